This design comes from an exercise in tuning for small area and a short achievable clock period on the open sky130 flow, not from production work.
RTL that was checked went through simulation tests only; none was proved equivalent to the original.
Order is by start time. A run may have started before the one above it ended, and the first run may already hold edits.
Some runs may be left out. An edit can pass the tests and still lose a function that they never use.
For runs 3 to 6, only the layout was checked, not whether the RTL still works.

==> flow/design.v <==
module hog_fetch #(
    parameter   PIX_W   = 8,
    parameter   CELL_S  = 10,  
    parameter  PIX_N   = CELL_S * CELL_S - 4,  
    parameter  IN_W    = PIX_W * PIX_N,
    parameter  OUT_W   = PIX_W * 4  
) (
    input                       clk,
    input                       rst,
    input                       ready,
    output                      request,
    input   [IN_W - 1   : 0]    i_data,
    output                      i_valid,
    output  [OUT_W - 1  : 0]    o_data  
);
    reg [5 : 0] cnt;  
    reg [IN_W - 1 : 0] i_data_r;
    wire [PIX_W - 1 : 0] top;
    wire [PIX_W - 1 : 0] bot;
    wire [PIX_W - 1 : 0] left;
    wire [PIX_W - 1 : 0] right;
    localparam bias_top = 64;
    localparam bias_bot = 88 - 56;
    localparam bias_left = 72;
    localparam bias_right = 79;
    assign top = (cnt == 0) ? i_data[64 * 8 +: 8] :
        (cnt < PIX_W) ? i_data_r[(cnt + bias_top) * PIX_W +: PIX_W] : i_data_r[(cnt - PIX_W) * PIX_W +: PIX_W];
    assign bot = (cnt == 0) ? i_data[8 * 8 +: 8] :
        (cnt >= PIX_W * (PIX_W - 1)) ? i_data_r[(cnt + bias_bot) * PIX_W +: PIX_W] : i_data_r[(cnt + PIX_W) * PIX_W +: PIX_W];
    assign left = (cnt == 0) ? i_data[72 * 8 +: 8] :
       (cnt % 8 == 0) ? i_data_r[(cnt / 8 + bias_left) * PIX_W +: PIX_W] : i_data_r[(cnt - 1) * PIX_W +: PIX_W];
    assign right = (cnt == 0) ? i_data[1 * 8 +: 8] :
       ((cnt + 1) % 8 == 0) ? i_data_r[((cnt + 1) / 8 + bias_right) * PIX_W +: PIX_W] : i_data_r[(cnt + 1) * PIX_W +: PIX_W];
    assign o_data = {top, bot, left, right};
    assign request = (cnt == 0); 
    always @(posedge clk) begin
        if(~rst)
            cnt <= 0;
        else if(request && ready)
            cnt <= cnt + 1'b1;
        else if(cnt != 0)
            cnt <= cnt + 1'b1;
    end
    always @(posedge clk) begin
        if(request && ready)
            i_data_r <= i_data;
    end
    assign i_valid = (cnt != 0) ? 1 :
        (request && ready) ? 1 : 0;
endmodule
module sum_sq_diff # (
    parameter PIX_W = 8
)(  
    input                                   clk, 
    input               [PIX_W - 1  : 0]    top, 
    input               [PIX_W - 1  : 0]    bot,  
    input               [PIX_W - 1  : 0]    left,  
    input               [PIX_W - 1  : 0]    right,
    output reg signed   [PIX_W      : 0]    ver_diff,  
    output reg signed   [PIX_W      : 0]    hor_diff,  
    output              [2 * PIX_W  : 0]    result
);
    reg [2 * PIX_W : 0]        ver_sq;  
    reg [2 * PIX_W : 0]        hor_sq;  
    reg [2 * PIX_W : 0] sum;  
    always @(posedge clk) begin
        ver_diff <= bot - top;
        hor_diff <= right - left;
        ver_sq <= ver_diff * ver_diff;
        hor_sq <= hor_diff * hor_diff;
        sum <= ver_sq + hor_sq;
    end
    assign result = sum;
endmodule
module sqrt #(
    parameter           IN_W    = 18,
    parameter           OUT_F   = 4,
    parameter integer  OUT_I   = (IN_W + 2 - 1) / 2,  
    parameter          OUT_W   = OUT_I + OUT_F
) (
    input                       clk,
    input  [IN_W - 1    : 0]    in,
    output [OUT_W - 1   : 0]    out
);
    localparam IN_ALI_W = 2 * OUT_W;
    wire [IN_ALI_W - 1 : 0] in_ali;  
    assign in_ali = in << (IN_ALI_W - OUT_I * 2);
    wire [IN_ALI_W - 1 : 0] d_o [0 : OUT_W - 1];
    wire [OUT_W - 1 : 0] q_o [0 : OUT_W - 1];
    genvar i;
    generate
        sqrt_pe #(
            .Q_W     (OUT_W),
            .LOOP    (1)
        ) u_sqrt_pe_0 (
            .clk     (clk),
            .d_i     (in_ali),
            .q_i     ({OUT_W{1'b0}}),
            .d_o     (d_o[0]),
            .q_o     (q_o[0])
        );
        for(i = 2 ; i <= OUT_W; i = i + 1) begin : SQRT_PE_GEN
            if(2 * i < OUT_W + 2) begin
                sqrt_pe #(
                    .Q_W     (OUT_W),
                    .LOOP    (i)
                ) u_sqrt_pe (
                    .clk     (clk),
                    .d_i     (d_o[i - 2]),
                    .q_i     (q_o[i - 2]),
                    .d_o     (d_o[i - 1]),
                    .q_o     (q_o[i - 1])
                );
            end else begin
                sqrt_pe2 #(
                    .Q_W     (OUT_W),
                    .LOOP    (i)
                ) u_sqrt_pe2 (
                    .clk     (clk),
                    .d_i     (d_o[i - 2]),
                    .q_i     (q_o[i - 2]),
                    .d_o     (d_o[i - 1]),
                    .q_o     (q_o[i - 1])
                );
            end
        end
    endgenerate
    assign out = q_o[OUT_W - 1];
endmodule
module sqrt_pe2 #(
    parameter Q_W   = 12,  
    parameter LOOP  = 1,  
    parameter D_W  = 2 * Q_W  
) (
    input                       clk,
    input       [D_W - 1 :  0]  d_i,  
    input       [Q_W - 1 :  0]  q_i,  
    output reg  [D_W - 1 :  0]  d_o,  
    output reg  [Q_W - 1 :  0]  q_o  
);
    localparam CUT = D_W - LOOP * 2;
    wire signed [LOOP * 2 - 1 : 0] ac_d;  
    wire signed [Q_W + 1 : 0] ac_dr;  
    wire sign;
    wire signed [LOOP * 2 : 0] ac_r;  
    assign sign = ac_r[LOOP * 2];
    assign ac_dr = {q_i, 2'b01};
    assign ac_d = d_i[D_W - 1 : CUT];
    assign ac_r = ac_d - ac_dr;
    generate
        if(CUT > 0) begin
            always @(posedge clk) begin
                if (sign) begin
                    d_o <= d_i;
                    q_o <= q_i << 1;
                end else begin
                    d_o <= {ac_r, d_i[CUT - 1 : 0]};
                    q_o <= {q_i, 1'b1};
                end
            end
        end else begin
            always @(posedge clk) begin
                if (sign) begin
                    d_o <= d_i;
                    q_o <= q_i << 1;
                end else begin
                    d_o <= ac_r;
                    q_o <= {q_i, 1'b1};
                end
            end
        end
    endgenerate
endmodule
module sqrt_pe #(
    parameter Q_W   = 12,  
    parameter LOOP  = 1,  
    parameter D_W  = 2 * Q_W  
) (
    input                       clk,
    input       [D_W - 1 :  0]  d_i,  
    input       [Q_W - 1 :  0]  q_i,  
    output reg  [D_W - 1 :  0]  d_o,  
    output reg  [Q_W - 1 :  0]  q_o  
);
    localparam CUT = D_W - LOOP * 2;
    wire [LOOP * 2 - 1 : 0] ac_d;  
    wire signed [Q_W + 1 : 0] ac_dr;  
    wire sign;
    wire signed [Q_W + 2 : 0] ac_r;  
    assign ac_dr = {q_i, 2'b01};
    assign ac_d = d_i[D_W - 1 : CUT];
    assign ac_r = ac_d - ac_dr;
    assign sign = ac_r[Q_W + 2];
    generate
        if(CUT > 0) begin
            always @(posedge clk) begin
                if (sign) begin
                    d_o <= d_i;
                    q_o <= q_i << 1;
                end else begin
                    d_o <= {ac_r, d_i[CUT - 1 : 0]};
                    q_o <= {q_i, 1'b1};
                end
            end
        end else begin
            always @(posedge clk) begin
                if (sign) begin
                    d_o <= d_i;
                    q_o <= q_i << 1;
                end else begin
                    d_o <= ac_r;
                    q_o <= {q_i, 1'b1};
                end
            end
        end
    endgenerate
endmodule
module div #(
    parameter   A_W     = 9,
    parameter   B_W     = 9,
    parameter   O_I_W   = 4,  
    parameter   O_F_W   = 16,  
    parameter  O_W     = O_I_W + O_F_W  
) (
    input clk,
    input signed    [A_W - 1 : 0] a,
    input signed    [B_W - 1 : 0] b,
    output          [O_W - 1 : 0] o
);
    reg [O_W - 1 : 0] o_r;
    wire signed [A_W + O_F_W - 1 : 0] a_w;
    reg signed [A_W + O_F_W - 1 : 0] temp;
    assign a_w = a << O_F_W;
    reg [O_W - 1 : 0] temp2;
    localparam signed [19:0] tan80 = 20'h5ABD9;
    localparam signed [19:0] tan100 = 20'hA5426;
    always @(posedge clk) begin
        if(b == 0 && a[A_W - 1] == 0)
            temp <= {1'b0, {(O_W - 1){1'b1}}};
        else if (b == 0 && a[A_W - 1] == 1)
            temp <= {1'b1, {(O_W - 2){1'b0}}, 1'b1};
        else 
            temp <= a_w / b;
        temp2 <= (temp > tan80) ? tan80 :
            (temp < tan100) ? tan100 : temp;
        o_r <= temp2;
    end
    assign o = o_r;
endmodule
module mag_cal #(
    parameter   PIX_W = 8,  
    parameter   MAG_F = 4, 
    parameter   TAN_I = 4,  
    parameter   TAN_F = 16,  
    parameter  MAG_I = PIX_W + 1,  
    parameter  MAG_W = MAG_I + MAG_F,
    parameter  TAN_W = TAN_I + TAN_F
) (
    input                           clk,
    input                           rst,
    input                           i_valid,
    input   [PIX_W * 4 - 1  : 0]    pixel,
    output  [MAG_W - 1      : 0]    magnitude,
    output  [TAN_W - 1      : 0]    tan,
    output                          o_valid
);
    wire signed [PIX_W - 1 : 0] top;
    wire signed [PIX_W - 1 : 0] bot;
    wire signed [PIX_W - 1 : 0] left;
    wire signed [PIX_W - 1 : 0] right;
    wire [PIX_W : 0] ver_diff;
    wire [PIX_W : 0] hor_diff;
    wire [2 * PIX_W : 0] result;
    assign {top, bot, left, right} = pixel;
    sum_sq_diff #(
        .PIX_W       (PIX_W)
    ) u_sum_sq_diff (
        .clk         (clk),
        .top         (top),
        .bot         (bot),
        .left        (left),
        .right       (right),
        .ver_diff    (ver_diff),
        .hor_diff    (hor_diff),
        .result      (result)
    );
    localparam pi_cycles = 16;  
    localparam pi_remain = pi_cycles - 4;
    wire [TAN_W - 1 : 0] tan_w;
    reg [TAN_W - 1 : 0] tan_r [0 : pi_remain - 1];
    reg valid_r [0 : pi_cycles - 1];
    sqrt #(
        .IN_W     (2 * PIX_W + 1),
        .OUT_F    (MAG_F)
    ) u_sqrt (
        .clk      (clk),
        .in       (result),
        .out      (magnitude)
    );
    div #(
        .A_W      (PIX_W + 1),
        .B_W      (PIX_W + 1),
        .O_I_W    (TAN_I),
        .O_F_W    (TAN_F)
    ) u_div (
        .clk      (clk),
        .a        (ver_diff),
        .b        (hor_diff),
        .o        (tan_w)
    );
    genvar i;
    generate
        always @(posedge clk) begin
            tan_r[0] <= tan_w;
        end
        for(i = 1; i <= pi_remain - 1; i = i + 1) begin : TAN_ASSIGN
            always @(posedge clk) begin
                tan_r[i] <= tan_r[i - 1];
            end
        end
    endgenerate
    generate
        always @(posedge clk) begin
            if(!rst)  valid_r[0] <= 0;
            else valid_r[0] <= i_valid;
        end
        for(i = 1; i <= pi_cycles - 1; i = i + 1) begin : VALID_GEN
            always @(posedge clk) begin
                if(!rst)  valid_r[i] <= 0;
                else valid_r[i] <= valid_r[i - 1];
            end
        end
    endgenerate
    assign o_valid = valid_r[pi_cycles - 1];
    assign tan = tan_r[pi_remain - 1];
endmodule
module bin_ctr #(
    parameter  TAN_W   = 20,
    parameter  CODE_W  = 4,
    parameter  CNT_W   = 6,
    parameter  MAX_CNT = 64
)(
    input                               clk,
    input                               rst,
    input                               i_valid,
    input signed    [TAN_W - 1  : 0]    tan,
    output          [CODE_W - 1 : 0]    code,
    output reg      [CNT_W - 1  : 0]    cnt,
    output reg                          o_valid
);
    localparam signed [19:0] tan0 = 20'h0;
    localparam signed [19:0] tan20 = 20'h5D2D;
    localparam signed [19:0] tan40 = 20'hD6CF;
    localparam signed [19:0] tan60 = 20'h1BB68;
    localparam signed [19:0] tan80 = 20'h5ABD9;
    localparam signed [19:0] tan100 = 20'hA5427;
    localparam signed [19:0] tan120 = 20'hE4498;
    localparam signed [19:0] tan140 = 20'hF2931;
    localparam signed [19:0] tan160 = 20'hFA2D3;
    always @(posedge clk) begin
        if(!rst) begin
            cnt <= 0;
            o_valid <= 0;
        end else if(i_valid) begin
            cnt <= cnt + 1;
            if(cnt == MAX_CNT - 1)
                o_valid <= 1;
            else
                o_valid <= 0;
        end else
            o_valid <= 0;
    end
    assign code = (tan0 <= tan  && tan < tan20) ? 0 :
        (tan20 <= tan && tan < tan40) ? 1 :
        (tan40 <= tan && tan < tan60) ? 2 :
        (tan60 <= tan && tan < tan80) ? 3 :
        (tan80 <= tan || tan < tan100) ? 4 :
        (tan100 <= tan && tan < tan120) ? 5 :
        (tan120 <= tan && tan < tan140) ? 6 :
        (tan140 <= tan && tan < tan160) ? 7 : 8;
endmodule
module bin_cal #(
    parameter   TAN_W   = 12,
    parameter   MAG_I   = 9,
    parameter   MAG_F   = 4,
    parameter   BIN_I   = 16,  
    parameter  BIN_F   = MAG_F,  
    parameter  BIN_W   = BIN_I + BIN_F,  
    parameter  MAG_W   = MAG_I + MAG_F
) (
    input                           clk,
    input                           rst,
    input                           i_valid,
    input   [MAG_W - 1      : 0]    magnitude,
    input   [TAN_W - 1      : 0]    tan,
    output                          o_valid,
    output  [BIN_W * 9 - 1  : 0]    bin
);
    localparam  CODE_W  = 4;
    reg [BIN_W - 1 : 0] bin_r [0 : 8];  
    wire [CODE_W - 1 : 0] code;
    wire [5 : 0] cnt;
    bin_ctr u_bin_ctr (
        .clk        (clk),
        .rst        (rst),
        .i_valid    (i_valid),
        .tan        (tan),
        .code       (code),
        .cnt        (cnt),
        .o_valid    (o_valid)
    );
    integer i;
    always @(posedge clk) begin
        if(i_valid) begin
            if(!cnt) begin
                for(i = 0; i < 9; i = i + 1)
                    bin_r[i] <= 0;
                bin_r[code] <= magnitude;
            end else begin
                bin_r[code] <= bin_r[code] + magnitude;
            end       
        end
    end
    assign bin = {
        bin_r[8],
        bin_r[7],
        bin_r[6],
        bin_r[5],
        bin_r[4],
        bin_r[3],
        bin_r[2],
        bin_r[1],
        bin_r[0]
    };
endmodule
module dp_ram #(
  parameter   DATA_W  = 180,
  parameter   ADDR_W  = 6,
  parameter   MEM_S   = 2 ** ADDR_W
) (
  input                         clk,
  input                         write_en,
  input       [ADDR_W - 1 : 0]  addr_a,
  input       [ADDR_W - 1 : 0]  addr_b,
  input       [DATA_W - 1 : 0]  i_data,
  output reg  [DATA_W - 1 : 0]  o_data
);
  reg [DATA_W - 1 : 0] ram [MEM_S - 1 : 0];
  always @(posedge clk) begin 
    if (write_en)   
      ram[addr_a] <= i_data;
  end
  always @(posedge clk) begin 
    o_data <= ram[addr_b];
  end
endmodule
module div2 #(
    parameter   A_W     = 9,
    parameter   B_W     = 9,
    parameter   O_I_W   = 4,  
    parameter   O_F_W   = 8,  
    parameter  O_W     = O_I_W + O_F_W  
) (
    input                       clk,
    input   [A_W - 1    : 0]    a,
    input   [B_W - 1    : 0]    b,
    output  [O_W - 1    : 0]    o
);
    reg [O_W - 1 : 0] o_r;
    reg  [A_W + O_F_W - 1 : 0] a_w;
    always @(posedge clk) begin
        a_w <= a << O_F_W;
        o_r <= a_w / b;
    end
    assign o = o_r;
endmodule
module normalize #(
    parameter BIN_I     = 16,  
    parameter BIN_F     = 4,  
    parameter FEA_I     = 4,  
    parameter FEA_F     = 8,  
    parameter BIN_W    = BIN_I + BIN_F,  
    parameter FEA_W    = FEA_I + FEA_F  
) (
    input                           clk,
    input                           rst,
    input   [9 * BIN_W - 1  : 0]    bin,
    input                           i_valid,
    output  [FEA_W - 1      : 0]    fea,
    output                          o_valid
);
    localparam SUM_W = BIN_W + 2;
    localparam ADDR_W = 6;
    localparam MAX_ADDR = 42;
    localparam CELL_NUM = 1200;
    localparam CNT_W = 11;  
    localparam QUO_I = 0;
    localparam QUO_F = FEA_F * 2;
    localparam QUO_W = QUO_I + QUO_F;
    localparam LINE = 40;
    localparam epsilon = 12'h1;
    reg [CNT_W - 1 : 0] cnt;
    reg o_valid_r;
    always @(posedge clk) begin
        if(!rst)
            cnt <= 0;
        else if(i_valid) begin
            if(cnt == CELL_NUM)
                cnt <= 0;
            else
                cnt <= cnt + 1;
        end else if(cnt == CELL_NUM && o_valid_r && ~o_valid) begin
                cnt <= 0;
        end
    end
    wire [ADDR_W - 1 : 0] addr_a;
    assign addr_a = cnt % MAX_ADDR;
    reg [6 : 0] cnt_after_valid;
    reg [ADDR_W - 1 : 0] addr_b;
    wire [9 * BIN_W - 1 : 0] o_data;
    always @(posedge clk) begin
        if(!rst)
            cnt_after_valid <= 0;
        else if(i_valid)
            cnt_after_valid <= 1;
        else
            cnt_after_valid <= cnt_after_valid + 1;
    end
    localparam div_with_fea_a = 8;
    localparam div_with_fea_b = div_with_fea_a + 9;
    localparam div_with_fea_c = div_with_fea_b + 9;
    localparam div_with_fea_d = div_with_fea_c + 9;
    always @(*) begin
        if(cnt_after_valid == 1 || (div_with_fea_a <= cnt_after_valid && cnt_after_valid < div_with_fea_b)) begin
            addr_b = addr_a;
        end else if(cnt_after_valid == 2 || (div_with_fea_b <= cnt_after_valid && cnt_after_valid < div_with_fea_c)) begin
            if(addr_a == MAX_ADDR - 1)
                addr_b = 0;
            else
                addr_b = addr_a + 1;
        end else if(cnt_after_valid == 3 || (div_with_fea_c <= cnt_after_valid && cnt_after_valid < div_with_fea_d)) begin
            if (addr_a == 0)
                addr_b = MAX_ADDR - 2;
            else if (addr_a == 1)
                addr_b = MAX_ADDR - 1;
            else
                addr_b = addr_a - 2;
        end else if(cnt_after_valid == 4 || div_with_fea_d <= cnt_after_valid) begin
            if (addr_a == 0)
                addr_b = MAX_ADDR - 1;
            else
                addr_b = addr_a - 1;
        end else
            addr_b = 1;
    end
    wire accumulate;
    assign accumulate = (2 < cnt_after_valid && cnt_after_valid < 6);
    wire save;
    assign save = cnt_after_valid >= 6;
    dp_ram #(
        .DATA_W      (9 * BIN_W),
        .ADDR_W      (ADDR_W),
        .MEM_S       (MAX_ADDR)
    ) u_dp_ram (
        .clk         (clk),
        .write_en    (i_valid),
        .addr_a      (addr_a),
        .addr_b      (addr_b),
        .i_data      (bin),
        .o_data      (o_data)
    );
    wire [SUM_W - 1 : 0] b_sum;
    reg [SUM_W - 1 : 0] sum;
    assign b_sum = bin_sum(o_data);
    always @(posedge clk) begin
        if(save)
            sum <= sum;
        else if(accumulate)
            sum <= sum + b_sum;
        else
            sum <= b_sum + epsilon;
    end
    wire [BIN_W - 1 : 0] dividend;
    assign dividend = (!(cnt_after_valid % 9)) ? o_data[0 +: 20] :
        (cnt_after_valid % 9 == 1) ? o_data[20 +: 20] :
        (cnt_after_valid % 9 == 2) ? o_data[40 +: 20] :
        (cnt_after_valid % 9 == 3) ? o_data[60 +: 20] :
        (cnt_after_valid % 9 == 4) ? o_data[80 +: 20] :
        (cnt_after_valid % 9 == 5) ? o_data[100 +: 20] :
        (cnt_after_valid % 9 == 6) ? o_data[120 +: 20] :
        (cnt_after_valid % 9 == 7) ? o_data[140 +: 20] : o_data[160 +: 20];
    wire [QUO_W - 1 : 0] quotient; 
    div2 #(
        .A_W      (BIN_W),
        .B_W      (SUM_W),
        .O_I_W    (QUO_I),
        .O_F_W    (QUO_F)
    ) u_div2 (
        .clk      (clk),
        .a        (dividend),
        .b        (sum),
        .o        (quotient)
    );
    wire [QUO_W / 2 - 1 : 0] sqrt_q;
    sqrt #(
        .IN_W     (QUO_W),
        .OUT_F    (0)
    ) u_sqrt (
        .clk      (clk),
        .in       (quotient),
        .out      (sqrt_q)
    );
    assign fea = {4'b0, sqrt_q};
    localparam s_valid_time = div_with_fea_a + FEA_F + 3;
    localparam e_valid_time = s_valid_time + 36;
    assign o_valid = (cnt >= MAX_ADDR && s_valid_time <= cnt_after_valid && cnt_after_valid < e_valid_time && cnt % LINE != 1);
    always @(posedge clk) begin
        o_valid_r <= o_valid;
    end
    function [21 : 0] bin_sum(input [179 : 0] bin);
        begin
            bin_sum = bin[0 +: 20] 
                + bin[20 +: 20]
                + bin[40 +: 20]
                + bin[60 +: 20]
                + bin[80 +: 20]
                + bin[100 +: 20]
                + bin[120 +: 20]
                + bin[140 +: 20]
                + bin[160 +: 20];
        end
    endfunction
endmodule
module hog #(
    parameter   PIX_W   = 8,  
    parameter   MAG_F   = 4, 
    parameter   TAN_I   = 4,  
    parameter   TAN_F   = 16,  
    parameter   BIN_I   = 16,  
    parameter   FEA_I   = 4,  
    parameter   FEA_F   = 8,  
    parameter  FEA_W   = FEA_I + FEA_F,
    parameter  IN_W    = PIX_W * 4
) (
    input                       clk,
    input                       rst,
    input                       i_valid,
    input   [IN_W - 1   : 0]    i_data,
    output  [FEA_W - 1  : 0]    fea,
    output                      o_valid
);
    localparam TAN_W = TAN_I + TAN_F;
    localparam MAG_I = PIX_W + 1;
    localparam BIN_F = MAG_F;
    localparam MAG_W = MAG_I + MAG_F;
    localparam BIN_W = BIN_I + BIN_F;
    wire [MAG_W - 1 : 0] magnitude;
    wire [TAN_W - 1 : 0] tan;
    wire [BIN_W * 9 - 1 : 0] bin;
    wire mag_cal_valid;
    wire bin_cal_valid;
    mag_cal #(
        .PIX_W        (PIX_W),
        .MAG_F        (MAG_F),
        .TAN_I        (TAN_I),
        .TAN_F        (TAN_F)
    ) u_mag_cal (
        .clk          (clk),
        .rst          (rst),
        .i_valid      (i_valid),
        .pixel        (i_data),
        .magnitude    (magnitude),
        .tan          (tan),
        .o_valid      (mag_cal_valid)
    );
    bin_cal #(
        .TAN_W        (TAN_W),
        .MAG_I        (MAG_I),
        .MAG_F        (MAG_F),
        .BIN_I        (BIN_I)
    ) u_bin_cal (
        .clk          (clk),
        .rst          (rst),
        .i_valid      (mag_cal_valid),
        .magnitude    (magnitude),
        .tan          (tan),
        .o_valid      (bin_cal_valid),
        .bin          (bin)
    );
    normalize #(
        .BIN_I      (BIN_I),
        .BIN_F      (BIN_F),
        .FEA_I      (FEA_I),
        .FEA_F      (FEA_F)
    ) u_normalize (
        .clk        (clk),
        .rst        (rst),
        .bin        (bin),
        .i_valid    (bin_cal_valid),
        .fea        (fea),
        .o_valid    (o_valid)
    );
endmodule
module hog_top (
    input               clk,
    input               rst,
    input               ready,
    output              request,
    input   [767 : 0]   i_data_fetch,
    output  [19 : 0]    fea,
    output              o_valid
);
    wire            i_valid_hog;
    wire [31 : 0]   i_data_hog;
    hog_fetch #(
        .PIX_W      (8),
        .CELL_S     (10)
    ) u_hog_fetch (
        .clk        (clk),
        .rst        (rst),
        .ready      (ready),
        .request    (request),
        .i_data     (i_data_fetch),
        .i_valid    (i_valid_hog),
        .o_data     (i_data_hog)
    );
    hog #(
        .PIX_W      (8),
        .MAG_F      (4),
        .TAN_I      (4),
        .TAN_F      (16),
        .BIN_I      (16),
        .FEA_I      (4),
        .FEA_F      (16)
    ) u_hog (
        .clk        (clk),
        .rst        (rst),
        .i_valid    (i_valid_hog),
        .i_data     (i_data_hog),
        .fea        (fea),
        .o_valid    (o_valid)
    );
endmodule
==> flow/run.sh <==
#!/bin/bash
# synth_recipe.tcl (not shown) runs the flow's synth.tcl, then flattens the netlist and writes it again
# the make line also repeats each setting of config.mk as NAME=value (left out here)
make -C /OpenROAD-flow-scripts/flow DESIGN_CONFIG=/design/flow/config.mk WORK_HOME=/design/flow/orfs CLKGATE_MAP_FILE= SYNTH_SCRIPT=/design/flow/synth_recipe.tcl finish
==> flow/config.mk <==
export PLATFORM = sky130hd
export DESIGN_NAME = hog_top
export DESIGN_NICKNAME = hog_top
export VERILOG_FILES = /design/flow/design.v
export SDC_FILE = /design/flow/constraint.sdc
export NUM_CORES = 4
export LEC_CHECK = 0
export CAP_MARGIN = 20
export CORE_MARGIN = 2
export CORE_UTILIZATION = 35
export PLACE_DENSITY = 0.5
export SLEW_MARGIN = 20
export SYNTH_MEMORY_MAX_BITS = 65536
==> flow/constraint.sdc <==
create_clock -name core_clock -period 220.0 [get_ports {clk}]
set_input_delay 44.0000 -clock core_clock [delete_from_list [all_inputs] [get_ports {clk}]]
set_output_delay 44.0000 -clock core_clock [all_outputs]
set_load 0.01 [all_outputs]
==> summary.txt, run 1 <==
- Outcome: timing/DRC/antenna clean
- Crit path launch: u_hog.u_normalize.sum[21]
- Setup tns final: 0 ns
- Cell Count, Final, Fillers Out: 56,200
- Tot GR Track Use: 0.237
- Die width: approximately 1.2 mm
- Unrepaired setup endpoints after global routing: no
- Crit path capture type: register
- Seq/Total Area, Yosys: 0.593
- H-tree depth: 7
- CP max FO: a little under 60
- Critical path data arrival time: 204.66 ns
- Worst R2R Path Depth: 951
- Skew final: 0.169 ns
- Rows: approximately 430
- CTS sink count: between 10,000 and 15,000
- Drt wl/cell: 30.6 um
- Count of cell types in the netlist: 167
- First-pass GRT wire length: between 2000 and 2500 mm
- DRT Pass-1 Iters: 6
- Clock Latency Late Sink: 1.31 ns
- Core Area: roughly 1.4 mm2
- Hold Path Depth: 0
- Layout cell share with drive strength beyond 1: 0.174
- Placer Congestion: between 0.9 and 1
- CP bufs+invs: 47
- Syn_area_per_cell: 14.0 um2
- Flop-to-flop setup slack: 16.43 ns
- Die Span Y: 1.19 mm
- Most frequent cells in the layout: 8,590 x edfxtp_1, 3,487 x nand2_1, 2,574 x mux4_2, 1,764 x a21oi_1, 1,701 x nor2_1
- Required time of the critical path: 221.09 ns
- Tmin final: 203.57 ns
- DR vias: about 320k
- Fmax: just under 5 MHz
- Reg-to-Reg End: u_hog.u_normalize.u_div2.o_r[0]
- Hpwl dp: 1120 mm
- Multi-input combinational cell area: 0.190 mm2
- CTS tree: done
- DRT iter0 DRCs: around 34,000
- Register bit total from synthesis: 10,200
- DRT Wirelength: roughly 1700 mm
- Delay-heaviest family, CP: compound AO/OA/AOI/OAI gates
- Cell count after synthesis: 34,800
- DR DRC count: 0
- Antenna-violating nets left: 0
- Layout area overhead: 15.2%
- Vias in the first global route: 319,000
- Crit path depth: roughly 870
- Crit path capture: u_hog.u_normalize.u_div2.o_r[0]
- Max Cap Violations: 0
- Yosys warns: 42
- Initial core utilization: 0.351
- Worst slew pin tran: between 1 and 1.5 ns
- Top cells by area, synth: edfxtp_1 53%, mux4_2 12%, dfxtp_1 6.5%
- I/O Pins: 793
- Final Cycle Share: 0.925
- R2R Path Start: u_hog.u_normalize.sum[21]
- Via-per-instance ratio: roughly 5.7
- Crit Path Category: reg -> reg
- Largest area contributor in the netlist: edfxtp_1
- Placed cells: 54,000
- Post-synth ARST share: 0
- Crit start category: register
- Slowest stage cell, crit path: or4_1
- Initial antenna violation count: 219
- I/O Buffers: 788
- Worst-path clk slew: 0.06 ns
- Cell mode on critical path: o21a_1
- Hold WC Path Type: reg -> reg
- Final-layout fill cell count: 128,000
- CTS Buf Count: 1,205
- Main flop type after synthesis: edfxtp_1
- CTS Hold Bufs: 0
- Nets: 39,300
- Most common cell after layout, fill and taps aside: edfxtp_1
- Top-area cell type share of the netlist area: 0.528
- Cell area after synthesis: ~0.49 mm2
- Slew headroom: 0.189
- Max-slew violations: 0
- Max stage delay on crit path: 0.70 ns
- Die area: between 1 and 1.5 mm2
- GRT Residual Overflow: 0
- Number of synthesized flops with an enable pin: 8,590
- Final setup fails: 0
- CTS Buffer Depth: 6
- Final Hold Fails: 0
- Root Buffer: clkbuf_16
- Total area of sequential cells: 0.290 mm2
- Largest net degree at the start of global routing: between 150 and 200
per-stage QoR:
| step | hold slack [ns] | setup slack, ns | utilization | cell area [um2] |
|---|---|---|---|---|
| after floorplan | 0.310 | 24.27 | - | 489000 |
| after global placement | 0.310 | 12.90 | 0.378 | 525000 |
| after detailed placement | 0.312 | 12.88 | 0.378 | 525000 |
| after CTS | 0.238 | 11.47 | 0.404 | 562000 |
| after global routing | 0.249 | 0.00203 | 0.405 | 563000 |
| final | 0.269 | 16.43 | 0.405 | 563000 |
routing by layer:
metal  part of all wire  track usage
met4              0.047        0.100
met2               0.48        0.398
met5            0.00052            0
met1               0.40        0.305
met3              0.069       0.0379
logic make-up (layout without fill, tap and decap cells):
| group | count (synthesis) | after routing | synth area share |
|---|---|---|---|
| AO/OA/AOI/OAI | 6444 | 6444 | 0.0873 |
| XOR/XNOR | 1459 | 1459 | 0.0264 |
| adder cells (fa/ha/maj) | 1880 | 1880 | 0.0522 |
| buffers and inverters | 2602 | 5228 | 0.0221 |
| flip-flops | 10200 | 10200 | 0.593 |
| multiplexers | 3183 | 3183 | 0.132 |
| other | 2 | 321 | 0.0000154 |
| AND/OR/NAND/NOR | 9025 | 9026 | 0.0866 |
Yosys cell counts (140+ instances only):
library cell  number
nor2b_1          234
and3_1           282
fa_1             261
nor4_1           141
a21o_1           960
a31oi_1          316
o21a_1           496
and2_1           248
edfxtp_1        8590
mux2i_1          260
buf_1            416
dfxtp_1         1583
o21ai_0          967
nand4_1          215
or3_1            167
a211oi_1         203
nand2_1         3503
mux2_2           312
a311oi_1         233
o21bai_1         140
nor2_1          1751
inv_1            921
o31ai_1          244
a21oi_1         1780
ha_1            1614
clkbuf_1        1047
nand2b_1         291
xor2_1           447
nor3_1           552
or2_2            143
mux4_2          2574
nand3_1         1081
xnor2_1         1004
timing repair:
action	CTS	global route
hold endpoints to repair	0	0
buffers inserted	0	5
gates resized for setup	0	24
setup endpoints to repair	0	2
state kept, by name, summed over array words and instances (netlist names), 99 cells and up:
name and cells:
u_hog_fetch.i_data_r 768, u_hog.u_bin_cal.bin_r 240, u_hog.u_mag_cal.tan_r 240, u_hog.u_normalize.u_sqrt.SQRT_PE_GEN.genblk1.u_sqrt_pe.d_o 224
u_hog.u_normalize.u_dp_ram.o_data 180, u_hog.u_normalize.u_dp_ram.ram 7560, u_hog.u_mag_cal.u_sqrt.SQRT_PE_GEN.genblk1.u_sqrt_pe2.d_o 99, u_hog.u_normalize.u_sqrt.SQRT_PE_GEN.genblk1.u_sqrt_pe2.d_o 224
u_hog.u_normalize.u_sqrt.SQRT_PE_GEN.genblk1.u_sqrt_pe2.q_o 100, u_hog.u_mag_cal.u_sqrt.SQRT_PE_GEN.genblk1.u_sqrt_pe.d_o 108
layout make-up:
cell class	instances	share of cell area
well taps	18500	0.0411
clock inverters	481	0.00728
flip-flops and latches	10200	0.515
clock buffers	1575	0.0582
diodes	162	0.000720
inverters	948	0.00640
repair buffers	2224	0.0348
multi-input cells	22200	0.337
Power of run 1 is not shown: the default activity estimate is doubtful for this run.
==> inputs of run 2 (changes only) <==
==> flow/design.v (replaced) <==
module hog_top (
    input               clk,
    input               rst,
    input               ready,
    output              request,
    input   [767 : 0]   i_data_fetch,
    output  [19 : 0]    fea,
    output              o_valid
);
    reg  [5:0] fcnt;
    reg        req;
    wire       accept = req & ready;
    assign request = req;
    always @(posedge clk) begin
        if (!rst) begin
            fcnt <= 6'd0;
            req <= 1'b1;
        end else if (accept || !req) begin
            fcnt <= fcnt + 6'd1;
            req <= (fcnt == 6'd63);
        end
    end
    reg [7:0] ch [0:79];
    always @(posedge clk) begin
        ch[0] <= req ? i_data_fetch[512 +: 8] : ch[1];
        ch[1] <= req ? i_data_fetch[520 +: 8] : ch[2];
        ch[2] <= req ? i_data_fetch[528 +: 8] : ch[3];
        ch[3] <= req ? i_data_fetch[536 +: 8] : ch[4];
        ch[4] <= req ? i_data_fetch[544 +: 8] : ch[5];
        ch[5] <= req ? i_data_fetch[552 +: 8] : ch[6];
        ch[6] <= req ? i_data_fetch[560 +: 8] : ch[7];
        ch[7] <= req ? i_data_fetch[568 +: 8] : ch[8];
        ch[8] <= req ? i_data_fetch[0 +: 8] : ch[9];
        ch[9] <= req ? i_data_fetch[8 +: 8] : ch[10];
        ch[10] <= req ? i_data_fetch[16 +: 8] : ch[11];
        ch[11] <= req ? i_data_fetch[24 +: 8] : ch[12];
        ch[12] <= req ? i_data_fetch[32 +: 8] : ch[13];
        ch[13] <= req ? i_data_fetch[40 +: 8] : ch[14];
        ch[14] <= req ? i_data_fetch[48 +: 8] : ch[15];
        ch[15] <= req ? i_data_fetch[56 +: 8] : ch[16];
        ch[16] <= req ? i_data_fetch[64 +: 8] : ch[17];
        ch[17] <= req ? i_data_fetch[72 +: 8] : ch[18];
        ch[18] <= req ? i_data_fetch[80 +: 8] : ch[19];
        ch[19] <= req ? i_data_fetch[88 +: 8] : ch[20];
        ch[20] <= req ? i_data_fetch[96 +: 8] : ch[21];
        ch[21] <= req ? i_data_fetch[104 +: 8] : ch[22];
        ch[22] <= req ? i_data_fetch[112 +: 8] : ch[23];
        ch[23] <= req ? i_data_fetch[120 +: 8] : ch[24];
        ch[24] <= req ? i_data_fetch[128 +: 8] : ch[25];
        ch[25] <= req ? i_data_fetch[136 +: 8] : ch[26];
        ch[26] <= req ? i_data_fetch[144 +: 8] : ch[27];
        ch[27] <= req ? i_data_fetch[152 +: 8] : ch[28];
        ch[28] <= req ? i_data_fetch[160 +: 8] : ch[29];
        ch[29] <= req ? i_data_fetch[168 +: 8] : ch[30];
        ch[30] <= req ? i_data_fetch[176 +: 8] : ch[31];
        ch[31] <= req ? i_data_fetch[184 +: 8] : ch[32];
        ch[32] <= req ? i_data_fetch[192 +: 8] : ch[33];
        ch[33] <= req ? i_data_fetch[200 +: 8] : ch[34];
        ch[34] <= req ? i_data_fetch[208 +: 8] : ch[35];
        ch[35] <= req ? i_data_fetch[216 +: 8] : ch[36];
        ch[36] <= req ? i_data_fetch[224 +: 8] : ch[37];
        ch[37] <= req ? i_data_fetch[232 +: 8] : ch[38];
        ch[38] <= req ? i_data_fetch[240 +: 8] : ch[39];
        ch[39] <= req ? i_data_fetch[248 +: 8] : ch[40];
        ch[40] <= req ? i_data_fetch[256 +: 8] : ch[41];
        ch[41] <= req ? i_data_fetch[264 +: 8] : ch[42];
        ch[42] <= req ? i_data_fetch[272 +: 8] : ch[43];
        ch[43] <= req ? i_data_fetch[280 +: 8] : ch[44];
        ch[44] <= req ? i_data_fetch[288 +: 8] : ch[45];
        ch[45] <= req ? i_data_fetch[296 +: 8] : ch[46];
        ch[46] <= req ? i_data_fetch[304 +: 8] : ch[47];
        ch[47] <= req ? i_data_fetch[312 +: 8] : ch[48];
        ch[48] <= req ? i_data_fetch[320 +: 8] : ch[49];
        ch[49] <= req ? i_data_fetch[328 +: 8] : ch[50];
        ch[50] <= req ? i_data_fetch[336 +: 8] : ch[51];
        ch[51] <= req ? i_data_fetch[344 +: 8] : ch[52];
        ch[52] <= req ? i_data_fetch[352 +: 8] : ch[53];
        ch[53] <= req ? i_data_fetch[360 +: 8] : ch[54];
        ch[54] <= req ? i_data_fetch[368 +: 8] : ch[55];
        ch[55] <= req ? i_data_fetch[376 +: 8] : ch[56];
        ch[56] <= req ? i_data_fetch[384 +: 8] : ch[57];
        ch[57] <= req ? i_data_fetch[392 +: 8] : ch[58];
        ch[58] <= req ? i_data_fetch[400 +: 8] : ch[59];
        ch[59] <= req ? i_data_fetch[408 +: 8] : ch[60];
        ch[60] <= req ? i_data_fetch[416 +: 8] : ch[61];
        ch[61] <= req ? i_data_fetch[424 +: 8] : ch[62];
        ch[62] <= req ? i_data_fetch[432 +: 8] : ch[63];
        ch[63] <= req ? i_data_fetch[440 +: 8] : ch[64];
        ch[64] <= req ? i_data_fetch[448 +: 8] : ch[65];
        ch[65] <= req ? i_data_fetch[456 +: 8] : ch[66];
        ch[66] <= req ? i_data_fetch[464 +: 8] : ch[67];
        ch[67] <= req ? i_data_fetch[472 +: 8] : ch[68];
        ch[68] <= req ? i_data_fetch[480 +: 8] : ch[69];
        ch[69] <= req ? i_data_fetch[488 +: 8] : ch[70];
        ch[70] <= req ? i_data_fetch[496 +: 8] : ch[71];
        ch[71] <= req ? i_data_fetch[504 +: 8] : ch[72];
        ch[72] <= req ? i_data_fetch[704 +: 8] : ch[73];
        ch[73] <= req ? i_data_fetch[712 +: 8] : ch[74];
        ch[74] <= req ? i_data_fetch[720 +: 8] : ch[75];
        ch[75] <= req ? i_data_fetch[728 +: 8] : ch[76];
        ch[76] <= req ? i_data_fetch[736 +: 8] : ch[77];
        ch[77] <= req ? i_data_fetch[744 +: 8] : ch[78];
        ch[78] <= req ? i_data_fetch[752 +: 8] : ch[79];
        ch[79] <= i_data_fetch[760 +: 8];
    end
    reg [63:0] lcol, rcol;
    always @(posedge clk) begin
        if (req) begin
            lcol <= i_data_fetch[72*8 +: 64];
            rcol <= i_data_fetch[80*8 +: 64];
        end
    end
    reg lastpend;
    always @(posedge clk) lastpend <= rst & (fcnt == 6'd63);
    wire [5:0] pix = fcnt - 6'd1;
    wire       pv  = (fcnt != 6'd0) | lastpend;
    wire [7:0] lsel = lcol[pix[5:3]*8 +: 8];
    wire [7:0] rsel = rcol[pix[5:3]*8 +: 8];
    wire [7:0] p_top = ch[0];
    wire [7:0] p_bot = ch[16];
    wire [7:0] p_left  = (pix[2:0] == 3'd0) ? lsel : ch[7];
    wire [7:0] p_right = (pix[2:0] == 3'd7) ? rsel : ch[9];
    wire [8:0] dy = {1'b0, p_bot} - {1'b0, p_top};
    wire [8:0] dx = {1'b0, p_right} - {1'b0, p_left};
    wire [7:0] ay = dy[8] ? (~dy[7:0] + 8'd1) : dy[7:0];
    wire [7:0] ax = dx[8] ? (~dx[7:0] + 8'd1) : dx[7:0];
    wire       neg = (dy != 9'd0) & (dy[8] ^ dx[8]);
    reg  [7:0] s1_a, s1_b;
    reg        s1_neg;
    always @(posedge clk) begin
        s1_a <= ay;
        s1_b <= ax;
        s1_neg <= neg;
    end
    wire c1 = ({s1_a, 11'd0} >= 20'd745   * s1_b);
    wire c2 = ({s1_a, 12'd0} >= 20'd3437  * s1_b);
    wire c3 = ({s1_a, 13'd0} >= 22'd14189 * s1_b);
    wire c4 = ({s1_a,  6'd0} >= 17'd363   * s1_b);
    reg [3:0] code_w;
    always @(*) begin
        if (c4)              code_w = 4'd4;
        else if (!s1_neg) begin
            if (c3)          code_w = 4'd3;
            else if (c2)     code_w = 4'd2;
            else if (c1)     code_w = 4'd1;
            else             code_w = 4'd0;
        end else begin
            if (c3)          code_w = 4'd5;
            else if (c2)     code_w = 4'd6;
            else if (c1)     code_w = 4'd7;
            else             code_w = 4'd8;
        end
    end
    wire [16:0] sq = s1_a * s1_a + s1_b * s1_b;
    reg  [16:0] s2_x;
    reg  [3:0]  s2_code;
    always @(posedge clk) begin
        s2_x <= sq;
        s2_code <= code_w;
    end
    function [13+2:0] mrow;  
        input [14:0] rem;    
        input [12:0] root;   
        input [1:0]  two;
        reg   [16:0] r2, tr, df;
        begin
            r2 = {rem, two};
            tr = {2'b0, root, 2'b01};
            df = r2 - tr;
            if (r2 >= tr) mrow = {df[14:0], 1'b1};
            else          mrow = {r2[14:0], 1'b0};
        end
    endfunction
    wire [25:0] mN = {1'b0, s2_x, 8'b0};
    wire [14:0] mrem [0:13];
    wire [12:0] mroot [0:13];
    assign mrem[0] = 15'd0;
    assign mroot[0] = 13'd0;
    genvar gi;
    generate
        for (gi = 1; gi <= 7; gi = gi + 1) begin : MR1
            wire [15:0] o = mrow(mrem[gi-1], mroot[gi-1], mN[25-2*(gi-1) -: 2]);
            assign mrem[gi] = o[15:1];
            assign mroot[gi] = {mroot[gi-1][11:0], o[0]};
        end
    endgenerate
    reg [14:0] s3_rem;
    reg [6:0]  s3_root;
    reg [11:0] s3_low;   
    reg [3:0]  s3_code;
    always @(posedge clk) begin
        s3_rem <= mrem[7];
        s3_root <= mroot[7][6:0];
        s3_low <= mN[11:0];
        s3_code <= s2_code;
    end
    wire [14:0] mrem2 [7:13];
    wire [12:0] mroot2 [7:13];
    assign mrem2[7] = s3_rem;
    assign mroot2[7] = {6'd0, s3_root};
    generate
        for (gi = 8; gi <= 13; gi = gi + 1) begin : MR2
            wire [15:0] o = mrow(mrem2[gi-1], mroot2[gi-1], s3_low[11-2*(gi-8) -: 2]);
            assign mrem2[gi] = o[15:1];
            assign mroot2[gi] = {mroot2[gi-1][11:0], o[0]};
        end
    endgenerate
    reg [12:0] s4_mag;
    reg [3:0]  s4_code;
    always @(posedge clk) begin
        s4_mag <= mroot2[13];
        s4_code <= s3_code;
    end
    reg [9:1] pvv;
    always @(posedge clk) begin
        if (!rst) pvv <= 9'd0;
        else pvv <= {pvv[8:1], pv};
    end
    reg [12:0] s5_mag; reg [3:0] s5_code;
    always @(posedge clk) begin s5_mag <= s4_mag; s5_code <= s4_code; end
    reg [12:0] s6_mag; reg [3:0] s6_code;
    always @(posedge clk) begin s6_mag <= s5_mag; s6_code <= s5_code; end
    reg [12:0] s7_mag; reg [3:0] s7_code;
    always @(posedge clk) begin s7_mag <= s6_mag; s7_code <= s6_code; end
    reg [12:0] s8_mag; reg [3:0] s8_code;
    always @(posedge clk) begin s8_mag <= s7_mag; s8_code <= s7_code; end
    reg [12:0] s9_mag; reg [3:0] s9_code;
    always @(posedge clk) begin s9_mag <= s8_mag; s9_code <= s8_code; end
    wire [12:0] a_mag = s9_mag;
    wire [3:0]  a_code = s9_code;
    wire        a_v = pvv[9];
    reg [5:0]  acnt;
    reg        xflag;
    reg [18:0] acc [0:8];
    wire       afirst = (acnt == 6'd0);
    wire [18:0] acc_sel = afirst ? 19'd0 : acc[a_code];
    wire [18:0] acc_sum = acc_sel + {6'd0, a_mag};
    always @(posedge clk) begin
        if (!rst) begin
            acnt <= 6'd0;
            xflag <= 1'b0;
        end else begin
            if (a_v) acnt <= acnt + 6'd1;
            xflag <= a_v & (acnt == 6'd63);
        end
    end
    integer ii;
    always @(posedge clk) begin
        if (a_v) begin
            for (ii = 0; ii < 9; ii = ii + 1)
                if (a_code == ii)
                    acc[ii] <= acc_sum;
                else if (afirst)
                    acc[ii] <= 19'd0;
        end
    end
    reg [170:0] st [0:41];
    always @(posedge clk) begin
        if (xflag) begin
            st[0] <= {acc[8], acc[7], acc[6], acc[5], acc[4], acc[3], acc[2], acc[1], acc[0]};
            for (ii = 1; ii < 42; ii = ii + 1)
                st[ii] <= st[ii-1];
        end
    end
    reg [5:0] wp;
    always @(posedge clk) begin
        if (!rst) wp <= 6'd0;
        else wp <= {wp[4:0], xflag};
    end
    wire wflag = wp[5];
    reg [10:0] ncnt;
    reg [6:0]  tcnt;
    reg [5:0]  m40;       
    reg        ge42;      
    reg        ov, ovr;
    reg [10:0] ncnt_n;
    reg [5:0]  m40_n;
    reg        ge42_n;
    wire [6:0] tcnt_nr = wflag ? 7'd1 : tcnt + 7'd1;
    wire       frame_end = (ncnt == 11'd1200);
    always @(*) begin
        ncnt_n = ncnt;
        m40_n = m40;
        ge42_n = ge42;
        if (wflag) begin
            if (frame_end) begin
                ncnt_n = 11'd0; m40_n = 6'd0; ge42_n = 1'b0;
            end else begin
                ncnt_n = ncnt + 11'd1;
                m40_n = (m40 == 6'd39) ? 6'd0 : m40 + 6'd1;
                ge42_n = ge42 | (ncnt == 11'd41);
            end
        end else if (frame_end && ovr && !ov) begin
            ncnt_n = 11'd0; m40_n = 6'd0; ge42_n = 1'b0;
        end
    end
    wire ov_n = ge42_n && (tcnt_nr >= 7'd27) && (tcnt_nr < 7'd63) && (m40_n != 6'd1);
    always @(posedge clk) begin
        ncnt <= rst ? ncnt_n : 11'd0;
        m40 <= rst ? m40_n : 6'd0;
        ge42 <= rst & ge42_n;
        tcnt <= rst ? tcnt_nr : 7'd0;
        ov <= rst & ov_n;
        ovr <= ov;
    end
    assign o_valid = ov;
    localparam integer LL = 6;
    reg [3:0] rbin;      
    reg [2:0] rgrp;      
    reg       ract;
    reg       fresh;
    wire [6:0] rofs = tcnt_nr - (7'd9 - LL);
    always @(posedge clk) begin
        ract <= (rofs < 7'd54);
        rgrp <= rofs / 9;
        rbin <= rofs % 9;
        if (!rst) fresh <= 1'b0;
        else if (wflag) fresh <= 1'b1;
        else if (tcnt == 7'd127) fresh <= 1'b0;
    end
    reg [170:0] rcell;
    always @(*) begin
        case (rgrp)
            3'd0: rcell = st[40];
            3'd1: rcell = st[0];
            3'd2: rcell = st[41];
            3'd3: rcell = st[40];
            3'd4: rcell = st[1];
            default: rcell = st[0];
        endcase
    end
    wire [18:0] rdat = rcell[rbin*19 +: 19];
    reg [20:0] dsum;
    reg [19:0] psum;
    always @(posedge clk) begin
        if (ract && fresh && rgrp == 3'd0 && rbin == 4'd0)
            dsum <= {1'b0, psum} + {2'b0, rdat} + 21'd1;
        else if (ract && fresh && rgrp <= 3'd1)
            dsum <= dsum + {2'b0, rdat};
        if (ract && fresh && rgrp == 3'd3 && rbin == 4'd0)
            psum <= {1'b0, rdat};
        else if (ract && fresh && (rgrp == 3'd3 || rgrp == 3'd5))
            psum <= psum + {1'b0, rdat};
    end
    function [21:0] drow;    
        input [20:0] r;
        input [20:0] d;
        reg   [22:0] df;
        begin
            df = {1'b0, r, 1'b0} - {2'b0, d};
            if (!df[22]) drow = {df[20:0], 1'b1};
            else         drow = {r[19:0], 1'b0, 1'b0};
        end
    endfunction
    function [18:0] srow;    
        input [17:0] rem;
        input [15:0] root;
        input [1:0]  two;
        reg   [19:0] r2, tr, df;
        begin
            r2 = {rem, two};
            tr = {2'b0, root, 2'b01};
            df = r2 - tr;
            if (r2 >= tr) srow = {df[17:0], 1'b1};
            else          srow = {r2[17:0], 1'b0};
        end
    endfunction
    wire [20:0] dv_r0 = {2'b0, rdat};
    wire [21:0] dr1 = drow(dv_r0, dsum);
    wire [21:0] dr2 = drow(dr1[21:1], dsum);
    wire [18:0] sr1 = srow(18'd0, 16'd0, {dr1[0], dr2[0]});
    wire [15:0] sr1_rt = {15'd0, sr1[0]};
    wire [21:0] dr3 = drow(dr2[21:1], dsum);
    wire [21:0] dr4 = drow(dr3[21:1], dsum);
    wire [18:0] sr2 = srow(sr1[18:1], sr1_rt, {dr3[0], dr4[0]});
    wire [15:0] sr2_rt = {sr1_rt[14:0], sr2[0]};
    wire [21:0] dr5 = drow(dr4[21:1], dsum);
    reg [20:0] p0_r; reg [17:0] p0_srem; reg [15:0] p0_root;
    reg [0:0] p0_q;
    always @(posedge clk) begin
        p0_r <= dr5[21:1]; p0_srem <= sr2[18:1]; p0_root <= sr2_rt;
        p0_q <= {dr5[0]};
    end
    wire [21:0] dr6 = drow(p0_r, dsum);
    wire [18:0] sr3 = srow(p0_srem, p0_root, {p0_q[0], dr6[0]});
    wire [15:0] sr3_rt = {p0_root[14:0], sr3[0]};
    wire [21:0] dr7 = drow(dr6[21:1], dsum);
    wire [21:0] dr8 = drow(dr7[21:1], dsum);
    wire [18:0] sr4 = srow(sr3[18:1], sr3_rt, {dr7[0], dr8[0]});
    wire [15:0] sr4_rt = {sr3_rt[14:0], sr4[0]};
    wire [21:0] dr9 = drow(dr8[21:1], dsum);
    wire [21:0] dr10 = drow(dr9[21:1], dsum);
    wire [18:0] sr5 = srow(sr4[18:1], sr4_rt, {dr9[0], dr10[0]});
    wire [15:0] sr5_rt = {sr4_rt[14:0], sr5[0]};
    reg [20:0] p1_r; reg [17:0] p1_srem; reg [15:0] p1_root;
    always @(posedge clk) begin
        p1_r <= dr10[21:1]; p1_srem <= sr5[18:1]; p1_root <= sr5_rt;
    end
    wire [21:0] dr11 = drow(p1_r, dsum);
    wire [21:0] dr12 = drow(dr11[21:1], dsum);
    wire [18:0] sr6 = srow(p1_srem, p1_root, {dr11[0], dr12[0]});
    wire [15:0] sr6_rt = {p1_root[14:0], sr6[0]};
    wire [21:0] dr13 = drow(dr12[21:1], dsum);
    wire [21:0] dr14 = drow(dr13[21:1], dsum);
    wire [18:0] sr7 = srow(sr6[18:1], sr6_rt, {dr13[0], dr14[0]});
    wire [15:0] sr7_rt = {sr6_rt[14:0], sr7[0]};
    wire [21:0] dr15 = drow(dr14[21:1], dsum);
    reg [20:0] p2_r; reg [17:0] p2_srem; reg [15:0] p2_root;
    reg [0:0] p2_q;
    always @(posedge clk) begin
        p2_r <= dr15[21:1]; p2_srem <= sr7[18:1]; p2_root <= sr7_rt;
        p2_q <= {dr15[0]};
    end
    wire [21:0] dr16 = drow(p2_r, dsum);
    wire [18:0] sr8 = srow(p2_srem, p2_root, {p2_q[0], dr16[0]});
    wire [15:0] sr8_rt = {p2_root[14:0], sr8[0]};
    wire [21:0] dr17 = drow(dr16[21:1], dsum);
    wire [21:0] dr18 = drow(dr17[21:1], dsum);
    wire [18:0] sr9 = srow(sr8[18:1], sr8_rt, {dr17[0], dr18[0]});
    wire [15:0] sr9_rt = {sr8_rt[14:0], sr9[0]};
    wire [21:0] dr19 = drow(dr18[21:1], dsum);
    wire [21:0] dr20 = drow(dr19[21:1], dsum);
    wire [18:0] sr10 = srow(sr9[18:1], sr9_rt, {dr19[0], dr20[0]});
    wire [15:0] sr10_rt = {sr9_rt[14:0], sr10[0]};
    reg [20:0] p3_r; reg [17:0] p3_srem; reg [15:0] p3_root;
    always @(posedge clk) begin
        p3_r <= dr20[21:1]; p3_srem <= sr10[18:1]; p3_root <= sr10_rt;
    end
    wire [21:0] dr21 = drow(p3_r, dsum);
    wire [21:0] dr22 = drow(dr21[21:1], dsum);
    wire [18:0] sr11 = srow(p3_srem, p3_root, {dr21[0], dr22[0]});
    wire [15:0] sr11_rt = {p3_root[14:0], sr11[0]};
    wire [21:0] dr23 = drow(dr22[21:1], dsum);
    wire [21:0] dr24 = drow(dr23[21:1], dsum);
    wire [18:0] sr12 = srow(sr11[18:1], sr11_rt, {dr23[0], dr24[0]});
    wire [15:0] sr12_rt = {sr11_rt[14:0], sr12[0]};
    wire [21:0] dr25 = drow(dr24[21:1], dsum);
    wire [21:0] dr26 = drow(dr25[21:1], dsum);
    wire [18:0] sr13 = srow(sr12[18:1], sr12_rt, {dr25[0], dr26[0]});
    wire [15:0] sr13_rt = {sr12_rt[14:0], sr13[0]};
    reg [20:0] p4_r; reg [17:0] p4_srem; reg [15:0] p4_root;
    always @(posedge clk) begin
        p4_r <= dr26[21:1]; p4_srem <= sr13[18:1]; p4_root <= sr13_rt;
    end
    wire [21:0] dr27 = drow(p4_r, dsum);
    wire [21:0] dr28 = drow(dr27[21:1], dsum);
    wire [18:0] sr14 = srow(p4_srem, p4_root, {dr27[0], dr28[0]});
    wire [15:0] sr14_rt = {p4_root[14:0], sr14[0]};
    wire [21:0] dr29 = drow(dr28[21:1], dsum);
    wire [21:0] dr30 = drow(dr29[21:1], dsum);
    wire [18:0] sr15 = srow(sr14[18:1], sr14_rt, {dr29[0], dr30[0]});
    wire [15:0] sr15_rt = {sr14_rt[14:0], sr15[0]};
    wire [21:0] dr31 = drow(dr30[21:1], dsum);
    wire [21:0] dr32 = drow(dr31[21:1], dsum);
    wire [18:0] sr16 = srow(sr15[18:1], sr15_rt, {dr31[0], dr32[0]});
    wire [15:0] sr16_rt = {sr15_rt[14:0], sr16[0]};
    reg [15:0] fea_r;
    always @(posedge clk) fea_r <= sr16_rt;
    assign fea = {4'b0, fea_r};
endmodule
==> summary.txt, run 2 <==
- Crit Path Category: reg -> out
- Setup tns final: 0 ns (unchanged)
- Initial antenna violation count: 128 (-42%)
- Resized Gates After CTS: 0 (unchanged)
- Die Span Y: 976 um (-18%)
- Slowest stage cell, crit path: clkdlybuf4s50_1
- Layout area overhead: 16.1%
- Synth top cells by count: 7,521 x edfxtp_1, 1,184 x ha_1, 1,120 x dfxtp_1
- Antenna-violating nets left: 0 (unchanged)
- Required time of the critical path: 176.00 ns (-45.09 ns)
- DRT iter0 DRCs: 14,500 (-58%)
- CTS Hold Bufs: 0 (unchanged)
- Top reg by flops: st
- Number of synthesized flops with an enable pin: 7,521 (-12%)
- Rows: 356 (-18%)
- Fmax: 21.6 MHz (+340%)
- Post CTS Setup Buffer Count: 0 (unchanged)
- CTS sink count: 8,641 (-15%)
- Most frequent cells in the layout: 7,521 x edfxtp_1, 1,184 x ha_1, 1,112 x dfxtp_1, 1,049 x nor2_1, 998 x mux2_2
- CP max FO: 26 (-56%)
- CP bufs+invs: 1 (-98%)
- Worst slew pin tran: 1.25 ns (+0.0326 ns)
- Critical path data arrival time: 2.29 ns (-202.37 ns)
- Largest net degree at the start of global routing: 200 (+31%)
- Final-layout fill cell count: 84,600 (-34%)
- First-pass GRT wire length: 1050 mm (-56%)
- I/O Buffers: 788 (unchanged)
- Final Util: 0.408 (+0.00331)
- CTS Buffer Depth: 5 (-1)
- Tot GR Track Use: 0.144 (-0.0932)
- Register bit total from synthesis: 8,641 (-15%)
- Max-slew violations: 0 (unchanged)
- GRT Residual Overflow: 0 (unchanged)
- H-tree depth: 6 (-1)
- Worst-path clk slew: 0.07 ns (about the same)
- Top cells by area, synth: edfxtp_1 68%, dfxtp_1 6.8%, ha_1 4.5%
- Most common cell after layout, fill and taps aside: edfxtp_1
- Main flop type after synthesis: edfxtp_1
- Largest area contributor in the netlist: edfxtp_1
- Seq/Total Area, Yosys: 0.751 (+0.158)
- Core Area: 0.940 mm2 (-32%)
- Syn_area_per_cell: 16.6 um2 (+18%)
- Nets: 23,600 (-40%)
- CP cell instances: clkdlybuf4s50_1
- Final Cycle Share: 0.210 (-0.715)
- Drt wl/cell: 20.4 um (-33%)
- Final setup fails: 0 (unchanged)
- Count leader, synth: edfxtp_1
- Count of cell types in the netlist: 112 (-33%)
- Placer Congestion: 0.835 (-9.4%)
- Top Registers: st (7182), ch (640), acc (171)
- Initial core utilization: 0.351 (+0.000383)
- Hold WC Path Type: reg -> reg
- Crit start category: register
- Top-area cell type share of the netlist area: 0.683 (+0.155)
- Hold Path Depth: 0 (unchanged)
- Die width: 976 um (-18%)
- Crit path capture type: output port
- Cell count after synthesis: 19,900 (-43%)
- Vias in the first global route: 165,000 (-48%)
- Crit path depth: 1 (-99.9%)
- Skew final: 0.128 ns (-0.0413 ns)
- Hpwl dp: 474 mm (-58%)
- Max Cap Violations: 0 (unchanged)
- Slew headroom: 0.162 (-0.0273)
- DR DRC count: 0 (unchanged)
- Post-synth ARST share: 0 (unchanged)
- Root Buffer: clkbuf_16
- Yosys warns: 4 (-90%)
- DR vias: 168,000 (-48%)
- CTS Buf Count: 886 (-26%)
- I/O Pins: 793 (unchanged)
- Number of flip-flops in the largest register: 7,182 (-5.0%)
- Layout cell share with drive strength beyond 1: 0.129 (-0.0455)
- Outcome: timing/DRC/antenna clean
- Max stage delay on crit path: 0.63 ns (-0.07 ns)
- Delay-heaviest family, CP: buffers and inverters
- DRT Wirelength: 710 mm (-59%)
- Final Hold Fails: 0 (unchanged)
- Via-per-instance ratio: 4.83 (-16%)
- Tmin final: 46.29 ns (-157.28 ns)
- Worst R2R Path Depth: 95 (-90%)
- Cell area after synthesis: 0.331 mm2 (-32%)
- CTS tree: done
- Die area: 0.952 mm2 (-32%)
- Flop-to-flop setup slack: 195.15 ns (+178.72 ns)
- Unrepaired setup endpoints after global routing: no
- DRT Pass-1 Iters: 6 (unchanged)
- Clock Latency Late Sink: 1.13 ns (-0.18 ns)
[run 2: cell count changes in the layout (fill, tap and decap cells not counted), moves of 847 or more]
cell      previous run  this run
buf_4             1359       267
edfxtp_1          8590      7521
nand2_1           3487       826
mux4_2            2574        78
a21oi_1           1764       917
nand3_1           1077       220
[run 2: cell families (layout without fill, tap and decap cells)]
family	after synthesis	in the layout	synth area share
xor gates and xnor gates	819	819	0.0217
buffers and inverters	1199	3471	0.0138
muxes	1181	1181	0.0426
adders and majority gates	1357	1357	0.0553
other	2	51	0.0000227
DFF	8641	8641	0.751
and+or+nand+nor	3342	3342	0.0484
AOI/OAI and AO/OA	3390	3390	0.0670
[run 2: path summary, 6_finish.rpt]
check / start / to
setup / recovery: req / request
hold / removal: s2_x[3] / s3_low[11]
setup reg to reg: dsum[2] / p4_srem[13]
hold reg to reg: s2_x[3] / s3_low[11]
[run 2: per-stage QoR]
step	cells	setup WS, ns	hold WS, ns	instance area, um2
finish	34800	173.71	0.243	384000
global route	34700	173.55	0.245	384000
CTS	34700	173.57	0.231	383000
detailed placement	33100	174.03	0.312	355000
global placement	33100	174.03	0.311	355000
floorplan	19900	52.58	0.310	331000
[run 2: per-layer routing]
metal	wire [um]	GRT usage
met5	535	0
met4	22100	0.0452
met3	38900	0.0289
met2	310000	0.218
met1	338000	0.209
[run 2: layout make-up]
type | count | area, um2 | area share
Tap cell | 12500 | 15700 | 0.0409
Sequential cell | 8641 | 248000 | 0.647
Clock inverter | 497 | 4400 | 0.0115
Clock buffer | 1119 | 23700 | 0.0618
Multi-Input combinational cell | 10100 | 78000 | 0.203
Inverter | 765 | 2870 | 0.00749
Timing Repair Buffer | 1090 | 10500 | 0.0275
Antenna cell | 45 | 113 | 0.000294
[run 2: worst register-to-register path, delay by kind of cell (launching register included)]
family,cells,cell delay (ns)
multiplexers,1,0.43
AND/OR/NAND/NOR,20,3.68
flip-flops,1,0.42
buffers and inverters,16,5.06
adder cells (fa/ha/maj),7,2.16
AO/OA/AOI/OAI,51,13.01
Power of run 2 is not shown: default switching activity piles up to over one toggle a cycle in this logic, so the estimate is an artifact.
==> inputs of run 3 (changes only) <==
==> flow/design.v (replaced) <==
module magcode (
    input             clk,
    input      [7:0]  p_top,
    input      [7:0]  p_bot,
    input      [7:0]  p_left,
    input      [7:0]  p_right,
    output reg [12:0] mag,
    output reg [3:0]  code
);
    wire [8:0] dy = {1'b0, p_bot} - {1'b0, p_top};
    wire [8:0] dx = {1'b0, p_right} - {1'b0, p_left};
    wire [7:0] ay = dy[8] ? (~dy[7:0] + 8'd1) : dy[7:0];
    wire [7:0] ax = dx[8] ? (~dx[7:0] + 8'd1) : dx[7:0];
    wire       neg = (dy != 9'd0) & (dy[8] ^ dx[8]);
    reg  [7:0] s1_a, s1_b;
    reg        s1_neg;
    always @(posedge clk) begin
        s1_a <= ay;
        s1_b <= ax;
        s1_neg <= neg;
    end
    wire signed [23:0] e1 = $signed({1'b0, s1_a, 11'd0})
        - $signed({1'b0, s1_b})
        - $signed({1'b0, s1_b, 3'd0})
        + $signed({1'b0, s1_b, 5'd0})
        + $signed({1'b0, s1_b, 8'd0})
        - $signed({1'b0, s1_b, 10'd0});
    wire c1 = ~e1[23];
    wire signed [23:0] e2 = $signed({1'b0, s1_a, 12'd0})
        - $signed({1'b0, s1_b})
        + $signed({1'b0, s1_b, 2'd0})
        + $signed({1'b0, s1_b, 4'd0})
        + $signed({1'b0, s1_b, 7'd0})
        + $signed({1'b0, s1_b, 9'd0})
        - $signed({1'b0, s1_b, 12'd0});
    wire c2 = ~e2[23];
    wire signed [23:0] e3 = $signed({1'b0, s1_a, 13'd0})
        - $signed({1'b0, s1_b})
        + $signed({1'b0, s1_b, 2'd0})
        + $signed({1'b0, s1_b, 4'd0})
        + $signed({1'b0, s1_b, 7'd0})
        + $signed({1'b0, s1_b, 11'd0})
        - $signed({1'b0, s1_b, 14'd0});
    wire c3 = ~e3[23];
    wire signed [23:0] e4 = $signed({1'b0, s1_a, 6'd0})
        + $signed({1'b0, s1_b})
        + $signed({1'b0, s1_b, 2'd0})
        + $signed({1'b0, s1_b, 4'd0})
        + $signed({1'b0, s1_b, 7'd0})
        - $signed({1'b0, s1_b, 9'd0});
    wire c4 = ~e4[23];
    reg [3:0] code_w;
    always @(*) begin
        if (c4)              code_w = 4'd4;
        else if (!s1_neg) begin
            if (c3)          code_w = 4'd3;
            else if (c2)     code_w = 4'd2;
            else if (c1)     code_w = 4'd1;
            else             code_w = 4'd0;
        end else begin
            if (c3)          code_w = 4'd5;
            else if (c2)     code_w = 4'd6;
            else if (c1)     code_w = 4'd7;
            else             code_w = 4'd8;
        end
    end
    wire [16:0] sq = s1_a * s1_a + s1_b * s1_b;
    reg  [16:0] s2_x;
    reg  [3:0]  s2_code;
    always @(posedge clk) begin
        s2_x <= sq;
        s2_code <= code_w;
    end
    function [13+2:0] mrow;  
        input [14:0] rem;    
        input [12:0] root;   
        input [1:0]  two;
        reg   [16:0] r2, tr, df;
        reg          bw;
        integer k;
        begin
            r2 = {rem, two};
            tr = {2'b0, root, 2'b01};
            bw = 1'b0;
            for (k = 0; k < 17; k = k + 1) begin
                df[k] = r2[k] ^ tr[k] ^ bw;
                bw = (~r2[k] & tr[k]) | (~(r2[k] ^ tr[k]) & bw);
            end
            if (!bw) mrow = {df[14:0], 1'b1};
            else     mrow = {r2[14:0], 1'b0};
        end
    endfunction
    wire [25:0] mN = {1'b0, s2_x, 8'b0};
    wire [14:0] mrem [0:13];
    wire [12:0] mroot [0:13];
    assign mrem[0] = 15'd0;
    assign mroot[0] = 13'd0;
    genvar gi;
    generate
        for (gi = 1; gi <= 7; gi = gi + 1) begin : MR1
            wire [15:0] o = mrow(mrem[gi-1], mroot[gi-1], mN[25-2*(gi-1) -: 2]);
            assign mrem[gi] = o[15:1];
            assign mroot[gi] = {mroot[gi-1][11:0], o[0]};
        end
    endgenerate
    reg [14:0] s3_rem;
    reg [6:0]  s3_root;
    reg [11:0] s3_low;   
    reg [3:0]  s3_code;
    always @(posedge clk) begin
        s3_rem <= mrem[7];
        s3_root <= mroot[7][6:0];
        s3_low <= mN[11:0];
        s3_code <= s2_code;
    end
    wire [14:0] mrem2 [7:13];
    wire [12:0] mroot2 [7:13];
    assign mrem2[7] = s3_rem;
    assign mroot2[7] = {6'd0, s3_root};
    generate
        for (gi = 8; gi <= 13; gi = gi + 1) begin : MR2
            wire [15:0] o = mrow(mrem2[gi-1], mroot2[gi-1], s3_low[11-2*(gi-8) -: 2]);
            assign mrem2[gi] = o[15:1];
            assign mroot2[gi] = {mroot2[gi-1][11:0], o[0]};
        end
    endgenerate
    always @(posedge clk) begin
        mag <= mroot2[13];
        code <= s3_code;
    end
endmodule
module divsqrt (
    input             clk,
    input      [18:0] rdat,
    input      [20:0] dsum,
    output reg [15:0] fea
);
    function [21:0] drow;    
        input [20:0] r;
        input [20:0] d;
        reg   [21:0] a, b, df;
        reg          bw;
        integer k;
        begin
            a = {r, 1'b0};
            b = {1'b0, d};
            bw = 1'b0;
            for (k = 0; k < 22; k = k + 1) begin
                df[k] = a[k] ^ b[k] ^ bw;
                bw = (~a[k] & b[k]) | (~(a[k] ^ b[k]) & bw);
            end
            if (!bw) drow = {df[20:0], 1'b1};
            else     drow = {a[20:0], 1'b0};
        end
    endfunction
    function [18:0] srow;    
        input [17:0] rem;
        input [15:0] root;
        input [1:0]  two;
        reg   [19:0] r2, tr, df;
        reg          bw;
        integer k;
        begin
            r2 = {rem, two};
            tr = {2'b0, root, 2'b01};
            bw = 1'b0;
            for (k = 0; k < 20; k = k + 1) begin
                df[k] = r2[k] ^ tr[k] ^ bw;
                bw = (~r2[k] & tr[k]) | (~(r2[k] ^ tr[k]) & bw);
            end
            if (!bw) srow = {df[17:0], 1'b1};
            else     srow = {r2[17:0], 1'b0};
        end
    endfunction
    wire [20:0] dv_r0 = {2'b0, rdat};
    wire [21:0] dr1 = drow(dv_r0, dsum);
    wire [21:0] dr2 = drow(dr1[21:1], dsum);
    wire [21:0] dr3 = drow(dr2[21:1], dsum);
    wire [21:0] dr4 = drow(dr3[21:1], dsum);
    reg [20:0] p0_r;
    reg [3:0] p0_q;
    always @(posedge clk) begin
        p0_r <= dr4[21:1];
        p0_q <= {dr1[0], dr2[0], dr3[0], dr4[0]};
    end
    wire [18:0] sr1 = srow(18'd0, 16'd0, {p0_q[3], p0_q[2]});
    wire [1:0] sr1_rem = sr1[2:1];
    wire [0:0] sr1_rt = sr1[0];
    wire [18:0] sr2 = srow(sr1_rem, sr1_rt, {p0_q[1], p0_q[0]});
    wire [2:0] sr2_rem = sr2[3:1];
    wire [1:0] sr2_rt = {sr1_rt, sr2[0]};
    wire [21:0] dr5 = drow(p0_r, dsum);
    wire [21:0] dr6 = drow(dr5[21:1], dsum);
    wire [21:0] dr7 = drow(dr6[21:1], dsum);
    wire [21:0] dr8 = drow(dr7[21:1], dsum);
    reg [20:0] p1_r;
    reg [2:0] p1_srem;
    reg [1:0] p1_root;
    reg [3:0] p1_q;
    always @(posedge clk) begin
        p1_r <= dr8[21:1];
        p1_srem <= sr2_rem;
        p1_root <= sr2_rt;
        p1_q <= {dr5[0], dr6[0], dr7[0], dr8[0]};
    end
    wire [18:0] sr3 = srow(p1_srem, p1_root, {p1_q[3], p1_q[2]});
    wire [3:0] sr3_rem = sr3[4:1];
    wire [2:0] sr3_rt = {p1_root, sr3[0]};
    wire [18:0] sr4 = srow(sr3_rem, sr3_rt, {p1_q[1], p1_q[0]});
    wire [4:0] sr4_rem = sr4[5:1];
    wire [3:0] sr4_rt = {sr3_rt, sr4[0]};
    wire [21:0] dr9 = drow(p1_r, dsum);
    wire [21:0] dr10 = drow(dr9[21:1], dsum);
    wire [21:0] dr11 = drow(dr10[21:1], dsum);
    wire [21:0] dr12 = drow(dr11[21:1], dsum);
    reg [20:0] p2_r;
    reg [4:0] p2_srem;
    reg [3:0] p2_root;
    reg [3:0] p2_q;
    always @(posedge clk) begin
        p2_r <= dr12[21:1];
        p2_srem <= sr4_rem;
        p2_root <= sr4_rt;
        p2_q <= {dr9[0], dr10[0], dr11[0], dr12[0]};
    end
    wire [18:0] sr5 = srow(p2_srem, p2_root, {p2_q[3], p2_q[2]});
    wire [5:0] sr5_rem = sr5[6:1];
    wire [4:0] sr5_rt = {p2_root, sr5[0]};
    wire [18:0] sr6 = srow(sr5_rem, sr5_rt, {p2_q[1], p2_q[0]});
    wire [6:0] sr6_rem = sr6[7:1];
    wire [5:0] sr6_rt = {sr5_rt, sr6[0]};
    wire [21:0] dr13 = drow(p2_r, dsum);
    wire [21:0] dr14 = drow(dr13[21:1], dsum);
    wire [21:0] dr15 = drow(dr14[21:1], dsum);
    wire [21:0] dr16 = drow(dr15[21:1], dsum);
    reg [20:0] p3_r;
    reg [6:0] p3_srem;
    reg [5:0] p3_root;
    reg [3:0] p3_q;
    always @(posedge clk) begin
        p3_r <= dr16[21:1];
        p3_srem <= sr6_rem;
        p3_root <= sr6_rt;
        p3_q <= {dr13[0], dr14[0], dr15[0], dr16[0]};
    end
    wire [18:0] sr7 = srow(p3_srem, p3_root, {p3_q[3], p3_q[2]});
    wire [7:0] sr7_rem = sr7[8:1];
    wire [6:0] sr7_rt = {p3_root, sr7[0]};
    wire [18:0] sr8 = srow(sr7_rem, sr7_rt, {p3_q[1], p3_q[0]});
    wire [8:0] sr8_rem = sr8[9:1];
    wire [7:0] sr8_rt = {sr7_rt, sr8[0]};
    wire [21:0] dr17 = drow(p3_r, dsum);
    wire [21:0] dr18 = drow(dr17[21:1], dsum);
    wire [21:0] dr19 = drow(dr18[21:1], dsum);
    wire [21:0] dr20 = drow(dr19[21:1], dsum);
    reg [20:0] p4_r;
    reg [8:0] p4_srem;
    reg [7:0] p4_root;
    reg [3:0] p4_q;
    always @(posedge clk) begin
        p4_r <= dr20[21:1];
        p4_srem <= sr8_rem;
        p4_root <= sr8_rt;
        p4_q <= {dr17[0], dr18[0], dr19[0], dr20[0]};
    end
    wire [18:0] sr9 = srow(p4_srem, p4_root, {p4_q[3], p4_q[2]});
    wire [9:0] sr9_rem = sr9[10:1];
    wire [8:0] sr9_rt = {p4_root, sr9[0]};
    wire [18:0] sr10 = srow(sr9_rem, sr9_rt, {p4_q[1], p4_q[0]});
    wire [10:0] sr10_rem = sr10[11:1];
    wire [9:0] sr10_rt = {sr9_rt, sr10[0]};
    wire [21:0] dr21 = drow(p4_r, dsum);
    wire [21:0] dr22 = drow(dr21[21:1], dsum);
    wire [21:0] dr23 = drow(dr22[21:1], dsum);
    wire [21:0] dr24 = drow(dr23[21:1], dsum);
    reg [20:0] p5_r;
    reg [10:0] p5_srem;
    reg [9:0] p5_root;
    reg [3:0] p5_q;
    always @(posedge clk) begin
        p5_r <= dr24[21:1];
        p5_srem <= sr10_rem;
        p5_root <= sr10_rt;
        p5_q <= {dr21[0], dr22[0], dr23[0], dr24[0]};
    end
    wire [18:0] sr11 = srow(p5_srem, p5_root, {p5_q[3], p5_q[2]});
    wire [11:0] sr11_rem = sr11[12:1];
    wire [10:0] sr11_rt = {p5_root, sr11[0]};
    wire [18:0] sr12 = srow(sr11_rem, sr11_rt, {p5_q[1], p5_q[0]});
    wire [12:0] sr12_rem = sr12[13:1];
    wire [11:0] sr12_rt = {sr11_rt, sr12[0]};
    wire [21:0] dr25 = drow(p5_r, dsum);
    wire [21:0] dr26 = drow(dr25[21:1], dsum);
    wire [21:0] dr27 = drow(dr26[21:1], dsum);
    wire [21:0] dr28 = drow(dr27[21:1], dsum);
    reg [20:0] p6_r;
    reg [12:0] p6_srem;
    reg [11:0] p6_root;
    reg [3:0] p6_q;
    always @(posedge clk) begin
        p6_r <= dr28[21:1];
        p6_srem <= sr12_rem;
        p6_root <= sr12_rt;
        p6_q <= {dr25[0], dr26[0], dr27[0], dr28[0]};
    end
    wire [18:0] sr13 = srow(p6_srem, p6_root, {p6_q[3], p6_q[2]});
    wire [13:0] sr13_rem = sr13[14:1];
    wire [12:0] sr13_rt = {p6_root, sr13[0]};
    wire [18:0] sr14 = srow(sr13_rem, sr13_rt, {p6_q[1], p6_q[0]});
    wire [14:0] sr14_rem = sr14[15:1];
    wire [13:0] sr14_rt = {sr13_rt, sr14[0]};
    wire [21:0] dr29 = drow(p6_r, dsum);
    wire [21:0] dr30 = drow(dr29[21:1], dsum);
    wire [21:0] dr31 = drow(dr30[21:1], dsum);
    wire [21:0] dr32 = drow(dr31[21:1], dsum);
    reg [14:0] p7_srem;
    reg [13:0] p7_root;
    reg [3:0] p7_q;
    always @(posedge clk) begin
        p7_srem <= sr14_rem;
        p7_root <= sr14_rt;
        p7_q <= {dr29[0], dr30[0], dr31[0], dr32[0]};
    end
    wire [18:0] sr15 = srow(p7_srem, p7_root, {p7_q[3], p7_q[2]});
    wire [15:0] sr15_rem = sr15[16:1];
    wire [14:0] sr15_rt = {p7_root, sr15[0]};
    wire [18:0] sr16 = srow(sr15_rem, sr15_rt, {p7_q[1], p7_q[0]});
    wire [16:0] sr16_rem = sr16[17:1];
    wire [15:0] sr16_rt = {sr15_rt, sr16[0]};
    always @(posedge clk) fea <= sr16_rt;
endmodule
module hog_top (
    input               clk,
    input               rst,
    input               ready,
    output              request,
    input   [767 : 0]   i_data_fetch,
    output  [19 : 0]    fea,
    output              o_valid
);
    reg  [5:0] fcnt;
    reg        req;
    wire       accept = req & ready;
    assign request = req;
    always @(posedge clk) begin
        if (!rst) begin
            fcnt <= 6'd0;
            req <= 1'b1;
        end else if (accept || !req) begin
            fcnt <= fcnt + 6'd1;
            req <= (fcnt == 6'd63);
        end
    end
    reg [7:0] ch [0:79];
    always @(posedge clk) begin
        ch[0] <= req ? i_data_fetch[512 +: 8] : ch[1];
        ch[1] <= req ? i_data_fetch[520 +: 8] : ch[2];
        ch[2] <= req ? i_data_fetch[528 +: 8] : ch[3];
        ch[3] <= req ? i_data_fetch[536 +: 8] : ch[4];
        ch[4] <= req ? i_data_fetch[544 +: 8] : ch[5];
        ch[5] <= req ? i_data_fetch[552 +: 8] : ch[6];
        ch[6] <= req ? i_data_fetch[560 +: 8] : ch[7];
        ch[7] <= req ? i_data_fetch[568 +: 8] : ch[8];
        ch[8] <= req ? i_data_fetch[0 +: 8] : ch[9];
        ch[9] <= req ? i_data_fetch[8 +: 8] : ch[10];
        ch[10] <= req ? i_data_fetch[16 +: 8] : ch[11];
        ch[11] <= req ? i_data_fetch[24 +: 8] : ch[12];
        ch[12] <= req ? i_data_fetch[32 +: 8] : ch[13];
        ch[13] <= req ? i_data_fetch[40 +: 8] : ch[14];
        ch[14] <= req ? i_data_fetch[48 +: 8] : ch[15];
        ch[15] <= req ? i_data_fetch[56 +: 8] : ch[16];
        ch[16] <= req ? i_data_fetch[64 +: 8] : ch[17];
        ch[17] <= req ? i_data_fetch[72 +: 8] : ch[18];
        ch[18] <= req ? i_data_fetch[80 +: 8] : ch[19];
        ch[19] <= req ? i_data_fetch[88 +: 8] : ch[20];
        ch[20] <= req ? i_data_fetch[96 +: 8] : ch[21];
        ch[21] <= req ? i_data_fetch[104 +: 8] : ch[22];
        ch[22] <= req ? i_data_fetch[112 +: 8] : ch[23];
        ch[23] <= req ? i_data_fetch[120 +: 8] : ch[24];
        ch[24] <= req ? i_data_fetch[128 +: 8] : ch[25];
        ch[25] <= req ? i_data_fetch[136 +: 8] : ch[26];
        ch[26] <= req ? i_data_fetch[144 +: 8] : ch[27];
        ch[27] <= req ? i_data_fetch[152 +: 8] : ch[28];
        ch[28] <= req ? i_data_fetch[160 +: 8] : ch[29];
        ch[29] <= req ? i_data_fetch[168 +: 8] : ch[30];
        ch[30] <= req ? i_data_fetch[176 +: 8] : ch[31];
        ch[31] <= req ? i_data_fetch[184 +: 8] : ch[32];
        ch[32] <= req ? i_data_fetch[192 +: 8] : ch[33];
        ch[33] <= req ? i_data_fetch[200 +: 8] : ch[34];
        ch[34] <= req ? i_data_fetch[208 +: 8] : ch[35];
        ch[35] <= req ? i_data_fetch[216 +: 8] : ch[36];
        ch[36] <= req ? i_data_fetch[224 +: 8] : ch[37];
        ch[37] <= req ? i_data_fetch[232 +: 8] : ch[38];
        ch[38] <= req ? i_data_fetch[240 +: 8] : ch[39];
        ch[39] <= req ? i_data_fetch[248 +: 8] : ch[40];
        ch[40] <= req ? i_data_fetch[256 +: 8] : ch[41];
        ch[41] <= req ? i_data_fetch[264 +: 8] : ch[42];
        ch[42] <= req ? i_data_fetch[272 +: 8] : ch[43];
        ch[43] <= req ? i_data_fetch[280 +: 8] : ch[44];
        ch[44] <= req ? i_data_fetch[288 +: 8] : ch[45];
        ch[45] <= req ? i_data_fetch[296 +: 8] : ch[46];
        ch[46] <= req ? i_data_fetch[304 +: 8] : ch[47];
        ch[47] <= req ? i_data_fetch[312 +: 8] : ch[48];
        ch[48] <= req ? i_data_fetch[320 +: 8] : ch[49];
        ch[49] <= req ? i_data_fetch[328 +: 8] : ch[50];
        ch[50] <= req ? i_data_fetch[336 +: 8] : ch[51];
        ch[51] <= req ? i_data_fetch[344 +: 8] : ch[52];
        ch[52] <= req ? i_data_fetch[352 +: 8] : ch[53];
        ch[53] <= req ? i_data_fetch[360 +: 8] : ch[54];
        ch[54] <= req ? i_data_fetch[368 +: 8] : ch[55];
        ch[55] <= req ? i_data_fetch[376 +: 8] : ch[56];
        ch[56] <= req ? i_data_fetch[384 +: 8] : ch[57];
        ch[57] <= req ? i_data_fetch[392 +: 8] : ch[58];
        ch[58] <= req ? i_data_fetch[400 +: 8] : ch[59];
        ch[59] <= req ? i_data_fetch[408 +: 8] : ch[60];
        ch[60] <= req ? i_data_fetch[416 +: 8] : ch[61];
        ch[61] <= req ? i_data_fetch[424 +: 8] : ch[62];
        ch[62] <= req ? i_data_fetch[432 +: 8] : ch[63];
        ch[63] <= req ? i_data_fetch[440 +: 8] : ch[64];
        ch[64] <= req ? i_data_fetch[448 +: 8] : ch[65];
        ch[65] <= req ? i_data_fetch[456 +: 8] : ch[66];
        ch[66] <= req ? i_data_fetch[464 +: 8] : ch[67];
        ch[67] <= req ? i_data_fetch[472 +: 8] : ch[68];
        ch[68] <= req ? i_data_fetch[480 +: 8] : ch[69];
        ch[69] <= req ? i_data_fetch[488 +: 8] : ch[70];
        ch[70] <= req ? i_data_fetch[496 +: 8] : ch[71];
        ch[71] <= req ? i_data_fetch[504 +: 8] : ch[72];
        ch[72] <= req ? i_data_fetch[704 +: 8] : ch[73];
        ch[73] <= req ? i_data_fetch[712 +: 8] : ch[74];
        ch[74] <= req ? i_data_fetch[720 +: 8] : ch[75];
        ch[75] <= req ? i_data_fetch[728 +: 8] : ch[76];
        ch[76] <= req ? i_data_fetch[736 +: 8] : ch[77];
        ch[77] <= req ? i_data_fetch[744 +: 8] : ch[78];
        ch[78] <= req ? i_data_fetch[752 +: 8] : ch[79];
        ch[79] <= i_data_fetch[760 +: 8];
    end
    reg [63:0] lcol, rcol;
    always @(posedge clk) begin
        if (req) begin
            lcol <= i_data_fetch[72*8 +: 64];
            rcol <= i_data_fetch[80*8 +: 64];
        end
    end
    reg lastpend;
    always @(posedge clk) lastpend <= rst & (fcnt == 6'd63);
    wire [5:0] pix = fcnt - 6'd1;
    wire       pv  = (fcnt != 6'd0) | lastpend;
    wire [7:0] lsel = lcol[pix[5:3]*8 +: 8];
    wire [7:0] rsel = rcol[pix[5:3]*8 +: 8];
    wire [7:0] p_top = ch[0];
    wire [7:0] p_bot = ch[16];
    wire [7:0] p_left  = (pix[2:0] == 3'd0) ? lsel : ch[7];
    wire [7:0] p_right = (pix[2:0] == 3'd7) ? rsel : ch[9];
    wire [12:0] s4_mag;
    wire [3:0]  s4_code;
    magcode u_magcode (.clk(clk), .p_top(p_top), .p_bot(p_bot), .p_left(p_left),
        .p_right(p_right), .mag(s4_mag), .code(s4_code));
    reg [6:1] pvv;
    always @(posedge clk) begin
        if (!rst) pvv <= 6'd0;
        else pvv <= {pvv[5:1], pv};
    end
    reg [12:0] s5_mag; reg [3:0] s5_code;
    always @(posedge clk) begin s5_mag <= s4_mag; s5_code <= s4_code; end
    reg [12:0] s6_mag; reg [3:0] s6_code;
    always @(posedge clk) begin s6_mag <= s5_mag; s6_code <= s5_code; end
    wire [12:0] a_mag = s6_mag;
    wire [3:0]  a_code = s6_code;
    wire        a_v = pvv[6];
    reg [5:0]  acnt;
    reg        xflag;
    reg [18:0] acc [0:8];
    wire       afirst = (acnt == 6'd0);
    wire [18:0] acc_sel = afirst ? 19'd0 : acc[a_code];
    wire [18:0] acc_sum = acc_sel + {6'd0, a_mag};
    always @(posedge clk) begin
        if (!rst) begin
            acnt <= 6'd0;
            xflag <= 1'b0;
        end else begin
            if (a_v) acnt <= acnt + 6'd1;
            xflag <= a_v & (acnt == 6'd63);
        end
    end
    integer ii;
    always @(posedge clk) begin
        if (a_v) begin
            for (ii = 0; ii < 9; ii = ii + 1)
                if (a_code == ii)
                    acc[ii] <= acc_sum;
                else if (afirst)
                    acc[ii] <= 19'd0;
        end
    end
    reg [170:0] st [0:41];
    always @(posedge clk) begin
        if (xflag) begin
            st[0] <= {acc[8], acc[7], acc[6], acc[5], acc[4], acc[3], acc[2], acc[1], acc[0]};
            for (ii = 1; ii < 42; ii = ii + 1)
                st[ii] <= st[ii-1];
        end
    end
    reg [8:0] wp;
    always @(posedge clk) begin
        if (!rst) wp <= 9'd0;
        else wp <= {wp[7:0], xflag};
    end
    wire wflag = wp[8];
    reg [10:0] ncnt;
    reg [6:0]  tcnt;
    reg [5:0]  m40;       
    reg        ge42;      
    reg        ov, ovr;
    reg [10:0] ncnt_n;
    reg [5:0]  m40_n;
    reg        ge42_n;
    wire [6:0] tcnt_nr = wflag ? 7'd1 : tcnt + 7'd1;
    wire       frame_end = (ncnt == 11'd1200);
    always @(*) begin
        ncnt_n = ncnt;
        m40_n = m40;
        ge42_n = ge42;
        if (wflag) begin
            if (frame_end) begin
                ncnt_n = 11'd0; m40_n = 6'd0; ge42_n = 1'b0;
            end else begin
                ncnt_n = ncnt + 11'd1;
                m40_n = (m40 == 6'd39) ? 6'd0 : m40 + 6'd1;
                ge42_n = ge42 | (ncnt == 11'd41);
            end
        end else if (frame_end && ovr && !ov) begin
            ncnt_n = 11'd0; m40_n = 6'd0; ge42_n = 1'b0;
        end
    end
    wire ov_n = ge42_n && (tcnt_nr >= 7'd27) && (tcnt_nr < 7'd63) && (m40_n != 6'd1);
    always @(posedge clk) begin
        ncnt <= rst ? ncnt_n : 11'd0;
        m40 <= rst ? m40_n : 6'd0;
        ge42 <= rst & ge42_n;
        tcnt <= rst ? tcnt_nr : 7'd0;
        ov <= rst & ov_n;
        ovr <= ov;
    end
    assign o_valid = ov;
    localparam integer LL = 9;
    reg [3:0] rbin;      
    reg [2:0] rgrp;      
    reg       ract;      
    reg [4:0] scnt;      
    reg       fresh;
    wire [4:0] scnt_n = xflag ? 5'd1 : (scnt != 5'd0 && scnt != 5'd18) ? scnt + 5'd1 : 5'd0;
    wire [6:0] rofs = tcnt_nr - (7'd27 - LL);
    always @(posedge clk) begin
        scnt <= rst ? scnt_n : 5'd0;
        if (scnt_n != 5'd0) begin
            ract <= 1'b0;
            rgrp <= (scnt_n <= 5'd9) ? 3'd0 : 3'd1;
            rbin <= (scnt_n <= 5'd9) ? scnt_n - 5'd1 : scnt_n - 5'd10;
        end else begin
            ract <= (rofs < 7'd36);
            rgrp <= 3'd2 + rofs / 9;
            rbin <= rofs % 9;
        end
        if (!rst) fresh <= 1'b0;
        else if (wflag) fresh <= 1'b1;
        else if (tcnt == 7'd127) fresh <= 1'b0;
    end
    reg [170:0] rcell;
    always @(*) begin
        case (rgrp)
            3'd0: rcell = st[40];
            3'd1: rcell = st[0];
            3'd2: rcell = st[41];
            3'd3: rcell = st[40];
            3'd4: rcell = st[1];
            default: rcell = st[0];
        endcase
    end
    wire [18:0] rdat = rcell[rbin*19 +: 19];
    reg [20:0] sacc, dsum;
    reg [19:0] psum;
    always @(posedge clk) begin
        if (scnt == 5'd1)
            sacc <= {1'b0, psum} + {2'b0, rdat} + 21'd1;
        else if (scnt != 5'd0)
            sacc <= sacc + {2'b0, rdat};
        if (fresh && tcnt == 7'd26 - LL)
            dsum <= sacc;
        if (ract && fresh && rgrp == 3'd3 && rbin == 4'd0)
            psum <= {1'b0, rdat};
        else if (ract && fresh && (rgrp == 3'd3 || rgrp == 3'd5))
            psum <= psum + {1'b0, rdat};
    end
    wire [15:0] fea_r;
    divsqrt u_divsqrt (.clk(clk), .rdat(rdat), .dsum(dsum), .fea(fea_r));
    assign fea = {4'b0, fea_r};
endmodule
--- a/flow/config.mk
+++ b/flow/config.mk
@@ -8,6 +8,6 @@
 export CAP_MARGIN = 20
 export CORE_MARGIN = 2
-export CORE_UTILIZATION = 35
-export PLACE_DENSITY = 0.5
+export CORE_UTILIZATION = 55
+export PLACE_DENSITY = 0.65
 export SLEW_MARGIN = 20
 export SYNTH_MEMORY_MAX_BITS = 65536
==> summary.txt, run 3 <==
- CTS Buffer Depth: 4 (-1)
- Top reg by flops: st
- Final setup fails: 0 (unchanged)
- Setup tns final: 0 ns (unchanged)
- Tot GR Track Use: 0.196 (+0.0517)
- Top cells by area, synth: edfxtp_1 73%, dfxtp_1 7.4%, fa_1 5.8%
- Crit path capture type: output port
- Max Cap Violations: 0 (unchanged)
- Unrepaired setup endpoints after global routing: no
- Synth top cells by count: 7,542 x edfxtp_1, 1,143 x dfxtp_1, 1,025 x mux2_2
- Final-layout fill cell count: 38,100 (-55%)
- Number of flip-flops in the largest register: 7,182 (unchanged)
- H-tree depth: 6 (unchanged)
- Yosys warns: 6 (+2)
- Resized Gates After CTS: 0 (unchanged)
- Die Span Y: 755 um (-23%)
- CTS Buf Count: 807 (-8.9%)
- Multi-input combinational cell area: 0.0574 mm2 (-26%)
- CP max FO: 53 (+100%)
- Initial antenna violation count: 96 (-25%)
- Vias in the first global route: 131,000 (-20%)
- Crit Path Category: reg -> out
- Cell count after synthesis: 15,200 (-24%)
- WL met2: 245 mm (-21%)
- Largest net degree at the start of global routing: 219 (+9.5%)
- Placer Congestion: 0.903 (+8.1%)
- DR DRC count: 0 (unchanged)
- Layout area overhead: 14.5%
- Nets: 18,800 (-20%)
- CP bufs+invs: 1 (unchanged)
- Skew final: 0.0716 ns (-0.0559 ns)
- Cell area after synthesis: 0.310 mm2 (-6.2%)
- Hold WC Path Type: reg -> reg
- Antenna-violating nets left: 0 (unchanged)
- Highest Signal Layer: met5
- DRT iter0 DRCs: 12,700 (-13%)
- DRT Pass-1 Iters: 8 (+2)
- CTS tree: done
- Crit start category: register
- Most common cell after layout, fill and taps aside: edfxtp_1
- Outcome: timing/DRC/antenna clean
- Post CTS Setup Buffer Count: 0 (unchanged)
- Max stage delay on crit path: 0.82 ns (+0.19 ns)
- Via-per-instance ratio: 5.36 (+11%)
- GRT Residual Overflow: 0 (unchanged)
- Final Cycle Share: 0.212 (+0.00114)
- First-pass GRT wire length: 835 mm (-20%)
- Post-synth ARST share: 0 (unchanged)
- Delay-heaviest family, CP: flip-flops
- Required time of the critical path: 176.00 ns (about the same)
- Hpwl dp: 364 mm (-23%)
- Count of cell types in the netlist: 105 (-6.3%)
- Root Buffer: clkbuf_16
- Register bit total from synthesis: 8,685 (+0.51%)
- Clock Latency Late Sink: 1.11 ns (-0.02 ns)
- Most frequent cells in the layout: 7,542 x edfxtp_1, 1,136 x dfxtp_1, 1,025 x mux2_2, 900 x fa_1, 814 x clkbuf_16
- Initial core utilization: 0.552 (+0.201)
- Total area of sequential cells: 0.249 mm2 (+0.44%)
- Top Registers: st (7182), ch (640), acc (171)
- Largest area contributor in the netlist: edfxtp_1
- Tmin final: 46.55 ns (+0.251 ns)
- DRT Wirelength: 566 mm (-20%)
- Worst slew pin tran: 1.22 ns (-0.0285 ns)
- Main flop type after synthesis: edfxtp_1
- Critical path data arrival time: 2.55 ns (+0.26 ns)
- Drt wl/cell: 22.7 um (+11%)
- Metal-1 WL: 261 mm (-23%)
- Fmax: 21.5 MHz (-0.54%)
- DR vias: 133,000 (-21%)
- Number of synthesized flops with an enable pin: 7,542 (+0.28%)
- Syn_area_per_cell: 20.4 um2 (+23%)
- Worst-path clk slew: 0.06 ns (about the same)
- CP cell instances: clkdlybuf4s50_1
- Top-area cell type share of the netlist area: 0.731 (+0.0474)
- Die area: 0.569 mm2 (-40%)
- Die width: 755 um (-23%)
- CTS Hold Bufs: 0 (unchanged)
- Rows: 275 (-23%)
- Final Hold Fails: 0 (unchanged)
- Layout cell share with drive strength beyond 1: 0.154 (+0.0253)
- CTS sink count: 8,685 (+0.51%)
- Count leader, synth: edfxtp_1
- Met3 wire length: 37.0 mm (-4.9%)
- I/O Pins: 793 (unchanged)
- Seq/Total Area, Yosys: 0.805 (+0.0534)
- Slowest stage cell, crit path: dfxtp_4
- I/O Buffers: 788 (unchanged)
- Slew headroom: 0.185 (+0.0225)
- Max-slew violations: 0 (unchanged)
- Core Area: 0.561 mm2 (-40%)
[run 3: cell types whose count changed after synthesis, moves of 354 or more]
cell | previous run | this run
fa_1 | 173 | 900
ha_1 | 1184 | 458
o21ai_0 | 745 | 238
a21oi_1 | 919 | 331
nor2_1 | 1051 | 411
xnor2_1 | 502 | 148
[run 3: path summary, 6_finish.rpt]
check	from	cells after the start	slack, ns	to
hold / removal	u_magcode.code[2]	0	0.31	s5_code[2]
hold reg to reg	u_magcode.code[2]	0	0.31	s5_code[2]
setup / recovery	req	1	173.45	request
setup reg to reg	rgrp[0]	101	182.08	u_divsqrt.p0_r[15]
[run 3: metal layers]
metal,up-vias,GRT usage
li1,60800,-
met1,67700,0.301
met2,3824,0.283
met3,1028,0.0370
met4,18,0.0721
met5,-,0
[run 3: metrics by stage]
stage	cells	util	hold slack (ns)	worst slack [ns]	area, um2
6_report	24900	0.632	0.310	173.45	355000
3_3_place_gp	23400	0.585	0.311	173.99	328000
4_1_cts	24900	0.632	0.316	173.31	355000
3_5_place_dp	23400	0.585	0.312	173.99	328000
5_1_grt	24900	0.632	0.316	173.30	355000
2_1_floorplan	15200	-	0.310	53.63	310000
[run 3: logic make-up after synthesis]
family | synth area share
fa+ha+maj | 0.0766
flops | 0.805
buf+inv | 0.0113
compound gates | 0.0267
mux | 0.0554
other cells | 0.0000242
xor+xnor | 0.00587
simple gates | 0.0194
[run 3: area by class of cell]
type / count / share of cell area
well taps: 7479 / 0.0264
diodes: 23 / 0.000162
clock buffers: 987 / 0.0598
repair buffers: 1069 / 0.0288
multi-input cells: 5616 / 0.162
clock inverters: 508 / 0.0151
inverters: 527 / 0.00557
flip-flops and latches: 8685 / 0.703
Power of run 3 is not shown: the default activity estimate is doubtful for this run.
==> inputs of run 4 (changes only) <==
--- a/flow/config.mk
+++ b/flow/config.mk
@@ -9,4 +9,6 @@
 export CORE_MARGIN = 2
 export CORE_UTILIZATION = 55
+export CTS_BUF_LIST = sky130_fd_sc_hd__clkbuf_8
+export CTS_CLUSTER_SIZE = 25
 export PLACE_DENSITY = 0.65
 export SLEW_MARGIN = 20
==> summary.txt, run 4 <==
- Yosys warns: 6 (unchanged)
- Slowest stage cell, crit path: dfxtp_4
- Initial core utilization: 0.552 (unchanged)
- Required time of the critical path: 176.00 ns (about the same)
- Rows: 275 (unchanged)
- Max stage delay on crit path: 0.81 ns (about the same)
- Root Buffer: clkbuf_8
- Crit Path Category: reg -> out
- R2R Path Start: rgrp[0]
- GRT Residual Overflow: 0 (unchanged)
- Number of flip-flops in the largest register: 7,182 (unchanged)
- DRT Wirelength: 571 mm (+0.86%)
- Crit path capture type: output port
- Delay-heaviest family, CP: flip-flops
- Final-layout fill cell count: 38,500 (+1.1%)
- Layout cell share with drive strength beyond 1: 0.174 (+0.0202)
- Critical path data arrival time: 2.75 ns (+0.20 ns)
- CTS sink count: 8,685 (unchanged)
- Post-synth ARST share: 0 (unchanged)
- Final Hold Fails: 0 (unchanged)
- Max Cap Violations: 0 (unchanged)
- CP max FO: 53 (unchanged)
- Cell area after synthesis: 0.310 mm2 (unchanged)
- Hold WC Path Type: reg -> reg
- Post CTS Setup Buffer Count: 0 (unchanged)
- Via-per-instance ratio: 5.30 (-1.1%)
- H-tree depth: 7 (+1)
- Nets: 19,400 (+3.1%)
- Most frequent cells in the layout: 7,542 x edfxtp_1, 1,467 x clkbuf_8, 1,136 x dfxtp_1, 1,025 x mux2_2, 902 x inv_1
- Cell Count, Final, Fillers Out: 25,800 (+3.4%)
- Antenna-violating nets left: 0 (unchanged)
- Hold Path Depth: 0 (unchanged)
- CTS Buffer Depth: 5 (+1)
- Clock Latency Late Sink: 1.38 ns (+0.27 ns)
- Worst-path clk slew: 0.06 ns (about the same)
- Hpwl dp: 364 mm (unchanged)
- Resized Gates After CTS: 0 (unchanged)
- Drt wl/cell: 22.2 um (-2.5%)
- Worst slew pin tran: 1.25 ns (+0.0341 ns)
- DR DRC count: 0 (unchanged)
- Layout area overhead: 13.9%
- Flop-to-flop setup slack: 182.02 ns (-0.06 ns)
- Final setup fails: 0 (unchanged)
- Worst R2R Path Depth: 101 (unchanged)
- Most common cell after layout, fill and taps aside: edfxtp_1
- CP bufs+invs: 1 (unchanged)
- Register bit total from synthesis: 8,685 (unchanged)
- Slew headroom: 0.158 (-0.0267)
- Crit start category: register
- DRT Pass-1 Iters: 7 (-1)
- Hold path start: s5_mag[8]
- Busiest grt layer: met1
- Syn_area_per_cell: 20.4 um2 (unchanged)
- Seq/Total Area, Yosys: 0.805 (unchanged)
- Tot GR Track Use: 0.200 (+0.00440)
- Top Registers: st (7182), ch (640), acc (171)
- CTS tree: done
- Largest area contributor in the netlist: edfxtp_1
- I/O Buffers: 788 (unchanged)
- Unrepaired setup endpoints after global routing: no
- Met1 usage: 0.300 (-0.000914)
- M3 GR Usage: 0.0474 (+0.0104)
- Count of cell types in the netlist: 105 (unchanged)
- DR vias: 136,000 (+2.3%)
- Top reg by flops: st
- Fmax: 21.4 MHz (-0.44%)
- Die width: 755 um (unchanged)
- Final WS setup: 173.25 ns (-0.206 ns)
- Top-area cell type share of the netlist area: 0.731 (unchanged)
- CTS Buf Count: 1,390 (+72%)
- Crit path depth: 1 (unchanged)
- Placed cells: 23,400 (unchanged)
- Setup tns final: 0 ns (unchanged)
- Die Span Y: 755 um (unchanged)
- CP cell instances: clkdlybuf4s50_1
- Reg-to-Reg End: u_divsqrt.p0_r[1]
- Vias in the first global route: 136,000 (+3.4%)
- Count leader, synth: edfxtp_1
- Die area: 0.569 mm2 (unchanged)
- CTS Hold Bufs: 0 (unchanged)
- Worst hold endpoint: s6_mag[8]
- GR Util met2: 0.283 (about the same)
- Place WS: 173.99 ns (unchanged)
- Top cells by area, synth: edfxtp_1 73%, dfxtp_1 7.4%, fa_1 5.8%
- Synth top cells by count: 7,542 x edfxtp_1, 1,143 x dfxtp_1, 1,025 x mux2_2
- First-pass GRT wire length: 843 mm (+1.0%)
- Max-slew violations: 0 (unchanged)
- DRT iter0 DRCs: 12,600 (-0.66%)
- Placer Congestion: 0.903 (unchanged)
- Tmin final: 46.75 ns (+0.206 ns)
- Cell count after synthesis: 15,200 (unchanged)
- Final Cycle Share: 0.213 (+0.000936)
- Initial antenna violation count: 108 (+13%)
- Largest net degree at the start of global routing: 219 (unchanged)
- I/O Pins: 793 (unchanged)
- Outcome: timing/DRC/antenna clean
- Skew final: 0.130 ns (+0.0589 ns)
- Main flop type after synthesis: edfxtp_1
- Number of synthesized flops with an enable pin: 7,542 (unchanged)
- Core Area: 0.561 mm2 (unchanged)
-- run 4: cell counts after synthesis --
Identical to the previous run, type by type.
-- run 4: metrics by stage --
stage	instance area (um2)	hold WS, ns	utilization
after floorplan	310000	0.310	-
after global placement	328000	0.311	0.585
after detailed placement	328000	0.312	0.585
after CTS	353000	0.320	0.629
after global routing	353000	0.310	0.629
final	353000	0.305	0.629
-- run 4: cells by family after synthesis --
family / after synthesis / share of synthesized area
AO/OA/AOI/OAI: 1225 / 0.0267
XOR/XNOR: 207 / 0.00587
adder cells (fa/ha/maj): 1358 / 0.0766
buffers and inverters: 907 / 0.0113
flip-flops: 8685 / 0.805
multiplexers: 1485 / 0.0554
other: 2 / 0.0000242
AND/OR/NAND/NOR: 1333 / 0.0194
-- run 4: worst max path at each step --
stage / start / end / slack, ns
floorplan: xflag / st[0][0] / 53.63
finish: req / request / 173.25
global placement: rst / ov / 173.99
global route: req / request / 173.03
CTS: req / request / 173.02
detailed placement: rst / ov / 173.99
-- run 4: layout make-up --
type	instances	area (um2)	area share
tap	7479	9360	0.0265
clock inverter	880	4400	0.0125
antenna	31	77.6	0.000220
sequential	8685	249000	0.707
timing repair buffer	1067	10200	0.0288
multi-input combinational	5616	57400	0.163
inverter	527	1980	0.00561
clock buffer	1467	20200	0.0572
-- run 4: metal layers --
| metal | vias to the layer above | part of all wire |
|---|---|---|
| li1 | 62100 | - |
| met1 | 68700 | 0.46 |
| met2 | 4422 | 0.43 |
| met3 | 1271 | 0.068 |
| met4 | 12 | 0.040 |
| met5 | - | 0.00013 |
Power of run 4 is not shown: the default activity estimate is doubtful for this run.
==> inputs of run 5 (changes only) <==
--- a/flow/design.v
+++ b/flow/design.v
@@ -104,21 +104,22 @@
         end
     endgenerate
-    reg [14:0] s3_rem;
+    reg [7:0]  s3_rem;    
     reg [6:0]  s3_root;
-    reg [11:0] s3_low;   
+    reg [3:0]  s3_low;   
     reg [3:0]  s3_code;
     always @(posedge clk) begin
-        s3_rem <= mrem[7];
+        s3_rem <= mrem[7][7:0];
         s3_root <= mroot[7][6:0];
-        s3_low <= mN[11:0];
+        s3_low <= mN[11:8];
         s3_code <= s2_code;
     end
     wire [14:0] mrem2 [7:13];
     wire [12:0] mroot2 [7:13];
-    assign mrem2[7] = s3_rem;
+    assign mrem2[7] = {7'd0, s3_rem};
+    wire [11:0] mlow = {s3_low, 8'd0};
     assign mroot2[7] = {6'd0, s3_root};
     generate
         for (gi = 8; gi <= 13; gi = gi + 1) begin : MR2
-            wire [15:0] o = mrow(mrem2[gi-1], mroot2[gi-1], s3_low[11-2*(gi-8) -: 2]);
+            wire [15:0] o = mrow(mrem2[gi-1], mroot2[gi-1], mlow[11-2*(gi-8) -: 2]);
             assign mrem2[gi] = o[15:1];
             assign mroot2[gi] = {mroot2[gi-1][11:0], o[0]};
@@ -341,13 +342,16 @@
     reg  [5:0] fcnt;
     reg        req;
+    reg        req_o;    
     wire       accept = req & ready;
-    assign request = req;
+    assign request = req_o;
     always @(posedge clk) begin
         if (!rst) begin
             fcnt <= 6'd0;
             req <= 1'b1;
+            req_o <= 1'b1;
         end else if (accept || !req) begin
             fcnt <= fcnt + 6'd1;
             req <= (fcnt == 6'd63);
+            req_o <= ((fcnt + 6'd1) == 6'd0);
         end
     end
@@ -512,4 +516,5 @@
     reg        ge42;      
     reg        ov, ovr;
+    reg        ov_o;     
     reg [10:0] ncnt_n;
     reg [5:0]  m40_n;
@@ -533,4 +538,6 @@
         end
     end
+    wire [6:0] tw = tcnt_nr - 7'd27;
+    wire ov_n2 = ge42_n && (tw < 7'd36) && (m40_n != 6'd1);
     wire ov_n = ge42_n && (tcnt_nr >= 7'd27) && (tcnt_nr < 7'd63) && (m40_n != 6'd1);
     always @(posedge clk) begin
@@ -540,7 +547,8 @@
         tcnt <= rst ? tcnt_nr : 7'd0;
         ov <= rst & ov_n;
+        ov_o <= rst & ov_n2;
         ovr <= ov;
     end
-    assign o_valid = ov;
+    assign o_valid = ov_o;
     localparam integer LL = 9;
     reg [3:0] rbin;      
--- a/flow/config.mk
+++ b/flow/config.mk
@@ -9,6 +9,7 @@
 export CORE_MARGIN = 2
 export CORE_UTILIZATION = 55
-export CTS_BUF_LIST = sky130_fd_sc_hd__clkbuf_8
-export CTS_CLUSTER_SIZE = 25
+export CTS_BUF_LIST = sky130_fd_sc_hd__clkbuf_16
+export CTS_CLUSTER_DIAMETER = 50
+export CTS_CLUSTER_SIZE = 30
 export PLACE_DENSITY = 0.65
 export SLEW_MARGIN = 20
==> summary.txt, run 5 <==
- Outcome: timing/DRC/antenna clean
- Syn_area_per_cell: 20.3 um2 (-0.47%)
- Max-slew violations: 0 (unchanged)
- Core Area: 0.561 mm2 (unchanged)
- Yosys warns: 6 (unchanged)
- CTS Buf Count: 615 (-56%)
- Slowest stage cell, crit path: clkdlybuf4s50_1
- Mux cell area share after synthesis: 0.0551 (-0.000336)
- Hold WC Path Type: reg -> reg
- Final setup fails: 0 (unchanged)
- Worst hold endpoint: s5_mag[9]
- Post-Synth Adder-Cell Area: 0.0760 (-0.000602)
- CTS Hold Bufs: 0 (unchanged)
- Final Cycle Share: 0.209 (-0.00363)
- Largest area contributor in the netlist: edfxtp_1
- Largest net degree at the start of global routing: 209 (-4.6%)
- Post CTS Setup Buffer Count: 0 (unchanged)
- Most common cell after layout, fill and taps aside: edfxtp_1
- Root Buffer: clkbuf_16
- Worst R2R Path Depth: 102 (+0.99%)
- Hold path start: u_magcode.mag[9]
- Synth top cells by count: 7,542 x edfxtp_1, 1,140 x dfxtp_1, 1,038 x mux2_2
- CP bufs+invs: 1 (unchanged)
- Number of synthesized flops with an enable pin: 7,542 (unchanged)
- Final WS setup: 174.05 ns (+0.798 ns)
- Required time of the critical path: 176.00 ns (about the same)
- First-pass GRT wire length: 827 mm (-2.0%)
- Flop-to-flop setup slack: 183.15 ns (+1.13 ns)
- Slew headroom: 0.122 (-0.0354)
- Hold Path Depth: 0 (unchanged)
- Hpwl dp: 367 mm (+0.95%)
- Post-synth ARST share: 0 (unchanged)
- Worst slew pin tran: 1.31 ns (+0.0533 ns)
- Rows: 275 (unchanged)
- Cell area after synthesis: 0.310 mm2 (about the same)
- Initial core utilization: 0.552 (about the same)
- Main flop type after synthesis: edfxtp_1
- Crit start category: register
- Unrepaired setup endpoints after global routing: no
- Critical path data arrival time: 1.95 ns (-0.80 ns)
- Hold slack final: 0.320 ns (+0.0152 ns)
- Clock Latency Late Sink: 1.11 ns (-0.27 ns)
- Synth Area in Compound Gates: 0.0271 (+0.000331)
- Die Span Y: 755 um (about the same)
- CTS Buffer Depth: 4 (-1)
- Tmin final: 45.95 ns (-0.798 ns)
- Count leader, synth: edfxtp_1
- I/O Pins: 793 (unchanged)
- DR DRC count: 0 (unchanged)
- Top-area cell type share of the netlist area: 0.731 (about the same)
- Placer Congestion: 0.894 (-1.0%)
- Simple-Gate Fraction of Synth Area: 0.0206 (+0.00117)
- CTS tree: done
- Final Hold Fails: 0 (unchanged)
- R2R Path Start: rgrp[2]
- Antenna-violating nets left: 0 (unchanged)
- CP cell instances: clkdlybuf4s50_1
- DRT Wirelength: 562 mm (-1.5%)
- Max stage delay on crit path: 0.56 ns (-0.25 ns)
- Layout area overhead: 13.2%
- Cell count after synthesis: 15,300 (+0.49%)
- I/O Buffers: 788 (unchanged)
- Final-layout fill cell count: 38,600 (+0.052%)
- DR vias: 133,000 (-2.6%)
- Resized Gates After CTS: 0 (unchanged)
- Max Cap Violations: 0 (unchanged)
- Die area: 0.570 mm2 (about the same)
- CP max FO: 2 (-96%)
- Vias in the first global route: 130,000 (-4.7%)
- Fmax: 21.8 MHz (+1.7%)
- Worst-path clk slew: 0.07 ns (about the same)
- Most frequent cells in the layout: 7,542 x edfxtp_1, 1,132 x dfxtp_1, 1,038 x mux2_2, 901 x fa_1, 788 x clkdlybuf4s50_1
- Top cells by area, synth: edfxtp_1 73%, dfxtp_1 7.4%, fa_1 5.8%
- Initial antenna violation count: 97 (-10%)
- Largest family of logic cells by synthesized area: adder cells
- Layout cell share with drive strength beyond 1: 0.154 (-0.0205)
- Nets: 18,700 (-3.8%)
- Tot GR Track Use: 0.194 (-0.00629)
- Delay-heaviest family, CP: buffers and inverters
- CTS sink count: 8,682 (-0.035%)
- Count of cell types in the netlist: 111 (+5.7%)
- DRT Pass-1 Iters: 9 (+2)
- Setup tns final: 0 ns (unchanged)
- Die width: 755 um (about the same)
- Place WS: 173.54 ns (-0.446 ns)
- DRT iter0 DRCs: 13,200 (+4.5%)
- Synth Area in XOR/XNOR: 0.00581 (-0.0000655)
- Via-per-instance ratio: 5.40 (+1.9%)
- GRT Residual Overflow: 0 (unchanged)
- Top Registers: st (7182), ch (640), acc (171)
- Drt wl/cell: 22.8 um (+3.0%)
- Skew final: 0.0794 ns (-0.0511 ns)
- Seq/Total Area, Yosys: 0.804 (about the same)
- Top reg by flops: st
- Register bit total from synthesis: 8,682 (-0.035%)
- Crit Path Category: reg -> out
- Crit path capture type: output port
- H-tree depth: 6 (-1)
- Number of flip-flops in the largest register: 7,182 (unchanged)
- Reg-to-Reg End: u_divsqrt.p0_r[1]
run 5: kinds of logic (layout without fill, tap and decap cells):
| logic type | count (synthesis) | in the layout |
|---|---|---|
| AO/OA/AOI/OAI | 1244 | 1244 |
| AND/OR/NAND/NOR | 1411 | 1411 |
| multiplexers | 1487 | 1487 |
| flip-flops | 8682 | 8682 |
| XOR/XNOR | 204 | 204 |
| other | 1 | 36 |
| adder cells (fa/ha/maj) | 1343 | 1343 |
| buffers and inverters | 904 | 2733 |
run 5: metal layers:
metal  up-vias  global-route usage  share of wire
met4        31              0.0699          0.038
met1     67700               0.300           0.47
met5         -                   0        0.00088
li1      60600                   -              -
met2      3614               0.278           0.43
met3       988              0.0357          0.064
run 5: per-stage QoR:
stage	utilization	area, um2	instances
2_1_floorplan	-	310000	15300
3_3_place_gp	0.585	328000	23400
4_1_cts	0.625	351000	24600
6_report	0.625	351000	24600
5_1_grt	0.625	351000	24600
3_5_place_dp	0.585	328000	23400
run 5: worst max path at each step:
stage	end	cells after the start	from
final	request	1	req_o
after global routing	o_valid	1	ov_o
after CTS	o_valid	1	ov_o
after detailed placement	ov	6	rst
after global placement	ov	6	rst
after floorplan	st[0][0]	0	xflag
run 5: final cells by class:
cell class,instances,area [um2],share of cell area
inverters,510,1910,0.00546
repair buffers,1069,10300,0.0293
flip-flops and latches,8682,249000,0.710
multi-input cells,5693,57500,0.164
clock inverters,531,6900,0.0197
diodes,32,80.1,0.000228
clock buffers,623,15600,0.0444
well taps,7479,9360,0.0267
Power of run 5 is not shown: the default activity estimate is doubtful for this run.
==> inputs of run 6 (changes only) <==
--- a/flow/config.mk
+++ b/flow/config.mk
@@ -10,6 +10,6 @@
 export CORE_UTILIZATION = 55
 export CTS_BUF_LIST = sky130_fd_sc_hd__clkbuf_16
-export CTS_CLUSTER_DIAMETER = 50
-export CTS_CLUSTER_SIZE = 30
+export CTS_CLUSTER_DIAMETER = 80
+export CTS_CLUSTER_SIZE = 24
 export PLACE_DENSITY = 0.65
 export SLEW_MARGIN = 20
==> summary.txt, run 6 <==
- Outcome: timing/DRC/antenna clean
- Via-per-instance ratio: 5.44 (+0.80%)
- I/O Pins: 793 (unchanged)
- H-tree depth: 5 (-1)
- Final Hold Fails: 0 (unchanged)
- Largest area contributor in the netlist: edfxtp_1
- Delay-heaviest family, CP: buffers and inverters
- Required time of the critical path: 176.00 ns (about the same)
- Hold path start: u_magcode.code[0]
- Tmin final: 45.98 ns (+0.0230 ns)
- Drt wl/cell: 23.1 um (+1.3%)
- Yosys warns: 6 (unchanged)
- Placer Congestion: 0.894 (unchanged)
- I/O Buffers: 788 (unchanged)
- Clock Latency Late Sink: 1.06 ns (-0.05 ns)
- Register bit total from synthesis: 8,682 (unchanged)
- Slew headroom: 0.122 (-0.000742)
- CP max FO: 1 (-1)
- DRT Wirelength: 557 mm (-0.80%)
- CTS Buffer Depth: 4 (unchanged)
- Setup tns final: 0 ns (unchanged)
- Cell count after synthesis: 15,300 (unchanged)
- Syn_area_per_cell: 20.3 um2 (unchanged)
- Placed cells: 23,400 (unchanged)
- Die Span Y: 755 um (unchanged)
- Core Area: 0.561 mm2 (unchanged)
- Count leader, synth: edfxtp_1
- Resized Gates After CTS: 0 (unchanged)
- CTS Buf Count: 432 (-30%)
- Critical path data arrival time: 1.98 ns (+0.03 ns)
- Vias in the first global route: 127,000 (-1.9%)
- Count of cell types in the netlist: 111 (unchanged)
- Max-slew violations: 0 (unchanged)
- Crit start category: register
- Nets: 18,500 (-0.97%)
- Cell Count, Final, Fillers Out: 24,100 (-2.1%)
- CTS tree: done
- Largest net degree at the start of global routing: 209 (unchanged)
- CTS sink count: 8,682 (unchanged)
- Rows: 275 (unchanged)
- Fmax: 21.7 MHz (about the same)
- Flop-to-flop setup slack: 183.08 ns (-0.07 ns)
- Number of synthesized flops with an enable pin: 7,542 (unchanged)
- Final Util: 0.608 (-0.0172)
- GRT Residual Overflow: 0 (unchanged)
- Worst slew pin tran: 1.31 ns (+0.00111 ns)
- Max Cap Violations: 0 (unchanged)
- DR vias: 131,000 (-1.3%)
- Slowest stage cell, crit path: clkdlybuf4s50_1
- Initial core utilization: 0.552 (unchanged)
- Crit Path Category: reg -> out
- Worst R2R Path Depth: 102 (unchanged)
- DRT Pass-1 Iters: 6 (-3)
- Final Cycle Share: 0.209 (about the same)
- Top cells by area, synth: edfxtp_1 73%, dfxtp_1 7.4%, fa_1 5.8%
- Number of flip-flops in the largest register: 7,182 (unchanged)
- Initial antenna violation count: 87 (-10%)
- CP bufs+invs: 1 (unchanged)
- Post-synth ARST share: 0 (unchanged)
- Max stage delay on crit path: 0.57 ns (about the same)
- R2R Path Start: rgrp[2]
- CTS Hold Bufs: 0 (unchanged)
- Worst hold endpoint: s5_code[0]
- DRT iter0 DRCs: 13,100 (-0.36%)
- Reg-to-Reg End: u_divsqrt.p0_r[1]
- Post CTS Setup Buffer Count: 0 (unchanged)
- Most common cell after layout, fill and taps aside: edfxtp_1
- CP cell instances: clkdlybuf4s50_1
- Most frequent cells in the layout: 7,542 x edfxtp_1, 1,132 x dfxtp_1, 1,038 x mux2_2, 901 x fa_1, 788 x clkdlybuf4s50_1
- Hold Path Depth: 0 (unchanged)
- Die area: 0.570 mm2 (unchanged)
- Top reg by flops: st
- Layout area overhead: 10.1%
- First-pass GRT wire length: 818 mm (-1.1%)
- Place WS: 173.54 ns (unchanged)
- Hpwl dp: 367 mm (unchanged)
- Main flop type after synthesis: edfxtp_1
- Final WS setup: 174.02 ns (-0.0230 ns)
- Worst-path clk slew: 0.09 ns (+0.02 ns)
- Die width: 755 um (unchanged)
- Root Buffer: clkbuf_16
- Tot GR Track Use: 0.192 (-0.00194)
- Final-layout fill cell count: 39,500 (+2.5%)
- Seq/Total Area, Yosys: 0.804 (unchanged)
- DR DRC count: 0 (unchanged)
- Top-area cell type share of the netlist area: 0.731 (unchanged)
- Skew final: 0.0770 ns (-0.00237 ns)
- Crit path capture type: output port
- Unrepaired setup endpoints after global routing: no
- Final setup fails: 0 (unchanged)
- Top Registers: st (7182), ch (640), acc (171)
- Hold WC Path Type: reg -> reg
- Cell area after synthesis: 0.310 mm2 (unchanged)
- Layout cell share with drive strength beyond 1: 0.123 (-0.0304)
- Antenna-violating nets left: 0 (unchanged)
- Synth top cells by count: 7,542 x edfxtp_1, 1,140 x dfxtp_1, 1,038 x mux2_2
[run 6: cell count changes in the layout (fill, tap and decap cells not counted), moves of 3 or more]
cell	change
bufinv_16	-24
clkbuf_16	-187
clkinv_1	-17
clkinv_16	-3
clkinv_2	-21
clkinv_4	-27
clkinv_8	-71
clkinvlp_4	-28
inv_1	+83
inv_12	-42
inv_16	-21
inv_6	-81
inv_8	-82
[run 6: logic make-up (layout without fill, tap and decap cells)]
kind of cell / count (synthesis) / count (layout) / share of synthesized area
adder cells (fa/ha/maj): 1343 / 1343 / 0.0760
AND/OR/NAND/NOR: 1411 / 1411 / 0.0206
flip-flops: 8682 / 8682 / 0.804
multiplexers: 1487 / 1487 / 0.0551
buffers and inverters: 904 / 2215 / 0.0112
AO/OA/AOI/OAI: 1244 / 1244 / 0.0271
other: 1 / 37 / 0.0000121
XOR/XNOR: 204 / 204 / 0.00581
[run 6: cell type report]
| class | count | area, um2 | area share |
|---|---|---|---|
| clock buffers | 436 | 10900 | 0.0320 |
| diodes | 33 | 82.6 | 0.000242 |
| repair buffers | 1070 | 10300 | 0.0302 |
| multi-input cells | 5693 | 57500 | 0.168 |
| flip-flops and latches | 8682 | 249000 | 0.731 |
| inverters | 510 | 1910 | 0.00561 |
| clock inverters | 199 | 1920 | 0.00562 |
| well taps | 7479 | 9360 | 0.0274 |
[run 6: worst max path at each step]
stage	start	end	slack, ns	cells past startpoint
after floorplan	xflag	st[0][0]	53.63	0
after global placement	rst	ov	173.59	6
after detailed placement	rst	ov	173.54	6
after CTS	ov_o	o_valid	173.86	1
after global routing	ov_o	o_valid	173.90	1
final	ov_o	o_valid	174.02	1
[run 6: metal layers]
metal,track usage,part of all wire,vias to the layer above,routed length [um]
met2,0.277,0.43,3372,241000
li1,-,-,59700,-
met3,0.0315,0.060,876,33200
met1,0.300,0.47,67200,262000
met4,0.0665,0.038,28,21200
met5,0,0.00028,-,156
[run 6: stage by stage]
step	instance area (um2)	hold slack, ns
finish	341000	0.309
global route	341000	0.312
CTS	341000	0.320
detailed placement	328000	0.312
global placement	328000	0.311
floorplan	310000	0.310
Power of run 6 is not shown: the default activity estimate is doubtful for this run.
==> inputs of run 7 (changes only) <==
--- a/flow/design.v
+++ b/flow/design.v
@@ -20,33 +20,33 @@
         s1_neg <= neg;
     end
-    wire signed [23:0] e1 = $signed({1'b0, s1_a, 11'd0})
-        - $signed({1'b0, s1_b})
-        - $signed({1'b0, s1_b, 3'd0})
-        + $signed({1'b0, s1_b, 5'd0})
-        + $signed({1'b0, s1_b, 8'd0})
-        - $signed({1'b0, s1_b, 10'd0});
+    wire signed [23:0] e1 = ({1'b0, s1_a, 11'd0})
+        - ({1'b0, s1_b})
+        - ({1'b0, s1_b, 3'd0})
+        + ({1'b0, s1_b, 5'd0})
+        + ({1'b0, s1_b, 8'd0})
+        - ({1'b0, s1_b, 10'd0});
     wire c1 = ~e1[23];
-    wire signed [23:0] e2 = $signed({1'b0, s1_a, 12'd0})
-        - $signed({1'b0, s1_b})
-        + $signed({1'b0, s1_b, 2'd0})
-        + $signed({1'b0, s1_b, 4'd0})
-        + $signed({1'b0, s1_b, 7'd0})
-        + $signed({1'b0, s1_b, 9'd0})
-        - $signed({1'b0, s1_b, 12'd0});
+    wire signed [23:0] e2 = ({1'b0, s1_a, 12'd0})
+        - ({1'b0, s1_b})
+        + ({1'b0, s1_b, 2'd0})
+        + ({1'b0, s1_b, 4'd0})
+        + ({1'b0, s1_b, 7'd0})
+        + ({1'b0, s1_b, 9'd0})
+        - ({1'b0, s1_b, 12'd0});
     wire c2 = ~e2[23];
-    wire signed [23:0] e3 = $signed({1'b0, s1_a, 13'd0})
-        - $signed({1'b0, s1_b})
-        + $signed({1'b0, s1_b, 2'd0})
-        + $signed({1'b0, s1_b, 4'd0})
-        + $signed({1'b0, s1_b, 7'd0})
-        + $signed({1'b0, s1_b, 11'd0})
-        - $signed({1'b0, s1_b, 14'd0});
+    wire signed [23:0] e3 = ({1'b0, s1_a, 13'd0})
+        - ({1'b0, s1_b})
+        + ({1'b0, s1_b, 2'd0})
+        + ({1'b0, s1_b, 4'd0})
+        + ({1'b0, s1_b, 7'd0})
+        + ({1'b0, s1_b, 11'd0})
+        - ({1'b0, s1_b, 14'd0});
     wire c3 = ~e3[23];
-    wire signed [23:0] e4 = $signed({1'b0, s1_a, 6'd0})
-        + $signed({1'b0, s1_b})
-        + $signed({1'b0, s1_b, 2'd0})
-        + $signed({1'b0, s1_b, 4'd0})
-        + $signed({1'b0, s1_b, 7'd0})
-        - $signed({1'b0, s1_b, 9'd0});
+    wire signed [23:0] e4 = ({1'b0, s1_a, 6'd0})
+        + ({1'b0, s1_b})
+        + ({1'b0, s1_b, 2'd0})
+        + ({1'b0, s1_b, 4'd0})
+        + ({1'b0, s1_b, 7'd0})
+        - ({1'b0, s1_b, 9'd0});
     wire c4 = ~e4[23];
     reg [3:0] code_w;
==> summary.txt, run 7 <==
- Post-Synth Adder-Cell Area: 0.0760 (unchanged)
- DR DRC count: 0 (unchanged)
- Outcome: timing/DRC/antenna clean
- Main flop type after synthesis: edfxtp_1
- Slowest stage cell, crit path: clkdlybuf4s50_1
- Hold path start: u_magcode.code[0]
- Post CTS Setup Buffer Count: 0 (unchanged)
- Tot GR Track Use: 0.192 (unchanged)
- Top-area cell type share of the netlist area: 0.731 (unchanged)
- Root Buffer: clkbuf_16
- Syn_area_per_cell: 20.3 um2 (unchanged)
- CTS Buf Count: 432 (unchanged)
- Final Hold Fails: 0 (unchanged)
- R2R Path Start: rgrp[2]
- Placer Congestion: 0.894 (unchanged)
- Top reg by flops: st
- Synth Area in XOR/XNOR: 0.00581 (unchanged)
- Setup tns final: 0 ns (unchanged)
- H-tree depth: 5 (unchanged)
- Number of flip-flops in the largest register: 7,182 (unchanged)
- Crit path launch: ov_o
- Via-per-instance ratio: 5.44 (unchanged)
- Critical path data arrival time: 1.98 ns (about the same)
- Hpwl dp: 367 mm (unchanged)
- CTS sink count: 8,682 (unchanged)
- Largest area contributor in the netlist: edfxtp_1
- Crit path capture type: output port
- Layout area overhead: 10.1% (unchanged)
- CTS Hold Bufs: 0 (unchanged)
- Crit Path Category: reg -> out
- I/O Pins: 793 (unchanged)
- Worst-path clk slew: 0.09 ns (about the same)
- Synth Area in Compound Gates: 0.0271 (unchanged)
- Placed cells: 23,400 (unchanged)
- DRT iter0 DRCs: 13,100 (unchanged)
- Most common cell after layout, fill and taps aside: edfxtp_1
- Vias in the first global route: 127,000 (unchanged)
- Initial core utilization: 0.552 (unchanged)
- Resized Gates After CTS: 0 (unchanged)
- Crit start category: register
- I/O Buffers: 788 (unchanged)
- Cell count after synthesis: 15,300 (unchanged)
- Seq/Total Area, Yosys: 0.804 (unchanged)
- Post-synth ARST share: 0 (unchanged)
- Max Cap Violations: 0 (unchanged)
- Count of cell types in the netlist: 111 (unchanged)
- Top Registers: st (7182), ch (640), acc (171)
- Rows: 275 (unchanged)
- Largest net degree at the start of global routing: 209 (unchanged)
- Max stage delay on crit path: 0.57 ns (about the same)
- Yosys warns: 6 (unchanged)
- Fin area: 0.341 mm2 (unchanged)
- Worst slew pin tran: 1.31 ns (unchanged)
- Cell area after synthesis: 0.310 mm2 (unchanged)
- Final Cycle Share: 0.209 (unchanged)
- Initial antenna violation count: 87 (unchanged)
- Required time of the critical path: 176.00 ns (about the same)
- Mux cell area share after synthesis: 0.0551 (unchanged)
- Slew headroom: 0.122 (unchanged)
- Tmin final: 45.98 ns (unchanged)
- Die width: 755 um (unchanged)
- CP max FO: 1 (unchanged)
- DRT Wirelength: 557 mm (unchanged)
- Cell Count, Final, Fillers Out: 24,100 (unchanged)
- Final-layout fill cell count: 39,500 (unchanged)
- Hold WC Path Type: reg -> reg
- CP bufs+invs: 1 (unchanged)
- Fmax: 21.7 MHz (unchanged)
- Max-slew violations: 0 (unchanged)
- CTS tree: done
- Nets: 18,500 (unchanged)
- Delay-heaviest family, CP: buffers and inverters
- Largest family of logic cells by synthesized area: adder cells
- DR vias: 131,000 (unchanged)
- Most frequent cells in the layout: 7,542 x edfxtp_1, 1,132 x dfxtp_1, 1,038 x mux2_2, 901 x fa_1, 788 x clkdlybuf4s50_1
- Unrepaired setup endpoints after global routing: no
- Final setup fails: 0 (unchanged)
- Count leader, synth: edfxtp_1
- Clock Latency Late Sink: 1.06 ns (about the same)
- CP cell instances: clkdlybuf4s50_1
- Layout cell share with drive strength beyond 1: 0.123 (unchanged)
- First-pass GRT wire length: 818 mm (unchanged)
- Die area: 0.570 mm2 (unchanged)
- Instance area at placement: 0.328 mm2 (unchanged)
- Number of synthesized flops with an enable pin: 7,542 (unchanged)
- DRT Pass-1 Iters: 6 (unchanged)
- Die Span Y: 755 um (unchanged)
- Register bit total from synthesis: 8,682 (unchanged)
- Synth top cells by count: 7,542 x edfxtp_1, 1,140 x dfxtp_1, 1,038 x mux2_2
- GRT Residual Overflow: 0 (unchanged)
- Core Area: 0.561 mm2 (unchanged)
- Antenna-violating nets left: 0 (unchanged)
- Top cells by area, synth: edfxtp_1 73%, dfxtp_1 7.4%, fa_1 5.8%
- Skew final: 0.0770 ns (unchanged)
- Simple-Gate Fraction of Synth Area: 0.0206 (unchanged)
- CTS Buffer Depth: 4 (unchanged)
- Drt wl/cell: 23.1 um (unchanged)
-- run 7: cell counts in the layout (fill, tap and decap cells not counted) --
Identical to the previous run, type by type.
-- run 7: per-layer routing --
| layer | global-route usage | vias up | wire [um] |
|---|---|---|---|
| met1 | 0.300 | 67200 | 262000 |
| li1 | - | 59700 | - |
| met3 | 0.0315 | 876 | 33200 |
| met5 | 0 | - | 156 |
| met4 | 0.0665 | 28 | 21200 |
| met2 | 0.277 | 3372 | 241000 |
-- run 7: kinds of logic after synthesis --
kind of cell	Yosys count
AO/OA/AOI/OAI	1244
XOR/XNOR	204
adder cells (fa/ha/maj)	1343
buffers and inverters	904
flip-flops	8682
multiplexers	1487
other	1
AND/OR/NAND/NOR	1411
-- run 7: final timing paths --
kind / end / cells past startpoint / slack, ns
max: o_valid / 1 / 174.02
min: s5_code[0] / 0 / 0.31
max reg2reg: u_divsqrt.p0_r[1] / 102 / 183.08
min reg2reg: s5_code[0] / 0 / 0.31
-- run 7: area by class of cell --
type | count | area, um2 | area share
clock buffers | 436 | 10900 | 0.0320
diodes | 33 | 82.6 | 0.000242
well taps | 7479 | 9360 | 0.0274
flip-flops and latches | 8682 | 249000 | 0.731
multi-input cells | 5693 | 57500 | 0.168
repair buffers | 1070 | 10300 | 0.0302
clock inverters | 199 | 1920 | 0.00562
inverters | 510 | 1910 | 0.00561
-- run 7: metrics by stage --
step	utilization	worst slack, ns	hold slack (ns)
after floorplan	-	53.63	0.310
after global placement	0.585	173.59	0.311
after detailed placement	0.585	173.54	0.312
after CTS	0.608	173.86	0.320
after global routing	0.608	173.90	0.312
final	0.608	174.02	0.309
Power of run 7 is not shown: the default activity estimate is doubtful for this run.
==> inputs of run 8 (changes only) <==
==> flow/flow/run.sh (new file) <==
#!/bin/bash
# The standard layout (standard.sh: standard synthesis, floorplan,
# placement, CTS, routing), with one change: the buffers that the flow puts
# on every input and output port are sky130_fd_sc_hd__buf_2 cells instead of
# the default choice.  make's output goes to standard.log; each ORFS step
# keeps its own log under orfs/logs.
export BUFFER_PORTS_ARGS="-buffer_cell sky130_fd_sc_hd__buf_2"
bash standard.sh > standard.log 2>&1
==> flow/standard.sh (new file) <==
#!/bin/bash
# synth_recipe.tcl (not shown) runs the flow's synth.tcl, then flattens the netlist and writes it again
# the make line also repeats each setting of config.mk as NAME=value (left out here)
make -C /OpenROAD-flow-scripts/flow DESIGN_CONFIG=/design/flow/config.mk WORK_HOME=/design/flow/orfs CLKGATE_MAP_FILE= SYNTH_SCRIPT=/design/flow/synth_recipe.tcl "${@:-finish}"
removed: flow/run.sh
==> summary.txt, run 8 <==
- CTS sink count: 8,682 (unchanged)
- Die width: 755 um (unchanged)
- Worst slew pin tran: 1.19 ns (-0.117 ns)
- Die Span Y: 755 um (unchanged)
- Final Hold Fails: 0 (unchanged)
- Worst-path clk slew: 0.09 ns (about the same)
- Final Cycle Share: 0.207 (-0.00176)
- Max-slew violations: 0 (unchanged)
- Count leader, synth: edfxtp_1
- CP cell instances: buf_2
- Cell area after synthesis: 0.310 mm2 (unchanged)
- Final WS setup: 174.41 ns (+0.387 ns)
- CP bufs+invs: 1 (unchanged)
- Top reg by flops: st
- Most common cell after layout, fill and taps aside: edfxtp_1
- CTS Buf Count: 433 (+0.23%)
- CP max FO: 1 (unchanged)
- Root Buffer: clkbuf_16
- Nets: 18,500 (unchanged)
- Place WS: 174.54 ns (+0.996 ns)
- Vias in the first global route: 128,000 (+0.51%)
- Critical path data arrival time: 1.59 ns (-0.39 ns)
- Unrepaired setup endpoints after global routing: no
- Setup tns final: 0 ns (unchanged)
- Fmax: 21.9 MHz (+0.85%)
- Synth top cells by count: 7,542 x edfxtp_1, 1,140 x dfxtp_1, 1,038 x mux2_2
- Clock Latency Late Sink: 1.09 ns (+0.03 ns)
- Post CTS Setup Buffer Count: 0 (unchanged)
- Initial core utilization: 0.552 (unchanged)
- Layout area overhead: 8.94%
- Tmin final: 45.59 ns (-0.387 ns)
- I/O Buffers: 788 (unchanged)
- WL met2: 239 mm (-0.72%)
- Core Area: 0.561 mm2 (unchanged)
- Yosys warns: 6 (unchanged)
- Register bit total from synthesis: 8,682 (unchanged)
- H-tree depth: 5 (unchanged)
- Most frequent cells in the layout: 7,542 x edfxtp_1, 1,132 x dfxtp_1, 1,038 x mux2_2, 901 x fa_1, 788 x buf_2
- Delay-heaviest family, CP: flip-flops
- Max stage delay on crit path: 0.40 ns (-0.17 ns)
- Count of cell types in the netlist: 111 (unchanged)
- Initial antenna violation count: 182 (+110%)
- Syn_area_per_cell: 20.3 um2 (unchanged)
- Seq/Total Area, Yosys: 0.804 (unchanged)
- Final setup fails: 0 (unchanged)
- Hold WC Path Type: reg -> reg
- Die area: 0.570 mm2 (unchanged)
- Metal-1 WL: 259 mm (-1.3%)
- Crit start category: register
- DR vias: 131,000 (-0.075%)
- Top Registers: st (7182), ch (640), acc (171)
- GRT Residual Overflow: 0 (unchanged)
- CTS Buffer Depth: 4 (unchanged)
- CTS Hold Bufs: 0 (unchanged)
- Max Cap Violations: 0 (unchanged)
- Layout cell share with drive strength beyond 1: 0.171 (+0.0476)
- CTS tree: done
- Post-synth ARST share: 0 (unchanged)
- First-pass GRT wire length: 814 mm (-0.44%)
- Main flop type after synthesis: edfxtp_1
- Slowest stage cell, crit path: dfxtp_1
- Top-area cell type share of the netlist area: 0.731 (unchanged)
- Tot GR Track Use: 0.191 (-0.000906)
- Required time of the critical path: 176.00 ns (about the same)
- Placer Congestion: 0.893 (-0.12%)
- Hpwl dp: 366 mm (-0.34%)
- Number of synthesized flops with an enable pin: 7,542 (unchanged)
- Skew final: 0.113 ns (+0.0362 ns)
- DR DRC count: 0 (unchanged)
- Drt wl/cell: 22.9 um (-0.90%)
- I/O Pins: 793 (unchanged)
- Highest Signal Layer: met5
- Slew headroom: 0.206 (+0.0840)
- DRT Wirelength: 553 mm (-0.72%)
- DRT iter0 DRCs: 12,900 (-1.8%)
- Crit Path Category: reg -> out
- Cell count after synthesis: 15,300 (unchanged)
- Met3 wire length: 33.7 mm (+1.4%)
- Rows: 275 (unchanged)
- Top cells by area, synth: edfxtp_1 73%, dfxtp_1 7.4%, fa_1 5.8%
- Largest area contributor in the netlist: edfxtp_1
- Largest net degree at the start of global routing: 222 (+6.2%)
- Antenna-violating nets left: 0 (unchanged)
- Via-per-instance ratio: 5.43 (-0.25%)
- Number of flip-flops in the largest register: 7,182 (unchanged)
- DRT Pass-1 Iters: 8 (+2)
- Resized Gates After CTS: 0 (unchanged)
- Crit path capture type: output port
- Outcome: timing/DRC/antenna clean
-- run 8: cell count changes in the layout (fill, tap and decap cells not counted), moves of 4 or more --
cell and change:
inv_6 -10, clkinv_1 +4, clkdlybuf4s50_1 -788, buf_4 -5
buf_2 +788, inv_1 +21, diode_2 +16, inv_8 +4
-- run 8: worst reg2reg max path, delay by kind of cell, from the launching register on --
kind	cells	cell delay, ns
muxes	2	0.65
DFF	1	0.34
buffers and inverters	10	2.98
AOI/OAI and AO/OA	6	1.59
adders and majority gates	78	30.24
and+or+nand+nor	7	1.31
-- run 8: cell type report --
type / instances / area (um2)
sequential: 8682 / 249000
fill: 40000 / 224000
multi-input combinational: 5693 / 57500
clock buffer: 434 / 10900
tap: 7479 / 9360
timing repair buffer: 1069 / 6420
clock inverter: 229 / 2180
inverter: 510 / 1910
antenna: 49 / 123
-- run 8: path summary, 6_finish.rpt --
check | to | start | cells past startpoint | slack [ns]
setup / recovery | o_valid | ov_o | 1 | 174.41
hold / removal | s6_mag[0] | s5_mag[0] | 0 | 0.28
setup reg to reg | u_divsqrt.p0_r[20] | rgrp[1] | 103 | 182.77
hold reg to reg | s6_mag[0] | s5_mag[0] | 0 | 0.28
-- run 8: logic make-up (layout without fill, tap and decap cells) --
| family | after synthesis | count (layout) | share of synthesized area |
|---|---|---|---|
| multiplexers | 1487 | 1487 | 0.0551 |
| other | 1 | 53 | 0.0000121 |
| XOR/XNOR | 204 | 204 | 0.00581 |
| AND/OR/NAND/NOR | 1411 | 1411 | 0.0206 |
| buffers and inverters | 904 | 2242 | 0.0112 |
| adder cells (fa/ha/maj) | 1343 | 1343 | 0.0760 |
| flip-flops | 8682 | 8682 | 0.804 |
| AO/OA/AOI/OAI | 1244 | 1244 | 0.0271 |
-- run 8: per-stage QoR --
stage | instance area, um2 | utilization | hold WS, ns | cells
3_5_place_dp | 324000 | 0.578 | 0.312 | 23400
2_1_floorplan | 310000 | - | 0.310 | 15300
4_1_cts | 337000 | 0.601 | 0.283 | 24100
5_1_grt | 338000 | 0.602 | 0.288 | 24100
6_report | 338000 | 0.602 | 0.281 | 24100
3_3_place_gp | 324000 | 0.578 | 0.311 | 23400
-- run 8: layer usage --
layer / up-vias / GRT usage
li1: 59800 / -
met1: 66700 / 0.296
met2: 3452 / 0.277
met3: 1002 / 0.0348
met4: 90 / 0.0643
met5: - / 0
Power of run 8 is not shown: the default activity estimate is doubtful for this run.
==> inputs of run 9 (changes only) <==
==> flow/flow/run.sh (replaced) <==
#!/bin/bash
# The standard layout (standard.sh: standard synthesis, floorplan,
# placement, CTS, routing), with two changes: the buffers that the flow puts
# on every input and output port are sky130_fd_sc_hd__buf_2 cells, and CTS
# inserts no dummy loads.  make's output goes to standard.log; each ORFS step
# keeps its own log under orfs/logs.
export BUFFER_PORTS_ARGS="-buffer_cell sky130_fd_sc_hd__buf_2"
export CTS_ARGS="-sink_clustering_enable -repair_clock_nets -sink_clustering_size 28 -sink_clustering_max_diameter 90 -buf_list sky130_fd_sc_hd__clkbuf_16 -dont_use_dummy_load"
bash standard.sh > standard.log 2>&1
--- a/flow/config.mk
+++ b/flow/config.mk
@@ -10,6 +10,6 @@
 export CORE_UTILIZATION = 55
 export CTS_BUF_LIST = sky130_fd_sc_hd__clkbuf_16
-export CTS_CLUSTER_DIAMETER = 80
-export CTS_CLUSTER_SIZE = 24
+export CTS_CLUSTER_DIAMETER = 90
+export CTS_CLUSTER_SIZE = 28
 export PLACE_DENSITY = 0.65
 export SLEW_MARGIN = 20
==> summary.txt, run 9 <==
- Syn_area_per_cell: 20.3 um2 (unchanged)
- Cell Count, Final, Fillers Out: 23,800 (-1.3%)
- Mux cell area share after synthesis: 0.0551 (unchanged)
- Max Cap Violations: 0 (unchanged)
- Antenna-violating nets left: 0 (unchanged)
- Worst slew pin tran: 1.16 ns (-0.0308 ns)
- Root Buffer: clkbuf_16
- Layout cell share with drive strength beyond 1: 0.163 (-0.00740)
- Final Cycle Share: 0.207 (-0.000241)
- Delay-heaviest family, CP: flip-flops
- Synth top cells by count: 7,542 x edfxtp_1, 1,140 x dfxtp_1, 1,038 x mux2_2
- I/O Buffers: 788 (unchanged)
- WL met2: 238 mm (-0.37%)
- Setup tns final: 0 ns (unchanged)
- Slew headroom: 0.222 (+0.0159)
- Final WS setup: 174.46 ns (+0.0530 ns)
- Synth Area in Compound Gates: 0.0271 (unchanged)
- Max-slew violations: 0 (unchanged)
- First-pass GRT wire length: 808 mm (-0.79%)
- Via-per-instance ratio: 5.46 (+0.59%)
- CP cell instances: buf_2
- Outcome: timing/DRC/antenna clean
- Crit Path Category: reg -> out
- Main flop type after synthesis: edfxtp_1
- Crit start category: register
- Worst-path clk slew: 0.10 ns (about the same)
- Post CTS Setup Buffer Count: 0 (unchanged)
- Top-area cell type share of the netlist area: 0.731 (unchanged)
- CTS Buf Count: 363 (-16%)
- Final setup fails: 0 (unchanged)
- Largest area contributor in the netlist: edfxtp_1
- DRT Wirelength: 551 mm (-0.46%)
- DR vias: 130,000 (-0.68%)
- DR DRC count: 0 (unchanged)
- Synth Area in XOR/XNOR: 0.00581 (unchanged)
- Largest family of logic cells by synthesized area: adder cells
- Simple-Gate Fraction of Synth Area: 0.0206 (unchanged)
- H-tree depth: 5 (unchanged)
- Top reg by flops: st
- DRT iter0 DRCs: 13,100 (+1.4%)
- Post-Synth Adder-Cell Area: 0.0760 (unchanged)
- Unrepaired setup endpoints after global routing: no
- Placer Congestion: 0.893 (unchanged)
- CP max FO: 1 (unchanged)
- Slowest stage cell, crit path: dfxtp_1
- Skew final: 0.105 ns (-0.00822 ns)
- Die width: 755 um (unchanged)
- Hpwl dp: 366 mm (unchanged)
- Hold WC Path Type: reg -> reg
- Most frequent cells in the layout: 7,542 x edfxtp_1, 1,132 x dfxtp_1, 1,038 x mux2_2, 901 x fa_1, 788 x buf_2
- Number of synthesized flops with an enable pin: 7,542 (unchanged)
- Fmax: 22.0 MHz (+0.12%)
- Layout area overhead: 7.66%
- Number of flip-flops in the largest register: 7,182 (unchanged)
- Post-synth ARST share: 0 (unchanged)
- CTS tree: done
- Register bit total from synthesis: 8,682 (unchanged)
- Top Registers: st (7182), ch (640), acc (171)
- CTS Hold Bufs: 0 (unchanged)
- Placed cells: 23,400 (unchanged)
- Metal-1 WL: 258 mm (-0.25%)
- Max stage delay on crit path: 0.40 ns (about the same)
- Die Span Y: 755 um (unchanged)
- Yosys warns: 6 (unchanged)
- DRT Pass-1 Iters: 9 (+1)
- Count leader, synth: edfxtp_1
- Place WS: 174.54 ns (unchanged)
- Core Area: 0.561 mm2 (unchanged)
- Nets: 18,400 (-0.38%)
- Count of cell types in the netlist: 111 (unchanged)
- Die area: 0.570 mm2 (unchanged)
- CP bufs+invs: 1 (unchanged)
- Crit path capture type: output port
- Drt wl/cell: 23.1 um (+0.81%)
- GRT Residual Overflow: 0 (unchanged)
- Final Hold Fails: 0 (unchanged)
- I/O Pins: 793 (unchanged)
- Largest net degree at the start of global routing: 222 (unchanged)
- Initial antenna violation count: 181 (-0.55%)
- Tot GR Track Use: 0.190 (-0.00127)
- Highest Signal Layer: met5
- Resized Gates After CTS: 0 (unchanged)
- Cell count after synthesis: 15,300 (unchanged)
- Seq/Total Area, Yosys: 0.804 (unchanged)
- Final Util: 0.595 (-0.00708)
- Vias in the first global route: 126,000 (-1.2%)
- Initial core utilization: 0.552 (unchanged)
- Critical path data arrival time: 1.54 ns (-0.05 ns)
- Rows: 275 (unchanged)
- Met3 wire length: 32.3 mm (-4.0%)
- Required time of the critical path: 176.00 ns (about the same)
- CTS Buffer Depth: 4 (unchanged)
- CTS sink count: 8,682 (unchanged)
- Top cells by area, synth: edfxtp_1 73%, dfxtp_1 7.4%, fa_1 5.8%
- Clock Latency Late Sink: 1.02 ns (-0.07 ns)
- Cell area after synthesis: 0.310 mm2 (unchanged)
- Tmin final: 45.54 ns (-0.0530 ns)
- Most common cell after layout, fill and taps aside: edfxtp_1
[run 9: cell counts after synthesis]
Identical to the previous run, type by type.
[run 9: metal layers]
metal  GRT usage  vias up
met4      0.0649       88
li1            -    59400
met3      0.0308      972
met2       0.276     3340
met5           0        -
met1       0.295    66400
[run 9: per-stage QoR]
| step | hold WS [ns] | cell area (um2) |
|---|---|---|
| global placement | 0.311 | 324000 |
| global route | 0.320 | 334000 |
| CTS | 0.294 | 333000 |
| floorplan | 0.310 | 310000 |
| finish | 0.307 | 334000 |
| detailed placement | 0.312 | 324000 |
[run 9: final cells by class]
type / count / area (um2)
clock buffer: 363 / 9080
inverter: 510 / 1910
timing repair buffer: 1069 / 6420
fill: 40300 / 227000
tap: 7479 / 9360
antenna: 45 / 113
multi-input combinational: 5693 / 57500
sequential: 8682 / 249000
[run 9: final timing paths]
check / to / slack [ns] / cells past startpoint / startpoint
worst max-delay path: o_valid / 174.46 / 1 / ov_o
worst min-delay path: u_magcode.s3_low[3] / 0.31 / 0 / u_magcode.s2_x[3]
worst max register to register: u_divsqrt.p0_r[11] / 182.79 / 103 / rgrp[1]
worst min register to register: u_magcode.s3_low[3] / 0.31 / 0 / u_magcode.s2_x[3]
[run 9: cells by family (layout without fill, tap and decap cells)]
family          after synthesis  in the layout
simple gates               1411           1411
flops                      8682           8682
buf+inv                     904           1942
xor+xnor                    204            204
compound gates             1244           1244
mux                        1487           1487
other cells                   1             49
fa+ha+maj                  1343           1343
Power of run 9 is not shown: the default activity estimate is doubtful for this run.

-- what the ideal ports hide --
How much do the figures lean on ideal ports? The routed layouts below were timed once more, with nothing changed but the port constraints. Step 1 assumes that a clkbuf_16 drives the clock port and a buf_2 every other input. Step 2 moves the port delays by t, midway between the first and last clock arrival at a register: inputs arrive t later, outputs are due t later. That takes back most of the time a late clock gives input paths. Three values: ideal ports, drivers, drivers and shift; two values: the first two.
run | shift t [ns] | slack for setup (ns) | worst setup path at the end | clock arrival spread, ns
run 1 | 1.434 | 16.427 / 16.427 / 16.427 | register to register | 0.220 / 0.219
run 2 | 1.206 | 173.705 / 173.554 / 174.112 | input to register | 0.148 / 0.148
run 3 | 1.220 | 173.454 / 173.307 / 174.064 | input to register | 0.087 / 0.087
run 4 | 1.435 | 173.248 / 173.110 / 174.057 | input to register | 0.175 / 0.175
run 5 | 1.214 | 174.046 / 173.901 / 173.583 | input to register | 0.086 / 0.085
run 6 | 1.169 | 174.023 / 173.877 / 173.627 | input to register | 0.109 / 0.109
run 7 | 1.169 | 174.023 / 173.877 / 173.627 | input to register | 0.109 / 0.109
run 8 | 1.179 | 174.410 / 174.265 / 174.583 | input to register | 0.118 / 0.118
run 9 | 1.119 | 174.463 / 174.316 / 174.590 | input to register | 0.123 / 0.123
After both steps every run listed still meets setup and hold. For run 5, which loses most, drivers alone change the setup slack by -0.145 ns; drivers and shift together by -0.463 ns.
